Background: an optimization exercise with open tools, aiming at small area. Do not read the settings as production practice. In this exercise RTL edits were held to simulation tests only and were not proved equivalent to the original. The runs stand in the order in which they began. Some may have run side by side, so a run need not build on the results above it, and the first need not be the original design. The series may have gaps, and a smaller design here may also do less where the tests do not look. In runs 17 to 36 the design's own scripts or RTL, not TritonCTS, make the clock network. The flow treats the clock pin as an ideal source. Dropping or thinning the clock tree relies on that and would not hold on a real chip. No activity file was given, so power comes from the tool's default toggle rates.

==> flow/design.v <==
module DebouncePulse (
    input  clk,
    input  in,
    output out
);
    reg [3:0] cnt;
    always @(posedge clk) begin
        if (!in)
            cnt <= 4'd0;
        else if (!(cnt[3] & cnt[1] & cnt[0]))
            cnt <= cnt + 4'd1;
    end
    assign out = (cnt == 4'd10);
endmodule
module UART (
    input        rst,
    input        clk,
    input        pop,       
    input  [2:0] code,      
    output       ready,
    output       tx
);
    reg [13:0] v;
    wire baud = v[13] & v[11] & v[7] & v[5] & v[4];
    always @(posedge clk) begin
        if (rst)       v <= 14'd0;
        else if (baud) v <= 14'd1;
        else           v <= v + 14'd1;
    end
    reg [3:0] u;
    reg [2:0] cd;
    always @(posedge clk) begin
        if (rst) u <= 4'd0;
        else case (u)
            4'd0:  if (pop) u <= 4'd1;
            4'd1:  u <= 4'd2;
            4'd12: u <= 4'd0;
            default: if (baud) u <= u + 4'd1;
        endcase
        if (u == 4'd0 && pop) cd <= code;
    end
    assign ready = (u == 4'd0) | (u == 4'd1);
    wire [3:0] d = (cd == 3'd5) ? 4'd8 : {1'b0, cd};
    assign tx = (u <= 4'd2) | (u == 4'd12) | (u[3:2] == 2'b01 & d[u[1:0]]);
endmodule
module PmodGYRO (
	input rst,
	input clk,
	output reg cs,
	output     sclk,
	output reg mosi,
	input      miso,
	output [15:0] data_x,
	output [15:0] data_y,
	output [15:0] data_z,
	output        valid,
	output        update
);
	reg [19:0] c;
	reg  [2:0] b;
	reg  [1:0] ph;
	reg [47:0] sr;
	reg [47:0] xyz;
	reg        vld;
	wire run = &ph;
	wire fin = run ? (&b) : b[1];
	wire e   = c[3] & c[0] & (fin ? c[19] : c[7]);
	always @(posedge clk) begin
		if (rst) begin
			c  <= 20'h80009;
			b  <= 3'd7;
			ph <= 2'd0;
		end else if (e) begin
			c <= 20'd9;
			if (fin) begin
				b <= 3'd0;
				if (!run && !b[2]) ph <= ph + 2'd1;
			end else
				b <= b + 3'd1;
		end else
			c <= c + 20'd1;
	end
	always @(posedge clk)
		cs <= rst | (fin & (cs | ~c[0]));
	wire load = run & fin & ~cs & c[0];
	assign update = run & fin & ~cs & ~c[0];
	reg [7:0] cmd;
	always @* begin
		if (run)
			cmd = (b == 3'd0) ? 8'hE8 : 8'h00;
		else case (ph + b[1:0])
			2'd0: cmd = 8'h20;
			2'd1: cmd = 8'h0F;
			2'd2: cmd = 8'h24;
			default: cmd = 8'h10;
		endcase
	end
	always @(posedge clk) begin
		if (rst)
			mosi <= 1'b0;
		else if (!fin && c[3:0] == 4'd15)
			mosi <= cmd[~c[6:4]];
	end
	assign sclk = fin | c[3];
	always @(posedge clk)
		if (c[3:0] == 4'd7)
			sr <= {sr[46:0], miso};
	always @(posedge clk) begin
		if (load)
			xyz <= {sr[7:0], sr[15:8], sr[23:16], sr[31:24], sr[39:32], sr[47:40]};
		if (rst)
			vld <= 1'b0;
		else if (load)
			vld <= 1'b1;
	end
	assign data_z = xyz[47:32];
	assign data_y = xyz[31:16];
	assign data_x = xyz[15:0];
	assign valid  = vld;
endmodule
module TopGlove (
    input clk,
    input rst,
    input [1:0] sw,
    input btn_up,
    input btn_down,
    input btn_left,
    input btn_center,
    output gyro_cs,
    output gyro_sclk,
    output gyro_mosi,
    input  gyro_miso,
    output reg [15:0] LED,
    input       master_rts,
    output      master_rx,
    input       master_tx,
    output      master_cts
);
    wire up_p, down_p, left_p, center_p;
    DebouncePulse db_up(.clk(clk), .in(btn_up), .out(up_p));
    DebouncePulse db_down(.clk(clk), .in(btn_down), .out(down_p));
    DebouncePulse db_left(.clk(clk), .in(btn_left), .out(left_p));
    DebouncePulse db_center(.clk(clk), .in(btn_center), .out(center_p));
    assign master_cts = 0;
    wire [15:0] data_x, data_y, data_z;
    wire valid, update;
    PmodGYRO pgyro0 (
        .rst   (rst),
        .clk   (clk),
        .cs    (gyro_cs),
        .sclk  (gyro_sclk),
        .mosi  (gyro_mosi),
        .miso  (gyro_miso),
        .data_x(data_x),
        .data_y(data_y),
        .data_z(data_z),
        .valid (valid),
        .update(update)
    );
    reg [2:0] buffer [0:3];
    reg [1:0] head, tail;
    reg       tb;       
    wire ready;
    wire pop = ready && !master_rts && head != tail;
    UART master (
        .rst  (rst),
        .clk  (clk),
        .pop  (pop),
        .code (buffer[head]),
        .ready(ready),
        .tx   (master_rx)
    );
    wire notfull = (tail == 2'd3) || (tail + 2'd1 != head);
    wire [4:0] g = tb ? data_z[15:11] : data_y[15:11];
    wire g_neg = g[4] & ~&g[3:0];    
    wire g_pos = ~g[4] & |g[3:1];    
    reg       push;
    reg [2:0] wcode;
    always @* begin
        push = 1'b1;
        if (left_p)        wcode = 3'd4;
        else if (center_p) wcode = 3'd5;
        else if (up_p)     wcode = 3'd6;
        else if (down_p)   wcode = 3'd7;
        else begin
            wcode = {1'b0, ~tb, g_pos};
            push  = update & (g_neg | g_pos);
        end
    end
    always @(posedge clk) begin
        if (notfull && push)
            buffer[tail] <= wcode;
        if (rst) begin
            head <= 0;
            tail <= 0;
            tb   <= 0;
        end else begin
            if (pop)
                head <= head + 1;
            if (notfull && push)
                tail <= tail + 1;
            if (!notfull)
                tb <= 0;
            else if (!(left_p | center_p | up_p | down_p) && update)
                tb <= ~tb;
        end
    end
    always @* begin
        if (!valid)        LED = 16'd0;
        else case (sw)
            2'b00:   LED = data_x;
            2'b01:   LED = data_y;
            default: LED = data_z;
        endcase
    end
endmodule
==> flow/run.sh <==
#!/bin/bash
# synth_recipe.tcl (not shown) runs the flow's synth.tcl, then flattens the netlist and writes it again
# the make line also repeats each setting of config.mk as NAME=value (left out here)
make -C /OpenROAD-flow-scripts/flow DESIGN_CONFIG=/design/flow/config.mk WORK_HOME=/design/flow/orfs CLKGATE_MAP_FILE= SYNTH_SCRIPT=/design/flow/synth_recipe.tcl finish
==> flow/config.mk <==
export PLATFORM = sky130hd
export DESIGN_NAME = TopGlove
export DESIGN_NICKNAME = TopGlove
export VERILOG_FILES = /design/flow/design.v
export SDC_FILE = /design/flow/constraint.sdc
export NUM_CORES = 4
export LEC_CHECK = 0
export CAP_MARGIN = 20
export CORE_MARGIN = 2
export CORE_UTILIZATION = 40
export SLEW_MARGIN = 20
==> flow/constraint.sdc <==
create_clock -name core_clock -period 10.0 [get_ports {clk}]
set_input_delay 2.0000 -clock core_clock [delete_from_list [all_inputs] [get_ports {clk}]]
set_output_delay 2.0000 -clock core_clock [all_outputs]
set_load 0.01 [all_outputs]
==> results.yml, run 1 <==
floorplanning:
  fp-row-count: 49
  coreArea_sq_um: 18000
  die-area_sq_um: 19500
  start_util: 0.409
  fp.dieW_um: 140
  die_h_um: 140
  io-pin-count: 32
yosys:
  synth_edf_count: 111
  avgSynthCellArea_sq_um: 12.6
  yosysWarnings: 4
  ys_types: 58
  netlist_area_sq_um: 7370
  syn_inst: 587
  synth_top_family_by_area: "simple AND/OR/NAND/NOR gates"
  ys_seq_area_frac: 0.635
  synthSimpleGateAreaFrac: 0.140
  syn_nets: 623
  synth-async-reset-ratio: 0
  synthMuxAreaShare: 0.0428
  ys_ff_latch: 178
  synth_ff_type: "edfxtp_1"
  synth_compound_area_frac: 0.0659
  yosys.area_share.xor_xnor: 0.0487
  synthAdderAreaFrac: 0.0425
power_and_ir_drop:
  seq_power_share: 0.520
  ir_drop_mv: 0.125
  leakage_nw: 2.93
  p_sw_mw: 0.381
  power.internal_mw: 1.17
  combPwrFrac: 0.063
  switching_share: 0.246
  clkPwrFrac: 0.417
  power_density_nw_per_um2: 183
global_route:
  grt_max_degree: 50
  grt_pass1_wl_um: 21100
  grt_pass1_vias: 4344
  grt_usage: 0.136
  antenna_found_initial: 0
  grt-ovfl-total: 0
placed_design:
  hpwlAfterDp_um: 8310
  placed_area_sq_um: 7870
  place.gp.congestion: 0.782
  io_buffer_count: 29
timing:
  slew_headroom: 0.332
  grt_setup_unrepaired: "false"
  tns_ns: 0
  slew_violations: 0
  fin_crit_sh: 0.613
  clock-skew-final_ns: 0.0130
  fin_hold_ws_ns: 0.429
  max_freq_mhz: 163
  min_period_ns: 6.13
  worst_pin_slew_ns: 1.00
  hold_violations: 0
  setup_violations: 0
clock_network:
  cts_inserted_buffers: 17
  ctsResizeCount: 0
  clkSlewWorstSetupHoldPaths_ns: 0.07
  cts_buffer_depth: 2
  cts_hold_buffers: 0
  root_buffer: "clkbuf_16"
  cts_setup_buffers: 0
  clkLatencyLatePin_ns: 0.43
  cts_sinks: 178
  cts_tree: "built"
  htree_levels: 4
finish:
  diodes: 0
  drive_gt1_frac: 0.0808
  syn_to_final_growth_pct: 14.7
  multi_input_area_sq_um: 2520
  fin_util: 0.469
  final_area_sq_um: 8450
  nets: 654
  seqCellArea_sq_um: 4670
  fill_cells: 1622
critical_path:
  required_ns: 8.00
  cp-startpoint: "sw[1]"
  reg2reg_from: "pgyro0.b[1]$_SDFFE_PP1P_"
  crit_path_max_fanout: 32
  arrival_ns: 4.13
  rrSetupSlack_ns: 7.61
  endpoint_kind: "output port"
  rr_endpoint: "buffer[2][2]$_DFFE_PP_"
  critPathKind: "input port to output port"
  endpoint: "LED[11]"
  r2r_cells: 7
  start_kind: "input port"
job:
  maxCapViolations: 0
detailed_routing:
  drt_iter0_markers: 253
  wire_per_inst_um: 14.7
  drc: 0
  wl_um: 12700
  ant_nets: 0
  vias: 4323
  vias_per_cell: 5.03
  first_pass_iters: 4
worst_hold_path:
  hp-class: "flip-flop to flip-flop"
status:
  outcome: "no timing/DRC/antenna violations"
cells in the mapped netlist (10+ instances only):
cell type / count / area [sq um]
xnor2_1: 31 / 272
nand2_1: 47 / 176
nand3_1: 12 / 60.1
inv_1: 21 / 78.8
nor2_1: 57 / 214
nor3_1: 13 / 65.1
and2_1: 23 / 144
ha_1: 25 / 313
o21ai_0: 24 / 120
edfxtp_1: 111 / 3330
mux2i_1: 21 / 210
dfxtp_1: 67 / 1340
xor2_1: 10 / 87.6
nand2b_1: 10 / 62.6
layer usage:
layer / up-vias / track usage / wire [um]
met2: 52 / 0.221 / 6080
li1: 2148 / - / -
met1: 2108 / 0.171 / 5990
met5: - / 0 / 0
met4: 0 / 0.0526 / 183
met3: 15 / 0.0385 / 416
sequential cells by signal, indices dropped and copies added (netlist names), 2 cells and up:
signal,count
pgyro0.sr,48
pgyro0.xyz,48
pgyro0.c,20
master.v,14
buffer,12
db_center.cnt,4
db_down.cnt,4
db_left.cnt,4
db_up.cnt,4
master.u,4
master.cd,3
pgyro0.b,3
head,2
pgyro0.ph,2
tail,2
cell families (layout without fill, tap and decap cells):
kind of cell	Yosys count	count (layout)
AND/OR/NAND/NOR	204	204
flip-flops	178	178
AO/OA/AOI/OAI	72	72
XOR/XNOR	41	41
buffers and inverters	40	84
multiplexers	26	26
adder cells (fa/ha/maj)	25	25
other	1	1
cells in the final DEF (no fill, tap or decap), drive strengths merged, types with 13 or more instances in the layout:
cell / Yosys / final
nor3: 13 / 13
inv: 21 / 29
edfxtp: 111 / 111
nand2: 48 / 48
clkdlybuf4s50: 0 / 28
and2: 26 / 26
ha: 25 / 25
xnor2: 31 / 31
mux2i: 22 / 22
o21ai: 24 / 24
clkbuf: 9 / 18
dfxtp: 67 / 67
nor2: 58 / 58
worst min path at each step:
stage	from	end	slack (ns)	depth (start not counted)
2_1_floorplan	pgyro0.sr[47]$_DFFE_PN_	pgyro0.xyz[7]$_DFFE_PP_	0.40	0
3_3_place_gp	pgyro0.sr[47]$_DFFE_PN_	pgyro0.xyz[7]$_DFFE_PP_	0.41	0
3_5_place_dp	pgyro0.sr[47]$_DFFE_PN_	pgyro0.xyz[7]$_DFFE_PP_	0.41	0
4_1_cts	pgyro0.sr[47]$_DFFE_PN_	pgyro0.xyz[7]$_DFFE_PP_	0.44	0
5_1_grt	pgyro0.sr[39]$_DFFE_PN_	pgyro0.sr[40]$_DFFE_PN_	0.45	0
6_report	pgyro0.sr[47]$_DFFE_PN_	pgyro0.xyz[7]$_DFFE_PP_	0.43	0
per-stage QoR:
stage | setup slack [ns] | std cells | power [mW]
after global placement | 3.66 | 828 | 0.914
after detailed placement | 3.64 | 828 | 0.920
final | 3.87 | 860 | 1.55
after global routing | 3.66 | 860 | 1.61
after floorplan | 5.10 | 587 | 0.897
after CTS | 3.63 | 860 | 1.57
power groups by stage:
stage               Sequential (mW)  Combinational (mW)  Clock, mW
CTS                           0.805               0.100      0.665
detailed placement            0.821              0.0990          0
floorplan                     0.817              0.0803          0
finish                        0.805              0.0980      0.645
global placement              0.819              0.0946          0
global route                  0.808               0.111      0.694
cell type report:
type | instances | share of cell area
clock inverters | 14 | 0.0184
clock buffers | 18 | 0.0508
repair buffers | 31 | 0.0355
flip-flops and latches | 178 | 0.553
multi-input cells | 369 | 0.299
well taps | 229 | 0.0339
inverters | 21 | 0.00933
worst max-delay path, cell delays in order:
cell and delay, ns:
clkdlybuf4s50_1 1.13, o21ai_0 0.28, and2_1 0.23, clkdlybuf4s50_1 0.47
==> run 2, diff against run 1 <==
--- a/flow/config.mk
+++ b/flow/config.mk
@@ -9,3 +9,4 @@
 export CORE_MARGIN = 2
 export CORE_UTILIZATION = 40
 export SLEW_MARGIN = 20
+export SYNTH_HIERARCHICAL = 1
==> run 2 against run 1 <==
Compared with the run above: global-route usage barely moved; synthesized cell count grew 2.9%; clock power is 2% higher; critical path depth grew 1; register-to-register slack got worse by 0.37 ns; sequential share of layout area fell by 0.75 points; combinational power grew 62%; clock-buffer cell count fell by 1; die area increased by 2.1%; power is 6.6% higher; core utilization shrank 0.38 points; cell count increased by 3.0%.
==> results.yml, run 2 <==
detailed_routing:
  dr_wl_met3_um: 306
  vias_per_cell: 5.08
  first_pass_iters: 5
  top_layer: "met4"
  wl_um: 12900
  drt_iter0_markers: 305
  ant_nets: 0
  vias: 4504
  wire_per_inst_um: 14.5
  drc: 0
  met2_length_um: 6350
  wl_met1_um: 6000
placed_design:
  hpwlAfterDp_um: 8440
  dp_cells: 854
  detailedPlace.worstSlack_ns: 3.65
  place.gp.congestion: 0.784
  io_buffer_count: 29
critical_path:
  rr_endpoint: "buffer[0][0]$_DFFE_PP_"
  start_kind: "input port"
  critPathKind: "input port to output port"
  reg2reg_from: "pgyro0.b[1]$_SDFFE_PP1P_"
  r2r_cells: 8
  crit_path_max_fanout: 16
  rrSetupSlack_ns: 7.24
  required_ns: 8.00
  endpoint_kind: "output port"
  arrival_ns: 4.26
clock_network:
  cts_buffer_depth: 2
  root_buffer: "clkbuf_16"
  cts_hold_buffers: 0
  clkLatencyLatePin_ns: 0.43
  clkSlewWorstSetupHoldPaths_ns: 0.07
  ctsResizeCount: 0
  cts_tree: "built"
  cts_setup_buffers: 0
  htree_levels: 4
  cts_sinks: 180
  cts_inserted_buffers: 17
timing:
  worst_pin_slew_ns: 1.04
  clock-skew-final_ns: 0.00845
  setup_violations: 0
  fin_crit_sh: 0.626
  hold_violations: 0
  tns_ns: 0
  slew_headroom: 0.302
  grt_setup_unrepaired: "false"
  worst_slack_ns: 3.74
  slew_violations: 0
  min_period_ns: 6.26
  max_freq_mhz: 160
  fin_hold_ws_ns: 0.436
finish:
  nets: 675
  layout_commonest_cell: "edfxtp_1"
  largestRegisters: "pgyro0.sr x48, pgyro0.xyz x48, pgyro0.c x20"
  syn_to_final_growth_pct: 14.8
  drive_gt1_frac: 0.0859
  layout.cells.non_filler: 886
  layout_common_cells: "edfxtp_1, dfxtp_1, nor2_1, nand2_1, clkdlybuf4s50_1"
  diodes: 0
floorplanning:
  fp.dieW_um: 141
  fp-row-count: 50
  io-pin-count: 32
  start_util: 0.405
  die-area_sq_um: 19900
  coreArea_sq_um: 18600
  die_h_um: 141
yosys:
  synth_ff_type: "edfxtp_1"
  synthTopCellsByArea: "edfxtp_1, dfxtp_1, ha_1"
  synth_edf_count: 111
  avgSynthCellArea_sq_um: 12.5
  yosysTopAreaCell: "edfxtp_1"
  yosysWarnings: 10
  syn_inst: 604
  synth_top_area_share: 0.443
  synth-async-reset-ratio: 0
  netlist_area_sq_um: 7530
  syn_nets: 640
  ys_seq_area_frac: 0.626
  ys_top_cells_by_count: "edfxtp_1, dfxtp_1, nand2_1, nor2_1"
  synth.most_common_cell: "edfxtp_1"
  ys_types: 65
  ys_ff_latch: 180
global_route:
  grt_pass1_wl_um: 21300
  grt_max_degree: 50
  grt_pass1_vias: 4473
  grt_usage: 0.136
  grt-ovfl-total: 0
  antenna_found_initial: 0
worst_hold_path:
  holdPathStages: 0
  hp-class: "flip-flop to flip-flop"
  hold_end: "pgyro0.xyz[7]$_DFFE_PP_"
  hp-start: "pgyro0.sr[47]$_DFFE_PN_"
power_and_ir_drop:
  p_total_mw: 1.65
  leakage_nw: 2.95
  ir_drop_mv: 0.120
  power_density_nw_per_um2: 191
job:
  maxCapViolations: 0
status:
  outcome: "no timing/DRC/antenna violations"
==> run 2: logic make-up after synthesis <==
family / after synthesis / share of synthesized area
multiplexers: 28 / 0.0422
flip-flops: 180 / 0.626
AO/OA/AOI/OAI: 86 / 0.0791
buffers and inverters: 42 / 0.0241
XOR/XNOR: 31 / 0.0361
adder cells (fa/ha/maj): 25 / 0.0416
other: 1 / 0.000498
AND/OR/NAND/NOR: 211 / 0.150
==> run 2: stage by stage <==
step                 util  cell area [sq um]
CTS                 0.465               8640
detailed placement  0.433               8050
floorplan               -               7530
global route        0.465               8640
finish              0.465               8640
global placement    0.433               8050
==> run 2: per-module statistics from Yosys (local to each module, per instance) <==
module,copies in the design,flops+latches,area (sq um)
PmodGYRO,1,124,4320
TopGlove,1,19,1440
UART,1,21,1030
DebouncePulse,4,4,184
==> run 2: final cells by class <==
| class | count | area [sq um] |
|---|---|---|
| clock buffer | 17 | 425 |
| clock inverter | 15 | 160 |
| fill | 1608 | 9940 |
| inverter | 27 | 101 |
| multi-input combinational | 382 | 2640 |
| sequential | 180 | 4710 |
| tap | 234 | 293 |
| timing repair buffer | 31 | 305 |
==> run 2: worst max path at each step <==
stage                     start      end  slack [ns]
after floorplan           sw[0]  LED[10]        5.10
after detailed placement  sw[0]  LED[15]        3.65
after global placement    sw[0]  LED[14]        3.67
after CTS                 sw[0]  LED[15]        3.64
after global routing      sw[0]  LED[13]        3.53
final                     sw[0]  LED[15]        3.74
==> run 2: layer usage <==
metal  vias up  track usage
li1       2271            -
met1      2158        0.167
met2        61        0.227
met3        14       0.0329
met4         0       0.0605
met5         -            0
==> run 2: power by group <==
part / internal [mW] / switching, mW
Clock: 0.354 / 0.301
Sequential: 0.803 / 0.0317
Combinational: 0.0685 / 0.0905
Total: 1.23 / 0.423
==> run 2: worst max-delay path, cell delays in order <==
cell	delay [ns]
clkdlybuf4s50_1	1.16
mux2i_1	0.16
o21ai_0	0.19
and2_1	0.20
clkdlybuf4s50_1	0.55
==> run 3, diff against run 2 <==
--- a/flow/config.mk
+++ b/flow/config.mk
@@ -8,5 +8,7 @@
 export CAP_MARGIN = 20
 export CORE_MARGIN = 2
 export CORE_UTILIZATION = 40
+export CTS_BUF_LIST = sky130_fd_sc_hd__clkbuf_8
+export CTS_CLUSTER_DIAMETER = 200
+export CTS_CLUSTER_SIZE = 60
 export SLEW_MARGIN = 20
-export SYNTH_HIERARCHICAL = 1
==> run 3 against run 2 <==
Compared with the run above: setup slack better by 0.15 ns; synthesized cell count is 2.8% lower; routed wire length is 2.8% lower; first-iteration DRC count is 21% lower; sequential power fell by 3.7%; cell count is 2.9% lower; highest routed layer unchanged.
==> results.yml, run 3 <==
clock_network:
  ctsResizeCount: 0
  cts_setup_buffers: 0
  root_buffer: "clkbuf_8"
  cts_buffer_depth: 2
  htree_levels: 4
  cts_inserted_buffers: 17
  clkLatencyLatePin_ns: 0.46
  clkSlewWorstSetupHoldPaths_ns: 0.11
  cts_hold_buffers: 0
  cts_sinks: 178
  cts_tree: "built"
critical_path:
  reg2reg_from: "pgyro0.b[1]$_SDFFE_PP1P_"
  required_ns: 8.00
  endpoint_kind: "output port"
  crit_path_max_fanout: 32
  start_kind: "input port"
  endpoint: "LED[11]"
  r2r_cells: 7
  rr_endpoint: "buffer[2][2]$_DFFE_PP_"
  critPathKind: "input port to output port"
  rrSetupSlack_ns: 7.62
  arrival_ns: 4.12
  cp-startpoint: "sw[1]"
power_and_ir_drop:
  ir_drop_mv: 0.0921
  switching_share: 0.259
  power.internal_mw: 1.02
  power_density_nw_per_um2: 167
  clkPwrFrac: 0.344
  combPwrFrac: 0.071
  seq_power_share: 0.585
  p_sw_mw: 0.357
  leakage_nw: 2.85
finish:
  layout_common_cells: "edfxtp_1, dfxtp_1, nor2_1, nand2_1, xnor2_1"
  largestRegisters: "pgyro0.sr x48, pgyro0.xyz x48, pgyro0.c x20"
  diodes: 0
  layout_commonest_cell: "edfxtp_1"
  syn_to_final_growth_pct: 12.1
  fin_util: 0.458
  nets: 654
  layout.cells.non_filler: 860
  drive_gt1_frac: 0.0808
  fill_cells: 1647
timing:
  fin_crit_sh: 0.612
  grt_setup_unrepaired: "false"
  hold_violations: 0
  setup_violations: 0
  slew_violations: 0
  slew_headroom: 0.339
  max_freq_mhz: 163
  worst_slack_ns: 3.88
  tns_ns: 0
  worst_pin_slew_ns: 0.989
  fin_hold_ws_ns: 0.441
  min_period_ns: 6.12
  clock-skew-final_ns: 0.0188
detailed_routing:
  first_pass_iters: 4
  ant_nets: 0
  drt_iter0_markers: 240
  vias_per_cell: 5.02
  drc: 0
  wire_per_inst_um: 14.5
  wl_um: 12500
  vias: 4318
placed_design:
  place.gp.congestion: 0.782
  hpwlAfterDp_um: 8310
  dp_cells: 828
  detailedPlace.worstSlack_ns: 3.64
  io_buffer_count: 29
yosys:
  synth_compound_area_frac: 0.0659
  ys_types: 58
  ys_top_cells_by_count: "edfxtp_1, dfxtp_1, nor2_1"
  synth.most_common_cell: "edfxtp_1"
  synth_top_area_share: 0.452
  yosysWarnings: 4
  yosysTopAreaCell: "edfxtp_1"
  synthSimpleGateAreaFrac: 0.140
  ys_seq_area_frac: 0.635
  syn_nets: 623
  netlist_area_sq_um: 7370
  synthAdderAreaFrac: 0.0425
  avgSynthCellArea_sq_um: 12.6
  syn_inst: 587
  synth_ff_type: "edfxtp_1"
  synth-async-reset-ratio: 0
  synthMuxAreaShare: 0.0428
  synth_top_family_by_area: "simple AND/OR/NAND/NOR gates"
  yosys.area_share.xor_xnor: 0.0487
  synth_edf_count: 111
  ys_ff_latch: 178
  synthTopCellsByArea: "edfxtp_1, dfxtp_1, ha_1"
global_route:
  grt_max_degree: 50
  grt-ovfl-total: 0
  grt_usage: 0.134
  antenna_found_initial: 0
  grt_pass1_wl_um: 20900
  grt_pass1_vias: 4324
worst_hold_path:
  hp-class: "flip-flop to flip-flop"
floorplanning:
  io-pin-count: 32
  start_util: 0.409
  die_h_um: 140
  fp-row-count: 49
  fp.dieW_um: 140
  die-area_sq_um: 19500
  coreArea_sq_um: 18000
status:
  outcome: "no timing/DRC/antenna violations"
job:
  maxCapViolations: 0
-- run 3: cell types whose count changed after synthesis, sizes merged, moves of 5 or more --
cell    before  now
inv         26   21
nand2       53   48
nand4       12    6
nor2        49   58
o211ai       5    0
or4          7    0
xnor2       25   31
-- run 3: through the flow --
stage / total power, mW / area [sq um]
6_report: 1.38 / 8260
5_1_grt: 1.44 / 8260
4_1_cts: 1.40 / 8260
3_5_place_dp: 0.920 / 7870
3_3_place_gp: 0.914 / 7870
2_1_floorplan: 0.897 / 7370
-- run 3: cell type report --
cell class              instances  area (sq um)  area share
flip-flops and latches        178          4670       0.566
multi-input cells             369          2520       0.306
repair buffers                 31           300      0.0364
well taps                     229           287      0.0347
clock buffers                  17           234      0.0283
clock inverters                15           159      0.0192
inverters                      21          78.8     0.00955
-- run 3: worst min-delay path by stage --
stage / start / to / slack (ns) / cells after the start
detailed placement: pgyro0.sr[47]$_DFFE_PN_ / pgyro0.xyz[7]$_DFFE_PP_ / 0.41 / 0
CTS: pgyro0.sr[47]$_DFFE_PN_ / pgyro0.xyz[7]$_DFFE_PP_ / 0.45 / 0
floorplan: pgyro0.sr[47]$_DFFE_PN_ / pgyro0.xyz[7]$_DFFE_PP_ / 0.40 / 0
global route: pgyro0.sr[39]$_DFFE_PN_ / pgyro0.sr[40]$_DFFE_PN_ / 0.46 / 0
global placement: pgyro0.sr[47]$_DFFE_PN_ / pgyro0.xyz[7]$_DFFE_PP_ / 0.41 / 0
finish: pgyro0.sr[47]$_DFFE_PN_ / pgyro0.xyz[7]$_DFFE_PP_ / 0.44 / 0
-- run 3: logic make-up (layout without fill, tap and decap cells) --
family / Yosys count / count (layout)
AO/OA/AOI/OAI: 72 / 72
other: 1 / 1
XOR/XNOR: 41 / 41
AND/OR/NAND/NOR: 204 / 204
adder cells (fa/ha/maj): 25 / 25
flip-flops: 178 / 178
buffers and inverters: 40 / 84
multiplexers: 26 / 26
-- run 3: layer usage --
layer / track usage / share of wire
met2: 0.219 / 0.48
met3: 0.0354 / 0.028
met1: 0.170 / 0.48
met5: 0 / 0
met4: 0.0516 / 0.015
-- run 3: critical path: stages --
cell	delay [ns]
clkdlybuf4s50_1	1.12
o21ai_0	0.28
and2_1	0.23
clkdlybuf4s50_1	0.47
-- run 3: power groups by stage --
stage                     registers [mW]  logic (mW)  clock network [mW]
after detailed placement           0.821      0.0990                   0
final                              0.804      0.0979               0.474
after global placement             0.819      0.0946                   0
after global routing               0.808       0.111               0.522
after floorplan                    0.817      0.0803                   0
after CTS                          0.804      0.0999               0.493
==> run 4, diff against run 3 <==
--- a/flow/design.v
+++ b/flow/design.v
@@ -3,14 +3,14 @@
     input  in,
     output out
 );
-    reg [3:0] cnt;
-    always @(posedge clk) begin
-        if (!in)
-            cnt <= 4'd0;
-        else if (!(cnt[3] & cnt[1] & cnt[0]))
-            cnt <= cnt + 4'd1;
-    end
-    assign out = (cnt == 4'd10);
+    reg [3:0] s;
+    always @(posedge clk) begin
+        s[0] <= in & (~s[1] | s[2]);
+        s[1] <= in & ~s[2];
+        s[2] <= in & (s[2] ^ s[3]);
+        s[3] <= in & ~s[0];
+    end
+    assign out = s[0] & s[1] & s[2];
 endmodule
 module UART (
     input        rst,
@@ -21,11 +21,11 @@
     output       tx
 );
     reg [13:0] v;
-    wire baud = v[13] & v[11] & v[7] & v[5] & v[4];
+    wire baud = (v == 14'h0E53);
     always @(posedge clk) begin
         if (rst)       v <= 14'd0;
         else if (baud) v <= 14'd1;
-        else           v <= v + 14'd1;
+        else           v <= {v[12:0], ~(v[13] ^ v[12])};
     end
     reg [3:0] u;
     reg [2:0] cd;
@@ -205,12 +205,9 @@
                 tb <= ~tb;
         end
     end
-    always @* begin
-        if (!valid)        LED = 16'd0;
-        else case (sw)
-            2'b00:   LED = data_x;
-            2'b01:   LED = data_y;
-            default: LED = data_z;
-        endcase
-    end
-endmodule
+    wire sel_x = valid & ~sw[1] & ~sw[0];
+    wire sel_y = valid & ~sw[1] & sw[0];
+    wire sel_z = valid & sw[1];
+    always @*
+        LED = ({16{sel_x}} & data_x) | ({16{sel_y}} & data_y) | ({16{sel_z}} & data_z);
+endmodule
--- a/flow/config.mk
+++ b/flow/config.mk
@@ -9,6 +9,4 @@
 export CORE_MARGIN = 2
 export CORE_UTILIZATION = 40
 export CTS_BUF_LIST = sky130_fd_sc_hd__clkbuf_8
-export CTS_CLUSTER_DIAMETER = 200
-export CTS_CLUSTER_SIZE = 60
 export SLEW_MARGIN = 20
==> run 4 against run 3 <==
Compared with the run above: clock-buffer cell count stayed put; sequential share of layout area is 3.3 points higher; die area is 6.2% lower; global-route usage is 0.15 points lower; via count is 11% lower; critical path depth is 1 higher; area after synthesis is 6.4% lower.
==> results.yml, run 4 <==
critical_path:
  start_kind: "input port"
  critPathKind: "input port to output port"
  reg2reg_from: "pgyro0.b[1]$_SDFFE_PP1P_"
  crit_path_frequent_cell: "clkdlybuf4s50_1"
  crit_path_max_fanout: 16
  required_ns: 8.00
  cp_slowest_cell: "clkdlybuf4s50_1"
  endpoint_kind: "output port"
  slowest_delay_ns: 1.20
  rr_endpoint: "pgyro0.c[3]$_SDFF_PP1_"
  crit_path_cell_trace: "clkdlybuf4s50_1, mux2i_1, o21ai_0, and2_1, clkdlybuf4s50_1"
  arrival_ns: 4.35
  r2r_cells: 7
  rrSetupSlack_ns: 7.47
power_and_ir_drop:
  p_total_mw: 1.43
  power_density_nw_per_um2: 183
  ir_drop_mv: 0.0912
  leakage_nw: 2.73
yosys:
  yosysTopAreaCell: "edfxtp_1"
  synth_ff_type: "edfxtp_1"
  avgSynthCellArea_sq_um: 13.3
  synth-async-reset-ratio: 0
  netlist_area_sq_um: 6900
  synth.most_common_cell: "edfxtp_1"
  yosysWarnings: 4
  ys_ff_latch: 178
  synth_top_area_share: 0.483
  ys_top_cells_by_count: "edfxtp_1, dfxtp_1, nor2_1"
  synth_edf_count: 111
  syn_nets: 547
  ys_types: 53
  ys_seq_area_frac: 0.678
  syn_inst: 519
  synthTopCellsByArea: "edfxtp_1, dfxtp_1, ha_1"
clock_network:
  htree_levels: 4
  cts_hold_buffers: 0
  cts_buffer_depth: 2
  cts_setup_buffers: 0
  root_buffer: "clkbuf_8"
  ctsResizeCount: 0
  cts_inserted_buffers: 17
  cts_sinks: 178
  clkSlewWorstSetupHoldPaths_ns: 0.09
  cts_tree: "built"
  clkLatencyLatePin_ns: 0.46
placed_design:
  place.gp.congestion: 0.798
  placed_area_sq_um: 7430
  detailedPlace.worstSlack_ns: 3.61
  hpwlAfterDp_um: 7400
  io_buffer_count: 29
global_route:
  grt_max_degree: 50
  grt_pass1_vias: 3835
  grt-ovfl-total: 0
  grt_usage: 0.132
  antenna_found_initial: 0
  grt_pass1_wl_um: 18500
timing:
  worst_slack_ns: 3.65
  clock-skew-final_ns: 0.0173
  setup_violations: 0
  grt_setup_unrepaired: "false"
  hold_violations: 0
  slew_violations: 0
  fin_crit_sh: 0.635
  max_freq_mhz: 157
  min_period_ns: 6.35
  tns_ns: 0
  slew_headroom: 0.264
  worst_pin_slew_ns: 1.10
detailed_routing:
  wire_per_inst_um: 14.5
  drt_iter0_markers: 227
  wl_um: 11500
  drc: 0
  vias: 3852
  first_pass_iters: 6
  vias_per_cell: 4.87
  ant_nets: 0
worst_hold_path:
  holdPathStages: 1
  hp-start: "db_center.s[0]$_DFF_P_"
  hold_end: "db_center.s[3]$_DFF_P_"
  hp-class: "flip-flop to flip-flop"
floorplanning:
  die_h_um: 135
  fp-row-count: 48
  fp.dieW_um: 135
  start_util: 0.404
  die-area_sq_um: 18300
  coreArea_sq_um: 17100
  io-pin-count: 32
finish:
  nets: 581
  drive_gt1_frac: 0.0813
  layout_common_cells: "edfxtp_1, dfxtp_1, nor2_1, nand2_1, and2_1"
  diodes: 0
  final_area_sq_um: 7810
  layout_commonest_cell: "edfxtp_1"
  largestRegisters: "pgyro0.sr x48, pgyro0.xyz x48, pgyro0.c x20"
  syn_to_final_growth_pct: 13.2
  fill_cells: 1562
job:
  maxCapViolations: 0
status:
  outcome: "no timing/DRC/antenna violations"
run 4: cells by family (layout without fill, tap and decap cells):
group	after synthesis	count (layout)	synth area share
other cells	1	1	0.000544
mux	25	25	0.0421
compound gates	56	56	0.0531
flops	178	178	0.678
fa+ha+maj	17	17	0.0308
simple gates	177	177	0.137
xor+xnor	30	30	0.0381
buf+inv	35	82	0.0203
run 4: per-layer routing:
layer,track usage,vias to the layer above,part of all wire
li1,-,1919,-
met1,0.169,1860,0.47
met2,0.213,59,0.48
met3,0.0367,14,0.033
met4,0.0556,0,0.014
met5,0,-,0
run 4: cell type report:
class                   count  area (sq um)  area share
clock buffers              17           234      0.0300
clock inverters            15           144      0.0184
inverters                  18          67.6     0.00865
multi-input cells         306          2100       0.269
flip-flops and latches    178          4670       0.599
well taps                 225           282      0.0361
repair buffers             32           308      0.0394
run 4: how the worst max path moves through the flow:
stage / startpoint / to / cells past startpoint
after global placement: sw[0] / LED[15] / 5
final: sw[0] / LED[15] / 5
after detailed placement: sw[0] / LED[15] / 5
after floorplan: sw[0] / LED[10] / 5
after global routing: sw[0] / LED[14] / 5
after CTS: sw[0] / LED[15] / 5
run 4: stage by stage:
step                      utilization  hold WS, ns  cells
after floorplan                     -        0.393    519
final                           0.458        0.429    791
after detailed placement        0.436        0.412    759
after global routing            0.458        0.440    791
after global placement          0.436        0.403    759
after CTS                       0.458        0.425    791
run 4: power by group:
part           switching, mW  internal [mW]  total, mW
sequential            0.0287          0.798      0.826
clock                  0.278          0.184      0.462
combinational         0.0777         0.0656      0.143
run 4: worst max-delay path, delay by kind of cell:
kind,cells,cell delay (ns)
AO/OA/AOI/OAI,1,0.28
AND/OR/NAND/NOR,1,0.17
buffers and inverters,2,1.73
multiplexers,1,0.17
==> run 5, diff against run 4 <==
--- a/flow/design.v
+++ b/flow/design.v
@@ -3,14 +3,14 @@
     input  in,
     output out
 );
-    reg [3:0] s;
-    always @(posedge clk) begin
-        s[0] <= in & (~s[1] | s[2]);
-        s[1] <= in & ~s[2];
-        s[2] <= in & (s[2] ^ s[3]);
-        s[3] <= in & ~s[0];
-    end
-    assign out = s[0] & s[1] & s[2];
+    reg [3:0] cnt;
+    always @(posedge clk) begin
+        if (!in)
+            cnt <= 4'd0;
+        else if (!(cnt[3] & cnt[1] & cnt[0]))
+            cnt <= cnt + 4'd1;
+    end
+    assign out = (cnt == 4'd10);
 endmodule
 module UART (
     input        rst,
@@ -21,11 +21,11 @@
     output       tx
 );
     reg [13:0] v;
-    wire baud = (v == 14'h0E53);
+    wire baud = v[13] & v[11] & v[7] & v[5] & v[4];
     always @(posedge clk) begin
         if (rst)       v <= 14'd0;
         else if (baud) v <= 14'd1;
-        else           v <= {v[12:0], ~(v[13] ^ v[12])};
+        else           v <= v + 14'd1;
     end
     reg [3:0] u;
     reg [2:0] cd;
@@ -205,9 +205,12 @@
                 tb <= ~tb;
         end
     end
-    wire sel_x = valid & ~sw[1] & ~sw[0];
-    wire sel_y = valid & ~sw[1] & sw[0];
-    wire sel_z = valid & sw[1];
-    always @*
-        LED = ({16{sel_x}} & data_x) | ({16{sel_y}} & data_y) | ({16{sel_z}} & data_z);
-endmodule
+    always @* begin
+        if (!valid)        LED = 16'd0;
+        else case (sw)
+            2'b00:   LED = data_x;
+            2'b01:   LED = data_y;
+            default: LED = data_z;
+        endcase
+    end
+endmodule
--- a/flow/config.mk
+++ b/flow/config.mk
@@ -8,5 +8,5 @@
 export CAP_MARGIN = 20
 export CORE_MARGIN = 2
 export CORE_UTILIZATION = 40
-export CTS_BUF_LIST = sky130_fd_sc_hd__clkbuf_8
+export CTS_BUF_LIST = sky130_fd_sc_hd__clkbuf_4 sky130_fd_sc_hd__clkbuf_8
 export SLEW_MARGIN = 20
==> run 5 against run 4 <==
Compared with the run above: sequential power decreased by 2.7%; synthesized cell count increased by 13%; global-route usage increased by 0.15 points; cell count increased by 8.7%; area after synthesis increased by 6.8%; hold slack improved by 0.013 ns; first-iteration DRC count increased by 10%; sequential share of layout area decreased by 3.3 points; design area increased by 5.8%; core utilization increased by 0.061 points; clock skew increased by 0.0018 ns; largest power group unchanged; highest routed layer unchanged.
==> results.yml, run 5 <==
critical_path:
  critPathKind: "input port to output port"
  crit_path_frequent_cell: "clkdlybuf4s50_1"
  required_ns: 8.00
  arrival_ns: 4.12
  crit_path_cell_trace: "clkdlybuf4s50_1, o21ai_0, and2_1, clkdlybuf4s50_1"
  slowest_delay_ns: 1.13
  start_kind: "input port"
  cp-startpoint: "sw[1]"
  reg2reg_from: "pgyro0.b[1]$_SDFFE_PP1P_"
  cp_slowest_cell: "clkdlybuf4s50_1"
  crit_path_max_fanout: 32
  endpoint_kind: "output port"
clock_network:
  cts_setup_buffers: 0
  htree_levels: 4
  cts_hold_buffers: 0
  cts_inserted_buffers: 17
  clkSlewWorstSetupHoldPaths_ns: 0.11
  ctsResizeCount: 0
  clkLatencyLatePin_ns: 0.46
  cts_sinks: 178
  root_buffer: "clkbuf_8"
  cts_tree: "built"
  cts_buffer_depth: 2
finish:
  syn_to_final_growth_pct: 12.1
  layout_common_cells: "edfxtp_1, dfxtp_1, nor2_1, nand2_1, xnor2_1"
  nets: 654
  diodes: 0
  layout_commonest_cell: "edfxtp_1"
  drive_gt1_frac: 0.0824
  fin_util: 0.458
  largestRegisters: "pgyro0.sr x48, pgyro0.xyz x48, pgyro0.c x20"
timing:
  slew_headroom: 0.334
  grt_setup_unrepaired: "false"
  worst_pin_slew_ns: 0.996
  min_period_ns: 6.12
  setup_violations: 0
  tns_ns: 0
  clock-skew-final_ns: 0.0191
  max_freq_mhz: 163
  slew_violations: 0
  fin_crit_sh: 0.612
  fin_hold_ws_ns: 0.442
  hold_violations: 0
detailed_routing:
  dr_wl_met3_um: 331
  wl_met1_um: 5990
  met2_length_um: 6030
  wire_per_inst_um: 14.6
  drc: 0
  drt_iter0_markers: 250
  vias: 4319
  first_pass_iters: 4
  ant_nets: 0
  wl_um: 12500
  vias_per_cell: 5.02
  top_layer: "met4"
global_route:
  grt-ovfl-total: 0
  antenna_found_initial: 0
  grt_usage: 0.134
  grt_pass1_vias: 4324
  grt_max_degree: 50
  grt_pass1_wl_um: 20900
power_and_ir_drop:
  leakage_nw: 2.85
  switching_share: 0.259
  p_sw_mw: 0.357
  seq_power_share: 0.583
  ir_drop_mv: 0.0922
  clkPwrFrac: 0.346
  power.internal_mw: 1.02
  combPwrFrac: 0.071
  p_total_mw: 1.38
  power_density_nw_per_um2: 167
floorplanning:
  fp-row-count: 49
  io-pin-count: 32
  start_util: 0.409
  die_h_um: 140
  coreArea_sq_um: 18000
  die-area_sq_um: 19500
  fp.dieW_um: 140
yosys:
  synthTopCellsByArea: "edfxtp_1, dfxtp_1, ha_1"
  syn_nets: 623
  synth_ff_type: "edfxtp_1"
  ys_top_cells_by_count: "edfxtp_1, dfxtp_1, nor2_1"
  netlist_area_sq_um: 7370
  synth.most_common_cell: "edfxtp_1"
  avgSynthCellArea_sq_um: 12.6
  ys_seq_area_frac: 0.635
  yosysWarnings: 4
  synth-async-reset-ratio: 0
  synth_edf_count: 111
  yosysTopAreaCell: "edfxtp_1"
  ys_types: 58
  ys_ff_latch: 178
  synth_top_area_share: 0.452
  syn_inst: 587
job:
  maxCapViolations: 0
status:
  outcome: "no timing/DRC/antenna violations"
worst_hold_path:
  hp-start: "pgyro0.sr[47]$_DFFE_PN_"
  hp-class: "flip-flop to flip-flop"
placed_design:
  hpwlAfterDp_um: 8310
  place.gp.congestion: 0.782
  io_buffer_count: 29
run 5: cell count changes after synthesis, moves of 5 or more:
cell	change
nor2b_1	-7
and2_1	-8
ha_1	+8
nor2_1	+18
nand2_1	+11
a21oi_1	+5
xnor2_1	+19
xor2_1	-8
nor3_1	+5
run 5: logic make-up (layout without fill, tap and decap cells):
logic type	after synthesis	after routing	synth area share
buf+inv	40	84	0.0248
other cells	1	1	0.000509
simple gates	204	204	0.140
fa+ha+maj	25	25	0.0425
xor+xnor	41	41	0.0487
flops	178	178	0.635
compound gates	72	72	0.0659
mux	26	26	0.0428
run 5: path summary, 6_finish.rpt:
kind                                   to  slack, ns  cells after the start
setup / recovery                  LED[11]       3.88                      4
hold / removal    pgyro0.xyz[7]$_DFFE_PP_       0.44                      0
setup reg to reg   buffer[2][2]$_DFFE_PP_       7.62                      7
hold reg to reg   pgyro0.xyz[7]$_DFFE_PP_       0.44                      0
run 5: through the flow:
step | instances | cell area, sq um | setup slack [ns]
6_report | 860 | 8260 | 3.88
5_1_grt | 860 | 8260 | 3.65
4_1_cts | 860 | 8270 | 3.63
3_5_place_dp | 828 | 7870 | 3.64
3_3_place_gp | 828 | 7870 | 3.66
2_1_floorplan | 587 | 7370 | 5.10
run 5: critical path: cells and delay by family:
| kind | cells | cell delay [ns] |
|---|---|---|
| buf+inv | 2 | 1.60 |
| compound gates | 1 | 0.28 |
| simple gates | 1 | 0.23 |
run 5: power groups by stage:
stage,combinational [mW],clock (mW),sequential (mW)
detailed placement,0.0990,0,0.821
global placement,0.0946,0,0.819
finish,0.0979,0.477,0.804
global route,0.111,0.526,0.808
floorplan,0.0803,0,0.817
CTS,0.0999,0.497,0.804
run 5: final cells by class:
cell class	count	area, sq um
tap	229	287
sequential	178	4670
clock buffer	18	241
clock inverter	14	155
multi-input combinational	369	2520
inverter	21	78.8
fill	1647	9760
timing repair buffer	31	300
run 5: routing by layer:
layer,global-route usage,vias up
met3,0.0354,14
met5,0,-
met1,0.170,2109
met2,0.219,44
met4,0.0516,0
li1,-,2152
==> run 6, diff against run 5 <==
--- a/flow/design.v
+++ b/flow/design.v
@@ -3,14 +3,14 @@
     input  in,
     output out
 );
-    reg [3:0] cnt;
-    always @(posedge clk) begin
-        if (!in)
-            cnt <= 4'd0;
-        else if (!(cnt[3] & cnt[1] & cnt[0]))
-            cnt <= cnt + 4'd1;
-    end
-    assign out = (cnt == 4'd10);
+    reg [3:0] s;
+    always @(posedge clk) begin
+        s[0] <= in & (~s[1] | s[2]);
+        s[1] <= in & ~s[2];
+        s[2] <= in & (s[2] ^ s[3]);
+        s[3] <= in & ~s[0];
+    end
+    assign out = s[0] & s[1] & s[2];
 endmodule
 module UART (
     input        rst,
@@ -21,11 +21,11 @@
     output       tx
 );
     reg [13:0] v;
-    wire baud = v[13] & v[11] & v[7] & v[5] & v[4];
+    wire baud = (v == 14'h0E53);
     always @(posedge clk) begin
         if (rst)       v <= 14'd0;
         else if (baud) v <= 14'd1;
-        else           v <= v + 14'd1;
+        else           v <= {v[12:0], ~(v[13] ^ v[12])};
     end
     reg [3:0] u;
     reg [2:0] cd;
@@ -205,12 +205,9 @@
                 tb <= ~tb;
         end
     end
-    always @* begin
-        if (!valid)        LED = 16'd0;
-        else case (sw)
-            2'b00:   LED = data_x;
-            2'b01:   LED = data_y;
-            default: LED = data_z;
-        endcase
-    end
-endmodule
+    wire sel_x = valid & ~sw[1] & ~sw[0];
+    wire sel_y = valid & ~sw[1] & sw[0];
+    wire sel_z = valid & sw[1];
+    always @*
+        LED = ({16{sel_x}} & data_x) | ({16{sel_y}} & data_y) | ({16{sel_z}} & data_z);
+endmodule
--- a/flow/config.mk
+++ b/flow/config.mk
@@ -8,5 +8,6 @@
 export CAP_MARGIN = 20
 export CORE_MARGIN = 2
 export CORE_UTILIZATION = 40
-export CTS_BUF_LIST = sky130_fd_sc_hd__clkbuf_4 sky130_fd_sc_hd__clkbuf_8
+export CTS_BUF_LIST = sky130_fd_sc_hd__clkbuf_8
 export SLEW_MARGIN = 20
+export SYNTH_HIERARCHICAL = 1
==> run 6 against run 5 <==
Compared with the run above: critical endpoint is now LED[0]; register-to-register slack got worse by 0.46 ns; via count down 3.1%; flip-flop and latch count up 2; fmax is 4.2% lower; clock-buffer cell count decreased by 1; setup slack worse by 0.27 ns; core utilization decreased by 0.28 points.
==> results.yml, run 6 <==
status:
  outcome: "no timing/DRC/antenna violations"
critical_path:
  cp_top_family: "buffers and inverters"
  reg2reg_from: "pgyro0.b[1]$_SDFFE_PP1P_"
  arrival_ns: 4.39
  rr_endpoint: "buffer[1][2]$_DFFE_PP_"
  crit_path_cell_trace: "clkdlybuf4s50_1, mux2i_1, o21ai_0, and2_1, clkdlybuf4s50_1"
  r2r_cells: 8
  slowest_delay_ns: 1.20
  crit_path_frequent_cell: "clkdlybuf4s50_1"
  endpoint_kind: "output port"
  cp_num_buf_inv: 2
  cp_slowest_cell: "clkdlybuf4s50_1"
  critPathKind: "input port to output port"
  start_kind: "input port"
  required_ns: 8.00
  crit_path_max_fanout: 16
  rrSetupSlack_ns: 7.16
timing:
  max_freq_mhz: 156
  grt_setup_unrepaired: "false"
  clock-skew-final_ns: 0.0135
  min_period_ns: 6.39
  slew_headroom: 0.256
  slew_violations: 0
  worst_pin_slew_ns: 1.11
  hold_violations: 0
  setup_violations: 0
  fin_crit_sh: 0.639
  tns_ns: 0
power_and_ir_drop:
  seq_power_share: 0.555
  leakage_nw: 2.75
  clkPwrFrac: 0.286
  combPwrFrac: 0.159
  power_density_nw_per_um2: 192
  power.internal_mw: 1.11
  ir_drop_mv: 0.0987
  switching_share: 0.286
  p_sw_mw: 0.444
placed_design:
  place.gp.congestion: 0.741
  placed_area_sq_um: 7740
  hpwlAfterDp_um: 7900
  io_buffer_count: 29
floorplanning:
  start_util: 0.405
  fp.dieW_um: 138
  die-area_sq_um: 19100
  io-pin-count: 32
  coreArea_sq_um: 17800
  die_h_um: 138
  fp-row-count: 49
clock_network:
  cts_buffer_depth: 2
  htree_levels: 4
  cts_hold_buffers: 0
  clkSlewWorstSetupHoldPaths_ns: 0.09
  root_buffer: "clkbuf_8"
  ctsResizeCount: 0
  cts_setup_buffers: 0
  clkLatencyLatePin_ns: 0.45
  cts_tree: "built"
  cts_inserted_buffers: 17
  cts_sinks: 180
finish:
  largestRegisters: "pgyro0.sr x48, pgyro0.xyz x48, pgyro0.c x20"
  diodes: 0
  drive_gt1_frac: 0.102
  multi_input_area_sq_um: 2330
  final_area_sq_um: 8100
  nets: 615
  syn_to_final_growth_pct: 12.6
  layout_commonest_cell: "edfxtp_1"
  fill_cells: 1582
  seqCellArea_sq_um: 4710
  layout_common_cells: "edfxtp_1, dfxtp_1, nor2_1, nand2_1, and2_1"
worst_hold_path:
  hp-start: "db_left.s[0]$_DFF_P_"
  hold_end: "db_left.s[3]$_DFF_P_"
  holdPathStages: 1
  hp-class: "flip-flop to flip-flop"
yosys:
  synthTopCellsByArea: "edfxtp_1, dfxtp_1, ha_1"
  synth-async-reset-ratio: 0
  synth_top_area_share: 0.463
  ys_top_cells_by_count: "edfxtp_1, dfxtp_1, nor2_1"
  synth_ff_type: "edfxtp_1"
  syn_nets: 580
  ys_ff_latch: 180
  synth_edf_count: 111
  syn_inst: 552
  ys_types: 65
  synth.most_common_cell: "edfxtp_1"
  yosysWarnings: 10
  ys_seq_area_frac: 0.655
  avgSynthCellArea_sq_um: 13.0
  yosysTopAreaCell: "edfxtp_1"
  netlist_area_sq_um: 7200
detailed_routing:
  wl_um: 12000
  first_pass_iters: 5
  wire_per_inst_um: 14.5
  ant_nets: 0
  vias_per_cell: 5.05
  drt_iter0_markers: 308
  vias: 4184
  drc: 0
global_route:
  grt_pass1_wl_um: 20300
  antenna_found_initial: 0
  grt_usage: 0.131
  grt_max_degree: 50
  grt-ovfl-total: 0
  grt_pass1_vias: 4208
job:
  maxCapViolations: 0
[run 6: layout make-up]
cell class                      instances  share of cell area
Clock buffer                           17              0.0289
Clock inverter                         15              0.0151
Inverter                               26              0.0120
Multi-Input combinational cell        330               0.288
Sequential cell                       180               0.582
Tap cell                              229              0.0354
Timing Repair Buffer                   32              0.0386
[run 6: worst max-delay path by stage]
stage | start | end | slack (ns) | cells after the start
final | sw[0] | LED[0] | 3.61 | 5
after global routing | sw[0] | LED[15] | 3.47 | 5
after CTS | sw[0] | LED[0] | 3.56 | 5
after detailed placement | sw[0] | LED[0] | 3.55 | 5
after global placement | sw[0] | LED[0] | 3.59 | 5
after floorplan | sw[0] | LED[0] | 5.10 | 5
[run 6: power by group through the flow]
| stage | combinational [mW] | clock [mW] | sequential, mW |
|---|---|---|---|
| floorplan | 0.194 | 0 | 0.868 |
| global placement | 0.235 | 0 | 0.877 |
| detailed placement | 0.245 | 0 | 0.880 |
| CTS | 0.247 | 0.461 | 0.863 |
| global route | 0.280 | 0.493 | 0.870 |
| finish | 0.247 | 0.445 | 0.863 |
[run 6: layer usage]
layer | global-route usage | vias up | wire length (um) | share of wire
met5 | 0 | - | 0 | 0
met4 | 0.0478 | 0 | 159 | 0.013
met3 | 0.0336 | 15 | 358 | 0.030
met2 | 0.221 | 74 | 6000 | 0.50
met1 | 0.163 | 2031 | 5520 | 0.46
li1 | - | 2064 | - | -
[run 6: modules after synthesis (local to each module, per instance)]
| module | cells | flops+latches |
|---|---|---|
| PmodGYRO | 262 | 124 |
| TopGlove | 153 | 19 |
| UART | 93 | 21 |
| DebouncePulse | 11 | 4 |
[run 6: kinds of logic (layout without fill, tap and decap cells)]
| logic type | Yosys count | count (layout) | synth area share |
|---|---|---|---|
| AOI/OAI and AO/OA | 64 | 64 | 0.0623 |
| xor gates and xnor gates | 27 | 27 | 0.0329 |
| adders and majority gates | 17 | 17 | 0.0296 |
| buffers and inverters | 42 | 90 | 0.0233 |
| DFF | 180 | 180 | 0.655 |
| muxes | 24 | 24 | 0.0391 |
| other | 1 | 1 | 0.000521 |
| and+or+nand+nor | 197 | 197 | 0.157 |
[run 6: through the flow]
stage	util	setup slack, ns	hold WS [ns]	power (mW)	instances
after floorplan	-	5.10	0.383	1.06	552
after global placement	0.435	3.59	0.391	1.11	797
after detailed placement	0.435	3.55	0.399	1.13	797
after CTS	0.455	3.56	0.414	1.57	829
after global routing	0.456	3.47	0.429	1.64	829
final	0.456	3.61	0.410	1.55	829
==> run 7, diff against run 6 <==
--- a/flow/config.mk
+++ b/flow/config.mk
@@ -5,9 +5,9 @@
 export SDC_FILE = /design/flow/constraint.sdc
 export NUM_CORES = 4
 export LEC_CHECK = 0
+export ABC_AREA = 1
 export CAP_MARGIN = 20
 export CORE_MARGIN = 2
 export CORE_UTILIZATION = 40
 export CTS_BUF_LIST = sky130_fd_sc_hd__clkbuf_8
 export SLEW_MARGIN = 20
-export SYNTH_HIERARCHICAL = 1
==> run 7 against run 6 <==
Compared with the run above: flip-flop and latch count shrank 2; global-route usage grew 1.0 points; hold slack gained 0.012 ns; first-iteration DRC count grew 9.4%; clock-buffer cell count is the same; register-to-register slack gained 0.73 ns; design area shrank 0.82%; synthesized cell count grew 20%; routed wire length is essentially flat; critical path depth is the same; setup slack gained 0.40 ns.
==> results.yml, run 7 <==
status:
  outcome: "no timing/DRC/antenna violations"
yosys:
  ys_top_cells_by_count: "nand2_1, edfxtp_1, inv_1"
  synth.most_common_cell: "nand2_1"
  avgSynthCellArea_sq_um: 10.6
  synth_ff_type: "edfxtp_1"
  ys_seq_area_frac: 0.663
  synth_top_area_share: 0.473
  netlist_area_sq_um: 7050
  synth_edf_count: 111
  synthTopCellsByArea: "edfxtp_1, dfxtp_1, nand2_1"
  syn_inst: 665
  ys_types: 39
  synth-async-reset-ratio: 0
  yosysWarnings: 4
  syn_nets: 693
  ys_ff_latch: 178
  yosysTopAreaCell: "edfxtp_1"
detailed_routing:
  vias_per_cell: 4.69
  wire_per_inst_um: 12.8
  first_pass_iters: 6
  drt_iter0_markers: 337
  wl_um: 12000
  drc: 0
  ant_nets: 0
  vias: 4428
global_route:
  grt_max_degree: 50
  grt_pass1_wl_um: 20300
  antenna_found_initial: 0
  grt_usage: 0.141
  grt-ovfl-total: 0
  grt_pass1_vias: 4328
critical_path:
  rrSetupSlack_ns: 7.89
  arrival_ns: 4.00
  required_ns: 8.00
  endpoint_kind: "output port"
  rr_endpoint: "buffer[3][2]$_DFFE_PP_"
  crit_path_cell_trace: "clkdlybuf4s50_1, nor3_4, nand2_1, o211ai_1, clkdlybuf4s50_1"
  slowest_delay_ns: 0.64
  reg2reg_from: "pgyro0.b[1]$_SDFFE_PP1P_"
  r2r_cells: 8
  crit_path_frequent_cell: "clkdlybuf4s50_1"
  critPathKind: "input port to output port"
  start_kind: "input port"
  cp_slowest_cell: "nor3_4"
  crit_path_max_fanout: 16
timing:
  hold_violations: 0
  worst_slack_ns: 4.00
  min_period_ns: 6.00
  clock-skew-final_ns: 0.0115
  tns_ns: 0
  setup_violations: 0
  slew_headroom: 0.532
  fin_crit_sh: 0.600
  grt_setup_unrepaired: "false"
  slew_violations: 0
  worst_pin_slew_ns: 0.699
  max_freq_mhz: 167
floorplanning:
  start_util: 0.409
  die_h_um: 137
  die-area_sq_um: 18700
  fp-row-count: 48
  coreArea_sq_um: 17200
  io-pin-count: 32
  fp.dieW_um: 137
clock_network:
  clkSlewWorstSetupHoldPaths_ns: 0.08
  cts_sinks: 178
  root_buffer: "clkbuf_8"
  cts_setup_buffers: 0
  clkLatencyLatePin_ns: 0.46
  cts_buffer_depth: 2
  ctsResizeCount: 0
  cts_hold_buffers: 0
  cts_tree: "built"
  cts_inserted_buffers: 17
  htree_levels: 4
finish:
  layout_common_cells: "nand2_1, edfxtp_1, inv_1, nor2_1, dfxtp_1"
  syn_to_final_growth_pct: 13.9
  nets: 734
  fill_cells: 1550
  drive_gt1_frac: 0.0793
  layout_commonest_cell: "nand2_1"
  diodes: 0
  largestRegisters: "pgyro0.sr x48, pgyro0.xyz x48, pgyro0.c x20"
worst_hold_path:
  hp-start: "db_center.s[0]$_DFF_P_"
  hp-class: "flip-flop to flip-flop"
  hold_end: "db_center.s[3]$_DFF_P_"
  holdPathStages: 1
power_and_ir_drop:
  leakage_nw: 2.97
  ir_drop_mv: 0.106
  power_density_nw_per_um2: 196
placed_design:
  place.gp.congestion: 0.806
  detailedPlace.worstSlack_ns: 3.69
  hpwlAfterDp_um: 8020
  io_buffer_count: 29
job:
  maxCapViolations: 0
## run 7: cell types whose count changed in the layout (fill, tap and decap cells not counted), moves of 10 or more
cell | before | now
nand2_1 | 33 | 140
nand3_1 | 11 | 39
and2_1 | 32 | 0
xnor2_1 | 20 | 7
a21oi_1 | 6 | 16
inv_1 | 28 | 88
nor2b_1 | 12 | 0
nor2_1 | 38 | 78
mux2i_1 | 20 | 0
## run 7: where the power goes
group / leakage (nW) / switching, mW / internal, mW
logic: 1.21 / 0.140 / 0.0835
clock network: 0.214 / 0.279 / 0.236
registers: 1.55 / 0.0344 / 0.806
## run 7: per-stage QoR
step | power, mW | util | std cells | area (sq um) | hold WS, ns
after floorplan | 1.03 | - | 665 | 7050 | 0.393
after global placement | 1.07 | 0.441 | 912 | 7600 | 0.402
after detailed placement | 1.08 | 0.441 | 912 | 7600 | 0.410
after CTS | 1.60 | 0.466 | 944 | 8030 | 0.426
after global routing | 1.67 | 0.466 | 944 | 8030 | 0.442
final | 1.58 | 0.466 | 944 | 8030 | 0.423
## run 7: critical path: cells and delay by family
family          cells  cell delay [ns]
compound gates      1             0.17
buf+inv             2             1.07
simple gates        2             0.75
## run 7: cells by family after synthesis
logic type / count (synthesis) / share of synthesized area
AO/OA/AOI/OAI: 63 / 0.0545
XOR/XNOR: 13 / 0.0161
adder cells (fa/ha/maj): 17 / 0.0302
buffers and inverters: 100 / 0.0559
flip-flops: 178 / 0.663
other: 1 / 0.000532
AND/OR/NAND/NOR: 293 / 0.180
## run 7: worst max path at each step
stage	end	slack [ns]	start	cells past startpoint
after floorplan	LED[10]	5.12	sw[1]	4
after global placement	LED[15]	3.73	sw[1]	5
after detailed placement	LED[15]	3.69	sw[1]	5
after CTS	LED[15]	3.67	sw[1]	5
after global routing	LED[0]	3.87	sw[1]	5
final	LED[15]	4.00	sw[1]	5
## run 7: metal layers
layer  GRT usage  share of wire  up-vias
met5           0              0        -
met4      0.0430         0.0085        0
met3      0.0456          0.037        9
met2       0.229           0.48       54
met1       0.179           0.48     2088
li1            -              -     2277
## run 7: layout make-up
cell class | instances | area [sq um] | area share
Sequential cell | 178 | 4670 | 0.582
Multi-Input combinational cell | 387 | 2010 | 0.250
Inverter | 91 | 342 | 0.0425
Timing Repair Buffer | 31 | 305 | 0.0380
Tap cell | 225 | 282 | 0.0350
Clock buffer | 17 | 234 | 0.0291
Clock inverter | 15 | 190 | 0.0237
==> run 8, diff against run 7 <==
==> flow/flow/run.sh (new file) <==
#!/bin/bash
# Standard layout, with small port buffers and a leaner clock tree.
bash standard.sh "BUFFER_PORTS_ARGS=-buffer_cell sky130_fd_sc_hd__buf_1" "CTS_ARGS=-sink_clustering_enable -repair_clock_nets -dont_use_dummy_load -buf_list {sky130_fd_sc_hd__clkbuf_2 sky130_fd_sc_hd__clkbuf_4 sky130_fd_sc_hd__clkbuf_8}" finish > standard.log 2>&1
==> flow/standard.sh (new file) <==
#!/bin/bash
# synth_recipe.tcl (not shown) runs the flow's synth.tcl, then flattens the netlist and writes it again
# the make line also repeats each setting of config.mk as NAME=value (left out here)
make -C /OpenROAD-flow-scripts/flow DESIGN_CONFIG=/design/flow/config.mk WORK_HOME=/design/flow/orfs CLKGATE_MAP_FILE= SYNTH_SCRIPT=/design/flow/synth_recipe.tcl "${@:-finish}"
--- a/flow/config.mk
+++ b/flow/config.mk
@@ -5,7 +5,6 @@
 export SDC_FILE = /design/flow/constraint.sdc
 export NUM_CORES = 4
 export LEC_CHECK = 0
-export ABC_AREA = 1
 export CAP_MARGIN = 20
 export CORE_MARGIN = 2
 export CORE_UTILIZATION = 40
removed: flow/run.sh
==> run 8 against run 7 <==
Compared with the run above: design area fell by 6.6%; non-clock buffer count rose by 3; die area fell by 2.1%; flip-flop and latch count did not move; global-route usage fell by 1.0 points; critical path depth rose by 1; sequential power fell by 2%; largest cell class unchanged.
==> results.yml, run 8 <==
critical_path:
  endpoint_kind: "output port"
  cp-startpoint: "sw[0]"
  start_kind: "input port"
  required_ns: 8.00
  critPathKind: "input port to output port"
  rrSetupSlack_ns: 7.51
  crit_path_max_fanout: 16
  reg2reg_from: "pgyro0.b[1]$_SDFFE_PP1P_"
  arrival_ns: 3.03
clock_network:
  cts_inserted_buffers: 17
  cts_setup_buffers: 0
  clkSlewWorstSetupHoldPaths_ns: 0.06
  cts_sinks: 178
  cts_tree: "built"
  root_buffer: "clkbuf_8"
  cts_buffer_depth: 2
  cts_hold_buffers: 0
  ctsResizeCount: 0
  htree_levels: 4
  clkLatencyLatePin_ns: 0.45
global_route:
  antenna_found_initial: 1
  grt_max_degree: 50
  grt_pass1_wl_um: 18400
  grt_pass1_vias: 3835
  grt-ovfl-total: 0
  grt_usage: 0.130
floorplanning:
  die_h_um: 135
  fp-row-count: 48
  coreArea_sq_um: 17100
  die-area_sq_um: 18300
  io-pin-count: 32
  fp.dieW_um: 135
  start_util: 0.404
yosys:
  syn_nets: 547
  avgSynthCellArea_sq_um: 13.3
  ys_top_cells_by_count: "edfxtp_1, dfxtp_1, nor2_1"
  synth_top_area_share: 0.483
  ys_types: 53
  yosysWarnings: 4
  synth-async-reset-ratio: 0
  yosysTopAreaCell: "edfxtp_1"
  syn_inst: 519
  synthTopCellsByArea: "edfxtp_1, dfxtp_1, ha_1"
  synth.most_common_cell: "edfxtp_1"
  netlist_area_sq_um: 6900
  synth_ff_type: "edfxtp_1"
  ys_ff_latch: 178
  ys_seq_area_frac: 0.678
  synth_edf_count: 111
detailed_routing:
  dr_wl_met3_um: 359
  wl_met1_um: 5320
  vias: 3809
  wl_um: 11200
  met2_length_um: 5340
  drc: 0
  ant_nets: 0
  drt_iter0_markers: 209
  top_layer: "met5"
  first_pass_iters: 5
  vias_per_cell: 4.90
  wire_per_inst_um: 14.4
timing:
  clock-skew-final_ns: 0.0327
  max_freq_mhz: 199
  tns_ns: 0
  hold_violations: 0
  slew_headroom: 0.495
  setup_violations: 0
  grt_setup_unrepaired: "false"
  fin_crit_sh: 0.503
  min_period_ns: 5.03
  worst_pin_slew_ns: 0.747
  slew_violations: 0
finish:
  largestRegisters: "pgyro0.sr x48, pgyro0.xyz x48, pgyro0.c x20"
  syn_to_final_growth_pct: 8.76
  drive_gt1_frac: 0.0597
  diodes: 0
  layout_common_cells: "edfxtp_1, dfxtp_1, nor2_1, nand2_1, and2_1"
  layout_commonest_cell: "edfxtp_1"
  nets: 583
  fill_cells: 1596
  final_area_sq_um: 7500
  layout.cells.non_filler: 778
placed_design:
  dp_cells: 761
  hpwlAfterDp_um: 7440
  place.gp.congestion: 0.783
  placed_area_sq_um: 7270
  io_buffer_count: 29
worst_hold_path:
  hp-class: "flip-flop to flip-flop"
  hp-start: "db_up.s[0]$_DFF_P_"
status:
  outcome: "no timing/DRC/antenna violations"
power_and_ir_drop:
  leakage_nw: 2.60
  p_total_mw: 1.32
  ir_drop_mv: 0.106
  power_density_nw_per_um2: 176
job:
  maxCapViolations: 0
==> run 8: cell types whose count changed after synthesis, sizes merged, moves of 20 or more <==
cell	previous run	this run
and2	0	32
inv	91	18
mux2i	0	20
nand2	143	36
nand3	39	13
nor2	82	39
==> run 8: logic make-up after synthesis <==
family / share of synthesized area
adders and majority gates: 0.0308
muxes: 0.0421
DFF: 0.678
other: 0.000544
and+or+nand+nor: 0.137
xor gates and xnor gates: 0.0381
buffers and inverters: 0.0203
AOI/OAI and AO/OA: 0.0531
==> run 8: worst max-delay path, stage by stage <==
cell,delay (ns)
buf_1,0.07
buf_4,0.29
mux2i_1,0.27
o21ai_0,0.09
and2_1,0.17
buf_1,0.12
==> run 8: through the flow <==
step,hold WS [ns],utilization,setup WS (ns)
finish,0.423,0.440,4.97
global route,0.446,0.440,4.88
CTS,0.425,0.440,4.96
detailed placement,0.407,0.426,4.96
global placement,0.403,0.426,4.94
floorplan,0.393,-,4.74
==> run 8: area by class of cell <==
class | instances | area [sq um] | share of cell area
flip-flops and latches | 178 | 4670 | 0.623
multi-input cells | 306 | 2100 | 0.280
well taps | 225 | 282 | 0.0375
clock buffers | 17 | 234 | 0.0312
repair buffers | 34 | 146 | 0.0195
inverters | 18 | 67.6 | 0.00901
==> run 8: power by group <==
group          internal (mW)  switching (mW)
clock                  0.150           0.203
sequential             0.798          0.0292
combinational         0.0620          0.0795
total                   1.01           0.312
==> run 8: worst paths after layout <==
check,to,cells after the start
worst max-delay path,LED[7],6
worst min register to register,db_up.s[3]$_DFF_P_,1
worst max register to register,pgyro0.c[3]$_SDFF_PP1_,7
worst min-delay path,db_up.s[3]$_DFF_P_,1
==> run 8: metal layers <==
metal / global-route usage / vias to the layer above
met3: 0.0363 / 14
met5: 0 / -
met2: 0.211 / 56
met4: 0.0527 / 2
li1: - / 1899
met1: 0.166 / 1838
==> run 9, diff against run 8 <==
==> flow/flow/run.sh (replaced) <==
#!/bin/bash
# Standard layout, with small port buffers and a leaner clock tree.
bash standard.sh "BUFFER_PORTS_ARGS=-buffer_cell sky130_fd_sc_hd__buf_1" "CTS_ARGS=-sink_clustering_enable -repair_clock_nets -dont_use_dummy_load -buf_list sky130_fd_sc_hd__clkbuf_8" finish > standard.log 2>&1
==> run 9 against run 8 <==
Compared with the run above: area after synthesis unchanged; critical path type unchanged; power is the same; design area unchanged; still clean; clock power about the same; first-iteration DRC count is the same.
==> results.yml, run 9 <==
finish:
  largestRegisters: "pgyro0.sr x48, pgyro0.xyz x48, pgyro0.c x20"
  drive_gt1_frac: 0.0597
  syn_to_final_growth_pct: 8.76
  fill_cells: 1596
  multi_input_area_sq_um: 2100
  layout.cells.non_filler: 778
  diodes: 0
  seqCellArea_sq_um: 4670
  nets: 583
  layout_commonest_cell: "edfxtp_1"
  layout_common_cells: "edfxtp_1, dfxtp_1, nor2_1, nand2_1, and2_1"
critical_path:
  path_depth: 6
  arrival_ns: 3.03
  cp_top_family: "buffers and inverters"
  crit_path_max_fanout: 16
  crit_path_frequent_cell: "buf_1"
  crit_path_cell_trace: "buf_1, buf_4, mux2i_1, o21ai_0, and2_1, buf_1"
  cp_slowest_cell: "buf_4"
  critPathKind: "input port to output port"
  r2r_cells: 7
  endpoint_kind: "output port"
  rr_endpoint: "pgyro0.c[3]$_SDFF_PP1_"
  cp_num_buf_inv: 3
  reg2reg_from: "pgyro0.b[1]$_SDFFE_PP1P_"
  rrSetupSlack_ns: 7.51
  start_kind: "input port"
  required_ns: 8.00
  slowest_delay_ns: 0.29
yosys:
  netlist_area_sq_um: 6900
  synth-async-reset-ratio: 0
  synth.most_common_cell: "edfxtp_1"
  synth_ff_type: "edfxtp_1"
  syn_inst: 519
  ys_ff_latch: 178
  syn_nets: 547
  avgSynthCellArea_sq_um: 13.3
  yosysTopAreaCell: "edfxtp_1"
  ys_types: 53
  synth_top_area_share: 0.483
  ys_top_cells_by_count: "edfxtp_1, dfxtp_1, nor2_1"
  yosysWarnings: 4
  synthTopCellsByArea: "edfxtp_1, dfxtp_1, ha_1"
  ys_seq_area_frac: 0.678
  synth_edf_count: 111
clock_network:
  htree_levels: 4
  cts_buffer_depth: 2
  cts_setup_buffers: 0
  root_buffer: "clkbuf_8"
  cts_tree: "built"
  cts_sinks: 178
  clkSlewWorstSetupHoldPaths_ns: 0.06
  ctsResizeCount: 0
  cts_inserted_buffers: 17
  cts_hold_buffers: 0
  clkLatencyLatePin_ns: 0.45
detailed_routing:
  vias: 3809
  drc: 0
  first_pass_iters: 5
  wire_per_inst_um: 14.4
  wl_um: 11200
  drt_iter0_markers: 209
  vias_per_cell: 4.90
  ant_nets: 0
floorplanning:
  io-pin-count: 32
  fp.dieW_um: 135
  die_h_um: 135
  coreArea_sq_um: 17100
  start_util: 0.404
  fp-row-count: 48
  die-area_sq_um: 18300
timing:
  setup_violations: 0
  hold_violations: 0
  slew_headroom: 0.495
  max_freq_mhz: 199
  grt_setup_unrepaired: "false"
  min_period_ns: 5.03
  worst_pin_slew_ns: 0.747
  fin_crit_sh: 0.503
  tns_ns: 0
  slew_violations: 0
  clock-skew-final_ns: 0.0327
power_and_ir_drop:
  leakage_nw: 2.60
  power_density_nw_per_um2: 176
  ir_drop_mv: 0.106
  p_total_mw: 1.32
placed_design:
  hpwlAfterDp_um: 7440
  place.gp.congestion: 0.783
  io_buffer_count: 29
  dp_cells: 761
worst_hold_path:
  holdPathStages: 1
  hp-start: "db_up.s[0]$_DFF_P_"
  hp-class: "flip-flop to flip-flop"
  hold_end: "db_up.s[3]$_DFF_P_"
global_route:
  antenna_found_initial: 1
  grt_pass1_wl_um: 18400
  grt_max_degree: 50
  grt_usage: 0.130
  grt-ovfl-total: 0
  grt_pass1_vias: 3835
job:
  maxCapViolations: 0
status:
  outcome: "no timing/DRC/antenna violations"
[run 9: worst register-to-register path, delay by kind of cell (launching register included)]
kind / cells / cell delay [ns]
AO/OA/AOI/OAI: 1 / 0.29
AND/OR/NAND/NOR: 2 / 0.66
flip-flops: 1 / 0.37
adder cells (fa/ha/maj): 2 / 0.40
multiplexers: 2 / 0.66
[run 9: how the worst max path moves through the flow]
stage | startpoint | to | slack [ns]
CTS | sw[0] | LED[15] | 4.96
floorplan | sw[0] | LED[10] | 4.74
global placement | sw[0] | LED[15] | 4.94
finish | sw[0] | LED[7] | 4.97
global route | sw[0] | LED[7] | 4.88
detailed placement | sw[0] | LED[15] | 4.96
[run 9: where the power goes]
group | total, mW | internal [mW] | switching (mW)
registers | 0.827 | 0.798 | 0.0292
clock network | 0.354 | 0.150 | 0.203
logic | 0.142 | 0.0620 | 0.0795
[run 9: layout make-up]
type / count / share of cell area
multi-input combinational: 306 / 0.280
sequential: 178 / 0.623
clock buffer: 17 / 0.0312
tap: 225 / 0.0375
timing repair buffer: 34 / 0.0195
inverter: 18 / 0.00901
[run 9: kinds of logic after synthesis]
family	count (synthesis)	share of synthesized area
muxes	25	0.0421
adders and majority gates	17	0.0308
AOI/OAI and AO/OA	56	0.0531
xor gates and xnor gates	30	0.0381
DFF	178	0.678
and+or+nand+nor	177	0.137
buffers and inverters	35	0.0203
other	1	0.000544
[run 9: through the flow]
step	setup slack [ns]	hold slack (ns)	instance area [sq um]	util
floorplan	4.74	0.393	6900	-
global placement	4.94	0.403	7270	0.426
detailed placement	4.96	0.407	7270	0.426
CTS	4.96	0.425	7500	0.440
global route	4.88	0.446	7500	0.440
finish	4.97	0.423	7500	0.440
[run 9: layer usage]
layer,GRT usage,wire length (um)
met2,0.211,5340
met4,0.0527,152
met5,0,10
met1,0.166,5320
met3,0.0363,359
==> run 10, diff against run 9 <==
--- a/flow/design.v
+++ b/flow/design.v
@@ -65,20 +65,27 @@
 	wire run = &ph;
 	wire fin = run ? (&b) : b[1];
 	wire e   = c[3] & c[0] & (fin ? c[19] : c[7]);
+	wire carry = &c[7:0];
 	always @(posedge clk) begin
 		if (rst) begin
 			c  <= 20'h80009;
 			b  <= 3'd7;
 			ph <= 2'd0;
-		end else if (e) begin
-			c <= 20'd9;
-			if (fin) begin
-				b <= 3'd0;
-				if (!run && !b[2]) ph <= ph + 2'd1;
-			end else
-				b <= b + 3'd1;
-		end else
-			c <= c + 20'd1;
+		end else begin
+			c[18:8] <= c[18:8] + {10'd0, carry};
+			if (e) begin
+				c[7:0] <= 8'd9;
+				c[19]  <= 1'b0;
+				if (fin) begin
+					b <= 3'd0;
+					if (!run && !b[2]) ph <= ph + 2'd1;
+				end else
+					b <= b + 3'd1;
+			end else begin
+				c[7:0] <= c[7:0] + 8'd1;
+				c[19]  <= c[19] | (carry & (&c[18:8]));
+			end
+		end
 	end
 	always @(posedge clk)
 		cs <= rst | (fin & (cs | ~c[0]));
==> flow/flow/run.sh (replaced) <==
#!/bin/bash
# The standard layout, with three changes:
#  - synthesis maps logic with an area-oriented ABC script (flow/area.abc)
#    in place of ORFS's speed script; everything else in synthesis is as
#    standard.sh runs it;
#  - port buffers are sky130_fd_sc_hd__buf_1;
#  - the clock tree uses clkbuf_8 and no dummy loads.
set -euo pipefail
W=$(pwd)
sed "s#^  log_cmd abc {\*}\$abc_args#  set abc_args [lreplace \$abc_args 1 1 $W/flow/area.abc]\n  log_cmd abc {*}\$abc_args#" \
  "$FLOW_HOME/scripts/synth.tcl" > "$W/synth_area.tcl"
sed "s#source \$::env(SCRIPTS_DIR)/synth.tcl#source $W/synth_area.tcl#" synth_recipe.tcl > "$W/synth_recipe_area.tcl"
bash standard.sh "SYNTH_SCRIPT=$W/synth_recipe_area.tcl" \
  "BUFFER_PORTS_ARGS=-buffer_cell sky130_fd_sc_hd__buf_1" \
  "CTS_ARGS=-sink_clustering_enable -repair_clock_nets -dont_use_dummy_load -buf_list sky130_fd_sc_hd__clkbuf_8" \
  finish > standard.log 2>&1
==> flow/flow/area.abc (new file) <==
strash
dc2
dch -f
amap
topo
==> run 10 against run 9 <==
Compared with the run above: still clean on timing, DRC and antenna; sequential power rose by 1%; core utilization grew 1.2 points; clock skew decreased by 0.0041 ns; clock power grew 1%; die area is 5.3% lower; hold slack lost 0.0030 ns; first-iteration DRC count is 78% higher; sequential share of layout area grew 2.8 points; critical endpoint is now LED[0].
==> results.yml, run 10 <==
status:
  outcome: "no timing/DRC/antenna violations"
global_route:
  grt_pass1_vias: 3900
  grt_pass1_wl_um: 18500
  grt_max_degree: 50
  grt-ovfl-total: 0
  grt_usage: 0.134
  antenna_found_initial: 0
critical_path:
  required_ns: 8.00
  start_kind: "input port"
  r2r_cells: 10
  arrival_ns: 3.42
  rrSetupSlack_ns: 7.49
  rr_endpoint: "pgyro0.c[4]$_SDFF_PP0_"
  critPathKind: "input port to output port"
  reg2reg_from: "pgyro0.b[0]$_SDFFE_PP1P_"
  endpoint_kind: "output port"
  crit_path_max_fanout: 16
clock_network:
  clkLatencyLatePin_ns: 0.45
  cts_setup_buffers: 0
  ctsResizeCount: 0
  root_buffer: "clkbuf_8"
  cts_buffer_depth: 2
  cts_sinks: 178
  cts_inserted_buffers: 17
  htree_levels: 4
  cts_tree: "built"
  cts_hold_buffers: 0
  clkSlewWorstSetupHoldPaths_ns: 0.06
yosys:
  ys_seq_area_frac: 0.717
  syn_inst: 503
  ys_ff_latch: 178
  synth-async-reset-ratio: 0
  syn_nets: 533
  ys_top_cells_by_count: "edfxtp_1, clkinv_1, dfxtp_1"
  synth_ff_type: "edfxtp_1"
  synth.most_common_cell: "edfxtp_1"
  netlist_area_sq_um: 6520
  synth_edf_count: 111
  ys_types: 40
  yosysWarnings: 4
  synthTopCellsByArea: "edfxtp_1, dfxtp_1, clkinv_1"
  yosysTopAreaCell: "edfxtp_1"
  synth_top_area_share: 0.511
  avgSynthCellArea_sq_um: 13.0
timing:
  setup_violations: 0
  slew_violations: 0
  slew_headroom: 0.463
  hold_violations: 0
  max_freq_mhz: 185
  fin_hold_ws_ns: 0.420
  worst_slack_ns: 4.58
  grt_setup_unrepaired: "false"
  fin_crit_sh: 0.542
  tns_ns: 0
  worst_pin_slew_ns: 0.797
  min_period_ns: 5.42
  clock-skew-final_ns: 0.0286
finish:
  syn_to_final_growth_pct: 10.1
  drive_gt1_frac: 0.0452
  layout_commonest_cell: "edfxtp_1"
  layout.cells.non_filler: 769
  diodes: 0
  nets: 585
  largestRegisters: "pgyro0.sr x48, pgyro0.xyz x48, pgyro0.c x20"
  layout_common_cells: "edfxtp_1, clkinv_1, dfxtp_1, nor2_1, buf_1"
  fill_cells: 1490
power_and_ir_drop:
  leakage_nw: 2.34
  ir_drop_mv: 0.103
  power_density_nw_per_um2: 190
  p_total_mw: 1.37
worst_hold_path:
  hp-class: "flip-flop to flip-flop"
  hold_end: "master.v[4]$_SDFF_PP0_"
  hp-start: "master.v[3]$_SDFF_PP0_"
  holdPathStages: 2
detailed_routing:
  drt_iter0_markers: 372
  drc: 0
  wire_per_inst_um: 14.3
  vias: 3891
  wl_um: 11000
  ant_nets: 0
  first_pass_iters: 4
  vias_per_cell: 5.06
  met2_length_um: 5370
  dr_wl_met3_um: 497
  wl_met1_um: 5010
  top_layer: "met4"
floorplanning:
  fp-row-count: 46
  io-pin-count: 32
  fp.dieW_um: 132
  start_util: 0.411
  die-area_sq_um: 17300
  die_h_um: 132
  coreArea_sq_um: 15900
job:
  maxCapViolations: 0
placed_design:
  detailedPlace.worstSlack_ns: 4.55
  dp_cells: 752
  place.gp.congestion: 0.797
  io_buffer_count: 29
  hpwlAfterDp_um: 7200
## run 10: layout make-up
cell class | instances | area (sq um) | share of cell area
clock buffers | 17 | 234 | 0.0326
inverters | 67 | 251 | 0.0350
multi-input cells | 257 | 1610 | 0.224
flip-flops and latches | 178 | 4670 | 0.651
well taps | 216 | 270 | 0.0376
repair buffers | 34 | 146 | 0.0204
## run 10: cells by family after synthesis
kind of cell,synth area share
DFF,0.717
and+or+nand+nor,0.0930
AOI/OAI and AO/OA,0.112
buffers and inverters,0.0397
adders and majority gates,0.0364
xor gates and xnor gates,0.00134
other,0.000575
## run 10: metrics by stage
step           utilization  cell area, sq um
2_1_floorplan            -              6520
3_3_place_gp         0.437              6950
3_5_place_dp         0.437              6950
4_1_cts              0.452              7180
5_1_grt              0.452              7180
6_report             0.452              7180
## run 10: worst max path at each step
stage	cells past startpoint	slack (ns)	startpoint	endpoint
4_1_cts	6	4.54	sw[1]	LED[0]
6_report	6	4.58	sw[1]	LED[0]
3_3_place_gp	6	4.52	sw[1]	LED[0]
2_1_floorplan	3	4.75	sw[1]	LED[13]
3_5_place_dp	6	4.55	sw[1]	LED[0]
5_1_grt	6	4.48	sw[1]	LED[0]
## run 10: metal layers
| metal | GRT usage | vias to the layer above |
|---|---|---|
| met4 | 0.0447 | 0 |
| met1 | 0.167 | 1881 |
| met2 | 0.221 | 63 |
| met5 | 0 | - |
| met3 | 0.0444 | 6 |
| li1 | - | 1941 |
## run 10: critical path, stage by stage
cell and delay (ns):
buf_1 0.12, clkinv_1 0.09, and3_1 0.40, a222oi_1 0.54
clkinv_1 0.13, buf_1 0.14
## run 10: report_power, final
part / internal (mW) / switching, mW
clock: 0.150 / 0.209
combinational: 0.0638 / 0.107
sequential: 0.805 / 0.0308
==> run 11, diff against run 10 <==
--- a/flow/flow/run.sh
+++ b/flow/flow/run.sh
@@ -12,5 +12,5 @@
 sed "s#source \$::env(SCRIPTS_DIR)/synth.tcl#source $W/synth_area.tcl#" synth_recipe.tcl > "$W/synth_recipe_area.tcl"
 bash standard.sh "SYNTH_SCRIPT=$W/synth_recipe_area.tcl" \
   "BUFFER_PORTS_ARGS=-buffer_cell sky130_fd_sc_hd__buf_1" \
-  "CTS_ARGS=-sink_clustering_enable -repair_clock_nets -dont_use_dummy_load -buf_list sky130_fd_sc_hd__clkbuf_8" \
+  "CTS_ARGS=-sink_clustering_enable -sink_clustering_size 40 -sink_clustering_max_diameter 150 -sink_clustering_levels 1 -repair_clock_nets -dont_use_dummy_load -buf_list sky130_fd_sc_hd__clkbuf_8" \
   finish > standard.log 2>&1
==> run 11 against run 10 <==
Compared with the run above: flip-flop and latch count unchanged; sequential power about the same; clock skew stayed put; setup slack is the same; core utilization is the same; global-route usage stayed put; via count stayed put; critical endpoint unchanged.
==> results.yml, run 11 <==
detailed_routing:
  vias_per_cell: 5.06
  drc: 0
  ant_nets: 0
  wire_per_inst_um: 14.3
  vias: 3891
  drt_iter0_markers: 372
  wl_um: 11000
  first_pass_iters: 4
finish:
  layout_common_cells: "edfxtp_1, clkinv_1, dfxtp_1, nor2_1, buf_1"
  drive_gt1_frac: 0.0452
  layout_commonest_cell: "edfxtp_1"
  diodes: 0
  syn_to_final_growth_pct: 10.1
  nets: 585
  largestRegisters: "pgyro0.sr x48, pgyro0.xyz x48, pgyro0.c x20"
clock_network:
  cts_buffer_depth: 2
  htree_levels: 4
  clkSlewWorstSetupHoldPaths_ns: 0.06
  ctsResizeCount: 0
  cts_sinks: 178
  cts_inserted_buffers: 17
  cts_setup_buffers: 0
  clkLatencyLatePin_ns: 0.45
  cts_hold_buffers: 0
  root_buffer: "clkbuf_8"
  cts_tree: "built"
critical_path:
  endpoint_kind: "output port"
  arrival_ns: 3.42
  cp_num_buf_inv: 4
  cp_top_family: "compound AO/OA/AOI/OAI gates"
  cp_slowest_cell: "a222oi_1"
  required_ns: 8.00
  slowest_delay_ns: 0.54
  critPathKind: "input port to output port"
  start_kind: "input port"
  crit_path_max_fanout: 16
  crit_path_cell_trace: "buf_1, clkinv_1, and3_1, a222oi_1, clkinv_1, buf_1"
floorplanning:
  io-pin-count: 32
  start_util: 0.411
  fp-row-count: 46
  die-area_sq_um: 17300
  fp.dieW_um: 132
  die_h_um: 132
  coreArea_sq_um: 15900
yosys:
  ys_types: 40
  synth_edf_count: 111
  netlist_area_sq_um: 6520
  avgSynthCellArea_sq_um: 13.0
  yosysWarnings: 4
  ys_ff_latch: 178
  syn_inst: 503
  synth_ff_type: "edfxtp_1"
  syn_nets: 533
  synthTopCellsByArea: "edfxtp_1, dfxtp_1, clkinv_1"
  synth-async-reset-ratio: 0
  synth_top_area_share: 0.511
  ys_top_cells_by_count: "edfxtp_1, clkinv_1, dfxtp_1"
  yosysTopAreaCell: "edfxtp_1"
  ys_seq_area_frac: 0.717
  synth.most_common_cell: "edfxtp_1"
global_route:
  grt_usage: 0.134
  antenna_found_initial: 0
  grt_max_degree: 50
  grt_pass1_wl_um: 18500
  grt_pass1_vias: 3900
  grt-ovfl-total: 0
power_and_ir_drop:
  ir_drop_mv: 0.103
  leakage_nw: 2.34
  p_total_mw: 1.37
  power_density_nw_per_um2: 190
timing:
  slew_headroom: 0.463
  max_freq_mhz: 185
  tns_ns: 0
  grt_setup_unrepaired: "false"
  fin_hold_ws_ns: 0.420
  fin_crit_sh: 0.542
  setup_violations: 0
  min_period_ns: 5.42
  clock-skew-final_ns: 0.0286
  slew_violations: 0
  worst_pin_slew_ns: 0.797
  hold_violations: 0
status:
  outcome: "no timing/DRC/antenna violations"
job:
  maxCapViolations: 0
worst_hold_path:
  hp-class: "flip-flop to flip-flop"
placed_design:
  place.gp.congestion: 0.797
  io_buffer_count: 29
  hpwlAfterDp_um: 7200
-- run 11: cell counts after synthesis --
No cell type changed its count.
-- run 11: layout make-up --
class / count / area, sq um
sequential: 178 / 4670
timing repair buffer: 34 / 146
fill: 1490 / 8700
multi-input combinational: 257 / 1610
clock buffer: 17 / 234
tap: 216 / 270
inverter: 67 / 251
-- run 11: final timing paths --
| check | from | end | slack (ns) | depth (start not counted) |
|---|---|---|---|---|
| setup / recovery | sw[1] | LED[0] | 4.58 | 6 |
| hold / removal | master.v[3]$_SDFF_PP0_ | master.v[4]$_SDFF_PP0_ | 0.42 | 2 |
| setup reg to reg | pgyro0.b[0]$_SDFFE_PP1P_ | pgyro0.c[4]$_SDFF_PP0_ | 7.49 | 10 |
| hold reg to reg | master.v[3]$_SDFF_PP0_ | master.v[4]$_SDFF_PP0_ | 0.42 | 2 |
-- run 11: cells by family (layout without fill, tap and decap cells) --
kind of cell,after synthesis,count (layout),synth area share
flip-flops,178,178,0.717
AND/OR/NAND/NOR,132,132,0.0930
AO/OA/AOI/OAI,104,104,0.112
buffers and inverters,68,118,0.0397
adder cells (fa/ha/maj),19,19,0.0364
other,1,1,0.000575
XOR/XNOR,1,1,0.00134
-- run 11: routing by layer --
layer,up-vias,share of wire,global-route usage
li1,1941,-,-
met1,1881,0.46,0.167
met2,63,0.49,0.221
met3,6,0.045,0.0444
met4,0,0.011,0.0447
met5,-,0,0
-- run 11: worst min-delay path, delay by kind of cell (launching register included) --
kind	cells	cell delay, ns
buffers and inverters	1	0.04
DFF	1	0.30
and+or+nand+nor	1	0.04
-- run 11: stage by stage --
| step | util | cells | setup WS [ns] | instance area (sq um) |
|---|---|---|---|---|
| 6_report | 0.452 | 769 | 4.58 | 7180 |
| 5_1_grt | 0.452 | 769 | 4.48 | 7180 |
| 4_1_cts | 0.452 | 769 | 4.54 | 7180 |
| 3_5_place_dp | 0.437 | 752 | 4.55 | 6950 |
| 3_3_place_gp | 0.437 | 752 | 4.52 | 6950 |
| 2_1_floorplan | - | 503 | 4.75 | 6520 |
-- run 11: where the power goes --
group          internal (mW)  switching (mW)  total (mW)  leakage, nW
Sequential             0.805          0.0308       0.836         1.55
Combinational         0.0638           0.107       0.171        0.667
Clock                  0.150           0.209       0.359        0.122
Total                   1.02           0.347        1.37         2.34
==> run 12, diff against run 11 <==
--- a/flow/flow/run.sh
+++ b/flow/flow/run.sh
@@ -12,5 +12,5 @@
 sed "s#source \$::env(SCRIPTS_DIR)/synth.tcl#source $W/synth_area.tcl#" synth_recipe.tcl > "$W/synth_recipe_area.tcl"
 bash standard.sh "SYNTH_SCRIPT=$W/synth_recipe_area.tcl" \
   "BUFFER_PORTS_ARGS=-buffer_cell sky130_fd_sc_hd__buf_1" \
-  "CTS_ARGS=-sink_clustering_enable -sink_clustering_size 40 -sink_clustering_max_diameter 150 -sink_clustering_levels 1 -repair_clock_nets -dont_use_dummy_load -buf_list sky130_fd_sc_hd__clkbuf_8" \
+  "CTS_ARGS=-sink_clustering_enable -sink_buffer_max_cap_derate 1.0 -repair_clock_nets -dont_use_dummy_load -buf_list sky130_fd_sc_hd__clkbuf_8" \
   finish > standard.log 2>&1
==> run 12 against run 11 <==
Compared with the run above: via count is the same; sequential share of layout area is the same; register-to-register slack about the same; cell count unchanged; design area unchanged; critical path type unchanged; critical endpoint unchanged; largest cell class unchanged.
==> results.yml, run 12 <==
status:
  outcome: "no timing/DRC/antenna violations"
finish:
  layout_common_cells: "edfxtp_1, clkinv_1, dfxtp_1, nor2_1, buf_1"
  syn_to_final_growth_pct: 10.1
  drive_gt1_frac: 0.0452
  multi_input_area_sq_um: 1610
  diodes: 0
  nets: 585
  fill_cells: 1490
  seqCellArea_sq_um: 4670
  largestRegisters: "pgyro0.sr x48, pgyro0.xyz x48, pgyro0.c x20"
  layout_commonest_cell: "edfxtp_1"
  final_area_sq_um: 7180
timing:
  max_freq_mhz: 185
  clock-skew-final_ns: 0.0286
  min_period_ns: 5.42
  worst_pin_slew_ns: 0.797
  setup_violations: 0
  slew_violations: 0
  fin_crit_sh: 0.542
  tns_ns: 0
  slew_headroom: 0.463
  hold_violations: 0
  grt_setup_unrepaired: "false"
  fin_hold_ws_ns: 0.420
power_and_ir_drop:
  p_sw_mw: 0.347
  power.internal_mw: 1.02
  switching_share: 0.254
  seq_power_share: 0.612
  clkPwrFrac: 0.263
  ir_drop_mv: 0.103
  power_density_nw_per_um2: 190
  leakage_nw: 2.34
  combPwrFrac: 0.125
detailed_routing:
  wire_per_inst_um: 14.3
  vias: 3891
  drc: 0
  wl_um: 11000
  vias_per_cell: 5.06
  ant_nets: 0
  first_pass_iters: 4
  drt_iter0_markers: 372
floorplanning:
  coreArea_sq_um: 15900
  fp-row-count: 46
  fp.dieW_um: 132
  die-area_sq_um: 17300
  die_h_um: 132
  start_util: 0.411
  io-pin-count: 32
yosys:
  yosysTopAreaCell: "edfxtp_1"
  synthTopCellsByArea: "edfxtp_1, dfxtp_1, clkinv_1"
  synth_ff_type: "edfxtp_1"
  avgSynthCellArea_sq_um: 13.0
  ys_ff_latch: 178
  syn_nets: 533
  synth.most_common_cell: "edfxtp_1"
  ys_seq_area_frac: 0.717
  ys_top_cells_by_count: "edfxtp_1, clkinv_1, dfxtp_1"
  synth-async-reset-ratio: 0
  synth_edf_count: 111
  syn_inst: 503
  yosysWarnings: 4
  synth_top_area_share: 0.511
  netlist_area_sq_um: 6520
  ys_types: 40
clock_network:
  cts_tree: "built"
  cts_buffer_depth: 2
  cts_sinks: 178
  clkSlewWorstSetupHoldPaths_ns: 0.06
  cts_hold_buffers: 0
  clkLatencyLatePin_ns: 0.45
  root_buffer: "clkbuf_8"
  cts_setup_buffers: 0
  cts_inserted_buffers: 17
  ctsResizeCount: 0
  htree_levels: 4
placed_design:
  io_buffer_count: 29
  hpwlAfterDp_um: 7200
  place.gp.congestion: 0.797
  placed_area_sq_um: 6950
critical_path:
  crit_path_max_fanout: 16
  critPathKind: "input port to output port"
  endpoint_kind: "output port"
  required_ns: 8.00
  arrival_ns: 3.42
  start_kind: "input port"
global_route:
  antenna_found_initial: 0
  grt-ovfl-total: 0
  grt_pass1_wl_um: 18500
  grt_max_degree: 50
  grt_usage: 0.134
  grt_pass1_vias: 3900
job:
  maxCapViolations: 0
worst_hold_path:
  hp-class: "flip-flop to flip-flop"
[run 12: power groups by stage]
stage          registers [mW]  logic (mW)  clock network (mW)
6_report                0.836       0.171               0.359
5_1_grt                 0.842       0.201               0.403
4_1_cts                 0.836       0.172               0.373
3_5_place_dp            0.853       0.171                   0
3_3_place_gp            0.851       0.162                   0
2_1_floorplan           0.845       0.132                   0
[run 12: critical path, cell delays in order]
cell and delay, ns:
buf_1 0.12, clkinv_1 0.09, and3_1 0.40, a222oi_1 0.54, clkinv_1 0.13, buf_1 0.14
[run 12: kinds of logic (layout without fill, tap and decap cells)]
logic type / Yosys count / after routing / share of synthesized area
buf+inv: 68 / 118 / 0.0397
other cells: 1 / 1 / 0.000575
simple gates: 132 / 132 / 0.0930
compound gates: 104 / 104 / 0.112
xor+xnor: 1 / 1 / 0.00134
fa+ha+maj: 19 / 19 / 0.0364
flops: 178 / 178 / 0.717
[run 12: final cells by class]
type                            count  area share
Clock buffer                       17      0.0326
Inverter                           67      0.0350
Multi-Input combinational cell    257       0.224
Sequential cell                   178       0.651
Tap cell                          216      0.0376
Timing Repair Buffer               34      0.0204
[run 12: final timing paths]
kind                            startpoint                     end  slack (ns)  cells past startpoint
setup / recovery                     sw[1]                  LED[0]        4.58                      6
hold / removal      master.v[3]$_SDFF_PP0_  master.v[4]$_SDFF_PP0_        0.42                      2
setup reg to reg  pgyro0.b[0]$_SDFFE_PP1P_  pgyro0.c[4]$_SDFF_PP0_        7.49                     10
hold reg to reg     master.v[3]$_SDFF_PP0_  master.v[4]$_SDFF_PP0_        0.42                      2
[run 12: per-stage QoR]
step	instances	setup WS, ns	util	power (mW)
5_1_grt	769	4.48	0.452	1.45
2_1_floorplan	503	4.75	-	0.977
4_1_cts	769	4.54	0.452	1.38
3_5_place_dp	752	4.55	0.437	1.02
6_report	769	4.58	0.452	1.37
3_3_place_gp	752	4.52	0.437	1.01
[run 12: metal layers]
| metal | global-route usage | routed length, um |
|---|---|---|
| met2 | 0.221 | 5370 |
| met5 | 0 | 0 |
| met4 | 0.0447 | 125 |
| met1 | 0.167 | 5010 |
| met3 | 0.0444 | 497 |
==> run 13, diff against run 12 <==
--- a/flow/flow/run.sh
+++ b/flow/flow/run.sh
@@ -12,5 +12,5 @@
 sed "s#source \$::env(SCRIPTS_DIR)/synth.tcl#source $W/synth_area.tcl#" synth_recipe.tcl > "$W/synth_recipe_area.tcl"
 bash standard.sh "SYNTH_SCRIPT=$W/synth_recipe_area.tcl" \
   "BUFFER_PORTS_ARGS=-buffer_cell sky130_fd_sc_hd__buf_1" \
-  "CTS_ARGS=-sink_clustering_enable -sink_buffer_max_cap_derate 1.0 -repair_clock_nets -dont_use_dummy_load -buf_list sky130_fd_sc_hd__clkbuf_8" \
+  "CTS_ARGS=-repair_clock_nets -dont_use_dummy_load -buf_list sky130_fd_sc_hd__clkbuf_8" \
   finish > standard.log 2>&1
==> run 13 against run 12 <==
Compared with the run above: largest power group unchanged; still clean; global-route usage is the same; hold slack is the same; via count unchanged; fmax stayed put; setup slack unchanged; first-iteration DRC count is the same; clock power is essentially flat.
==> results.yml, run 13 <==
status:
  outcome: "no timing/DRC/antenna violations"
placed_design:
  io_buffer_count: 29
  hpwlAfterDp_um: 7200
  dp_cells: 752
  place.gp.congestion: 0.797
timing:
  slew_violations: 0
  slew_headroom: 0.463
  fin_crit_sh: 0.542
  grt_setup_unrepaired: "false"
  setup_violations: 0
  max_freq_mhz: 185
  min_period_ns: 5.42
  worst_pin_slew_ns: 0.797
  hold_violations: 0
  tns_ns: 0
  clock-skew-final_ns: 0.0286
clock_network:
  clkLatencyLatePin_ns: 0.45
  cts_setup_buffers: 0
  htree_levels: 4
  ctsResizeCount: 0
  cts_buffer_depth: 2
  cts_inserted_buffers: 17
  cts_sinks: 178
  cts_hold_buffers: 0
  root_buffer: "clkbuf_8"
  clkSlewWorstSetupHoldPaths_ns: 0.06
  cts_tree: "built"
yosys:
  synth-async-reset-ratio: 0
  synth_top_area_share: 0.511
  synth.most_common_cell: "edfxtp_1"
  ys_seq_area_frac: 0.717
  ys_ff_latch: 178
  yosysTopAreaCell: "edfxtp_1"
  synthTopCellsByArea: "edfxtp_1, dfxtp_1, clkinv_1"
  yosysWarnings: 4
  avgSynthCellArea_sq_um: 13.0
  synth_edf_count: 111
  ys_types: 40
  netlist_area_sq_um: 6520
  syn_inst: 503
  synth_ff_type: "edfxtp_1"
  syn_nets: 533
  ys_top_cells_by_count: "edfxtp_1, clkinv_1, dfxtp_1"
critical_path:
  cp_num_buf_inv: 4
  cp_slowest_cell: "a222oi_1"
  required_ns: 8.00
  r2r_cells: 10
  critPathKind: "input port to output port"
  start_kind: "input port"
  slowest_delay_ns: 0.54
  path_depth: 6
  crit_path_cell_trace: "buf_1, clkinv_1, and3_1, a222oi_1, clkinv_1, buf_1"
  cp_top_family: "compound AO/OA/AOI/OAI gates"
  endpoint_kind: "output port"
  arrival_ns: 3.42
  crit_path_max_fanout: 16
power_and_ir_drop:
  power_density_nw_per_um2: 190
  ir_drop_mv: 0.103
  leakage_nw: 2.34
global_route:
  grtUsageMet3: 0.0444
  grt_usage: 0.134
  grt_pass1_vias: 3900
  grt-ovfl-total: 0
  grt_pass1_wl_um: 18500
  gr-usage-met2: 0.221
  antenna_found_initial: 0
  top_usage_layer: "met2"
  grtUsageMet1: 0.167
  grt_max_degree: 50
floorplanning:
  io-pin-count: 32
  die-area_sq_um: 17300
  fp-row-count: 46
  start_util: 0.411
  coreArea_sq_um: 15900
  die_h_um: 132
  fp.dieW_um: 132
finish:
  drive_gt1_frac: 0.0452
  layout_common_cells: "edfxtp_1, clkinv_1, dfxtp_1, nor2_1, buf_1"
  syn_to_final_growth_pct: 10.1
  layout_commonest_cell: "edfxtp_1"
  layout.cells.non_filler: 769
  multi_input_area_sq_um: 1610
  diodes: 0
  seqCellArea_sq_um: 4670
  fill_cells: 1490
  largestRegisters: "pgyro0.sr x48, pgyro0.xyz x48, pgyro0.c x20"
  nets: 585
worst_hold_path:
  hp-class: "flip-flop to flip-flop"
  holdPathStages: 2
detailed_routing:
  vias: 3891
  drc: 0
  wire_per_inst_um: 14.3
  first_pass_iters: 4
  wl_um: 11000
  drt_iter0_markers: 372
  vias_per_cell: 5.06
  ant_nets: 0
job:
  maxCapViolations: 0
==> run 13: cell counts in the layout (fill, tap and decap cells not counted) <==
No cell type changed its count.
==> run 13: report_power, final <==
group          leakage [nW]  total (mW)  switching (mW)  internal, mW
Sequential             1.55       0.836          0.0308         0.805
Clock                 0.122       0.359           0.209         0.150
Combinational         0.667       0.171           0.107        0.0638
Total                  2.34        1.37           0.347          1.02
==> run 13: worst min-delay path, cell delays in order, from the launching register on <==
cell      delay (ns)
dfxtp_1         0.30
clkinv_1        0.04
nor2_1          0.04
==> run 13: final timing paths <==
path                                 start                      to  slack, ns
setup / recovery                     sw[1]                  LED[0]       4.58
hold / removal      master.v[3]$_SDFF_PP0_  master.v[4]$_SDFF_PP0_       0.42
setup reg to reg  pgyro0.b[0]$_SDFFE_PP1P_  pgyro0.c[4]$_SDFF_PP0_       7.49
hold reg to reg     master.v[3]$_SDFF_PP0_  master.v[4]$_SDFF_PP0_       0.42
==> run 13: kinds of logic (layout without fill, tap and decap cells) <==
kind of cell,count (synthesis),count (layout),share of synthesized area
AOI/OAI and AO/OA,104,104,0.112
adders and majority gates,19,19,0.0364
and+or+nand+nor,132,132,0.0930
xor gates and xnor gates,1,1,0.00134
buffers and inverters,68,118,0.0397
other,1,1,0.000575
DFF,178,178,0.717
==> run 13: final cells by class <==
cell class,instances,share of cell area
timing repair buffer,34,0.0204
inverter,67,0.0350
multi-input combinational,257,0.224
sequential,178,0.651
tap,216,0.0376
clock buffer,17,0.0326
==> run 13: layer usage <==
layer	vias up	wire, um
met5	-	0
met4	0	125
met3	6	497
met2	63	5370
met1	1881	5010
li1	1941	-
==> run 13: stage by stage <==
stage / setup slack, ns / power (mW) / utilization / instance area [sq um] / hold slack, ns
CTS: 4.54 / 1.38 / 0.452 / 7180 / 0.422
floorplan: 4.75 / 0.977 / - / 6520 / 0.385
finish: 4.58 / 1.37 / 0.452 / 7180 / 0.420
global placement: 4.52 / 1.01 / 0.437 / 6950 / 0.394
detailed placement: 4.55 / 1.02 / 0.437 / 6950 / 0.405
global route: 4.48 / 1.45 / 0.452 / 7180 / 0.432
==> run 14, diff against run 13 <==
--- a/flow/flow/run.sh
+++ b/flow/flow/run.sh
@@ -12,5 +12,5 @@
 sed "s#source \$::env(SCRIPTS_DIR)/synth.tcl#source $W/synth_area.tcl#" synth_recipe.tcl > "$W/synth_recipe_area.tcl"
 bash standard.sh "SYNTH_SCRIPT=$W/synth_recipe_area.tcl" \
   "BUFFER_PORTS_ARGS=-buffer_cell sky130_fd_sc_hd__buf_1" \
-  "CTS_ARGS=-repair_clock_nets -dont_use_dummy_load -buf_list sky130_fd_sc_hd__clkbuf_8" \
+  "CTS_ARGS=-sink_clustering_enable -sink_clustering_size 40 -sink_clustering_max_diameter 300 -repair_clock_nets -dont_use_dummy_load -buf_list sky130_fd_sc_hd__clkbuf_16" \
   finish > standard.log 2>&1
==> run 14 against run 13 <==
Compared with the run above: still clean on timing, DRC and antenna; non-clock buffer count stayed put; largest power group unchanged; hold slack worse by 0.0031 ns; die area stayed put.
==> results.yml, run 14 <==
status:
  outcome: "no timing/DRC/antenna violations"
floorplanning:
  start_util: 0.411
  coreArea_sq_um: 15900
  io-pin-count: 32
  die-area_sq_um: 17300
  fp-row-count: 46
  fp.dieW_um: 132
  die_h_um: 132
yosys:
  yosysTopAreaCell: "edfxtp_1"
  synth_edf_count: 111
  ys_top_cells_by_count: "edfxtp_1, clkinv_1, dfxtp_1"
  syn_nets: 533
  netlist_area_sq_um: 6520
  synth.most_common_cell: "edfxtp_1"
  synth-async-reset-ratio: 0
  synth_ff_type: "edfxtp_1"
  ys_seq_area_frac: 0.717
  ys_ff_latch: 178
  yosysWarnings: 4
  synthTopCellsByArea: "edfxtp_1, dfxtp_1, clkinv_1"
  avgSynthCellArea_sq_um: 13.0
  synth_top_area_share: 0.511
  ys_types: 40
  syn_inst: 503
power_and_ir_drop:
  leakage_nw: 2.42
  p_total_mw: 1.53
  power_density_nw_per_um2: 208
  ir_drop_mv: 0.140
detailed_routing:
  drc: 0
  drt_iter0_markers: 385
  first_pass_iters: 4
  wl_um: 11100
  vias: 3884
  vias_per_cell: 5.05
  ant_nets: 0
  wire_per_inst_um: 14.4
critical_path:
  critPathKind: "input port to output port"
  crit_path_max_fanout: 16
  endpoint_kind: "output port"
  start_kind: "input port"
  arrival_ns: 3.43
  required_ns: 8.00
clock_network:
  cts_buffer_depth: 2
  ctsResizeCount: 0
  cts_hold_buffers: 0
  cts_setup_buffers: 0
  clkSlewWorstSetupHoldPaths_ns: 0.06
  htree_levels: 4
  cts_inserted_buffers: 17
  cts_sinks: 178
  clkLatencyLatePin_ns: 0.42
  root_buffer: "clkbuf_16"
  cts_tree: "built"
timing:
  setup_violations: 0
  clock-skew-final_ns: 0.0245
  hold_violations: 0
  slew_headroom: 0.475
  slew_violations: 0
  max_freq_mhz: 184
  min_period_ns: 5.43
  tns_ns: 0
  worst_pin_slew_ns: 0.779
  fin_crit_sh: 0.543
  grt_setup_unrepaired: "false"
global_route:
  grt_max_degree: 50
  grt-ovfl-total: 0
  grt_pass1_vias: 3905
  antenna_found_initial: 0
  grt_usage: 0.135
  grt_pass1_wl_um: 18700
finish:
  diodes: 0
  nets: 585
  syn_to_final_growth_pct: 13.1
  fill_cells: 1475
  layout_commonest_cell: "edfxtp_1"
  seqCellArea_sq_um: 4670
  layout_common_cells: "edfxtp_1, clkinv_1, dfxtp_1, nor2_1, buf_1"
  drive_gt1_frac: 0.0452
  layout.cells.non_filler: 769
  largestRegisters: "pgyro0.sr x48, pgyro0.xyz x48, pgyro0.c x20"
  multi_input_area_sq_um: 1610
placed_design:
  hpwlAfterDp_um: 7200
  place.gp.congestion: 0.797
  dp_cells: 752
  io_buffer_count: 29
worst_hold_path:
  hp-class: "flip-flop to flip-flop"
job:
  maxCapViolations: 0
run 14: cell counts after synthesis:
Identical to the previous run, type by type.
run 14: final timing paths:
check / startpoint / end / slack [ns] / cells past startpoint
max: sw[1] / LED[0] / 4.57 / 6
min: db_center.s[0]$_DFF_P_ / db_center.s[3]$_DFF_P_ / 0.42 / 1
max reg2reg: pgyro0.b[0]$_SDFFE_PP1P_ / pgyro0.c[4]$_SDFF_PP0_ / 7.50 / 10
min reg2reg: db_center.s[0]$_DFF_P_ / db_center.s[3]$_DFF_P_ / 0.42 / 1
run 14: per-stage QoR:
step | utilization | instance area (sq um) | hold slack (ns) | setup slack [ns]
floorplan | - | 6520 | 0.385 | 4.75
global placement | 0.437 | 6950 | 0.394 | 4.52
detailed placement | 0.437 | 6950 | 0.405 | 4.55
CTS | 0.464 | 7370 | 0.418 | 4.54
global route | 0.464 | 7370 | 0.431 | 4.48
finish | 0.464 | 7370 | 0.416 | 4.57
run 14: where the power goes:
part           switching, mW  total, mW  internal (mW)
clock                  0.227      0.522          0.295
sequential            0.0308      0.837          0.806
combinational          0.108      0.171         0.0638
total                  0.365       1.53           1.17
run 14: critical path, cell delays in order:
cell      delay [ns]
buf_1           0.12
clkinv_1        0.09
and3_1          0.41
a222oi_1        0.55
clkinv_1        0.13
buf_1           0.14
run 14: cell families after synthesis:
kind of cell | count (synthesis) | synth area share
xor gates and xnor gates | 1 | 0.00134
adders and majority gates | 19 | 0.0364
AOI/OAI and AO/OA | 104 | 0.112
other | 1 | 0.000575
buffers and inverters | 68 | 0.0397
and+or+nand+nor | 132 | 0.0930
DFF | 178 | 0.717
run 14: layer usage:
layer,track usage,vias up,share of wire
li1,-,1945,-
met1,0.166,1880,0.47
met2,0.225,52,0.49
met3,0.0455,7,0.028
met4,0.0465,0,0.011
met5,0,-,0
run 14: final cells by class:
cell class,instances,area share
clock buffer,17,0.0577
inverter,67,0.0341
multi-input combinational,257,0.218
sequential,178,0.634
tap,216,0.0366
timing repair buffer,34,0.0199
==> run 15, diff against run 14 <==
--- a/flow/design.v
+++ b/flow/design.v
@@ -34,14 +34,33 @@
         else case (u)
             4'd0:  if (pop) u <= 4'd1;
             4'd1:  u <= 4'd2;
-            4'd12: u <= 4'd0;
-            default: if (baud) u <= u + 4'd1;
+            4'd2:  if (baud) u <= 4'd3;
+            4'd3:  if (baud) u <= 4'd4;
+            4'd4:  if (baud) u <= 4'd5;
+            4'd5:  if (baud) u <= 4'd6;
+            4'd6:  if (baud) u <= 4'd7;
+            4'd7:  if (baud) u <= 4'd8;
+            4'd8:  if (baud) u <= 4'd9;
+            4'd9:  if (baud) u <= 4'd10;
+            4'd10: if (baud) u <= 4'd11;
+            4'd11: if (baud) u <= 4'd12;
+            default: u <= 4'd0;
         endcase
         if (u == 4'd0 && pop) cd <= code;
     end
     assign ready = (u == 4'd0) | (u == 4'd1);
     wire [3:0] d = (cd == 3'd5) ? 4'd8 : {1'b0, cd};
-    assign tx = (u <= 4'd2) | (u == 4'd12) | (u[3:2] == 2'b01 & d[u[1:0]]);
+    reg txr;
+    always @* case (u)
+        4'd3:  txr = 1'b0;           
+        4'd4:  txr = d[0];
+        4'd5:  txr = d[1];
+        4'd6:  txr = d[2];
+        4'd7:  txr = d[3];
+        4'd8, 4'd9, 4'd10, 4'd11: txr = 1'b0;
+        default: txr = 1'b1;         
+    endcase
+    assign tx = txr;
 endmodule
 module PmodGYRO (
 	input rst,
@@ -91,22 +110,28 @@
 		cs <= rst | (fin & (cs | ~c[0]));
 	wire load = run & fin & ~cs & c[0];
 	assign update = run & fin & ~cs & ~c[0];
-	reg [7:0] cmd;
-	always @* begin
-		if (run)
-			cmd = (b == 3'd0) ? 8'hE8 : 8'h00;
-		else case (ph + b[1:0])
-			2'd0: cmd = 8'h20;
-			2'd1: cmd = 8'h0F;
-			2'd2: cmd = 8'h24;
-			default: cmd = 8'h10;
-		endcase
-	end
+	reg nb;
+	wire [2:0] bi = run ? ((b == 3'd0) ? 3'd4 : 3'd5) : {1'b0, ph + b[1:0]};
+	always @* case ({bi, c[6:4]})
+		6'd2: nb = 1'b1;
+		6'd12: nb = 1'b1;
+		6'd13: nb = 1'b1;
+		6'd14: nb = 1'b1;
+		6'd15: nb = 1'b1;
+		6'd18: nb = 1'b1;
+		6'd21: nb = 1'b1;
+		6'd27: nb = 1'b1;
+		6'd32: nb = 1'b1;
+		6'd33: nb = 1'b1;
+		6'd34: nb = 1'b1;
+		6'd36: nb = 1'b1;
+		default: nb = 1'b0;
+	endcase
 	always @(posedge clk) begin
 		if (rst)
 			mosi <= 1'b0;
 		else if (!fin && c[3:0] == 4'd15)
-			mosi <= cmd[~c[6:4]];
+			mosi <= nb;
 	end
 	assign sclk = fin | c[3];
 	always @(posedge clk)
--- a/flow/flow/run.sh
+++ b/flow/flow/run.sh
@@ -12,5 +12,5 @@
 sed "s#source \$::env(SCRIPTS_DIR)/synth.tcl#source $W/synth_area.tcl#" synth_recipe.tcl > "$W/synth_recipe_area.tcl"
 bash standard.sh "SYNTH_SCRIPT=$W/synth_recipe_area.tcl" \
   "BUFFER_PORTS_ARGS=-buffer_cell sky130_fd_sc_hd__buf_1" \
-  "CTS_ARGS=-sink_clustering_enable -sink_clustering_size 40 -sink_clustering_max_diameter 300 -repair_clock_nets -dont_use_dummy_load -buf_list sky130_fd_sc_hd__clkbuf_16" \
+  "CTS_ARGS=-sink_clustering_enable -repair_clock_nets -dont_use_dummy_load -buf_list sky130_fd_sc_hd__clkbuf_8" \
   finish > standard.log 2>&1
==> flow/flow/area.abc (replaced) <==
strash
dc2
dch -f
amap -m
topo
mfs3 -aez
topo
--- a/flow/config.mk
+++ b/flow/config.mk
@@ -5,8 +5,8 @@
 export SDC_FILE = /design/flow/constraint.sdc
 export NUM_CORES = 4
 export LEC_CHECK = 0
-export CAP_MARGIN = 20
+export CAP_MARGIN = 0
 export CORE_MARGIN = 2
 export CORE_UTILIZATION = 40
 export CTS_BUF_LIST = sky130_fd_sc_hd__clkbuf_8
-export SLEW_MARGIN = 20
+export SLEW_MARGIN = 0
==> run 15 against run 14 <==
Compared with the run above: still clean on timing, DRC and antenna; routed wire length shrank 2.8%; design area shrank 3.5%; non-clock buffer count shrank 1.
==> results.yml, run 15 <==
status:
  outcome: "no timing/DRC/antenna violations"
yosys:
  synth.most_common_cell: "edfxtp_1"
  synthMuxAreaShare: 0
  yosysTopAreaCell: "edfxtp_1"
  ys_ff_latch: 178
  synth_edf_count: 111
  netlist_area_sq_um: 6460
  synth_compound_area_frac: 0.112
  ys_types: 39
  yosys.area_share.xor_xnor: 0.00407
  synthSimpleGateAreaFrac: 0.0965
  synthAdderAreaFrac: 0.0271
  yosysWarnings: 4
  syn_inst: 497
  synth_ff_type: "edfxtp_1"
  synth-async-reset-ratio: 0
  synth_top_area_share: 0.516
  syn_nets: 522
  synth_top_family_by_area: "compound AO/OA/AOI/OAI gates"
  ys_seq_area_frac: 0.724
  ys_top_cells_by_count: "edfxtp_1, dfxtp_1, nor2_1"
  avgSynthCellArea_sq_um: 13.0
  synthTopCellsByArea: "edfxtp_1, dfxtp_1, nor2_1"
finish:
  largestRegisters: "pgyro0.sr x48, pgyro0.xyz x48, pgyro0.c x20"
  nets: 573
  multi_input_area_sq_um: 1570
  layout_common_cells: "edfxtp_1, dfxtp_1, clkinv_1, nor2_1, buf_1"
  final_area_sq_um: 7120
  seqCellArea_sq_um: 4670
  layout_commonest_cell: "edfxtp_1"
  syn_to_final_growth_pct: 10.1
  drive_gt1_frac: 0.0440
  fill_cells: 1456
  diodes: 0
detailed_routing:
  drc: 0
  wl_um: 10700
  first_pass_iters: 7
  ant_nets: 0
  drt_iter0_markers: 332
  vias: 3870
  wire_per_inst_um: 14.1
  vias_per_cell: 5.08
clock_network:
  clkSlewWorstSetupHoldPaths_ns: 0.06
  clkLatencyLatePin_ns: 0.45
  cts_hold_buffers: 0
  cts_sinks: 178
  root_buffer: "clkbuf_8"
  cts_setup_buffers: 0
  ctsResizeCount: 0
  cts_tree: "built"
  cts_buffer_depth: 2
  htree_levels: 4
  cts_inserted_buffers: 17
timing:
  slew_headroom: 0.175
  hold_violations: 0
  max_freq_mhz: 177
  slew_violations: 0
  fin_crit_sh: 0.566
  worst_pin_slew_ns: 1.23
  grt_setup_unrepaired: "false"
  clock-skew-final_ns: 0.0241
  min_period_ns: 5.66
  tns_ns: 0
  setup_violations: 0
floorplanning:
  fp.dieW_um: 131
  coreArea_sq_um: 15800
  fp-row-count: 46
  start_util: 0.408
  io-pin-count: 32
  die_h_um: 131
  die-area_sq_um: 17200
critical_path:
  crit_path_max_fanout: 16
  endpoint_kind: "output port"
  required_ns: 8.00
  arrival_ns: 3.66
  r2r_cells: 15
  critPathKind: "input port to output port"
  start_kind: "input port"
worst_hold_path:
  hp-class: "flip-flop to flip-flop"
  holdPathStages: 1
power_and_ir_drop:
  p_sw_mw: 0.325
  combPwrFrac: 0.107
  switching_share: 0.244
  clkPwrFrac: 0.268
  power_density_nw_per_um2: 187
  seq_power_share: 0.625
  leakage_nw: 2.31
  power.internal_mw: 1.01
  ir_drop_mv: 0.0980
placed_design:
  hpwlAfterDp_um: 6970
  place.gp.congestion: 0.804
  placed_area_sq_um: 6880
  io_buffer_count: 29
global_route:
  grt-ovfl-total: 0
  antenna_found_initial: 0
  grt_pass1_wl_um: 17700
  grt_usage: 0.135
  grt_pass1_vias: 3729
  grt_max_degree: 50
job:
  maxCapViolations: 0
run 15: changes by cell type in the layout (fill, tap and decap cells not counted), sizes merged, moves of 2 or more:
cell / delta
xnor2: +2
and2: +7
a31oi: -2
nand2: -2
o21a: -2
nor2: +4
clkinv: -6
a21oi: +3
nand4: -2
nor3: -5
a311oi: -3
nor2b: +2
or3: -2
ha: -5
run 15: cell families after synthesis:
logic type,Yosys count
compound gates,104
fa+ha+maj,14
buf+inv,62
other cells,1
xor+xnor,3
flops,178
simple gates,135
run 15: layer usage:
| metal | wire length [um] | global-route usage | vias to the layer above |
|---|---|---|---|
| li1 | - | - | 1902 |
| met1 | 4950 | 0.171 | 1863 |
| met2 | 5130 | 0.215 | 81 |
| met3 | 417 | 0.0386 | 24 |
| met4 | 257 | 0.0663 | 0 |
| met5 | 0 | 0 | - |
run 15: per-stage QoR:
| stage | hold slack, ns | setup slack, ns | power (mW) | instances | utilization |
|---|---|---|---|---|---|
| floorplan | 0.385 | 4.66 | 0.948 | 497 | - |
| CTS | 0.419 | 4.37 | 1.35 | 762 | 0.450 |
| global placement | 0.393 | 4.37 | 0.979 | 745 | 0.435 |
| finish | 0.416 | 4.34 | 1.33 | 762 | 0.450 |
| global route | 0.428 | 4.14 | 1.40 | 762 | 0.450 |
| detailed placement | 0.411 | 4.37 | 0.990 | 745 | 0.435 |
run 15: area by class of cell:
| class | instances | area share |
|---|---|---|
| sequential | 178 | 0.657 |
| multi-input combinational | 257 | 0.221 |
| tap | 216 | 0.0380 |
| clock buffer | 17 | 0.0329 |
| inverter | 61 | 0.0322 |
| timing repair buffer | 33 | 0.0195 |
run 15: worst paths after layout:
kind,startpoint,endpoint,slack (ns)
worst min-delay path,db_center.s[0]$_DFF_P_,db_center.s[3]$_DFF_P_,0.42
worst max register to register,pgyro0.c[0]$_SDFF_PP1_,pgyro0.c[18]$_SDFF_PP0_,7.38
worst min register to register,db_center.s[0]$_DFF_P_,db_center.s[3]$_DFF_P_,0.42
worst max-delay path,sw[1],LED[0],4.34
run 15: worst max-delay path, stage by stage:
cell and delay (ns):
buf_1 0.11, nor3b_2 1.00, a222oi_1 0.30, clkinv_1 0.09, buf_1 0.16
run 15: power by group through the flow:
stage	sequential, mW	clock [mW]	combinational, mW
2_1_floorplan	0.842	0	0.106
3_3_place_gp	0.847	0	0.132
3_5_place_dp	0.849	0	0.141
4_1_cts	0.832	0.373	0.142
5_1_grt	0.837	0.400	0.167
6_report	0.833	0.356	0.143
==> run 16, diff against run 15 <==
--- a/flow/config.mk
+++ b/flow/config.mk
@@ -5,8 +5,8 @@
 export SDC_FILE = /design/flow/constraint.sdc
 export NUM_CORES = 4
 export LEC_CHECK = 0
-export CAP_MARGIN = 0
+export CAP_MARGIN = 20
 export CORE_MARGIN = 2
 export CORE_UTILIZATION = 40
 export CTS_BUF_LIST = sky130_fd_sc_hd__clkbuf_8
-export SLEW_MARGIN = 0
+export SLEW_MARGIN = 20
==> run 16 against run 15 <==
Compared with the run above: cell count stayed put; area after synthesis stayed put; first-iteration DRC count increased by 2.4%; critical path type unchanged; clock-buffer cell count unchanged; clock power barely moved; register-to-register slack improved by 0.04 ns; global-route usage about the same; combinational power is essentially flat.
==> results.yml, run 16 <==
finish:
  layout_commonest_cell: "edfxtp_1"
  drive_gt1_frac: 0.0440
  fill_cells: 1467
  nets: 573
  fin_util: 0.450
  syn_to_final_growth_pct: 10.2
  largestRegisters: "pgyro0.sr x48, pgyro0.xyz x48, pgyro0.c x20"
  layout_common_cells: "edfxtp_1, dfxtp_1, clkinv_1, nor2_1, buf_1"
  final_area_sq_um: 7120
  diodes: 0
  layout.cells.non_filler: 762
floorplanning:
  io-pin-count: 32
  die-area_sq_um: 17200
  fp-row-count: 46
  start_util: 0.408
  die_h_um: 131
  fp.dieW_um: 131
  coreArea_sq_um: 15800
timing:
  min_period_ns: 5.57
  worst_pin_slew_ns: 1.13
  slew_violations: 0
  clock-skew-final_ns: 0.0267
  max_freq_mhz: 180
  setup_violations: 0
  fin_crit_sh: 0.557
  tns_ns: 0
  worst_slack_ns: 4.43
  slew_headroom: 0.248
  hold_violations: 0
  fin_hold_ws_ns: 0.412
  grt_setup_unrepaired: "false"
detailed_routing:
  drt_iter0_markers: 340
  ant_nets: 0
  vias: 3856
  wire_per_inst_um: 14.2
  wl_um: 10800
  drc: 0
  first_pass_iters: 5
  vias_per_cell: 5.06
clock_network:
  root_buffer: "clkbuf_8"
  cts_inserted_buffers: 17
  cts_tree: "built"
  clkLatencyLatePin_ns: 0.45
  cts_hold_buffers: 0
  cts_buffer_depth: 2
  clkSlewWorstSetupHoldPaths_ns: 0.08
  ctsResizeCount: 0
  htree_levels: 4
  cts_setup_buffers: 0
  cts_sinks: 178
critical_path:
  required_ns: 8.00
  critPathKind: "input port to output port"
  start_kind: "input port"
  endpoint_kind: "output port"
  crit_path_max_fanout: 16
  arrival_ns: 3.57
placed_design:
  place.gp.congestion: 0.804
  dp_cells: 745
  io_buffer_count: 29
  placed_area_sq_um: 6890
  hpwlAfterDp_um: 6960
  detailedPlace.worstSlack_ns: 4.48
global_route:
  antenna_found_initial: 0
  grt_pass1_wl_um: 17600
  grt_max_degree: 50
  grt_pass1_vias: 3734
  grt_usage: 0.135
  grt-ovfl-total: 0
yosys:
  syn_nets: 522
  ys_seq_area_frac: 0.724
  synthTopCellsByArea: "edfxtp_1, dfxtp_1, nor2_1"
  avgSynthCellArea_sq_um: 13.0
  ys_types: 39
  netlist_area_sq_um: 6460
  yosysWarnings: 4
  ys_ff_latch: 178
  synth_ff_type: "edfxtp_1"
  synth_edf_count: 111
  synth-async-reset-ratio: 0
  syn_inst: 497
  synth.most_common_cell: "edfxtp_1"
  ys_top_cells_by_count: "edfxtp_1, dfxtp_1, nor2_1"
  yosysTopAreaCell: "edfxtp_1"
  synth_top_area_share: 0.516
power_and_ir_drop:
  ir_drop_mv: 0.0867
  power_density_nw_per_um2: 187
  p_total_mw: 1.33
  leakage_nw: 2.31
status:
  outcome: "no timing/DRC/antenna violations"
worst_hold_path:
  hp-class: "flip-flop to flip-flop"
job:
  maxCapViolations: 0
==> run 16: changes by cell type in the layout (fill, tap and decap cells not counted) <==
cell	change
nor3b_2	-1
nor3b_4	+1
==> run 16: cell families after synthesis <==
family,share of synthesized area
buffers and inverters,0.0366
flip-flops,0.724
adder cells (fa/ha/maj),0.0271
other,0.000581
AO/OA/AOI/OAI,0.112
AND/OR/NAND/NOR,0.0965
XOR/XNOR,0.00407
==> run 16: worst paths after layout <==
kind / from / to / slack (ns) / cells past startpoint
setup reg to reg: pgyro0.c[0]$_SDFF_PP1_ / pgyro0.c[18]$_SDFF_PP0_ / 7.42 / 15
hold reg to reg: pgyro0.sr[47]$_DFFE_PN_ / pgyro0.xyz[7]$_DFFE_PP_ / 0.41 / 0
setup / recovery: sw[1] / LED[0] / 4.43 / 5
hold / removal: pgyro0.sr[47]$_DFFE_PN_ / pgyro0.xyz[7]$_DFFE_PP_ / 0.41 / 0
==> run 16: layout make-up <==
type	count	area [sq um]	area share
timing repair buffer	33	139	0.0195
clock buffer	17	234	0.0329
inverter	61	229	0.0322
tap	216	270	0.0379
multi-input combinational	257	1580	0.221
sequential	178	4670	0.656
==> run 16: where the power goes <==
group | internal (mW) | switching (mW)
Combinational | 0.0528 | 0.0900
Sequential | 0.805 | 0.0281
Clock | 0.150 | 0.207
==> run 16: per-layer routing <==
layer / global-route usage / wire, um / part of all wire / up-vias
met5: 0 / 0 / 0 / -
met3: 0.0479 / 460 / 0.043 / 10
met1: 0.171 / 5050 / 0.47 / 1846
met2: 0.215 / 5170 / 0.48 / 91
met4: 0.0501 / 123 / 0.011 / 0
li1: - / - / - / 1909
==> run 16: critical path: stages <==
cell and delay (ns):
buf_1 0.18, and2_0 0.91, a222oi_1 0.23, clkinv_1 0.09, buf_1 0.15
==> run 17, diff against run 16 <==
--- a/flow/flow/run.sh
+++ b/flow/flow/run.sh
@@ -6,11 +6,13 @@
 #  - port buffers are sky130_fd_sc_hd__buf_1;
 #  - the clock tree uses clkbuf_8 and no dummy loads.
 set -euo pipefail
+export CTS_TREE_NET=clk CTS_TREE_MAX_SINKS=16 CTS_TREE_LEAF=sky130_fd_sc_hd__clkbuf_8 CTS_TREE_ROOT=sky130_fd_sc_hd__clkbuf_8
 W=$(pwd)
 sed "s#^  log_cmd abc {\*}\$abc_args#  set abc_args [lreplace \$abc_args 1 1 $W/flow/area.abc]\n  log_cmd abc {*}\$abc_args#" \
   "$FLOW_HOME/scripts/synth.tcl" > "$W/synth_area.tcl"
 sed "s#source \$::env(SCRIPTS_DIR)/synth.tcl#source $W/synth_area.tcl#" synth_recipe.tcl > "$W/synth_recipe_area.tcl"
 bash standard.sh "SYNTH_SCRIPT=$W/synth_recipe_area.tcl" \
   "BUFFER_PORTS_ARGS=-buffer_cell sky130_fd_sc_hd__buf_1" \
+  "PRE_CTS_TCL=$W/flow/cts_tree.tcl" \
   "CTS_ARGS=-sink_clustering_enable -repair_clock_nets -dont_use_dummy_load -buf_list sky130_fd_sc_hd__clkbuf_8" \
   finish > standard.log 2>&1
==> flow/flow/cts_tree.tcl (new file) <==
# Sourced before CTS (PRE_CTS_TCL). Replaces TritonCTS with a two-level
# clock tree: the flip-flops are split by recursive median bisection into
# groups of at most CTS_TREE_MAX_SINKS, each group is driven by a leaf
# buffer at its centre, and one root buffer, driven by the clock port,
# drives the leaf buffers. All flip-flops are two buffers from the port.
rename clock_tree_synthesis __triton_clock_tree_synthesis

proc cts_tree_bisect {pts maxn} {
  set n [llength $pts]
  if {$n <= $maxn} { return [list $pts] }
  set xs {}; set ys {}
  foreach p $pts { lappend xs [lindex $p 0]; lappend ys [lindex $p 1] }
  set dx [expr {[tcl::mathfunc::max {*}$xs] - [tcl::mathfunc::min {*}$xs]}]
  set dy [expr {[tcl::mathfunc::max {*}$ys] - [tcl::mathfunc::min {*}$ys]}]
  set k [expr {$dx >= $dy ? 0 : 1}]
  set s [lsort -integer -index $k $pts]
  set g [expr {($n + $maxn - 1) / $maxn}]
  set g1 [expr {$g / 2}]
  set cut [expr {int(round(double($n) * $g1 / $g))}]
  return [concat [cts_tree_bisect [lrange $s 0 [expr {$cut - 1}]] $maxn] \
                 [cts_tree_bisect [lrange $s $cut end] $maxn]]
}

proc cts_tree_place {inst x y} {
  set m [$inst getMaster]
  $inst setLocation [expr {int($x - [$m getWidth] / 2)}] [expr {int($y - [$m getHeight] / 2)}]
  $inst setPlacementStatus PLACED
}

proc clock_tree_synthesis {args} {
  set db [ord::get_db]
  set block [ord::get_db_block]
  set clk [$block findNet $::env(CTS_TREE_NET)]
  set pts {}
  foreach it [$clk getITerms] {
    set bb [[$it getInst] getBBox]
    lappend pts [list [expr {([$bb xMin] + [$bb xMax]) / 2}] \
                      [expr {([$bb yMin] + [$bb yMax]) / 2}] $it]
  }
  set groups [cts_tree_bisect $pts $::env(CTS_TREE_MAX_SINKS)]
  set leafm [$db findMaster $::env(CTS_TREE_LEAF)]
  set rootm [$db findMaster $::env(CTS_TREE_ROOT)]
  set rootnet [odb::dbNet_create $block clknet_root]
  $rootnet setSigType CLOCK
  set i 0; set sx 0.0; set sy 0.0
  foreach grp $groups {
    set cx 0.0; set cy 0.0
    foreach p $grp { set cx [expr {$cx + [lindex $p 0]}]; set cy [expr {$cy + [lindex $p 1]}] }
    set cx [expr {$cx / [llength $grp]}]; set cy [expr {$cy / [llength $grp]}]
    set net [odb::dbNet_create $block clknet_leaf_$i]
    $net setSigType CLOCK
    foreach p $grp {
      set it [lindex $p 2]
      $it disconnect
      $it connect $net
    }
    set buf [odb::dbInst_create $block $leafm clkbuf_leaf_$i]
    [$buf findITerm A] connect $rootnet
    [$buf findITerm X] connect $net
    cts_tree_place $buf $cx $cy
    puts "cts_tree: leaf $i drives [llength $grp] sinks at ([expr {int($cx)}], [expr {int($cy)}])"
    set sx [expr {$sx + $cx}]; set sy [expr {$sy + $cy}]
    incr i
  }
  set root [odb::dbInst_create $block $rootm clkbuf_root]
  [$root findITerm A] connect $clk
  [$root findITerm X] connect $rootnet
  cts_tree_place $root [expr {$sx / $i}] [expr {$sy / $i}]
  puts "cts_tree: root drives $i leaf buffers"
  global_connect
  set_propagated_clock [all_clocks]
}
==> run 17 against run 16 <==
Compared with the run above: largest cell class unchanged; still clean on timing, DRC and antenna; first-iteration DRC count down 17%; clock skew down 0.016 ns; critical path type unchanged; combinational power about the same.
==> results.yml, run 17 <==
yosys:
  ys_seq_area_frac: 0.724
  yosysWarnings: 4
  netlist_area_sq_um: 6460
  synth-async-reset-ratio: 0
  synth_ff_type: "edfxtp_1"
  synth_top_area_share: 0.516
  avgSynthCellArea_sq_um: 13.0
  synth.most_common_cell: "edfxtp_1"
  ys_types: 39
  syn_nets: 522
  syn_inst: 497
  synthTopCellsByArea: "edfxtp_1, dfxtp_1, nor2_1"
  synth_edf_count: 111
  ys_ff_latch: 178
  yosysTopAreaCell: "edfxtp_1"
  ys_top_cells_by_count: "edfxtp_1, dfxtp_1, nor2_1"
timing:
  min_period_ns: 5.53
  fin_hold_ws_ns: 0.419
  worst_pin_slew_ns: 1.08
  slew_violations: 0
  worst_slack_ns: 4.47
  setup_violations: 0
  grt_setup_unrepaired: "false"
  hold_violations: 0
  tns_ns: 0
  slew_headroom: 0.282
  clock-skew-final_ns: 0.0111
  max_freq_mhz: 181
  fin_crit_sh: 0.553
finish:
  syn_to_final_growth_pct: 9.39
  seqCellArea_sq_um: 4670
  largestRegisters: "pgyro0.sr x48, pgyro0.xyz x48, pgyro0.c x20"
  fill_cells: 1471
  nets: 569
  layout_commonest_cell: "edfxtp_1"
  multi_input_area_sq_um: 1580
  drive_gt1_frac: 0.0369
  fin_util: 0.446
  layout_common_cells: "edfxtp_1, dfxtp_1, clkinv_1, nor2_1, buf_1"
  final_area_sq_um: 7070
  layout.cells.non_filler: 758
  diodes: 0
critical_path:
  arrival_ns: 3.53
  start_kind: "input port"
  required_ns: 8.00
  crit_path_frequent_cell: "buf_1"
  crit_path_max_fanout: 16
  endpoint_kind: "output port"
  cp_slowest_cell: "and2_0"
  slowest_delay_ns: 0.87
  r2r_cells: 15
  crit_path_cell_trace: "buf_1, and2_0, a222oi_1, clkinv_1, buf_1"
  critPathKind: "input port to output port"
power_and_ir_drop:
  ir_drop_mv: 0.119
  power.internal_mw: 0.973
  p_total_mw: 1.29
  power_density_nw_per_um2: 183
  leakage_nw: 2.28
  combPwrFrac: 0.110
  clkPwrFrac: 0.247
  p_sw_mw: 0.321
  seq_power_share: 0.643
  switching_share: 0.248
floorplanning:
  fp.dieW_um: 131
  die_h_um: 131
  fp-row-count: 46
  start_util: 0.408
  io-pin-count: 32
  die-area_sq_um: 17200
  coreArea_sq_um: 15800
global_route:
  antenna_found_initial: 0
  grt_pass1_vias: 3727
  grt_pass1_wl_um: 17600
  grt_usage: 0.125
  grt_max_degree: 50
  grt-ovfl-total: 0
job:
  maxCapViolations: 0
detailed_routing:
  drc: 0
  wire_per_inst_um: 14.2
  wl_um: 10800
  first_pass_iters: 5
  ant_nets: 0
  vias: 3838
  vias_per_cell: 5.06
  drt_iter0_markers: 281
clock_network:
  cts_hold_buffers: 0
  clkSlewWorstSetupHoldPaths_ns: 0.08
  clkLatencyLatePin_ns: 0.44
  ctsResizeCount: 0
  cts_setup_buffers: 0
placed_design:
  placed_area_sq_um: 6890
  io_buffer_count: 29
  hpwlAfterDp_um: 6960
  dp_cells: 745
  place.gp.congestion: 0.804
  detailedPlace.worstSlack_ns: 4.48
worst_hold_path:
  hp-class: "flip-flop to flip-flop"
  holdPathStages: 1
status:
  outcome: "no timing/DRC/antenna violations"
[run 17: worst max-delay path, delay by kind of cell]
kind	cells	cell delay [ns]
buffers and inverters	3	0.42
AO/OA/AOI/OAI	1	0.22
AND/OR/NAND/NOR	1	0.87
[run 17: area by class of cell]
type | instances | area share
Sequential cell | 178 | 0.661
Multi-Input combinational cell | 257 | 0.223
Tap cell | 216 | 0.0382
Inverter | 61 | 0.0324
Buffer | 13 | 0.0253
Timing Repair Buffer | 33 | 0.0197
[run 17: final timing paths]
kind,endpoint,slack [ns],startpoint
min reg2reg,db_center.s[3]$_DFF_P_,0.42,db_center.s[0]$_DFF_P_
max,LED[10],4.47,sw[1]
max reg2reg,pgyro0.c[18]$_SDFF_PP0_,7.41,pgyro0.c[0]$_SDFF_PP1_
min,db_center.s[3]$_DFF_P_,0.42,db_center.s[0]$_DFF_P_
[run 17: logic make-up after synthesis]
family	count (synthesis)	share of synthesized area
compound gates	104	0.112
xor+xnor	3	0.00407
fa+ha+maj	14	0.0271
buf+inv	62	0.0366
flops	178	0.724
other cells	1	0.000581
simple gates	135	0.0965
[run 17: power groups by stage]
stage	combinational [mW]	clock (mW)	sequential, mW
after global routing	0.166	0.363	0.837
after detailed placement	0.141	0	0.849
after CTS	0.142	0.338	0.832
after global placement	0.132	0	0.847
after floorplan	0.106	0	0.842
final	0.142	0.320	0.832
[run 17: metal layers]
| metal | vias to the layer above | wire length [um] | global-route usage |
|---|---|---|---|
| met4 | 0 | 197 | 0.0238 |
| met5 | - | 0 | 0 |
| met3 | 21 | 456 | 0.0158 |
| met1 | 1849 | 4940 | 0.170 |
| li1 | 1896 | - | - |
| met2 | 72 | 5190 | 0.217 |
==> run 18, diff against run 17 <==
--- a/flow/flow/run.sh
+++ b/flow/flow/run.sh
@@ -6,7 +6,7 @@
 #  - port buffers are sky130_fd_sc_hd__buf_1;
 #  - the clock tree uses clkbuf_8 and no dummy loads.
 set -euo pipefail
-export CTS_TREE_NET=clk CTS_TREE_MAX_SINKS=16 CTS_TREE_LEAF=sky130_fd_sc_hd__clkbuf_8 CTS_TREE_ROOT=sky130_fd_sc_hd__clkbuf_8
+export CTS_TREE_NET=clk CTS_TREE_MAX_SINKS=20 CTS_TREE_LEAF=sky130_fd_sc_hd__clkbuf_8 CTS_TREE_ROOT=sky130_fd_sc_hd__clkbuf_4
 W=$(pwd)
 sed "s#^  log_cmd abc {\*}\$abc_args#  set abc_args [lreplace \$abc_args 1 1 $W/flow/area.abc]\n  log_cmd abc {*}\$abc_args#" \
   "$FLOW_HOME/scripts/synth.tcl" > "$W/synth_area.tcl"
==> run 18 against run 17 <==
Compared with the run above: still clean on timing, DRC and antenna; global-route usage down 0.18 points; power shrank 3.1%; routed wire length shrank 1.3%; design area down 0.67%; hold slack better by 0.0037 ns; sequential share of layout area up 0.45 points; combinational power about the same; clock skew is 0.0049 ns higher; largest cell class unchanged; largest power group unchanged; highest routed layer is now met5.
==> results.yml, run 18 <==
placed_design:
  dp_cells: 745
  place.gp.congestion: 0.804
  hpwlAfterDp_um: 6960
  io_buffer_count: 29
clock_network:
  cts_setup_buffers: 0
  clkSlewWorstSetupHoldPaths_ns: 0.11
  clkLatencyLatePin_ns: 0.52
  cts_hold_buffers: 0
  ctsResizeCount: 0
detailed_routing:
  wl_met1_um: 5010
  drt_iter0_markers: 309
  met2_length_um: 5060
  wire_per_inst_um: 14.1
  drc: 0
  ant_nets: 0
  wl_um: 10600
  dr_wl_met3_um: 363
  first_pass_iters: 5
  vias_per_cell: 5.05
  vias: 3809
  top_layer: "met5"
global_route:
  grt_pass1_vias: 3697
  grt_max_degree: 50
  antenna_found_initial: 1
  grt-ovfl-total: 0
  grt_usage: 0.123
  grt_pass1_wl_um: 17400
floorplanning:
  fp-row-count: 46
  coreArea_sq_um: 15800
  die-area_sq_um: 17200
  fp.dieW_um: 131
  io-pin-count: 32
  start_util: 0.408
  die_h_um: 131
critical_path:
  rrSetupSlack_ns: 7.40
  arrival_ns: 3.51
  endpoint_kind: "output port"
  r2r_cells: 15
  reg2reg_from: "pgyro0.c[0]$_SDFF_PP1_"
  start_kind: "input port"
  crit_path_max_fanout: 16
  cp-startpoint: "sw[1]"
  critPathKind: "input port to output port"
  rr_endpoint: "pgyro0.c[18]$_SDFF_PP0_"
  required_ns: 8.00
timing:
  worst_pin_slew_ns: 1.04
  tns_ns: 0
  slew_headroom: 0.309
  fin_crit_sh: 0.551
  clock-skew-final_ns: 0.0160
  setup_violations: 0
  grt_setup_unrepaired: "false"
  hold_violations: 0
  slew_violations: 0
  min_period_ns: 5.51
  max_freq_mhz: 181
status:
  outcome: "no timing/DRC/antenna violations"
power_and_ir_drop:
  leakage_nw: 2.26
  power_density_nw_per_um2: 179
  ir_drop_mv: 0.0961
yosys:
  synth_top_area_share: 0.516
  synth.most_common_cell: "edfxtp_1"
  synthTopCellsByArea: "edfxtp_1, dfxtp_1, nor2_1"
  ys_ff_latch: 178
  netlist_area_sq_um: 6460
  ys_seq_area_frac: 0.724
  synth_edf_count: 111
  synth-async-reset-ratio: 0
  yosysWarnings: 4
  syn_inst: 497
  syn_nets: 522
  ys_types: 39
  synth_ff_type: "edfxtp_1"
  yosysTopAreaCell: "edfxtp_1"
  avgSynthCellArea_sq_um: 13.0
  ys_top_cells_by_count: "edfxtp_1, dfxtp_1, nor2_1"
finish:
  drive_gt1_frac: 0.0315
  layout_common_cells: "edfxtp_1, dfxtp_1, clkinv_1, nor2_1, buf_1"
  diodes: 0
  nets: 566
  syn_to_final_growth_pct: 8.66
  fill_cells: 1465
  layout.cells.non_filler: 755
  largestRegisters: "pgyro0.sr x48, pgyro0.xyz x48, pgyro0.c x20"
  layout_commonest_cell: "edfxtp_1"
job:
  maxCapViolations: 0
worst_hold_path:
  holdPathStages: 1
  hold_end: "db_up.s[3]$_DFF_P_"
  hp-start: "db_up.s[0]$_DFF_P_"
  hp-class: "flip-flop to flip-flop"
-- run 18: cell types whose count changed in the layout (fill, tap and decap cells not counted), sizes merged --
cell,delta
clkbuf,-3
-- run 18: cell type report --
class | instances | area [sq um] | share of cell area
Inverter | 61 | 229 | 0.0326
Sequential cell | 178 | 4670 | 0.666
Timing Repair Buffer | 33 | 139 | 0.0198
Tap cell | 216 | 270 | 0.0385
Buffer | 10 | 131 | 0.0187
Multi-Input combinational cell | 257 | 1580 | 0.224
-- run 18: critical path, stage by stage --
cell	delay (ns)
buf_1	0.17
and2_0	0.84
a222oi_1	0.25
clkinv_1	0.09
buf_1	0.15
-- run 18: worst max path at each step --
| stage | cells past startpoint | to |
|---|---|---|
| 5_1_grt | 5 | LED[0] |
| 2_1_floorplan | 3 | LED[3] |
| 6_report | 5 | LED[0] |
| 4_1_cts | 5 | LED[0] |
| 3_5_place_dp | 5 | LED[0] |
| 3_3_place_gp | 5 | LED[3] |
-- run 18: cells by family after synthesis --
group,synth area share
flops,0.724
simple gates,0.0965
compound gates,0.112
buf+inv,0.0366
fa+ha+maj,0.0271
xor+xnor,0.00407
other cells,0.000581
-- run 18: per-layer routing --
| layer | vias up | track usage |
|---|---|---|
| met2 | 59 | 0.214 |
| li1 | 1889 | - |
| met1 | 1837 | 0.167 |
| met5 | - | 0 |
| met4 | 2 | 0.0263 |
| met3 | 22 | 0.0142 |
-- run 18: stage by stage --
stage	util	setup WS [ns]	hold slack, ns	power (mW)	instance area (sq um)
3_3_place_gp	0.435	4.37	0.393	0.979	6880
3_5_place_dp	0.435	4.48	0.411	0.989	6890
5_1_grt	0.443	4.32	0.445	1.32	7020
2_1_floorplan	-	4.66	0.385	0.948	6460
6_report	0.443	4.49	0.423	1.25	7020
4_1_cts	0.443	4.47	0.429	1.27	7020
-- run 18: report_power, final --
part	switching, mW	internal (mW)	total [mW]
logic	0.0899	0.0528	0.143
registers	0.0279	0.804	0.832
clock network	0.194	0.0853	0.279
==> run 19, diff against run 18 <==
--- a/flow/flow/run.sh
+++ b/flow/flow/run.sh
@@ -6,7 +6,7 @@
 #  - port buffers are sky130_fd_sc_hd__buf_1;
 #  - the clock tree uses clkbuf_8 and no dummy loads.
 set -euo pipefail
-export CTS_TREE_NET=clk CTS_TREE_MAX_SINKS=20 CTS_TREE_LEAF=sky130_fd_sc_hd__clkbuf_8 CTS_TREE_ROOT=sky130_fd_sc_hd__clkbuf_4
+export CTS_TREE_NET=clk CTS_TREE_MAX_SINKS=30 CTS_TREE_LEAF=sky130_fd_sc_hd__clkbuf_16 CTS_TREE_ROOT=sky130_fd_sc_hd__clkbuf_4
 W=$(pwd)
 sed "s#^  log_cmd abc {\*}\$abc_args#  set abc_args [lreplace \$abc_args 1 1 $W/flow/area.abc]\n  log_cmd abc {*}\$abc_args#" \
   "$FLOW_HOME/scripts/synth.tcl" > "$W/synth_area.tcl"
==> run 19 against run 18 <==
Compared with the run above: still clean; power increased by 2.2%; cell count decreased by 0.40%; setup slack got worse by 0.013 ns; area after synthesis unchanged; first-iteration DRC count unchanged; via count decreased by 0.63%; clock skew decreased by 0.0073 ns; sequential power about the same; sequential share of layout area decreased by 0.25 points; core utilization increased by 0.17 points; design area increased by 0.37%; critical path type unchanged; critical endpoint is now LED[10]; largest power group unchanged; highest routed layer unchanged.
==> results.yml, run 19 <==
status:
  outcome: "no timing/DRC/antenna violations"
floorplanning:
  fp.dieW_um: 131
  fp-row-count: 46
  die_h_um: 131
  start_util: 0.408
  coreArea_sq_um: 15800
  io-pin-count: 32
  die-area_sq_um: 17200
timing:
  max_freq_mhz: 181
  worst_pin_slew_ns: 1.09
  hold_violations: 0
  grt_setup_unrepaired: "false"
  fin_crit_sh: 0.552
  setup_violations: 0
  slew_headroom: 0.274
  fin_hold_ws_ns: 0.422
  min_period_ns: 5.52
  tns_ns: 0
  clock-skew-final_ns: 0.00874
  slew_violations: 0
global_route:
  grt_max_degree: 50
  grt_pass1_wl_um: 17300
  grt_pass1_vias: 3649
  grt_usage: 0.122
  grt-ovfl-total: 0
  antenna_found_initial: 1
finish:
  seqCellArea_sq_um: 4670
  nets: 563
  largestRegisters: "pgyro0.sr x48, pgyro0.xyz x48, pgyro0.c x20"
  layout_commonest_cell: "edfxtp_1"
  layout_common_cells: "edfxtp_1, dfxtp_1, clkinv_1, nor2_1, buf_1"
  fill_cells: 1463
  diodes: 0
  fin_util: 0.445
  drive_gt1_frac: 0.0261
  final_area_sq_um: 7050
  multi_input_area_sq_um: 1580
  syn_to_final_growth_pct: 9.06
yosys:
  ys_types: 39
  synthTopCellsByArea: "edfxtp_1, dfxtp_1, nor2_1"
  synth_edf_count: 111
  ys_ff_latch: 178
  netlist_area_sq_um: 6460
  syn_nets: 522
  syn_inst: 497
  synth_top_area_share: 0.516
  ys_seq_area_frac: 0.724
  avgSynthCellArea_sq_um: 13.0
  yosysWarnings: 4
  synth-async-reset-ratio: 0
  synth_ff_type: "edfxtp_1"
  ys_top_cells_by_count: "edfxtp_1, dfxtp_1, nor2_1"
  synth.most_common_cell: "edfxtp_1"
  yosysTopAreaCell: "edfxtp_1"
placed_design:
  hpwlAfterDp_um: 6960
  placed_area_sq_um: 6890
  io_buffer_count: 29
  place.gp.congestion: 0.804
detailed_routing:
  drt_iter0_markers: 309
  vias_per_cell: 5.03
  vias: 3785
  ant_nets: 0
  drc: 0
  first_pass_iters: 5
  wl_um: 10600
  wire_per_inst_um: 14.1
critical_path:
  start_kind: "input port"
  arrival_ns: 3.52
  endpoint_kind: "output port"
  critPathKind: "input port to output port"
  crit_path_max_fanout: 16
  required_ns: 8.00
power_and_ir_drop:
  p_total_mw: 1.28
  leakage_nw: 2.27
  ir_drop_mv: 0.148
  power_density_nw_per_um2: 182
clock_network:
  ctsResizeCount: 0
  cts_setup_buffers: 0
  cts_hold_buffers: 0
  clkSlewWorstSetupHoldPaths_ns: 0.11
  clkLatencyLatePin_ns: 0.52
worst_hold_path:
  hp-class: "flip-flop to flip-flop"
job:
  maxCapViolations: 0
## run 19: cell types whose count changed in the layout (fill, tap and decap cells not counted), sizes merged
cell / delta
clkbuf: -3
## run 19: cells by family after synthesis
| group | count (synthesis) | synth area share |
|---|---|---|
| AOI/OAI and AO/OA | 104 | 0.112 |
| xor gates and xnor gates | 3 | 0.00407 |
| adders and majority gates | 14 | 0.0271 |
| buffers and inverters | 62 | 0.0366 |
| DFF | 178 | 0.724 |
| other | 1 | 0.000581 |
| and+or+nand+nor | 135 | 0.0965 |
## run 19: final timing paths
check                                          endpoint                   start  depth (start not counted)  slack, ns
worst max-delay path                            LED[10]                   sw[1]                          5       4.48
worst min-delay path                 db_up.s[3]$_DFF_P_      db_up.s[0]$_DFF_P_                          1       0.42
worst max register to register  pgyro0.c[18]$_SDFF_PP0_  pgyro0.c[0]$_SDFF_PP1_                         15       7.41
worst min register to register       db_up.s[3]$_DFF_P_      db_up.s[0]$_DFF_P_                          1       0.42
## run 19: worst max-delay path, stage by stage
cell and delay [ns]:
buf_1 0.18, and2_0 0.88, a222oi_1 0.22, clkinv_1 0.09
buf_1 0.15
## run 19: layer usage
| metal | vias to the layer above | share of wire | GRT usage |
|---|---|---|---|
| met1 | 1827 | 0.47 | 0.170 |
| li1 | 1883 | - | - |
| met2 | 56 | 0.48 | 0.213 |
| met5 | - | 0.0011 | 0 |
| met3 | 17 | 0.032 | 0.0114 |
| met4 | 2 | 0.017 | 0.0225 |
## run 19: layout make-up
class | instances | share of cell area
multi-input cells | 257 | 0.224
flip-flops and latches | 178 | 0.663
well taps | 216 | 0.0384
repair buffers | 33 | 0.0197
inverters | 61 | 0.0325
plain buffers | 7 | 0.0224
## run 19: stage by stage
stage / std cells / setup WS (ns)
2_1_floorplan: 497 / 4.66
3_3_place_gp: 745 / 4.37
3_5_place_dp: 745 / 4.48
4_1_cts: 752 / 4.47
5_1_grt: 752 / 4.33
6_report: 752 / 4.48
## run 19: report_power, final
part | leakage (nW) | internal [mW] | total [mW] | switching (mW)
Clock | 0.0785 | 0.112 | 0.307 | 0.195
Sequential | 1.55 | 0.804 | 0.832 | 0.0280
Combinational | 0.645 | 0.0527 | 0.142 | 0.0895
==> run 20, diff against run 19 <==
--- a/flow/flow/run.sh
+++ b/flow/flow/run.sh
@@ -6,7 +6,7 @@
 #  - port buffers are sky130_fd_sc_hd__buf_1;
 #  - the clock tree uses clkbuf_8 and no dummy loads.
 set -euo pipefail
-export CTS_TREE_NET=clk CTS_TREE_MAX_SINKS=30 CTS_TREE_LEAF=sky130_fd_sc_hd__clkbuf_16 CTS_TREE_ROOT=sky130_fd_sc_hd__clkbuf_4
+export CTS_TREE_NET=clk CTS_TREE_MAX_SINKS=18 CTS_TREE_LEAF=sky130_fd_sc_hd__clkbuf_8 CTS_TREE_ROOT=sky130_fd_sc_hd__clkbuf_4
 W=$(pwd)
 sed "s#^  log_cmd abc {\*}\$abc_args#  set abc_args [lreplace \$abc_args 1 1 $W/flow/area.abc]\n  log_cmd abc {*}\$abc_args#" \
   "$FLOW_HOME/scripts/synth.tcl" > "$W/synth_area.tcl"
==> run 20 against run 19 <==
Compared with the run above: flip-flop and latch count stayed put; power is 1.1% lower; via count is 0.53% higher; register-to-register slack hardly changed; critical path depth stayed put; hold slack worse by 0.0012 ns; sequential power hardly changed; core utilization is 0.063 points lower; design area is 0.14% lower; combinational power hardly changed; global-route usage is 0.096 points higher; critical endpoint is now LED[0]; largest cell class unchanged; largest power group unchanged.
==> results.yml, run 20 <==
clock_network:
  clkSlewWorstSetupHoldPaths_ns: 0.10
  cts_hold_buffers: 0
  clkLatencyLatePin_ns: 0.54
  ctsResizeCount: 0
  cts_setup_buffers: 0
placed_design:
  placed_area_sq_um: 6890
  detailedPlace.worstSlack_ns: 4.48
  place.gp.congestion: 0.804
  hpwlAfterDp_um: 6960
  io_buffer_count: 29
timing:
  slew_headroom: 0.289
  worst_slack_ns: 4.46
  max_freq_mhz: 180
  worst_pin_slew_ns: 1.07
  tns_ns: 0
  min_period_ns: 5.54
  fin_crit_sh: 0.554
  hold_violations: 0
  slew_violations: 0
  grt_setup_unrepaired: "false"
  setup_violations: 0
  clock-skew-final_ns: 0.0131
critical_path:
  cp_slowest_cell: "and2_0"
  critPathKind: "input port to output port"
  crit_path_cell_trace: "buf_1, and2_0, a222oi_1, clkinv_1, buf_1"
  endpoint: "LED[0]"
  r2r_cells: 15
  cp-startpoint: "sw[1]"
  required_ns: 8.00
  crit_path_max_fanout: 16
  rr_endpoint: "pgyro0.c[18]$_SDFF_PP0_"
  reg2reg_from: "pgyro0.c[0]$_SDFF_PP1_"
  rrSetupSlack_ns: 7.41
  path_depth: 5
  crit_path_frequent_cell: "buf_1"
  start_kind: "input port"
  cp_top_family: "simple AND/OR/NAND/NOR gates"
  cp_num_buf_inv: 3
  slowest_delay_ns: 0.87
  endpoint_kind: "output port"
  arrival_ns: 3.54
yosys:
  synth_edf_count: 111
  yosysWarnings: 4
  synth.most_common_cell: "edfxtp_1"
  syn_inst: 497
  netlist_area_sq_um: 6460
  syn_nets: 522
  avgSynthCellArea_sq_um: 13.0
  synth_top_area_share: 0.516
  ys_top_cells_by_count: "edfxtp_1, dfxtp_1, nor2_1"
  ys_seq_area_frac: 0.724
  yosysTopAreaCell: "edfxtp_1"
  synth_ff_type: "edfxtp_1"
  synth-async-reset-ratio: 0
  ys_types: 39
  ys_ff_latch: 178
  synthTopCellsByArea: "edfxtp_1, dfxtp_1, nor2_1"
detailed_routing:
  drt_iter0_markers: 331
  vias: 3805
  ant_nets: 0
  vias_per_cell: 5.03
  wire_per_inst_um: 14.1
  wl_um: 10700
  first_pass_iters: 6
  drc: 0
floorplanning:
  die-area_sq_um: 17200
  io-pin-count: 32
  coreArea_sq_um: 15800
  start_util: 0.408
  die_h_um: 131
  fp-row-count: 46
  fp.dieW_um: 131
finish:
  syn_to_final_growth_pct: 8.91
  fill_cells: 1471
  final_area_sq_um: 7040
  layout_common_cells: "edfxtp_1, dfxtp_1, clkinv_1, nor2_1, buf_1"
  layout_commonest_cell: "edfxtp_1"
  nets: 567
  largestRegisters: "pgyro0.sr x48, pgyro0.xyz x48, pgyro0.c x20"
  drive_gt1_frac: 0.0333
global_route:
  grt_pass1_vias: 3705
  grt_usage: 0.123
  grt_pass1_wl_um: 17400
  antenna_found_initial: 1
  grt-ovfl-total: 0
  grt_max_degree: 50
power_and_ir_drop:
  leakage_nw: 2.27
  ir_drop_mv: 0.0936
  power_density_nw_per_um2: 180
job:
  maxCapViolations: 0
worst_hold_path:
  hp-class: "flip-flop to flip-flop"
status:
  outcome: "no timing/DRC/antenna violations"
==> run 20: per-layer routing <==
layer / routed length, um / share of wire / vias up / track usage
li1: - / - / 1895 / -
met1: 5060 / 0.47 / 1826 / 0.168
met2: 5020 / 0.47 / 63 / 0.212
met3: 384 / 0.036 / 21 / 0.0138
met4: 242 / 0.023 / 0 / 0.0307
met5: 0 / 0 / - / 0
==> run 20: power by group <==
part / leakage (nW) / total [mW] / internal [mW] / switching, mW
clock network: 0.0765 / 0.293 / 0.0935 / 0.199
registers: 1.55 / 0.832 / 0.804 / 0.0278
logic: 0.645 / 0.142 / 0.0526 / 0.0895
==> run 20: how the worst min path moves through the flow <==
stage	start	endpoint	slack (ns)	cells after the start
floorplan	db_center.s[0]$_DFF_P_	db_center.s[3]$_DFF_P_	0.38	1
global placement	db_center.s[0]$_DFF_P_	db_center.s[3]$_DFF_P_	0.39	1
detailed placement	db_center.s[0]$_DFF_P_	db_center.s[3]$_DFF_P_	0.41	1
CTS	db_center.s[0]$_DFF_P_	db_center.s[3]$_DFF_P_	0.43	1
global route	db_center.s[0]$_DFF_P_	db_center.s[3]$_DFF_P_	0.44	1
finish	db_up.s[0]$_DFF_P_	db_up.s[3]$_DFF_P_	0.42	1
==> run 20: cell type report <==
class,instances,area (sq um),area share
sequential,178,4670,0.664
inverter,61,229,0.0325
multi-input combinational,257,1580,0.224
buffer,11,145,0.0206
antenna,1,2.50,0.000356
timing repair buffer,33,139,0.0197
tap,216,270,0.0384
==> run 20: through the flow <==
| step | total power, mW | utilization | hold slack, ns | cells |
|---|---|---|---|---|
| after floorplan | 0.948 | - | 0.385 | 497 |
| after global placement | 0.979 | 0.435 | 0.393 | 745 |
| after detailed placement | 0.989 | 0.435 | 0.411 | 745 |
| after CTS | 1.28 | 0.444 | 0.427 | 756 |
| after global routing | 1.33 | 0.444 | 0.436 | 756 |
| final | 1.27 | 0.445 | 0.421 | 757 |
==> run 20: cell families after synthesis <==
family,count (synthesis),share of synthesized area
xor+xnor,3,0.00407
fa+ha+maj,14,0.0271
simple gates,135,0.0965
buf+inv,62,0.0366
flops,178,0.724
compound gates,104,0.112
other cells,1,0.000581
==> run 21, diff against run 20 <==
--- a/flow/flow/run.sh
+++ b/flow/flow/run.sh
@@ -6,7 +6,7 @@
 #  - port buffers are sky130_fd_sc_hd__buf_1;
 #  - the clock tree uses clkbuf_8 and no dummy loads.
 set -euo pipefail
-export CTS_TREE_NET=clk CTS_TREE_MAX_SINKS=18 CTS_TREE_LEAF=sky130_fd_sc_hd__clkbuf_8 CTS_TREE_ROOT=sky130_fd_sc_hd__clkbuf_4
+export CTS_TREE_NET=clk CTS_TREE_MAX_SINKS=36 CTS_TREE_LEAF=sky130_fd_sc_hd__clkbuf_16 CTS_TREE_ROOT=sky130_fd_sc_hd__clkbuf_4
 W=$(pwd)
 sed "s#^  log_cmd abc {\*}\$abc_args#  set abc_args [lreplace \$abc_args 1 1 $W/flow/area.abc]\n  log_cmd abc {*}\$abc_args#" \
   "$FLOW_HOME/scripts/synth.tcl" > "$W/synth_area.tcl"
==> run 21 against run 20 <==
Compared with the run above: still clean; global-route usage fell by 0.12 points; die area is the same; flip-flop and latch count stayed put; core utilization shrank 0.095 points; routed wire length shrank 1.4%; cell count fell by 0.79%; sequential share of layout area is 0.14 points higher; sequential power hardly changed; combinational power about the same; critical path type unchanged; largest cell class unchanged; largest power group unchanged.
==> results.yml, run 21 <==
status:
  outcome: "no timing/DRC/antenna violations"
critical_path:
  arrival_ns: 3.49
  crit_path_max_fanout: 16
  rrSetupSlack_ns: 7.41
  required_ns: 8.00
  endpoint_kind: "output port"
  critPathKind: "input port to output port"
  start_kind: "input port"
yosys:
  syn_inst: 497
  ys_types: 39
  yosysTopAreaCell: "edfxtp_1"
  synth_ff_type: "edfxtp_1"
  ys_top_cells_by_count: "edfxtp_1, dfxtp_1, nor2_1"
  synth_edf_count: 111
  yosysWarnings: 4
  synth_top_area_share: 0.516
  ys_seq_area_frac: 0.724
  ys_ff_latch: 178
  syn_nets: 522
  synth-async-reset-ratio: 0
  avgSynthCellArea_sq_um: 13.0
  synth.most_common_cell: "edfxtp_1"
  netlist_area_sq_um: 6460
  synthTopCellsByArea: "edfxtp_1, dfxtp_1, nor2_1"
timing:
  setup_violations: 0
  hold_violations: 0
  fin_crit_sh: 0.549
  fin_hold_ws_ns: 0.424
  tns_ns: 0
  min_period_ns: 5.49
  worst_pin_slew_ns: 1.06
  clock-skew-final_ns: 0.0113
  slew_violations: 0
  worst_slack_ns: 4.51
  slew_headroom: 0.294
  max_freq_mhz: 182
  grt_setup_unrepaired: "false"
finish:
  layout_commonest_cell: "edfxtp_1"
  nets: 562
  final_area_sq_um: 7020
  syn_to_final_growth_pct: 8.68
  layout_common_cells: "edfxtp_1, dfxtp_1, clkinv_1, nor2_1, buf_1"
  fin_util: 0.444
  largestRegisters: "pgyro0.sr x48, pgyro0.xyz x48, pgyro0.c x20"
  drive_gt1_frac: 0.0243
  diodes: 0
clock_network:
  cts_setup_buffers: 0
  ctsResizeCount: 0
  clkSlewWorstSetupHoldPaths_ns: 0.12
  clkLatencyLatePin_ns: 0.49
  cts_hold_buffers: 0
floorplanning:
  die_h_um: 131
  coreArea_sq_um: 15800
  fp.dieW_um: 131
  die-area_sq_um: 17200
  start_util: 0.408
  fp-row-count: 46
  io-pin-count: 32
detailed_routing:
  wl_um: 10600
  drt_iter0_markers: 360
  drc: 0
  ant_nets: 0
  wire_per_inst_um: 14.0
  vias_per_cell: 5.02
  first_pass_iters: 5
  vias: 3773
global_route:
  antenna_found_initial: 1
  grt_max_degree: 50
  grt_pass1_wl_um: 17300
  grt-ovfl-total: 0
  grt_usage: 0.122
  grt_pass1_vias: 3619
placed_design:
  io_buffer_count: 29
  place.gp.congestion: 0.804
  placed_area_sq_um: 6890
  hpwlAfterDp_um: 6960
  detailedPlace.worstSlack_ns: 4.48
power_and_ir_drop:
  leakage_nw: 2.26
  power_density_nw_per_um2: 180
  ir_drop_mv: 0.151
job:
  maxCapViolations: 0
worst_hold_path:
  hp-class: "flip-flop to flip-flop"
-- run 21: stage by stage --
step / std cells / power [mW]
floorplan: 497 / 0.948
global placement: 745 / 0.979
detailed placement: 745 / 0.989
CTS: 751 / 1.27
global route: 751 / 1.33
finish: 751 / 1.26
-- run 21: worst paths after layout --
check	from	to	cells past startpoint
worst max-delay path	sw[1]	LED[14]	5
worst min-delay path	db_up.s[0]$_DFF_P_	db_up.s[3]$_DFF_P_	1
worst max register to register	pgyro0.c[0]$_SDFF_PP1_	pgyro0.c[18]$_SDFF_PP0_	15
worst min register to register	db_up.s[0]$_DFF_P_	db_up.s[3]$_DFF_P_	1
-- run 21: per-layer routing --
metal  routed length (um)  up-vias  GRT usage
li1                     -     1889          -
met1                 4980     1816      0.172
met2                 5070       53      0.212
met3                  360       13     0.0122
met4                  126        2     0.0169
met5                   12        -          0
-- run 21: kinds of logic after synthesis --
group | Yosys count | synth area share
DFF | 178 | 0.724
and+or+nand+nor | 135 | 0.0965
AOI/OAI and AO/OA | 104 | 0.112
buffers and inverters | 62 | 0.0366
adders and majority gates | 14 | 0.0271
xor gates and xnor gates | 3 | 0.00407
other | 1 | 0.000581
-- run 21: final cells by class --
type / count / area, sq um
sequential: 178 / 4670
fill: 1466 / 8810
inverter: 61 / 229
tap: 216 / 270
timing repair buffer: 33 / 139
multi-input combinational: 257 / 1580
buffer: 6 / 133
-- run 21: power breakdown --
group	leakage [nW]	internal, mW	total (mW)	switching (mW)
registers	1.55	0.804	0.832	0.0280
logic	0.645	0.0527	0.142	0.0892
clock network	0.0662	0.0956	0.286	0.191
total	2.26	0.953	1.26	0.308
-- run 21: worst max-delay path: stages --
cell and delay [ns]:
buf_1 0.17, and2_0 0.86, a222oi_1 0.17, clkinv_1 0.12, buf_1 0.16
==> run 22, diff against run 21 <==
--- a/flow/flow/run.sh
+++ b/flow/flow/run.sh
@@ -1,12 +1,15 @@
 #!/bin/bash
-# The standard layout, with three changes:
+# The standard layout, with these changes:
 #  - synthesis maps logic with an area-oriented ABC script (flow/area.abc)
 #    in place of ORFS's speed script; everything else in synthesis is as
 #    standard.sh runs it;
 #  - port buffers are sky130_fd_sc_hd__buf_1;
-#  - the clock tree uses clkbuf_8 and no dummy loads.
+#  - the clock tree is built by flow/cts_tree.tcl (a root buffer driving
+#    leaf buffers of at most CTS_TREE_MAX_SINKS flip-flops each) in place
+#    of TritonCTS.
+# Each tool's output goes to the ORFS logs under orfs/logs and to standard.log.
 set -euo pipefail
-export CTS_TREE_NET=clk CTS_TREE_MAX_SINKS=36 CTS_TREE_LEAF=sky130_fd_sc_hd__clkbuf_16 CTS_TREE_ROOT=sky130_fd_sc_hd__clkbuf_4
+export CTS_TREE_NET=clk CTS_TREE_MAX_SINKS=18 CTS_TREE_LEAF=sky130_fd_sc_hd__clkbuf_8 CTS_TREE_ROOT=sky130_fd_sc_hd__clkbuf_4
 W=$(pwd)
 sed "s#^  log_cmd abc {\*}\$abc_args#  set abc_args [lreplace \$abc_args 1 1 $W/flow/area.abc]\n  log_cmd abc {*}\$abc_args#" \
   "$FLOW_HOME/scripts/synth.tcl" > "$W/synth_area.tcl"
==> run 22 against run 21 <==
Compared with the run above: core utilization is 0.095 points higher; design area is 0.21% higher; cell count is 0.80% higher; routed wire length is 1.5% higher; sequential share of layout area is 0.14 points lower; clock skew is 0.0018 ns higher; area after synthesis stayed put; critical path depth stayed put; register-to-register slack hardly changed; clock power is 2% higher; synthesized cell count stayed put; critical path type unchanged.
==> results.yml, run 22 <==
status:
  outcome: "no timing/DRC/antenna violations"
power_and_ir_drop:
  power_density_nw_per_um2: 180
  ir_drop_mv: 0.0936
  leakage_nw: 2.27
yosys:
  synth_ff_type: "edfxtp_1"
  ys_types: 39
  synth_edf_count: 111
  syn_inst: 497
  synth.most_common_cell: "edfxtp_1"
  ys_seq_area_frac: 0.724
  synthTopCellsByArea: "edfxtp_1, dfxtp_1, nor2_1"
  synth-async-reset-ratio: 0
  synth_top_area_share: 0.516
  ys_ff_latch: 178
  yosysWarnings: 4
  netlist_area_sq_um: 6460
  syn_nets: 522
  avgSynthCellArea_sq_um: 13.0
  ys_top_cells_by_count: "edfxtp_1, dfxtp_1, nor2_1"
  yosysTopAreaCell: "edfxtp_1"
detailed_routing:
  wl_um: 10700
  wire_per_inst_um: 14.1
  ant_nets: 0
  vias_per_cell: 5.03
  vias: 3805
  drt_iter0_markers: 331
  drc: 0
  first_pass_iters: 6
timing:
  hold_violations: 0
  grt_setup_unrepaired: "false"
  max_freq_mhz: 180
  setup_violations: 0
  slew_violations: 0
  fin_crit_sh: 0.554
  worst_pin_slew_ns: 1.07
  min_period_ns: 5.54
  clock-skew-final_ns: 0.0131
  worst_slack_ns: 4.46
  fin_hold_ws_ns: 0.421
  slew_headroom: 0.289
  tns_ns: 0
clock_network:
  cts_hold_buffers: 0
  clkLatencyLatePin_ns: 0.54
  ctsResizeCount: 0
  cts_setup_buffers: 0
  clkSlewWorstSetupHoldPaths_ns: 0.10
critical_path:
  arrival_ns: 3.54
  critPathKind: "input port to output port"
  rrSetupSlack_ns: 7.41
  start_kind: "input port"
  r2r_cells: 15
  endpoint: "LED[0]"
  endpoint_kind: "output port"
  required_ns: 8.00
  crit_path_max_fanout: 16
  cp-startpoint: "sw[1]"
  reg2reg_from: "pgyro0.c[0]$_SDFF_PP1_"
  rr_endpoint: "pgyro0.c[18]$_SDFF_PP0_"
global_route:
  grt_pass1_wl_um: 17400
  grt_usage: 0.123
  grt_pass1_vias: 3705
  grt-ovfl-total: 0
  antenna_found_initial: 1
  grt_max_degree: 50
finish:
  syn_to_final_growth_pct: 8.91
  nets: 567
  fill_cells: 1471
  layout.cells.non_filler: 757
  layout_commonest_cell: "edfxtp_1"
  fin_util: 0.445
  drive_gt1_frac: 0.0333
  largestRegisters: "pgyro0.sr x48, pgyro0.xyz x48, pgyro0.c x20"
  layout_common_cells: "edfxtp_1, dfxtp_1, clkinv_1, nor2_1, buf_1"
placed_design:
  io_buffer_count: 29
  dp_cells: 745
  place.gp.congestion: 0.804
  hpwlAfterDp_um: 6960
  detailedPlace.worstSlack_ns: 4.48
floorplanning:
  coreArea_sq_um: 15800
  fp-row-count: 46
  die_h_um: 131
  die-area_sq_um: 17200
  start_util: 0.408
  fp.dieW_um: 131
  io-pin-count: 32
worst_hold_path:
  hp-class: "flip-flop to flip-flop"
job:
  maxCapViolations: 0
[run 22: cell counts after synthesis]
No cell type changed its count.
[run 22: power breakdown]
group	total [mW]	internal, mW	switching [mW]
combinational	0.142	0.0526	0.0895
clock	0.293	0.0935	0.199
sequential	0.832	0.804	0.0278
total	1.27	0.950	0.316
[run 22: logic make-up (layout without fill, tap and decap cells)]
kind of cell | Yosys count | in the layout | synth area share
buffers and inverters | 62 | 105 | 0.0366
DFF | 178 | 178 | 0.724
other | 1 | 2 | 0.000581
adders and majority gates | 14 | 14 | 0.0271
and+or+nand+nor | 135 | 135 | 0.0965
AOI/OAI and AO/OA | 104 | 104 | 0.112
xor gates and xnor gates | 3 | 3 | 0.00407
[run 22: cell type report]
cell class | instances | area, sq um | area share
inverter | 61 | 229 | 0.0325
timing repair buffer | 33 | 139 | 0.0197
buffer | 11 | 145 | 0.0206
sequential | 178 | 4670 | 0.664
tap | 216 | 270 | 0.0384
multi-input combinational | 257 | 1580 | 0.224
antenna | 1 | 2.50 | 0.000356
[run 22: how the worst min path moves through the flow]
stage	start	end	slack, ns	cells after the start
after floorplan	db_center.s[0]$_DFF_P_	db_center.s[3]$_DFF_P_	0.38	1
after global placement	db_center.s[0]$_DFF_P_	db_center.s[3]$_DFF_P_	0.39	1
after detailed placement	db_center.s[0]$_DFF_P_	db_center.s[3]$_DFF_P_	0.41	1
after CTS	db_center.s[0]$_DFF_P_	db_center.s[3]$_DFF_P_	0.43	1
after global routing	db_center.s[0]$_DFF_P_	db_center.s[3]$_DFF_P_	0.44	1
final	db_up.s[0]$_DFF_P_	db_up.s[3]$_DFF_P_	0.42	1
[run 22: metal layers]
layer | GRT usage | routed length, um | vias to the layer above
li1 | - | - | 1895
met1 | 0.168 | 5060 | 1826
met2 | 0.212 | 5020 | 63
met3 | 0.0138 | 384 | 21
met4 | 0.0307 | 242 | 0
met5 | 0 | 0 | -
[run 22: critical path, stage by stage]
cell and delay [ns]:
buf_1 0.18, and2_0 0.87, a222oi_1 0.25, clkinv_1 0.09
buf_1 0.15
[run 22: metrics by stage]
stage                     total power, mW  cell area (sq um)
after global routing                 1.33               7030
after floorplan                     0.948               6460
final                                1.27               7040
after detailed placement            0.989               6890
after CTS                            1.28               7030
after global placement              0.979               6880
==> run 23, diff against run 22 <==
--- a/flow/design.v
+++ b/flow/design.v
@@ -3,12 +3,13 @@
     input  in,
     output out
 );
-    reg [3:0] s;
-    always @(posedge clk) begin
-        s[0] <= in & (~s[1] | s[2]);
-        s[1] <= in & ~s[2];
-        s[2] <= in & (s[2] ^ s[3]);
-        s[3] <= in & ~s[0];
+    reg  [3:0] t;
+    wire [3:0] s = t ^ 4'b1011;
+    always @(posedge clk) begin
+        t[0] <= ~(in & (~s[1] | s[2]));
+        t[1] <= ~(in & ~s[2]);
+        t[2] <=   in & (s[2] ^ s[3]);
+        t[3] <= ~(in & ~s[0]);
     end
     assign out = s[0] & s[1] & s[2];
 endmodule
@@ -20,32 +21,40 @@
     output       ready,
     output       tx
 );
-    reg [13:0] v;
+    localparam [13:0] PV = 14'h0008;    
+    reg  [13:0] vt;
+    wire [13:0] v = vt ^ PV;
     wire baud = (v == 14'h0E53);
     always @(posedge clk) begin
-        if (rst)       v <= 14'd0;
-        else if (baud) v <= 14'd1;
-        else           v <= {v[12:0], ~(v[13] ^ v[12])};
-    end
-    reg [3:0] u;
-    reg [2:0] cd;
-    always @(posedge clk) begin
-        if (rst) u <= 4'd0;
+        if (rst)       vt <= 14'd0 ^ PV;
+        else if (baud) vt <= 14'd1 ^ PV;
+        else           vt <= {v[12:0], ~(v[13] ^ v[12])} ^ PV;
+    end
+    localparam [3:0] PU = 4'h1;          
+    reg  [3:0] ut;
+    wire [3:0] u = ut ^ PU;
+    reg  [3:0] u_n;
+    reg  [2:0] cd;
+    always @* begin
+        if (rst) u_n = 4'd0;
         else case (u)
-            4'd0:  if (pop) u <= 4'd1;
-            4'd1:  u <= 4'd2;
-            4'd2:  if (baud) u <= 4'd3;
-            4'd3:  if (baud) u <= 4'd4;
-            4'd4:  if (baud) u <= 4'd5;
-            4'd5:  if (baud) u <= 4'd6;
-            4'd6:  if (baud) u <= 4'd7;
-            4'd7:  if (baud) u <= 4'd8;
-            4'd8:  if (baud) u <= 4'd9;
-            4'd9:  if (baud) u <= 4'd10;
-            4'd10: if (baud) u <= 4'd11;
-            4'd11: if (baud) u <= 4'd12;
-            default: u <= 4'd0;
+            4'd0:  u_n = pop ? 4'd1 : 4'd0;
+            4'd1:  u_n = 4'd2;
+            4'd2:  u_n = baud ? 4'd3 : 4'd2;
+            4'd3:  u_n = baud ? 4'd4 : 4'd3;
+            4'd4:  u_n = baud ? 4'd5 : 4'd4;
+            4'd5:  u_n = baud ? 4'd6 : 4'd5;
+            4'd6:  u_n = baud ? 4'd7 : 4'd6;
+            4'd7:  u_n = baud ? 4'd8 : 4'd7;
+            4'd8:  u_n = baud ? 4'd9 : 4'd8;
+            4'd9:  u_n = baud ? 4'd10 : 4'd9;
+            4'd10: u_n = baud ? 4'd11 : 4'd10;
+            4'd11: u_n = baud ? 4'd12 : 4'd11;
+            default: u_n = 4'd0;
         endcase
+    end
+    always @(posedge clk) begin
+        ut <= u_n ^ PU;
         if (u == 4'd0 && pop) cd <= code;
     end
     assign ready = (u == 4'd0) | (u == 4'd1);
@@ -75,9 +84,15 @@
 	output        valid,
 	output        update
 );
-	reg [19:0] c;
-	reg  [2:0] b;
-	reg  [1:0] ph;
+	localparam [19:0] PC = 20'h00810;
+	localparam [2:0]  PB = 3'h0;
+	localparam [1:0]  PP = 2'h0;
+	reg [19:0] ct;
+	reg  [2:0] bt;
+	reg  [1:0] pt;
+	wire [19:0] c  = ct ^ PC;
+	wire  [2:0] b  = bt ^ PB;
+	wire  [1:0] ph = pt ^ PP;
 	reg [47:0] sr;
 	reg [47:0] xyz;
 	reg        vld;
@@ -85,26 +100,37 @@
 	wire fin = run ? (&b) : b[1];
 	wire e   = c[3] & c[0] & (fin ? c[19] : c[7]);
 	wire carry = &c[7:0];
-	always @(posedge clk) begin
+	reg [19:0] c_n;
+	reg  [2:0] b_n;
+	reg  [1:0] ph_n;
+	always @* begin
+		c_n  = c;
+		b_n  = b;
+		ph_n = ph;
 		if (rst) begin
-			c  <= 20'h80009;
-			b  <= 3'd7;
-			ph <= 2'd0;
+			c_n  = 20'h80009;
+			b_n  = 3'd7;
+			ph_n = 2'd0;
 		end else begin
-			c[18:8] <= c[18:8] + {10'd0, carry};
+			c_n[18:8] = c[18:8] + {10'd0, carry};
 			if (e) begin
-				c[7:0] <= 8'd9;
-				c[19]  <= 1'b0;
+				c_n[7:0] = 8'd9;
+				c_n[19]  = 1'b0;
 				if (fin) begin
-					b <= 3'd0;
-					if (!run && !b[2]) ph <= ph + 2'd1;
+					b_n = 3'd0;
+					if (!run && !b[2]) ph_n = ph + 2'd1;
 				end else
-					b <= b + 3'd1;
+					b_n = b + 3'd1;
 			end else begin
-				c[7:0] <= c[7:0] + 8'd1;
-				c[19]  <= c[19] | (carry & (&c[18:8]));
+				c_n[7:0] = c[7:0] + 8'd1;
+				c_n[19]  = c[19] | (carry & (&c[18:8]));
 			end
 		end
+	end
+	always @(posedge clk) begin
+		ct <= c_n ^ PC;
+		bt <= b_n ^ PB;
+		pt <= ph_n ^ PP;
 	end
 	always @(posedge clk)
 		cs <= rst | (fin & (cs | ~c[0]));
==> run 23 against run 22 <==
Compared with the run above: fmax grew 0.88%; power shrank 3.4%; cell count fell by 3.0%; core utilization decreased by 0.28 points; clock power is 2% lower.
==> results.yml, run 23 <==
detailed_routing:
  ant_nets: 0
  wl_um: 10600
  vias: 3668
  drc: 0
  wire_per_inst_um: 14.4
  vias_per_cell: 5.00
  first_pass_iters: 5
  drt_iter0_markers: 280
global_route:
  grt_max_degree: 50
  grt-ovfl-total: 0
  antenna_found_initial: 1
  grt_pass1_wl_um: 17200
  grt_usage: 0.123
  grt_pass1_vias: 3731
yosys:
  synth_top_area_share: 0.524
  synthTopCellsByArea: "edfxtp_1, dfxtp_1, clkinv_1"
  ys_ff_latch: 178
  syn_nets: 498
  synth_ff_type: "edfxtp_1"
  ys_seq_area_frac: 0.735
  synth_edf_count: 111
  ys_types: 37
  netlist_area_sq_um: 6360
  yosysWarnings: 4
  avgSynthCellArea_sq_um: 13.5
  ys_top_cells_by_count: "edfxtp_1, dfxtp_1, clkinv_1"
  syn_inst: 473
  synth.most_common_cell: "edfxtp_1"
  yosysTopAreaCell: "edfxtp_1"
  synth-async-reset-ratio: 0
clock_network:
  clkLatencyLatePin_ns: 0.51
  cts_hold_buffers: 0
  clkSlewWorstSetupHoldPaths_ns: 0.10
  ctsResizeCount: 0
  cts_setup_buffers: 0
finish:
  drive_gt1_frac: 0.0368
  syn_to_final_growth_pct: 9.06
  multi_input_area_sq_um: 1520
  largestRegisters: "pgyro0.sr x48, pgyro0.xyz x48, pgyro0.ct x20"
  layout_commonest_cell: "edfxtp_1"
  layout.cells.non_filler: 734
  seqCellArea_sq_um: 4670
  nets: 544
  layout_common_cells: "edfxtp_1, dfxtp_1, clkinv_1, nor2_1, buf_1"
  fill_cells: 1435
  fin_util: 0.442
placed_design:
  io_buffer_count: 29
  place.gp.congestion: 0.766
  dp_cells: 722
  hpwlAfterDp_um: 6940
timing:
  slew_violations: 0
  min_period_ns: 5.49
  slew_headroom: 0.316
  fin_hold_ws_ns: 0.395
  max_freq_mhz: 182
  clock-skew-final_ns: 0.0101
  hold_violations: 0
  fin_crit_sh: 0.549
  setup_violations: 0
  tns_ns: 0
  grt_setup_unrepaired: "false"
  worst_pin_slew_ns: 1.03
floorplanning:
  die_h_um: 130
  die-area_sq_um: 16900
  fp.dieW_um: 130
  io-pin-count: 32
  fp-row-count: 46
  start_util: 0.405
  coreArea_sq_um: 15700
critical_path:
  start_kind: "input port"
  reg2reg_from: "pgyro0.pt[0]$_SDFFE_PP0P_"
  arrival_ns: 3.49
  rrSetupSlack_ns: 7.38
  critPathKind: "input port to output port"
  endpoint: "LED[14]"
  r2r_cells: 9
  required_ns: 8.00
  endpoint_kind: "output port"
  rr_endpoint: "pgyro0.pt[1]$_SDFFE_PP0P_"
  crit_path_max_fanout: 16
  cp-startpoint: "sw[1]"
power_and_ir_drop:
  power_density_nw_per_um2: 176
  ir_drop_mv: 0.0969
  p_total_mw: 1.22
  leakage_nw: 2.26
job:
  maxCapViolations: 0
worst_hold_path:
  hp-class: "flip-flop to flip-flop"
status:
  outcome: "no timing/DRC/antenna violations"
[run 23: cell count changes in the layout (fill, tap and decap cells not counted), moves of 3 or more]
cell | previous run | this run
and3_1 | 5 | 9
a211oi_1 | 14 | 4
nor2b_1 | 14 | 9
nor3_1 | 7 | 17
o221ai_1 | 1 | 6
o21ai_0 | 19 | 23
nor2_1 | 60 | 44
clkinv_1 | 61 | 48
nor3b_1 | 0 | 3
and2_0 | 8 | 4
[run 23: report_power, final]
group / total [mW] / internal, mW / switching, mW
registers: 0.824 / 0.801 / 0.0230
logic: 0.112 / 0.0416 / 0.0701
clock network: 0.288 / 0.0937 / 0.194
[run 23: worst min-delay path by stage]
stage | slack (ns) | end | cells after the start | start
after floorplan | 0.36 | db_center.t[3]$_DFF_P_ | 1 | db_center.t[0]$_DFF_P_
after CTS | 0.39 | db_up.t[3]$_DFF_P_ | 1 | db_up.t[0]$_DFF_P_
after global placement | 0.36 | db_left.t[3]$_DFF_P_ | 1 | db_left.t[0]$_DFF_P_
final | 0.39 | db_left.t[3]$_DFF_P_ | 1 | db_left.t[0]$_DFF_P_
after global routing | 0.42 | db_center.t[3]$_DFF_P_ | 1 | db_center.t[0]$_DFF_P_
after detailed placement | 0.37 | db_up.t[3]$_DFF_P_ | 1 | db_up.t[0]$_DFF_P_
[run 23: layout make-up]
cell class                 instances  share of cell area
inverter                          48              0.0260
timing repair buffer              34              0.0211
buffer                            11              0.0209
antenna                            1            0.000361
multi-input combinational        246               0.219
tap                              216              0.0389
sequential                       178               0.674
[run 23: cells by family after synthesis]
family,Yosys count,synth area share
flops,178,0.735
simple gates,130,0.0979
compound gates,98,0.106
buf+inv,49,0.0295
fa+ha+maj,14,0.0275
xor+xnor,2,0.00275
other cells,1,0.000589
mux,1,0.00157
[run 23: critical path, stage by stage]
cell      delay (ns)
buf_1           0.18
and2_0          0.84
a222oi_1        0.24
clkinv_1        0.09
buf_1           0.15
[run 23: per-stage QoR]
stage               setup WS (ns)  instance area [sq um]
floorplan                    4.67                   6360
global placement             4.46                   6790
detailed placement           4.47                   6790
CTS                          4.47                   6940
global route                 4.36                   6940
finish                       4.51                   6940
[run 23: per-layer routing]
metal  share of wire  vias to the layer above  global-route usage
met5               0                        -                   0
met4           0.020                        0              0.0247
met3           0.034                       17              0.0176
met2            0.48                       55               0.224
met1            0.47                     1743               0.157
li1                -                     1853                   -
==> run 24, diff against run 23 <==
--- a/flow/config.mk
+++ b/flow/config.mk
@@ -5,8 +5,8 @@
 export SDC_FILE = /design/flow/constraint.sdc
 export NUM_CORES = 4
 export LEC_CHECK = 0
-export CAP_MARGIN = 20
+export CAP_MARGIN = 0
 export CORE_MARGIN = 2
 export CORE_UTILIZATION = 40
 export CTS_BUF_LIST = sky130_fd_sc_hd__clkbuf_8
-export SLEW_MARGIN = 20
+export SLEW_MARGIN = 0
==> run 24 against run 23 <==
Compared with the run above: still clean; critical path depth stayed put; clock skew stayed put; clock power hardly changed; cell count stayed put; critical path type unchanged; critical endpoint unchanged; largest power group unchanged.
==> results.yml, run 24 <==
timing:
  grt_setup_unrepaired: "false"
  worst_slack_ns: 4.51
  clock-skew-final_ns: 0.0101
  hold_violations: 0
  slew_headroom: 0.316
  slew_violations: 0
  setup_violations: 0
  fin_hold_ws_ns: 0.395
  max_freq_mhz: 182
  worst_pin_slew_ns: 1.03
  tns_ns: 0
  min_period_ns: 5.49
  fin_crit_sh: 0.549
critical_path:
  r2r_cells: 9
  arrival_ns: 3.49
  cp_slowest_cell: "and2_0"
  crit_path_frequent_cell: "buf_1"
  endpoint_kind: "output port"
  slowest_delay_ns: 0.84
  cp_num_buf_inv: 3
  rrSetupSlack_ns: 7.38
  critPathKind: "input port to output port"
  start_kind: "input port"
  crit_path_max_fanout: 16
  crit_path_cell_trace: "buf_1, and2_0, a222oi_1, clkinv_1, buf_1"
  rr_endpoint: "pgyro0.pt[1]$_SDFFE_PP0P_"
  required_ns: 8.00
  reg2reg_from: "pgyro0.pt[0]$_SDFFE_PP0P_"
  cp_top_family: "simple AND/OR/NAND/NOR gates"
power_and_ir_drop:
  p_sw_mw: 0.287
  leakage_nw: 2.26
  switching_share: 0.235
  power_density_nw_per_um2: 176
  combPwrFrac: 0.091
  power.internal_mw: 0.936
  ir_drop_mv: 0.0969
  seq_power_share: 0.674
  p_total_mw: 1.22
  clkPwrFrac: 0.235
worst_hold_path:
  hp-class: "flip-flop to flip-flop"
  hold_end: "db_left.t[3]$_DFF_P_"
  holdPathStages: 1
  hp-start: "db_left.t[0]$_DFF_P_"
floorplanning:
  die_h_um: 130
  io-pin-count: 32
  coreArea_sq_um: 15700
  fp.dieW_um: 130
  start_util: 0.405
  die-area_sq_um: 16900
  fp-row-count: 46
job:
  maxCapViolations: 0
global_route:
  grt_pass1_vias: 3731
  grt_pass1_wl_um: 17200
  grt_usage: 0.123
  antenna_found_initial: 1
  grt_max_degree: 50
  grt-ovfl-total: 0
finish:
  layout_commonest_cell: "edfxtp_1"
  drive_gt1_frac: 0.0368
  layout_common_cells: "edfxtp_1, dfxtp_1, clkinv_1, nor2_1, buf_1"
  largestRegisters: "pgyro0.sr x48, pgyro0.xyz x48, pgyro0.ct x20"
  syn_to_final_growth_pct: 9.06
  fin_util: 0.442
  nets: 544
  fill_cells: 1435
  layout.cells.non_filler: 734
  final_area_sq_um: 6940
yosys:
  syn_nets: 498
  synth_top_area_share: 0.524
  netlist_area_sq_um: 6360
  ys_ff_latch: 178
  yosysTopAreaCell: "edfxtp_1"
  ys_types: 37
  synth.most_common_cell: "edfxtp_1"
  avgSynthCellArea_sq_um: 13.5
  syn_inst: 473
  synthTopCellsByArea: "edfxtp_1, dfxtp_1, clkinv_1"
  synth_ff_type: "edfxtp_1"
  yosysWarnings: 4
  synth_edf_count: 111
  ys_top_cells_by_count: "edfxtp_1, dfxtp_1, clkinv_1"
  ys_seq_area_frac: 0.735
  synth-async-reset-ratio: 0
clock_network:
  ctsResizeCount: 0
  cts_setup_buffers: 0
  cts_hold_buffers: 0
  clkLatencyLatePin_ns: 0.51
  clkSlewWorstSetupHoldPaths_ns: 0.10
detailed_routing:
  vias: 3668
  drt_iter0_markers: 280
  wire_per_inst_um: 14.4
  first_pass_iters: 5
  wl_um: 10600
  ant_nets: 0
  vias_per_cell: 5.00
  drc: 0
placed_design:
  place.gp.congestion: 0.766
  io_buffer_count: 29
  placed_area_sq_um: 6790
  dp_cells: 722
  hpwlAfterDp_um: 6940
  detailedPlace.worstSlack_ns: 4.47
status:
  outcome: "no timing/DRC/antenna violations"
## run 24: cell counts in the layout (fill, tap and decap cells not counted)
No cell type changed its count.
## run 24: routing by layer
| layer | track usage | up-vias | wire length (um) |
|---|---|---|---|
| met3 | 0.0176 | 17 | 364 |
| met4 | 0.0247 | 0 | 214 |
| li1 | - | 1853 | - |
| met1 | 0.157 | 1743 | 4930 |
| met5 | 0 | - | 0 |
| met2 | 0.224 | 55 | 5090 |
## run 24: cell type report
class | count | area [sq um] | area share
plain buffers | 11 | 145 | 0.0209
well taps | 216 | 270 | 0.0389
flip-flops and latches | 178 | 4670 | 0.674
repair buffers | 34 | 146 | 0.0211
inverters | 48 | 180 | 0.0260
multi-input cells | 246 | 1520 | 0.219
diodes | 1 | 2.50 | 0.000361
## run 24: worst register-to-register path, delay by kind of cell (launching register included)
kind / cells / cell delay (ns)
and+or+nand+nor: 5 / 1.43
DFF: 1 / 0.42
adders and majority gates: 1 / 0.26
muxes: 1 / 0.25
buffers and inverters: 1 / 0.09
AOI/OAI and AO/OA: 1 / 0.08
## run 24: how the worst max path moves through the flow
| stage | startpoint | end | slack, ns | depth (start not counted) |
|---|---|---|---|---|
| CTS | sw[1] | LED[14] | 4.47 | 5 |
| floorplan | sw[1] | LED[13] | 4.67 | 3 |
| detailed placement | sw[1] | LED[14] | 4.47 | 5 |
| global placement | sw[1] | LED[14] | 4.46 | 5 |
| finish | sw[1] | LED[14] | 4.51 | 5 |
| global route | sw[1] | LED[15] | 4.36 | 5 |
## run 24: power by group through the flow
stage,clock (mW),sequential [mW],combinational (mW)
floorplan,0,0.836,0.0840
global placement,0,0.839,0.106
detailed placement,0,0.841,0.111
CTS,0.304,0.824,0.113
global route,0.328,0.829,0.130
finish,0.288,0.824,0.112
## run 24: kinds of logic (layout without fill, tap and decap cells)
group	Yosys count	after routing	synth area share
and+or+nand+nor	130	130	0.0979
adders and majority gates	14	14	0.0275
muxes	1	1	0.00157
DFF	178	178	0.735
other	1	2	0.000589
buffers and inverters	49	93	0.0295
xor gates and xnor gates	2	2	0.00275
AOI/OAI and AO/OA	98	98	0.106
==> run 25, diff against run 24 <==
--- a/flow/design.v
+++ b/flow/design.v
@@ -217,6 +217,8 @@
     );
     reg [2:0] buffer [0:3];
     reg [1:0] head, tail;
+    wire [1:0] head_inc = {head[0], ~head[1]};
+    wire [1:0] tail_inc = {tail[0], ~tail[1]};
     reg       tb;       
     wire ready;
     wire pop = ready && !master_rts && head != tail;
@@ -228,7 +230,7 @@
         .ready(ready),
         .tx   (master_rx)
     );
-    wire notfull = (tail == 2'd3) || (tail + 2'd1 != head);
+    wire notfull = (tail == 2'b10) || (tail_inc != head);
     wire [4:0] g = tb ? data_z[15:11] : data_y[15:11];
     wire g_neg = g[4] & ~&g[3:0];    
     wire g_pos = ~g[4] & |g[3:1];    
@@ -254,9 +256,9 @@
             tb   <= 0;
         end else begin
             if (pop)
-                head <= head + 1;
+                head <= head_inc;
             if (notfull && push)
-                tail <= tail + 1;
+                tail <= tail_inc;
             if (!notfull)
                 tb <= 0;
             else if (!(left_p | center_p | up_p | down_p) && update)
--- a/flow/config.mk
+++ b/flow/config.mk
@@ -5,8 +5,8 @@
 export SDC_FILE = /design/flow/constraint.sdc
 export NUM_CORES = 4
 export LEC_CHECK = 0
-export CAP_MARGIN = 0
+export CAP_MARGIN = 20
 export CORE_MARGIN = 2
 export CORE_UTILIZATION = 40
 export CTS_BUF_LIST = sky130_fd_sc_hd__clkbuf_8
-export SLEW_MARGIN = 0
+export SLEW_MARGIN = 20
==> run 25 against run 24 <==
Compared with the run above: routed wire length up 2.4%; first-iteration DRC count down 2.9%; hold slack worse by 0.0010 ns; register-to-register slack worse by 0.09 ns.
==> results.yml, run 25 <==
job:
  maxCapViolations: 0
critical_path:
  reg2reg_from: "tb$_SDFFE_PP0P_"
  required_ns: 8.00
  crit_path_max_fanout: 16
  r2r_cells: 10
  start_kind: "input port"
  critPathKind: "input port to output port"
  rr_endpoint: "buffer[2][2]$_DFFE_PP_"
  endpoint_kind: "output port"
  rrSetupSlack_ns: 7.29
  arrival_ns: 3.48
floorplanning:
  die-area_sq_um: 16900
  io-pin-count: 32
  coreArea_sq_um: 15700
  fp.dieW_um: 130
  start_util: 0.404
  fp-row-count: 46
  die_h_um: 130
timing:
  worst_slack_ns: 4.52
  slew_violations: 0
  min_period_ns: 5.48
  tns_ns: 0
  slew_headroom: 0.318
  worst_pin_slew_ns: 1.02
  hold_violations: 0
  clock-skew-final_ns: 0.0122
  max_freq_mhz: 182
  setup_violations: 0
  grt_setup_unrepaired: "false"
  fin_crit_sh: 0.548
finish:
  drive_gt1_frac: 0.0345
  layout_common_cells: "edfxtp_1, dfxtp_1, clkinv_1, nor2_1, buf_1"
  diodes: 0
  nets: 545
  syn_to_final_growth_pct: 9.02
  fill_cells: 1434
  fin_util: 0.441
  largestRegisters: "pgyro0.sr x48, pgyro0.xyz x48, pgyro0.ct x20"
  layout.cells.non_filler: 738
  layout_commonest_cell: "edfxtp_1"
yosys:
  synth_top_area_share: 0.525
  ys_types: 40
  yosysWarnings: 4
  synth-async-reset-ratio: 0
  synth_edf_count: 111
  synth_ff_type: "edfxtp_1"
  synthTopCellsByArea: "edfxtp_1, dfxtp_1, nor2_1"
  synth.most_common_cell: "edfxtp_1"
  ys_top_cells_by_count: "edfxtp_1, dfxtp_1, nor2_1"
  netlist_area_sq_um: 6350
  avgSynthCellArea_sq_um: 13.3
  yosysTopAreaCell: "edfxtp_1"
  ys_ff_latch: 178
  syn_inst: 479
  syn_nets: 500
  ys_seq_area_frac: 0.736
placed_design:
  hpwlAfterDp_um: 7030
  detailedPlace.worstSlack_ns: 4.29
  place.gp.congestion: 0.789
  io_buffer_count: 29
  dp_cells: 727
global_route:
  grt_usage: 0.129
  antenna_found_initial: 1
  grt-ovfl-total: 0
  grt_pass1_vias: 3670
  grt_max_degree: 50
  grt_pass1_wl_um: 17900
detailed_routing:
  wire_per_inst_um: 14.7
  vias: 3753
  wl_um: 10800
  drt_iter0_markers: 272
  first_pass_iters: 5
  vias_per_cell: 5.09
  drc: 0
  ant_nets: 0
clock_network:
  cts_setup_buffers: 0
  clkLatencyLatePin_ns: 0.55
  ctsResizeCount: 0
  cts_hold_buffers: 0
  clkSlewWorstSetupHoldPaths_ns: 0.09
power_and_ir_drop:
  power_density_nw_per_um2: 178
  ir_drop_mv: 0.0957
  leakage_nw: 2.25
worst_hold_path:
  hp-class: "flip-flop to flip-flop"
  hold_end: "db_center.t[3]$_DFF_P_"
  hp-start: "db_center.t[0]$_DFF_P_"
  holdPathStages: 1
status:
  outcome: "no timing/DRC/antenna violations"
-- run 25: through the flow --
stage / cell area (sq um) / total power, mW / hold WS (ns)
6_report: 6920 / 1.23 / 0.394
5_1_grt: 6920 / 1.30 / 0.415
4_1_cts: 6920 / 1.25 / 0.400
3_5_place_dp: 6770 / 0.959 / 0.367
3_3_place_gp: 6770 / 0.952 / 0.365
2_1_floorplan: 6350 / 0.925 / 0.358
-- run 25: kinds of logic after synthesis --
family,count (synthesis),share of synthesized area
AO/OA/AOI/OAI,93,0.103
XOR/XNOR,2,0.00276
adder cells (fa/ha/maj),10,0.0197
buffers and inverters,52,0.0313
flip-flops,178,0.736
multiplexers,1,0.00158
other,1,0.000590
AND/OR/NAND/NOR,142,0.105
-- run 25: area by class of cell --
type | count | area [sq um] | area share
Sequential cell | 178 | 4670 | 0.675
Multi-Input combinational cell | 249 | 1500 | 0.217
Tap cell | 216 | 270 | 0.0390
Inverter | 51 | 191 | 0.0276
Buffer | 11 | 145 | 0.0210
Timing Repair Buffer | 33 | 139 | 0.0201
-- run 25: report_power, final --
group	total (mW)	internal [mW]	switching, mW
clock network	0.290	0.0933	0.197
logic	0.116	0.0437	0.0724
registers	0.828	0.802	0.0254
-- run 25: per-layer routing --
layer | up-vias | routed length, um | track usage
met3 | 18 | 306 | 0.0103
met2 | 58 | 5320 | 0.232
met4 | 2 | 260 | 0.0240
met1 | 1813 | 4950 | 0.173
li1 | 1862 | - | -
met5 | - | 13 | 0
-- run 25: how the worst max path moves through the flow --
| stage | startpoint | endpoint | slack (ns) |
|---|---|---|---|
| floorplan | sw[1] | LED[13] | 4.66 |
| global placement | sw[0] | LED[13] | 4.32 |
| detailed placement | sw[1] | LED[13] | 4.29 |
| CTS | sw[1] | LED[13] | 4.29 |
| global route | sw[1] | LED[14] | 4.34 |
| finish | sw[1] | LED[13] | 4.52 |
-- run 25: critical path: stages --
cell and delay, ns:
buf_1 0.17, and2_0 0.83, a222oi_1 0.25, clkinv_1 0.09
buf_1 0.15
==> run 26, diff against run 25 <==
==> flow/flow/area.abc (replaced) <==
strash
dc2
dch -f
amap -m
topo
mfs3 -aez
topo
strash
dch -f
amap -m
topo
mfs3 -aez
topo
strash
dch -f
amap -m
topo
mfs3 -aez
topo
strash
dch -f
amap -m
topo
mfs3 -aez
topo
strash
dch -f
amap -m
topo
mfs3 -aez
topo
==> run 26 against run 25 <==
Compared with the run above: hold slack worse by 0.0021 ns; via count down 1.4%; clock power is essentially flat; design area fell by 0.47%; flip-flop and latch count is the same; global-route usage down 0.46 points; setup slack improved by 0.030 ns; core utilization is 0.93 points higher; power rose by 0.22%; critical endpoint is now LED[14]; largest cell class unchanged.
==> results.yml, run 26 <==
finish:
  layout_common_cells: "edfxtp_1, dfxtp_1, nor2_1, clkinv_1, buf_1"
  drive_gt1_frac: 0.0366
  layout_commonest_cell: "edfxtp_1"
  nets: 542
  fin_util: 0.450
  syn_to_final_growth_pct: 9.03
  largestRegisters: "pgyro0.sr x48, pgyro0.xyz x48, pgyro0.ct x20"
job:
  maxCapViolations: 0
critical_path:
  rr_endpoint: "buffer[2][1]$_DFFE_PP_"
  required_ns: 8.00
  cp_slowest_cell: "and2_0"
  start_kind: "input port"
  endpoint_kind: "output port"
  r2r_cells: 10
  slowest_delay_ns: 0.52
  reg2reg_from: "pgyro0.bt[0]$_SDFFE_PP1P_"
  crit_path_max_fanout: 16
  critPathKind: "input port to output port"
  arrival_ns: 3.45
  crit_path_frequent_cell: "buf_1"
  crit_path_cell_trace: "buf_1, and2_0, a222oi_1, clkinv_1, buf_1"
  rrSetupSlack_ns: 7.20
  cp_top_family: "simple AND/OR/NAND/NOR gates"
  cp_num_buf_inv: 3
placed_design:
  place.gp.congestion: 0.802
  io_buffer_count: 29
  hpwlAfterDp_um: 6750
power_and_ir_drop:
  power_density_nw_per_um2: 179
  leakage_nw: 2.21
  ir_drop_mv: 0.0967
  p_total_mw: 1.24
timing:
  fin_hold_ws_ns: 0.392
  clock-skew-final_ns: 0.0153
  fin_crit_sh: 0.545
  min_period_ns: 5.45
  grt_setup_unrepaired: "false"
  worst_pin_slew_ns: 1.01
  max_freq_mhz: 183
  slew_violations: 0
  setup_violations: 0
  slew_headroom: 0.328
  tns_ns: 0
  hold_violations: 0
detailed_routing:
  ant_nets: 0
  vias_per_cell: 5.06
  drt_iter0_markers: 268
  wl_um: 10600
  vias: 3700
  wire_per_inst_um: 14.5
  drc: 0
  first_pass_iters: 5
global_route:
  grt_pass1_vias: 3593
  grt_pass1_wl_um: 17200
  grtUsageMet1: 0.171
  grt_max_degree: 50
  antenna_found_initial: 0
  gr-usage-met2: 0.217
  grt-ovfl-total: 0
  grtUsageMet3: 0.0103
  grt_usage: 0.124
  top_usage_layer: "met2"
yosys:
  synth_top_area_share: 0.527
  ys_ff_latch: 178
  yosysTopAreaCell: "edfxtp_1"
  ys_types: 39
  syn_nets: 496
  synth.most_common_cell: "edfxtp_1"
  netlist_area_sq_um: 6320
  synth_edf_count: 111
  synth_ff_type: "edfxtp_1"
  synth-async-reset-ratio: 0
  yosysWarnings: 4
  ys_seq_area_frac: 0.740
  syn_inst: 475
  synthTopCellsByArea: "edfxtp_1, dfxtp_1, nor2_1"
  ys_top_cells_by_count: "edfxtp_1, dfxtp_1, nor2_1"
  avgSynthCellArea_sq_um: 13.3
worst_hold_path:
  hold_end: "db_down.t[3]$_DFF_P_"
  holdPathStages: 1
  hp-start: "db_down.t[0]$_DFF_P_"
  hp-class: "flip-flop to flip-flop"
clock_network:
  clkLatencyLatePin_ns: 0.54
  cts_hold_buffers: 0
  ctsResizeCount: 0
  cts_setup_buffers: 0
  clkSlewWorstSetupHoldPaths_ns: 0.10
status:
  outcome: "no timing/DRC/antenna violations"
floorplanning:
  coreArea_sq_um: 15300
  die-area_sq_um: 16800
  fp.dieW_um: 130
  fp-row-count: 45
  start_util: 0.413
  die_h_um: 130
  io-pin-count: 32
## run 26: cell types whose count changed in the layout (fill, tap and decap cells not counted), sizes merged, moves of 3 or more
| cell | before | now |
|---|---|---|
| nor2b | 9 | 6 |
| o21ai | 20 | 17 |
| o22ai | 5 | 11 |
| a211oi | 4 | 7 |
| a221oi | 7 | 4 |
| nand3 | 7 | 4 |
| and3 | 9 | 6 |
## run 26: layout make-up
| type | instances | area, sq um |
|---|---|---|
| antenna | 1 | 2.50 |
| buffer | 11 | 145 |
| fill | 1407 | 8420 |
| inverter | 50 | 188 |
| multi-input combinational | 246 | 1470 |
| sequential | 178 | 4670 |
| tap | 211 | 264 |
| timing repair buffer | 34 | 146 |
## run 26: worst max path at each step
stage          start  endpoint  slack, ns  depth (start not counted)
6_report       sw[1]   LED[14]       4.55                          5
5_1_grt        sw[1]   LED[14]       4.38                          5
4_1_cts        sw[1]   LED[13]       4.50                          5
3_5_place_dp   sw[1]   LED[13]       4.50                          5
3_3_place_gp   sw[1]   LED[14]       4.51                          5
2_1_floorplan  sw[1]   LED[13]       4.66                          3
## run 26: kinds of logic (layout without fill, tap and decap cells)
logic type | count (synthesis) | count (layout) | synth area share
other cells | 1 | 2 | 0.000593
fa+ha+maj | 10 | 10 | 0.0198
compound gates | 98 | 98 | 0.108
mux | 1 | 1 | 0.00158
simple gates | 136 | 136 | 0.0996
buf+inv | 51 | 95 | 0.0309
flops | 178 | 178 | 0.740
## run 26: where the power goes
| part | switching [mW] | internal, mW |
|---|---|---|
| Clock | 0.198 | 0.0935 |
| Combinational | 0.0740 | 0.0434 |
| Sequential | 0.0254 | 0.802 |
## run 26: worst register-to-register path, stage by stage, from the launching register on
cell,delay (ns)
dfxtp_1,0.41
ha_1,0.18
ha_1,0.15
nand2_1,0.08
or2_0,0.27
or2_0,0.29
nor2_1,0.13
nor2_1,0.04
nor2_1,0.23
clkinv_1,0.19
nor3_1,0.48
## run 26: through the flow
stage	area, sq um	std cells	worst slack (ns)
after floorplan	6320	475	4.66
after global placement	6740	719	4.51
after detailed placement	6740	719	4.50
after CTS	6890	730	4.50
after global routing	6890	730	4.38
final	6890	731	4.55
## run 26: layer usage
layer  up-vias  wire length, um
met4         0              247
met1      1768             4990
met5         -                0
met2        64             5030
met3        17              362
li1       1851                -
==> run 27, diff against run 26 <==
--- a/flow/design.v
+++ b/flow/design.v
@@ -21,7 +21,7 @@
     output       ready,
     output       tx
 );
-    localparam [13:0] PV = 14'h0008;    
+    localparam [13:0] PV = 14'h000a;    
     reg  [13:0] vt;
     wire [13:0] v = vt ^ PV;
     wire baud = (v == 14'h0E53);
@@ -84,53 +84,57 @@
 	output        valid,
 	output        update
 );
-	localparam [19:0] PC = 20'h00810;
+	localparam [16:0] PC = 17'h00000;
 	localparam [2:0]  PB = 3'h0;
 	localparam [1:0]  PP = 2'h0;
-	reg [19:0] ct;
+	reg [16:0] ct;
 	reg  [2:0] bt;
 	reg  [1:0] pt;
-	wire [19:0] c  = ct ^ PC;
+	reg        fin;
+	wire [16:0] c  = ct ^ PC;
 	wire  [2:0] b  = bt ^ PB;
 	wire  [1:0] ph = pt ^ PP;
 	reg [47:0] sr;
 	reg [47:0] xyz;
 	reg        vld;
-	wire run = &ph;
-	wire fin = run ? (&b) : b[1];
-	wire e   = c[3] & c[0] & (fin ? c[19] : c[7]);
-	wire carry = &c[7:0];
-	reg [19:0] c_n;
+	wire run  = &ph;
+	wire last = run ? (b == 3'd6) : (b == 3'd1);    
+	wire e    = c[3] & c[0] & (fin ? b[2] : c[7]);
+	reg [16:0] c_n;
 	reg  [2:0] b_n;
 	reg  [1:0] ph_n;
+	reg        fin_n;
 	always @* begin
-		c_n  = c;
-		b_n  = b;
-		ph_n = ph;
+		c_n   = c;
+		b_n   = b;
+		ph_n  = ph;
+		fin_n = fin;
 		if (rst) begin
-			c_n  = 20'h80009;
-			b_n  = 3'd7;
-			ph_n = 2'd0;
+			c_n   = 17'd11;
+			b_n   = 3'd4;
+			ph_n  = 2'd0;
+			fin_n = 1'b1;
+		end else if (e) begin
+			c_n = 17'd9;
+			if (fin) begin
+				b_n   = 3'd0;
+				fin_n = 1'b0;
+				if (!run && !c[1]) ph_n = ph + 2'd1;
+			end else if (last) begin
+				b_n   = 3'd0;
+				fin_n = 1'b1;
+			end else
+				b_n = b + 3'd1;
 		end else begin
-			c_n[18:8] = c[18:8] + {10'd0, carry};
-			if (e) begin
-				c_n[7:0] = 8'd9;
-				c_n[19]  = 1'b0;
-				if (fin) begin
-					b_n = 3'd0;
-					if (!run && !b[2]) ph_n = ph + 2'd1;
-				end else
-					b_n = b + 3'd1;
-			end else begin
-				c_n[7:0] = c[7:0] + 8'd1;
-				c_n[19]  = c[19] | (carry & (&c[18:8]));
-			end
+			c_n = c + 17'd1;
+			if (fin && (&c)) b_n = b + 3'd1;
 		end
 	end
 	always @(posedge clk) begin
-		ct <= c_n ^ PC;
-		bt <= b_n ^ PB;
-		pt <= ph_n ^ PP;
+		ct  <= c_n ^ PC;
+		bt  <= b_n ^ PB;
+		pt  <= ph_n ^ PP;
+		fin <= fin_n;
 	end
 	always @(posedge clk)
 		cs <= rst | (fin & (cs | ~c[0]));
==> run 27 against run 26 <==
Compared with the run above: die area fell by 1.2%; clock power barely moved; largest power group unchanged; synthesized cell count fell by 0.63%; area after synthesis fell by 1.3%; design area fell by 1.6%; still clean; flip-flop and latch count fell by 2; register-to-register slack got worse by 0.32 ns; fmax fell by 0.46%; sequential power rose by 0.6%; via count rose by 0.30%.
==> results.yml, run 27 <==
yosys:
  ys_ff_latch: 176
  yosysWarnings: 4
  netlist_area_sq_um: 6240
  synth_ff_type: "edfxtp_1"
  synthTopCellsByArea: "edfxtp_1, dfxtp_1, nor2_1"
  ys_top_cells_by_count: "edfxtp_1, dfxtp_1, nor2_1"
  yosysTopAreaCell: "edfxtp_1"
  syn_inst: 472
  synthSimpleGateAreaFrac: 0.102
  ys_types: 36
  synth_top_area_share: 0.534
  synth-async-reset-ratio: 0
  syn_nets: 490
  synth_top_family_by_area: "compound AO/OA/AOI/OAI gates"
  synth_compound_area_frac: 0.108
  synth.most_common_cell: "edfxtp_1"
  synth_edf_count: 111
  synthAdderAreaFrac: 0.0140
  avgSynthCellArea_sq_um: 13.2
  synthMuxAreaShare: 0.00160
  yosys.area_share.xor_xnor: 0
  ys_seq_area_frac: 0.743
placed_design:
  place.gp.congestion: 0.804
  dp_cells: 693
  io_buffer_count: 29
  hpwlAfterDp_um: 6820
critical_path:
  crit_path_frequent_cell: "buf_1"
  arrival_ns: 3.48
  rr_endpoint: "pgyro0.bt[2]$_SDFFE_PP1P_"
  cp_top_family: "simple AND/OR/NAND/NOR gates"
  required_ns: 8.00
  reg2reg_from: "pgyro0.ct[0]$_SDFF_PP1_"
  endpoint: "LED[14]"
  r2r_cells: 18
  start_kind: "input port"
  cp-startpoint: "sw[1]"
  crit_path_max_fanout: 16
  endpoint_kind: "output port"
  critPathKind: "input port to output port"
  cp_slowest_cell: "and2_0"
  crit_path_cell_trace: "buf_1, and2_0, a222oi_1, clkinv_1, buf_1"
  path_depth: 5
  rrSetupSlack_ns: 6.88
  cp_num_buf_inv: 3
  slowest_delay_ns: 0.88
power_and_ir_drop:
  seq_power_share: 0.659
  power.internal_mw: 0.944
  p_sw_mw: 0.320
  combPwrFrac: 0.110
  ir_drop_mv: 0.0733
  power_density_nw_per_um2: 186
  clkPwrFrac: 0.231
  leakage_nw: 2.19
  switching_share: 0.253
finish:
  seqCellArea_sq_um: 4630
  layout_commonest_cell: "edfxtp_1"
  multi_input_area_sq_um: 1440
  nets: 536
  diodes: 0
  layout.cells.non_filler: 704
  layout_common_cells: "edfxtp_1, dfxtp_1, nor2_1, clkinv_1"
  fin_util: 0.446
  syn_to_final_growth_pct: 8.64
  largestRegisters: "pgyro0.sr x48, pgyro0.xyz x48, pgyro0.ct x17"
  fill_cells: 1391
  drive_gt1_frac: 0.0368
detailed_routing:
  ant_nets: 0
  vias: 3711
  drt_iter0_markers: 292
  wl_um: 10600
  first_pass_iters: 5
  wire_per_inst_um: 15.1
  vias_per_cell: 5.27
  drc: 0
timing:
  slew_violations: 0
  hold_violations: 0
  clock-skew-final_ns: 0.0123
  fin_crit_sh: 0.548
  grt_setup_unrepaired: "false"
  fin_hold_ws_ns: 0.391
  worst_pin_slew_ns: 1.10
  max_freq_mhz: 183
  tns_ns: 0
  setup_violations: 0
  min_period_ns: 5.48
  slew_headroom: 0.264
floorplanning:
  fp.dieW_um: 129
  fp-row-count: 45
  die-area_sq_um: 16600
  coreArea_sq_um: 15200
  start_util: 0.411
  io-pin-count: 32
  die_h_um: 129
global_route:
  antenna_found_initial: 1
  top_usage_layer: "met2"
  grt_max_degree: 50
  grtUsageMet3: 0.0137
  grt_usage: 0.126
  gr-usage-met2: 0.213
  grt-ovfl-total: 0
  grt_pass1_wl_um: 17300
  grt_pass1_vias: 3575
  grtUsageMet1: 0.179
clock_network:
  cts_hold_buffers: 0
  cts_setup_buffers: 0
  clkLatencyLatePin_ns: 0.54
  ctsResizeCount: 0
  clkSlewWorstSetupHoldPaths_ns: 0.11
job:
  maxCapViolations: 0
worst_hold_path:
  hp-class: "flip-flop to flip-flop"
status:
  outcome: "no timing/DRC/antenna violations"
-- run 27: area by class of cell --
| cell class | instances | share of cell area |
|---|---|---|
| sequential | 176 | 0.684 |
| buffer | 11 | 0.0214 |
| tap | 188 | 0.0347 |
| timing repair buffer | 34 | 0.0216 |
| multi-input combinational | 246 | 0.212 |
| inverter | 49 | 0.0271 |
-- run 27: cells by family after synthesis --
group           count (synthesis)
mux                             1
fa+ha+maj                       7
flops                         176
buf+inv                        50
other cells                     1
compound gates                 98
simple gates                  139
-- run 27: worst min-delay path by stage --
stage	slack, ns	depth (start not counted)	to	from
2_1_floorplan	0.36	1	db_center.t[3]$_DFF_P_	db_center.t[0]$_DFF_P_
3_3_place_gp	0.37	1	db_down.t[3]$_DFF_P_	db_down.t[0]$_DFF_P_
3_5_place_dp	0.37	1	master.vt[3]$_SDFF_PP1_	master.vt[2]$_SDFF_PP0_
4_1_cts	0.40	1	master.vt[3]$_SDFF_PP1_	master.vt[2]$_SDFF_PP0_
5_1_grt	0.41	1	master.vt[3]$_SDFF_PP1_	master.vt[2]$_SDFF_PP0_
6_report	0.39	1	master.vt[3]$_SDFF_PP1_	master.vt[2]$_SDFF_PP0_
-- run 27: power by group through the flow --
stage / clock [mW] / combinational (mW) / sequential, mW
after floorplan: 0 / 0.103 / 0.841
after global placement: 0 / 0.132 / 0.848
after detailed placement: 0 / 0.136 / 0.849
after CTS: 0.304 / 0.138 / 0.833
final: 0.292 / 0.139 / 0.833
after global routing: 0.326 / 0.158 / 0.838
-- run 27: layer usage --
layer,up-vias,wire (um)
met5,-,13
met4,2,207
met3,17,556
met2,96,4930
met1,1753,4940
li1,1843,-
-- run 27: worst register-to-register path, stage by stage, from the launching register on --
cell and delay [ns]:
dfxtp_1 0.40, ha_1 0.19, nand2_1 0.12, nor2_1 0.24, clkinv_1 0.13, nor2_1 0.16
nand2_1 0.08, nor2_1 0.16, and3_1 0.19, and2_0 0.23, nand3_1 0.10, and4b_1 0.29
ha_1 0.15, a21boi_0 0.15, clkinv_1 0.13, nand2_1 0.07, nor2_1 0.09, a21oi_1 0.04
o21ai_0 0.13
-- run 27: stage by stage --
stage / cell area, sq um / power, mW / setup slack, ns
2_1_floorplan: 6240 / 0.944 / 4.66
3_3_place_gp: 6640 / 0.979 / 4.48
3_5_place_dp: 6640 / 0.985 / 4.48
4_1_cts: 6780 / 1.27 / 4.49
5_1_grt: 6780 / 1.32 / 4.33
6_report: 6780 / 1.26 / 4.52
==> run 28, diff against run 27 <==
==> flow/flow/run.sh (replaced) <==
#!/bin/bash
# The standard layout, with these changes:
#  - synthesis maps logic with an area-oriented ABC script (flow/area.abc)
#    in place of ORFS's speed script; everything else in synthesis is as
#    standard.sh runs it. Should ABC fail on it, synthesis is rerun with
#    flow/area_safe.abc, the same mapping without the don't-care passes;
#  - port buffers are sky130_fd_sc_hd__buf_1;
#  - the clock tree is built by flow/cts_tree.tcl (a root buffer driving
#    leaf buffers of at most CTS_TREE_MAX_SINKS flip-flops each) in place
#    of TritonCTS.
# Each step's full output is in the ORFS logs under orfs/logs; the make
# output of each call is in synth.log, synth_safe.log and standard.log.
set -uo pipefail
export CTS_TREE_NET=clk CTS_TREE_MAX_SINKS=18 CTS_TREE_LEAF=sky130_fd_sc_hd__clkbuf_8 CTS_TREE_ROOT=sky130_fd_sc_hd__clkbuf_4
W=$(pwd)
make_synth_script() {  # $1 = ABC script, $2 = output name
  sed "s#^  log_cmd abc {\*}\$abc_args#  set abc_args [lreplace \$abc_args 1 1 $1]\n  log_cmd abc {*}\$abc_args#" \
    "$FLOW_HOME/scripts/synth.tcl" > "$W/synth_$2.tcl"
  sed "s#source \$::env(SCRIPTS_DIR)/synth.tcl#source $W/synth_$2.tcl#" synth_recipe.tcl > "$W/synth_recipe_$2.tcl"
}
make_synth_script "$W/flow/area.abc" area
make_synth_script "$W/flow/area_safe.abc" safe
S="$W/synth_recipe_area.tcl"
if ! bash standard.sh "SYNTH_SCRIPT=$S" synth > synth.log 2>&1; then
  S="$W/synth_recipe_safe.tcl"
  bash standard.sh "SYNTH_SCRIPT=$S" synth > synth_safe.log 2>&1 || exit 1
fi
bash standard.sh "SYNTH_SCRIPT=$S" \
  "BUFFER_PORTS_ARGS=-buffer_cell sky130_fd_sc_hd__buf_1" \
  "PRE_CTS_TCL=$W/flow/cts_tree.tcl" \
  finish > standard.log 2>&1
==> flow/flow/area.abc (replaced) <==
strash
bogus_command_xyz
==> flow/flow/area_safe.abc (new file) <==
strash
dc2
dch -f
amap
topo
==> run 28 against run 27 <==
Compared with the run above: design area grew 2.2%; cell count is 6.4% higher; register-to-register slack improved by 0.13 ns; setup slack improved by 0.061 ns; critical path type unchanged; highest routed layer is now met4.
==> results.yml, run 28 <==
status:
  outcome: "no timing/DRC/antenna violations"
floorplanning:
  io-pin-count: 32
  die_h_um: 130
  fp-row-count: 46
  die-area_sq_um: 16900
  fp.dieW_um: 130
  coreArea_sq_um: 15700
  start_util: 0.404
yosys:
  netlist_area_sq_um: 6340
  synth-async-reset-ratio: 0
  synth_ff_type: "edfxtp_1"
  ys_ff_latch: 176
  synth_top_family_by_area: "compound AO/OA/AOI/OAI gates"
  syn_inst: 489
  synth.most_common_cell: "edfxtp_1"
  synthMuxAreaShare: 0
  synth_edf_count: 111
  yosysWarnings: 4
  synth_top_area_share: 0.525
  synth_compound_area_frac: 0.111
  ys_top_cells_by_count: "edfxtp_1, dfxtp_1, clkinv_1"
  syn_nets: 507
  avgSynthCellArea_sq_um: 13.0
  synthAdderAreaFrac: 0.0138
  ys_types: 42
  yosysTopAreaCell: "edfxtp_1"
  synthSimpleGateAreaFrac: 0.107
  synthTopCellsByArea: "edfxtp_1, dfxtp_1, clkinv_1"
  ys_seq_area_frac: 0.730
  yosys.area_share.xor_xnor: 0
critical_path:
  crit_path_max_fanout: 16
  crit_path_frequent_cell: "buf_1"
  reg2reg_from: "pgyro0.ct[0]$_SDFF_PP1_"
  slowest_delay_ns: 0.71
  critPathKind: "input port to output port"
  r2r_cells: 18
  required_ns: 8.00
  crit_path_cell_trace: "buf_1, nor3b_4, a222oi_1, clkinv_1, buf_1"
  start_kind: "input port"
  arrival_ns: 3.42
  cp_slowest_cell: "nor3b_4"
  endpoint_kind: "output port"
  cp-startpoint: "sw[0]"
worst_hold_path:
  hp-start: "db_center.t[0]$_DFF_P_"
  holdPathStages: 1
  hp-class: "flip-flop to flip-flop"
power_and_ir_drop:
  leakage_nw: 2.19
  ir_drop_mv: 0.118
  power_density_nw_per_um2: 184
timing:
  fin_crit_sh: 0.542
  hold_violations: 0
  setup_violations: 0
  worst_pin_slew_ns: 0.794
  max_freq_mhz: 185
  grt_setup_unrepaired: "false"
  slew_violations: 0
  min_period_ns: 5.42
  tns_ns: 0
  clock-skew-final_ns: 0.0196
  slew_headroom: 0.470
finish:
  drive_gt1_frac: 0.0357
  seqCellArea_sq_um: 4630
  layout_common_cells: "edfxtp_1, dfxtp_1, clkinv_1, nor2_1, nand2_1"
  layout_commonest_cell: "edfxtp_1"
  multi_input_area_sq_um: 1520
  syn_to_final_growth_pct: 9.25
  nets: 552
  final_area_sq_um: 6930
  fill_cells: 1444
  largestRegisters: "pgyro0.sr x48, pgyro0.xyz x48, pgyro0.ct x17"
global_route:
  grt_usage: 0.130
  grtUsageMet1: 0.187
  top_usage_layer: "met2"
  gr-usage-met2: 0.218
  grt_pass1_vias: 3715
  grt-ovfl-total: 0
  grt_pass1_wl_um: 18100
  grt_max_degree: 50
  grtUsageMet3: 0.0160
  antenna_found_initial: 1
placed_design:
  place.gp.congestion: 0.801
  io_buffer_count: 29
  hpwlAfterDp_um: 7240
  placed_area_sq_um: 6780
detailed_routing:
  ant_nets: 0
  wl_um: 11100
  first_pass_iters: 5
  wire_per_inst_um: 14.9
  drt_iter0_markers: 306
  vias_per_cell: 5.15
  drc: 0
  vias: 3857
clock_network:
  cts_setup_buffers: 0
  clkSlewWorstSetupHoldPaths_ns: 0.10
  ctsResizeCount: 0
  clkLatencyLatePin_ns: 0.53
  cts_hold_buffers: 0
job:
  maxCapViolations: 0
-- run 28: worst paths after layout --
path | end | slack [ns]
max | LED[13] | 4.58
min | db_center.t[3]$_DFF_P_ | 0.39
max reg2reg | pgyro0.bt[2]$_SDFFE_PP1P_ | 7.01
min reg2reg | db_center.t[3]$_DFF_P_ | 0.39
-- run 28: logic make-up after synthesis --
kind of cell | count (synthesis)
adders and majority gates | 7
and+or+nand+nor | 147
DFF | 176
other | 1
buffers and inverters | 61
AOI/OAI and AO/OA | 97
-- run 28: area by class of cell --
type / count / share of cell area
well taps: 216 / 0.0390
plain buffers: 11 / 0.0209
inverters: 60 / 0.0325
repair buffers: 33 / 0.0200
diodes: 1 / 0.000361
multi-input cells: 252 / 0.219
flip-flops and latches: 176 / 0.669
-- run 28: critical path: cells and delay by family --
| kind | cells | cell delay [ns] |
|---|---|---|
| AO/OA/AOI/OAI | 1 | 0.28 |
| buffers and inverters | 3 | 0.43 |
| AND/OR/NAND/NOR | 1 | 0.71 |
-- run 28: through the flow --
step           hold WS [ns]  setup WS [ns]  power (mW)   util  cells
5_1_grt               0.419           4.44        1.35  0.441    748
4_1_cts               0.396           4.56        1.29  0.441    748
3_5_place_dp          0.372           4.57        1.00  0.432    737
3_3_place_gp          0.365           4.26       0.995  0.431    737
6_report              0.393           4.58        1.28  0.441    749
2_1_floorplan         0.358           4.69       0.958      -    489
-- run 28: where the power goes --
| group | internal (mW) | leakage, nW | switching, mW |
|---|---|---|---|
| logic | 0.0523 | 0.573 | 0.101 |
| clock network | 0.0936 | 0.0765 | 0.197 |
| registers | 0.803 | 1.54 | 0.0317 |
-- run 28: per-layer routing --
layer | part of all wire | vias to the layer above
li1 | - | 1914
met1 | 0.47 | 1865
met2 | 0.47 | 67
met3 | 0.045 | 11
met4 | 0.012 | 0
met5 | 0 | -
==> run 29, diff against run 28 <==
==> flow/flow/area.abc (replaced) <==
strash
dc2
dch -f
amap -m
topo
mfs3 -aez
topo
strash
dch -f
amap -m
topo
mfs3 -aez
topo
strash
dch -f
amap -m
topo
mfs3 -aez
topo
strash
dch -f
amap -m
topo
mfs3 -aez
topo
strash
dch -f
amap -m
topo
mfs3 -aez
topo
==> run 29 against run 28 <==
Compared with the run above: still clean; global-route usage down 0.36 points; synthesized cell count fell by 3.5%; setup slack got worse by 0.061 ns; sequential share of layout area rose by 1.5 points; clock power hardly changed.
==> results.yml, run 29 <==
timing:
  hold_violations: 0
  tns_ns: 0
  min_period_ns: 5.48
  slew_headroom: 0.264
  clock-skew-final_ns: 0.0123
  grt_setup_unrepaired: "false"
  setup_violations: 0
  worst_slack_ns: 4.52
  slew_violations: 0
  fin_crit_sh: 0.548
  max_freq_mhz: 183
  worst_pin_slew_ns: 1.10
global_route:
  grt_pass1_wl_um: 17300
  grt_pass1_vias: 3575
  grt_max_degree: 50
  grt_usage: 0.126
  grt-ovfl-total: 0
  antenna_found_initial: 1
detailed_routing:
  wl_um: 10600
  vias: 3711
  ant_nets: 0
  drt_iter0_markers: 292
  drc: 0
  first_pass_iters: 5
  wire_per_inst_um: 15.1
  vias_per_cell: 5.27
finish:
  layout_common_cells: "edfxtp_1, dfxtp_1, nor2_1, clkinv_1"
  drive_gt1_frac: 0.0368
  syn_to_final_growth_pct: 8.64
  nets: 536
  largestRegisters: "pgyro0.sr x48, pgyro0.xyz x48, pgyro0.ct x17"
  diodes: 0
  layout_commonest_cell: "edfxtp_1"
  fin_util: 0.446
power_and_ir_drop:
  power_density_nw_per_um2: 186
  leakage_nw: 2.19
  p_total_mw: 1.26
  ir_drop_mv: 0.0733
worst_hold_path:
  hold_end: "master.vt[3]$_SDFF_PP1_"
  holdPathStages: 1
  hp-class: "flip-flop to flip-flop"
  hp-start: "master.vt[2]$_SDFF_PP0_"
critical_path:
  reg2reg_from: "pgyro0.ct[0]$_SDFF_PP1_"
  required_ns: 8.00
  arrival_ns: 3.48
  rr_endpoint: "pgyro0.bt[2]$_SDFFE_PP1P_"
  endpoint_kind: "output port"
  critPathKind: "input port to output port"
  crit_path_max_fanout: 16
  rrSetupSlack_ns: 6.88
  start_kind: "input port"
  r2r_cells: 18
clock_network:
  cts_setup_buffers: 0
  cts_hold_buffers: 0
  clkLatencyLatePin_ns: 0.54
  clkSlewWorstSetupHoldPaths_ns: 0.11
  ctsResizeCount: 0
floorplanning:
  coreArea_sq_um: 15200
  start_util: 0.411
  fp-row-count: 45
  io-pin-count: 32
  fp.dieW_um: 129
  die-area_sq_um: 16600
  die_h_um: 129
yosys:
  synthTopCellsByArea: "edfxtp_1, dfxtp_1, nor2_1"
  netlist_area_sq_um: 6240
  ys_seq_area_frac: 0.743
  synth.most_common_cell: "edfxtp_1"
  synth_ff_type: "edfxtp_1"
  syn_inst: 472
  yosysWarnings: 4
  syn_nets: 490
  avgSynthCellArea_sq_um: 13.2
  ys_top_cells_by_count: "edfxtp_1, dfxtp_1, nor2_1"
  ys_ff_latch: 176
  synth-async-reset-ratio: 0
  yosysTopAreaCell: "edfxtp_1"
  ys_types: 36
  synth_top_area_share: 0.534
  synth_edf_count: 111
placed_design:
  io_buffer_count: 29
  place.gp.congestion: 0.804
  hpwlAfterDp_um: 6820
  detailedPlace.worstSlack_ns: 4.48
status:
  outcome: "no timing/DRC/antenna violations"
job:
  maxCapViolations: 0
[run 29: changes by cell type after synthesis, sizes merged, moves of 3 or more]
| cell | change |
|---|---|
| clkinv | -11 |
| o22ai | +10 |
| nand2 | -7 |
| a31oi | -6 |
| o21ai | +6 |
| a211oi | -5 |
| nor3 | +5 |
| and3 | +4 |
| nand4 | -4 |
| a21oi | +3 |
[run 29: per-layer routing]
metal | vias to the layer above | wire length, um | track usage
li1 | 1843 | - | -
met1 | 1753 | 4940 | 0.179
met2 | 96 | 4930 | 0.213
met3 | 17 | 556 | 0.0137
met4 | 2 | 207 | 0.0230
met5 | - | 13 | 0
[run 29: how the worst max path moves through the flow]
stage,from,end,cells past startpoint,slack [ns]
2_1_floorplan,sw[1],LED[14],3,4.66
3_3_place_gp,sw[1],LED[12],5,4.48
3_5_place_dp,sw[1],LED[12],5,4.48
4_1_cts,sw[1],LED[12],5,4.49
5_1_grt,sw[1],LED[12],5,4.33
6_report,sw[1],LED[14],5,4.52
[run 29: stage by stage]
| stage | cells | instance area, sq um | hold slack (ns) |
|---|---|---|---|
| 2_1_floorplan | 472 | 6240 | 0.358 |
| 3_5_place_dp | 693 | 6640 | 0.371 |
| 4_1_cts | 704 | 6780 | 0.396 |
| 3_3_place_gp | 693 | 6640 | 0.365 |
| 5_1_grt | 704 | 6780 | 0.407 |
| 6_report | 704 | 6780 | 0.391 |
[run 29: cell type report]
class / count / area [sq um]
sequential: 176 / 4630
fill: 1391 / 8420
buffer: 11 / 145
inverter: 49 / 184
timing repair buffer: 34 / 146
tap: 188 / 235
multi-input combinational: 246 / 1440
[run 29: where the power goes]
group	leakage, nW	switching (mW)	internal, mW
registers	1.53	0.0328	0.800
logic	0.581	0.0889	0.0498
clock network	0.0765	0.198	0.0935
total	2.19	0.320	0.944
[run 29: worst max-delay path, cell delays in order]
cell and delay [ns]:
buf_1 0.13, and2_0 0.88, a222oi_1 0.22, clkinv_1 0.09, buf_1 0.15
[run 29: logic make-up after synthesis]
group / Yosys count / share of synthesized area
DFF: 176 / 0.743
other: 1 / 0.000601
adders and majority gates: 7 / 0.0140
AOI/OAI and AO/OA: 98 / 0.108
muxes: 1 / 0.00160
and+or+nand+nor: 139 / 0.102
buffers and inverters: 50 / 0.0307
==> run 30, diff against run 29 <==
--- a/flow/design.v
+++ b/flow/design.v
@@ -90,7 +90,6 @@
 	reg [16:0] ct;
 	reg  [2:0] bt;
 	reg  [1:0] pt;
-	reg        fin;
 	wire [16:0] c  = ct ^ PC;
 	wire  [2:0] b  = bt ^ PB;
 	wire  [1:0] ph = pt ^ PP;
@@ -98,31 +97,28 @@
 	reg [47:0] xyz;
 	reg        vld;
 	wire run  = &ph;
+	wire fin  = cs | c[8];
 	wire last = run ? (b == 3'd6) : (b == 3'd1);    
-	wire e    = c[3] & c[0] & (fin ? b[2] : c[7]);
+	wire e    = c[3] & c[1] & (fin ? (b[2] & c[8]) : c[7]);
 	reg [16:0] c_n;
 	reg  [2:0] b_n;
 	reg  [1:0] ph_n;
-	reg        fin_n;
 	always @* begin
-		c_n   = c;
-		b_n   = b;
-		ph_n  = ph;
-		fin_n = fin;
+		c_n  = c;
+		b_n  = b;
+		ph_n = ph;
 		if (rst) begin
-			c_n   = 17'd11;
-			b_n   = 3'd4;
-			ph_n  = 2'd0;
-			fin_n = 1'b1;
+			c_n  = 17'h10109;
+			b_n  = 3'd4;
+			ph_n = 2'd0;
 		end else if (e) begin
-			c_n = 17'd9;
+			c_n = 17'd10;
 			if (fin) begin
-				b_n   = 3'd0;
-				fin_n = 1'b0;
-				if (!run && !c[1]) ph_n = ph + 2'd1;
+				b_n = 3'd0;
+				if (!run && !c[16]) ph_n = ph + 2'd1;
 			end else if (last) begin
-				b_n   = 3'd0;
-				fin_n = 1'b1;
+				b_n = 3'd0;
+				c_n = 17'h10A;
 			end else
 				b_n = b + 3'd1;
 		end else begin
@@ -131,15 +127,13 @@
 		end
 	end
 	always @(posedge clk) begin
-		ct  <= c_n ^ PC;
-		bt  <= b_n ^ PB;
-		pt  <= ph_n ^ PP;
-		fin <= fin_n;
-	end
-	always @(posedge clk)
-		cs <= rst | (fin & (cs | ~c[0]));
-	wire load = run & fin & ~cs & c[0];
-	assign update = run & fin & ~cs & ~c[0];
+		ct <= c_n ^ PC;
+		bt <= b_n ^ PB;
+		pt <= ph_n ^ PP;
+		cs <= rst | (fin & ~e);
+	end
+	wire load = run & ~fin & e & last;
+	assign update = run & fin & ~cs;
 	reg nb;
 	wire [2:0] bi = run ? ((b == 3'd0) ? 3'd4 : 3'd5) : {1'b0, ph + b[1:0]};
 	always @* case ({bi, c[6:4]})
==> run 30 against run 29 <==
Compared with the run above: critical path type unchanged; sequential share of layout area down 0.094 points; largest power group unchanged; flip-flop and latch count down 1; clock skew grew 0.0012 ns; register-to-register slack lost 0.13 ns; power is 7.3% lower; critical path depth unchanged; design area shrank 0.30%; first-iteration DRC count shrank 13%.
==> results.yml, run 30 <==
power_and_ir_drop:
  power_density_nw_per_um2: 173
  leakage_nw: 2.17
  ir_drop_mv: 0.0872
floorplanning:
  coreArea_sq_um: 15200
  start_util: 0.410
  io-pin-count: 32
  die_h_um: 129
  fp-row-count: 45
  die-area_sq_um: 16600
  fp.dieW_um: 129
yosys:
  syn_nets: 500
  avgSynthCellArea_sq_um: 12.9
  syn_inst: 482
  netlist_area_sq_um: 6230
  ys_types: 34
  synth_ff_type: "edfxtp_1"
  ys_seq_area_frac: 0.741
  ys_top_cells_by_count: "edfxtp_1, nor2_1, dfxtp_1"
  yosysTopAreaCell: "edfxtp_1"
  synth_edf_count: 111
  ys_ff_latch: 175
  yosysWarnings: 4
  synthTopCellsByArea: "edfxtp_1, dfxtp_1, nor2_1"
  synth_top_area_share: 0.535
  synth-async-reset-ratio: 0
  synth.most_common_cell: "edfxtp_1"
status:
  outcome: "no timing/DRC/antenna violations"
timing:
  setup_violations: 0
  clock-skew-final_ns: 0.0135
  fin_crit_sh: 0.560
  hold_violations: 0
  tns_ns: 0
  worst_pin_slew_ns: 1.13
  grt_setup_unrepaired: "false"
  worst_slack_ns: 4.40
  max_freq_mhz: 179
  slew_violations: 0
  min_period_ns: 5.60
  slew_headroom: 0.248
finish:
  drive_gt1_frac: 0.0343
  layout.cells.non_filler: 713
  syn_to_final_growth_pct: 8.54
  layout_commonest_cell: "edfxtp_1"
  fin_util: 0.445
  layout_common_cells: "edfxtp_1, nor2_1, dfxtp_1, clkinv_1, nand2_1"
  nets: 545
  diodes: 0
  largestRegisters: "pgyro0.sr x48, pgyro0.xyz x48, pgyro0.ct x17"
placed_design:
  place.gp.congestion: 0.789
  dp_cells: 702
  hpwlAfterDp_um: 6760
  io_buffer_count: 29
  detailedPlace.worstSlack_ns: 4.43
critical_path:
  required_ns: 8.00
  endpoint_kind: "output port"
  critPathKind: "input port to output port"
  start_kind: "input port"
  arrival_ns: 3.60
  crit_path_max_fanout: 16
detailed_routing:
  wire_per_inst_um: 14.7
  wl_um: 10500
  ant_nets: 0
  vias: 3698
  vias_per_cell: 5.19
  drc: 0
  drt_iter0_markers: 254
  first_pass_iters: 5
global_route:
  grt-ovfl-total: 0
  grt_max_degree: 50
  antenna_found_initial: 1
  grt_pass1_wl_um: 17000
  grt_usage: 0.123
  grt_pass1_vias: 3513
clock_network:
  ctsResizeCount: 0
  clkLatencyLatePin_ns: 0.53
  cts_hold_buffers: 0
  cts_setup_buffers: 0
  clkSlewWorstSetupHoldPaths_ns: 0.10
worst_hold_path:
  hp-class: "flip-flop to flip-flop"
job:
  maxCapViolations: 0
## run 30: changes by cell type in the layout (fill, tap and decap cells not counted), sizes merged, moves of 2 or more
cell | previous run | this run
a22oi | 4 | 7
nor4 | 1 | 4
a311oi | 2 | 0
and3 | 10 | 6
a21oi | 19 | 15
clkinv | 49 | 52
o21ai | 21 | 23
nor2b | 6 | 8
a2111oi | 3 | 1
nor2 | 53 | 68
nand2 | 29 | 33
nor3 | 23 | 18
## run 30: critical path: stages
cell,delay [ns]
buf_1,0.19
and2_0,0.91
a222oi_1,0.25
clkinv_1,0.09
buf_1,0.15
## run 30: final timing paths
kind | startpoint | endpoint | slack, ns | cells past startpoint
setup reg to reg | pgyro0.ct[1]$_SDFF_PP0_ | pgyro0.bt[2]$_SDFFE_PP1P_ | 6.75 | 20
setup / recovery | sw[1] | LED[15] | 4.40 | 5
hold reg to reg | db_center.t[0]$_DFF_P_ | db_center.t[3]$_DFF_P_ | 0.39 | 1
hold / removal | db_center.t[0]$_DFF_P_ | db_center.t[3]$_DFF_P_ | 0.39 | 1
## run 30: stage by stage
stage	hold slack (ns)	instance area, sq um	total power [mW]
detailed placement	0.372	6620	0.902
finish	0.394	6760	1.17
CTS	0.396	6760	1.19
global placement	0.365	6610	0.897
global route	0.412	6760	1.23
floorplan	0.358	6230	0.877
## run 30: layer usage
metal,GRT usage,wire (um)
met2,0.205,4780
met5,0,13
met1,0.179,5000
met4,0.0153,149
met3,0.0170,547
## run 30: logic make-up (layout without fill, tap and decap cells)
kind of cell,Yosys count,count (layout),share of synthesized area
adder cells (fa/ha/maj),7,7,0.0141
AO/OA/AOI/OAI,94,94,0.103
other,1,1,0.000602
flip-flops,175,175,0.741
XOR/XNOR,1,1,0.00141
buffers and inverters,53,96,0.0325
AND/OR/NAND/NOR,150,150,0.106
multiplexers,1,1,0.00161
## run 30: area by class of cell
| type | count | area (sq um) |
|---|---|---|
| plain buffers | 11 | 145 |
| fillers | 1394 | 8440 |
| multi-input cells | 254 | 1430 |
| well taps | 188 | 235 |
| inverters | 52 | 195 |
| flip-flops and latches | 175 | 4610 |
| repair buffers | 33 | 139 |
## run 30: where the power goes
part | internal (mW) | switching [mW] | leakage (nW)
Combinational | 0.0301 | 0.0510 | 0.578
Sequential | 0.784 | 0.0204 | 1.52
Clock | 0.0935 | 0.192 | 0.0765
Total | 0.908 | 0.264 | 2.17
==> run 31, diff against run 30 <==
--- a/flow/config.mk
+++ b/flow/config.mk
@@ -9,4 +9,5 @@
 export CORE_MARGIN = 2
 export CORE_UTILIZATION = 40
 export CTS_BUF_LIST = sky130_fd_sc_hd__clkbuf_8
+export GPL_TIMING_DRIVEN = 0
 export SLEW_MARGIN = 20
==> run 31 against run 30 <==
Compared with the run above: critical path type unchanged; still clean on timing, DRC and antenna; highest routed layer is now met4; clock power about the same; clock skew shrank 0.0025 ns; via count down 0.32%.
==> results.yml, run 31 <==
clock_network:
  ctsResizeCount: 0
  cts_setup_buffers: 0
  clkSlewWorstSetupHoldPaths_ns: 0.10
  cts_hold_buffers: 0
  clkLatencyLatePin_ns: 0.52
yosys:
  ys_ff_latch: 175
  synth_compound_area_frac: 0.103
  synth_ff_type: "edfxtp_1"
  avgSynthCellArea_sq_um: 12.9
  netlist_area_sq_um: 6230
  synth_edf_count: 111
  syn_inst: 482
  synth-async-reset-ratio: 0
  synth_top_family_by_area: "simple AND/OR/NAND/NOR gates"
  ys_types: 34
  yosysWarnings: 4
  synthSimpleGateAreaFrac: 0.106
  yosysTopAreaCell: "edfxtp_1"
  syn_nets: 500
  synth.most_common_cell: "edfxtp_1"
  ys_seq_area_frac: 0.741
  synth_top_area_share: 0.535
  synthTopCellsByArea: "edfxtp_1, dfxtp_1, nor2_1"
  synthAdderAreaFrac: 0.0141
  yosys.area_share.xor_xnor: 0.00141
  ys_top_cells_by_count: "edfxtp_1, nor2_1, dfxtp_1"
  synthMuxAreaShare: 0.00161
detailed_routing:
  ant_nets: 0
  first_pass_iters: 6
  wire_per_inst_um: 14.7
  vias: 3686
  drc: 0
  vias_per_cell: 5.16
  wl_um: 10500
  drt_iter0_markers: 298
critical_path:
  endpoint: "LED[12]"
  reg2reg_from: "pgyro0.ct[1]$_SDFF_PP0_"
  crit_path_frequent_cell: "buf_1"
  cp_slowest_cell: "and2_0"
  required_ns: 8.00
  rrSetupSlack_ns: 6.80
  r2r_cells: 20
  start_kind: "input port"
  rr_endpoint: "pgyro0.bt[2]$_SDFFE_PP1P_"
  crit_path_cell_trace: "buf_1, and2_0, a222oi_1, clkinv_1, buf_1"
  endpoint_kind: "output port"
  cp-startpoint: "sw[1]"
  slowest_delay_ns: 0.87
  crit_path_max_fanout: 16
  arrival_ns: 3.50
  critPathKind: "input port to output port"
status:
  outcome: "no timing/DRC/antenna violations"
finish:
  syn_to_final_growth_pct: 9.28
  final_area_sq_um: 6810
  drive_gt1_frac: 0.0380
  layout_commonest_cell: "edfxtp_1"
  nets: 546
  largestRegisters: "pgyro0.sr x48, pgyro0.xyz x48, pgyro0.ct x17"
  layout_common_cells: "edfxtp_1, nor2_1, dfxtp_1, clkinv_1, nand2_1"
placed_design:
  io_buffer_count: 29
  hpwlAfterDp_um: 7000
  detailedPlace.worstSlack_ns: 4.46
  placed_area_sq_um: 6650
  place.gp.congestion: 0.775
timing:
  max_freq_mhz: 182
  slew_headroom: 0.280
  setup_violations: 0
  worst_pin_slew_ns: 1.08
  hold_violations: 0
  clock-skew-final_ns: 0.0110
  fin_crit_sh: 0.550
  min_period_ns: 5.50
  worst_slack_ns: 4.50
  grt_setup_unrepaired: "false"
  slew_violations: 0
  tns_ns: 0
floorplanning:
  start_util: 0.410
  die-area_sq_um: 16600
  io-pin-count: 32
  fp.dieW_um: 129
  fp-row-count: 45
  die_h_um: 129
  coreArea_sq_um: 15200
global_route:
  grt_usage: 0.124
  grt-ovfl-total: 0
  grt_pass1_vias: 3511
  grt_max_degree: 29
  antenna_found_initial: 1
  grt_pass1_wl_um: 17000
power_and_ir_drop:
  leakage_nw: 2.19
  power_density_nw_per_um2: 172
  ir_drop_mv: 0.125
  p_total_mw: 1.17
worst_hold_path:
  hp-class: "flip-flop to flip-flop"
  hp-start: "db_down.t[0]$_DFF_P_"
job:
  maxCapViolations: 0
-- run 31: cell counts after synthesis --
No cell type changed its count.
-- run 31: worst min path at each step --
| stage | endpoint | slack (ns) | cells after the start |
|---|---|---|---|
| global route | db_left.t[3]$_DFF_P_ | 0.41 | 1 |
| global placement | db_down.t[3]$_DFF_P_ | 0.37 | 1 |
| CTS | db_down.t[3]$_DFF_P_ | 0.40 | 1 |
| finish | db_down.t[3]$_DFF_P_ | 0.39 | 1 |
| floorplan | db_center.t[3]$_DFF_P_ | 0.36 | 1 |
| detailed placement | db_down.t[3]$_DFF_P_ | 0.37 | 1 |
-- run 31: worst max-delay path: cells and delay by family --
kind	cells	cell delay, ns
AND/OR/NAND/NOR	1	0.87
buffers and inverters	3	0.43
AO/OA/AOI/OAI	1	0.20
-- run 31: cell type report --
class / count / area, sq um
fillers: 1406 / 8400
flip-flops and latches: 175 / 4610
multi-input cells: 254 / 1430
well taps: 188 / 235
inverters: 52 / 195
repair buffers: 33 / 179
plain buffers: 12 / 153
diodes: 1 / 2.50
-- run 31: stage by stage --
stage,utilization,std cells,hold slack (ns)
after floorplan,-,482,0.358
final,0.448,715,0.393
after detailed placement,0.437,702,0.372
after CTS,0.447,713,0.396
after global routing,0.448,714,0.414
after global placement,0.432,699,0.365
-- run 31: where the power goes --
part,switching [mW],leakage [nW],internal [mW]
Combinational,0.0513,0.589,0.0303
Clock,0.192,0.0765,0.0935
Sequential,0.0207,1.52,0.784
Total,0.264,2.19,0.908
-- run 31: routing by layer --
layer | track usage | wire length [um] | vias to the layer above
li1 | - | - | 1850
met1 | 0.180 | 5040 | 1755
met2 | 0.205 | 4770 | 66
met3 | 0.0141 | 489 | 15
met4 | 0.0217 | 204 | 0
met5 | 0 | 0 | -
-- run 31: cells by family after synthesis --
family,after synthesis
other,1
XOR/XNOR,1
buffers and inverters,53
AO/OA/AOI/OAI,94
AND/OR/NAND/NOR,150
flip-flops,175
multiplexers,1
adder cells (fa/ha/maj),7
==> run 32, diff against run 31 <==
--- a/flow/design.v
+++ b/flow/design.v
@@ -84,23 +84,19 @@
 	output        valid,
 	output        update
 );
-	localparam [16:0] PC = 17'h00000;
-	localparam [2:0]  PB = 3'h0;
-	localparam [1:0]  PP = 2'h0;
-	reg [16:0] ct;
-	reg  [2:0] bt;
-	reg  [1:0] pt;
-	wire [16:0] c  = ct ^ PC;
-	wire  [2:0] b  = bt ^ PB;
-	wire  [1:0] ph = pt ^ PP;
-	reg [47:0] sr;
+	reg  [7:0] c;
+	reg  [8:0] h;
+	reg  [2:0] b;
+	reg  [1:0] ph;
+	reg [38:0] sr;
 	reg [47:0] xyz;
 	reg        vld;
-	wire run  = &ph;
-	wire fin  = cs | c[8];
-	wire last = run ? (b == 3'd6) : (b == 3'd1);    
-	wire e    = c[3] & c[1] & (fin ? (b[2] & c[8]) : c[7]);
-	reg [16:0] c_n;
+	wire run    = &ph;
+	wire fin    = cs | (c[7] & c[6]);
+	wire last   = run ? (b == 3'd6) : (b == 3'd1);    
+	wire sample = c[3:0] == 4'd7;                    
+	wire e      = c[7] & c[1] & (fin ? (b[2] & c[6]) : c[3]);
+	reg  [7:0] c_n;
 	reg  [2:0] b_n;
 	reg  [1:0] ph_n;
 	always @* begin
@@ -108,28 +104,32 @@
 		b_n  = b;
 		ph_n = ph;
 		if (rst) begin
-			c_n  = 17'h10109;
-			b_n  = 3'd4;
+			c_n  = 8'hC1;
+			b_n  = 3'd5;
 			ph_n = 2'd0;
 		end else if (e) begin
-			c_n = 17'd10;
+			c_n = 8'd10;
 			if (fin) begin
 				b_n = 3'd0;
-				if (!run && !c[16]) ph_n = ph + 2'd1;
+				if (!run && !b[0]) ph_n = ph + 2'd1;
 			end else if (last) begin
 				b_n = 3'd0;
-				c_n = 17'h10A;
+				c_n = 8'hC2;
 			end else
 				b_n = b + 3'd1;
 		end else begin
-			c_n = c + 17'd1;
-			if (fin && (&c)) b_n = b + 3'd1;
+			c_n = c + 8'd1;
+			if (fin && (&c) && (&h)) b_n = b + 3'd1;
 		end
 	end
+	wire       h_en = fin ? ~e : (sample | e & last);
+	wire [8:0] h_d  = fin ? h + {8'd0, &c} : (e ? 9'd0 : {h[7:0], miso});
 	always @(posedge clk) begin
-		ct <= c_n ^ PC;
-		bt <= b_n ^ PB;
-		pt <= ph_n ^ PP;
+		c  <= c_n;
+		b  <= b_n;
+		ph <= ph_n;
+		if (h_en)
+			h <= h_d;
 		cs <= rst | (fin & ~e);
 	end
 	wire load = run & ~fin & e & last;
@@ -159,11 +159,12 @@
 	end
 	assign sclk = fin | c[3];
 	always @(posedge clk)
-		if (c[3:0] == 4'd7)
-			sr <= {sr[46:0], miso};
+		if (sample)
+			sr <= {sr[37:0], h[8]};
+	wire [47:0] ch = {sr, h};
 	always @(posedge clk) begin
 		if (load)
-			xyz <= {sr[7:0], sr[15:8], sr[23:16], sr[31:24], sr[39:32], sr[47:40]};
+			xyz <= {ch[7:0], ch[15:8], ch[23:16], ch[31:24], ch[39:32], ch[47:40]};
 		if (rst)
 			vld <= 1'b0;
 		else if (load)
--- a/flow/config.mk
+++ b/flow/config.mk
@@ -9,5 +9,4 @@
 export CORE_MARGIN = 2
 export CORE_UTILIZATION = 40
 export CTS_BUF_LIST = sky130_fd_sc_hd__clkbuf_8
-export GPL_TIMING_DRIVEN = 0
 export SLEW_MARGIN = 20
==> run 32 against run 31 <==
Compared with the run above: largest power group unchanged; fmax is 0.15% higher; critical endpoint is now LED[15]; first-iteration DRC count rose by 28%; sequential power grew 9.4%; synthesized cell count is 0.21% higher; highest routed layer unchanged; routed wire length increased by 4.9%.
==> results.yml, run 32 <==
placed_design:
  placed_area_sq_um: 6550
  place.gp.congestion: 0.817
  hpwlAfterDp_um: 7330
  io_buffer_count: 29
  dp_cells: 703
clock_network:
  cts_hold_buffers: 0
  ctsResizeCount: 0
  clkSlewWorstSetupHoldPaths_ns: 0.10
  cts_setup_buffers: 0
  clkLatencyLatePin_ns: 0.53
yosys:
  synthMuxAreaShare: 0
  synth_edf_count: 111
  ys_seq_area_frac: 0.719
  synth_compound_area_frac: 0.120
  syn_nets: 504
  avgSynthCellArea_sq_um: 12.8
  yosysTopAreaCell: "edfxtp_1"
  synthTopCellsByArea: "edfxtp_1, dfxtp_1, clkinv_1"
  ys_ff_latch: 166
  synth.most_common_cell: "edfxtp_1"
  synth_ff_type: "edfxtp_1"
  ys_types: 39
  netlist_area_sq_um: 6170
  yosysWarnings: 4
  synth_top_area_share: 0.541
  synthSimpleGateAreaFrac: 0.101
  synth_top_family_by_area: "compound AO/OA/AOI/OAI gates"
  ys_top_cells_by_count: "edfxtp_1, clkinv_1, nor2_1"
  synthAdderAreaFrac: 0.0203
  yosys.area_share.xor_xnor: 0.00142
  syn_inst: 483
  synth-async-reset-ratio: 0
global_route:
  grt_pass1_wl_um: 18200
  grt-ovfl-total: 0
  grt_max_degree: 50
  grt_pass1_vias: 3785
  grt_usage: 0.133
  antenna_found_initial: 1
critical_path:
  arrival_ns: 3.50
  reg2reg_from: "pgyro0.c[6]$_SDFF_PP1_"
  r2r_cells: 7
  cp-startpoint: "sw[1]"
  required_ns: 8.00
  rrSetupSlack_ns: 6.71
  endpoint_kind: "output port"
  crit_path_max_fanout: 16
  critPathKind: "input port to output port"
  start_kind: "input port"
  slowest_delay_ns: 0.84
  crit_path_cell_trace: "buf_1, and2_0, a222oi_1, clkinv_1, buf_1"
  cp_slowest_cell: "and2_0"
  crit_path_frequent_cell: "buf_1"
finish:
  largestRegisters: "pgyro0.xyz x48, pgyro0.sr x39, master.vt x14"
  final_area_sq_um: 6730
  multi_input_area_sq_um: 1530
  seqCellArea_sq_um: 4430
  drive_gt1_frac: 0.0361
  layout.cells.non_filler: 716
  syn_to_final_growth_pct: 9.21
  fill_cells: 1376
  layout_commonest_cell: "edfxtp_1"
  layout_common_cells: "edfxtp_1, clkinv_1, nor2_1, dfxtp_1, nand2_1"
  nets: 550
  largest-register: "pgyro0.xyz"
  largest_reg_flops: 48
timing:
  hold_violations: 0
  worst_pin_slew_ns: 1.02
  fin_crit_sh: 0.550
  grt_setup_unrepaired: "false"
  slew_headroom: 0.317
  setup_violations: 0
  max_freq_mhz: 182
  clock-skew-final_ns: 0.0139
  tns_ns: 0
  min_period_ns: 5.50
  slew_violations: 0
floorplanning:
  die-area_sq_um: 16400
  start_util: 0.407
  coreArea_sq_um: 15100
  io-pin-count: 32
  fp.dieW_um: 128
  fp-row-count: 45
  die_h_um: 128
detailed_routing:
  vias_per_cell: 5.41
  drt_iter0_markers: 380
  first_pass_iters: 5
  vias: 3872
  drc: 0
  ant_nets: 0
  wl_um: 11000
  wire_per_inst_um: 15.4
job:
  maxCapViolations: 0
power_and_ir_drop:
  power_density_nw_per_um2: 205
  p_total_mw: 1.38
  leakage_nw: 2.16
  ir_drop_mv: 0.0786
worst_hold_path:
  hp-start: "db_up.t[0]$_DFF_P_"
  hp-class: "flip-flop to flip-flop"
  holdPathStages: 1
status:
  outcome: "no timing/DRC/antenna violations"
run 32: changes by cell type after synthesis, sizes merged, moves of 4 or more:
| cell | before | now |
|---|---|---|
| o32ai | 1 | 7 |
| clkinv | 52 | 59 |
| a211oi | 6 | 1 |
| o22ai | 14 | 9 |
| nor3 | 18 | 14 |
| nand2 | 33 | 38 |
| a22oi | 7 | 2 |
| dfxtp | 64 | 55 |
| nor2 | 68 | 58 |
run 32: critical path, delay by kind of cell:
| kind | cells | cell delay, ns |
|---|---|---|
| buffers and inverters | 3 | 0.42 |
| AO/OA/AOI/OAI | 1 | 0.23 |
| AND/OR/NAND/NOR | 1 | 0.84 |
run 32: cell type report:
class / instances / share of cell area
diodes: 1 / 0.000372
repair buffers: 34 / 0.0247
well taps: 188 / 0.0349
inverters: 59 / 0.0329
flip-flops and latches: 166 / 0.658
plain buffers: 11 / 0.0216
multi-input cells: 257 / 0.227
run 32: report_power, final:
part           total, mW  internal (mW)  switching [mW]
sequential         0.881          0.819          0.0624
combinational      0.217         0.0781           0.139
clock              0.282         0.0934           0.188
total               1.38          0.991           0.390
run 32: metal layers:
metal	share of wire	vias up	global-route usage	routed length, um
met1	0.48	1889	0.191	5300
met5	0	-	0	0
met3	0.035	18	0.00876	385
met2	0.46	73	0.223	5100
li1	-	1892	-	-
met4	0.021	0	0.0271	231
run 32: cells by family after synthesis:
group	after synthesis
adders and majority gates	10
other	1
and+or+nand+nor	142
DFF	166
buffers and inverters	60
xor gates and xnor gates	1
AOI/OAI and AO/OA	103
run 32: per-stage QoR:
step                 util  hold slack (ns)  setup slack, ns
floorplan               -            0.358             4.67
global placement    0.433            0.365             4.37
detailed placement  0.433            0.364             4.36
CTS                 0.442            0.390             4.36
global route        0.445            0.414             4.33
finish              0.445            0.388             4.50
run 32: worst paths after layout:
kind | end
max | LED[15]
min | db_up.t[3]$_DFF_P_
max reg2reg | pgyro0.h[4]$_DFFE_PP_
min reg2reg | db_up.t[3]$_DFF_P_
==> run 33, diff against run 32 <==
--- a/flow/design.v
+++ b/flow/design.v
@@ -21,7 +21,7 @@
     output       ready,
     output       tx
 );
-    localparam [13:0] PV = 14'h000a;    
+    localparam [13:0] PV = 14'h200a;    
     reg  [13:0] vt;
     wire [13:0] v = vt ^ PV;
     wire baud = (v == 14'h0E53);
@@ -84,10 +84,16 @@
 	output        valid,
 	output        update
 );
-	reg  [7:0] c;
+	localparam [7:0] PC = 8'h20;
+	localparam [2:0] PB = 3'h0;
+	localparam [1:0] PP = 2'h0;
+	reg  [7:0] ct;
+	wire [7:0] c = ct ^ PC;
 	reg  [8:0] h;
-	reg  [2:0] b;
-	reg  [1:0] ph;
+	reg  [2:0] bt;
+	reg  [1:0] pt;
+	wire [2:0] b = bt ^ PB;
+	wire [1:0] ph = pt ^ PP;
 	reg [38:0] sr;
 	reg [47:0] xyz;
 	reg        vld;
@@ -125,9 +131,9 @@
 	wire       h_en = fin ? ~e : (sample | e & last);
 	wire [8:0] h_d  = fin ? h + {8'd0, &c} : (e ? 9'd0 : {h[7:0], miso});
 	always @(posedge clk) begin
-		c  <= c_n;
-		b  <= b_n;
-		ph <= ph_n;
+		ct <= c_n ^ PC;
+		bt <= b_n ^ PB;
+		pt <= ph_n ^ PP;
 		if (h_en)
 			h <= h_d;
 		cs <= rst | (fin & ~e);
==> run 33 against run 32 <==
Compared with the run above: still clean; flip-flop and latch count unchanged; die area decreased by 0.39%; clock power about the same; synthesized cell count decreased by 2.3%; sequential power about the same; power decreased by 1.5%; first-iteration DRC count increased by 6.6%; routed wire length increased by 1.2%; cell count decreased by 1.4%; clock skew increased by 0.0020 ns; sequential share of layout area increased by 0.37 points; combinational power decreased by 9.2%; critical path type unchanged; critical endpoint is now LED[10]; largest cell class unchanged.
==> results.yml, run 33 <==
status:
  outcome: "no timing/DRC/antenna violations"
critical_path:
  arrival_ns: 3.50
  cp_slowest_cell: "and2_0"
  rrSetupSlack_ns: 6.84
  crit_path_max_fanout: 16
  rr_endpoint: "pgyro0.xyz[24]$_DFFE_PP_"
  path_depth: 5
  r2r_cells: 7
  reg2reg_from: "pgyro0.ct[6]$_SDFF_PP1_"
  crit_path_frequent_cell: "buf_1"
  critPathKind: "input port to output port"
  cp_num_buf_inv: 3
  required_ns: 8.00
  endpoint_kind: "output port"
  cp_top_family: "simple AND/OR/NAND/NOR gates"
  cp-startpoint: "sw[1]"
  slowest_delay_ns: 0.86
  endpoint: "LED[10]"
  crit_path_cell_trace: "buf_1, and2_0, a222oi_1, clkinv_1, buf_1"
  start_kind: "input port"
yosys:
  synth_top_area_share: 0.543
  ys_seq_area_frac: 0.722
  ys_top_cells_by_count: "edfxtp_1, clkinv_1, dfxtp_1"
  syn_nets: 493
  synthTopCellsByArea: "edfxtp_1, dfxtp_1, clkinv_1"
  ys_ff_latch: 166
  synth_edf_count: 111
  ys_types: 36
  synth_ff_type: "edfxtp_1"
  synth.most_common_cell: "edfxtp_1"
  netlist_area_sq_um: 6140
  avgSynthCellArea_sq_um: 13.0
  yosysTopAreaCell: "edfxtp_1"
  synth-async-reset-ratio: 0
  syn_inst: 472
  yosysWarnings: 4
placed_design:
  hpwlAfterDp_um: 7300
  placed_area_sq_um: 6540
  place.gp.congestion: 0.880
  io_buffer_count: 29
  detailedPlace.worstSlack_ns: 4.35
global_route:
  grt-ovfl-total: 0
  grt_usage: 0.132
  grt_max_degree: 50
  grt_pass1_vias: 3647
  grt_pass1_wl_um: 17900
  antenna_found_initial: 1
finish:
  largestRegisters: "pgyro0.xyz x48, pgyro0.sr x39, master.vt x14"
  seqCellArea_sq_um: 4430
  layout_commonest_cell: "edfxtp_1"
  fill_cells: 1352
  largest_reg_flops: 48
  final_area_sq_um: 6700
  multi_input_area_sq_um: 1520
  layout_common_cells: "edfxtp_1, clkinv_1, dfxtp_1, nor2_1, buf_1"
  drive_gt1_frac: 0.0387
  syn_to_final_growth_pct: 9.05
  nets: 540
  largest-register: "pgyro0.xyz"
clock_network:
  cts_hold_buffers: 0
  clkSlewWorstSetupHoldPaths_ns: 0.10
  ctsResizeCount: 0
  clkLatencyLatePin_ns: 0.53
  cts_setup_buffers: 0
floorplanning:
  io-pin-count: 32
  die-area_sq_um: 16400
  start_util: 0.407
  die_h_um: 128
  fp.dieW_um: 128
  fp-row-count: 45
  coreArea_sq_um: 15100
power_and_ir_drop:
  power_density_nw_per_um2: 203
  ir_drop_mv: 0.0755
  leakage_nw: 2.17
timing:
  hold_violations: 0
  grt_setup_unrepaired: "false"
  max_freq_mhz: 182
  worst_slack_ns: 4.50
  slew_violations: 0
  fin_crit_sh: 0.550
  slew_headroom: 0.292
  tns_ns: 0
  worst_pin_slew_ns: 1.06
  fin_hold_ws_ns: 0.395
  min_period_ns: 5.50
  setup_violations: 0
  clock-skew-final_ns: 0.0159
detailed_routing:
  first_pass_iters: 5
  drc: 0
  drt_iter0_markers: 405
  ant_nets: 0
  vias: 3846
  wl_um: 11100
  vias_per_cell: 5.45
  wire_per_inst_um: 15.8
job:
  maxCapViolations: 0
worst_hold_path:
  hp-class: "flip-flop to flip-flop"
## run 33: cell type report
| type | count | share of cell area |
|---|---|---|
| Buffer | 11 | 0.0217 |
| Multi-Input combinational cell | 250 | 0.227 |
| Antenna cell | 1 | 0.000374 |
| Inverter | 55 | 0.0308 |
| Timing Repair Buffer | 35 | 0.0230 |
| Sequential cell | 166 | 0.662 |
| Tap cell | 188 | 0.0351 |
## run 33: where the power goes
group	switching (mW)	internal [mW]	leakage (nW)	total, mW
registers	0.0644	0.817	1.46	0.881
logic	0.124	0.0729	0.630	0.197
clock network	0.188	0.0933	0.0765	0.282
total	0.377	0.983	2.17	1.36
## run 33: worst min path at each step
stage | startpoint | to | slack [ns] | cells past startpoint
2_1_floorplan | db_center.t[0]$_DFF_P_ | db_center.t[3]$_DFF_P_ | 0.36 | 1
3_3_place_gp | db_down.t[0]$_DFF_P_ | db_down.t[3]$_DFF_P_ | 0.36 | 1
3_5_place_dp | db_center.t[0]$_DFF_P_ | db_center.t[3]$_DFF_P_ | 0.37 | 1
4_1_cts | db_up.t[0]$_DFF_P_ | db_up.t[3]$_DFF_P_ | 0.40 | 1
5_1_grt | db_center.t[0]$_DFF_P_ | db_center.t[3]$_DFF_P_ | 0.41 | 1
6_report | db_center.t[0]$_DFF_P_ | db_center.t[3]$_DFF_P_ | 0.40 | 1
## run 33: metal layers
layer | wire length (um) | vias up | track usage
met5 | 0 | - | 0
met4 | 177 | 0 | 0.0187
met3 | 472 | 14 | 0.0154
met2 | 5200 | 86 | 0.223
met1 | 5300 | 1866 | 0.188
li1 | - | 1880 | -
## run 33: through the flow
| step | util | instances | power, mW |
|---|---|---|---|
| after floorplan | - | 472 | 1.02 |
| after global placement | 0.434 | 694 | 1.08 |
| after detailed placement | 0.434 | 694 | 1.09 |
| after CTS | 0.443 | 705 | 1.37 |
| after global routing | 0.444 | 705 | 1.43 |
| final | 0.444 | 706 | 1.36 |
## run 33: logic make-up after synthesis
kind of cell,after synthesis,share of synthesized area
other,1,0.000611
adder cells (fa/ha/maj),10,0.0204
buffers and inverters,56,0.0348
flip-flops,166,0.722
AND/OR/NAND/NOR,130,0.0970
AO/OA/AOI/OAI,109,0.125
==> run 34, diff against run 33 <==
--- a/flow/flow/run.sh
+++ b/flow/flow/run.sh
@@ -11,7 +11,7 @@
 # Each step's full output is in the ORFS logs under orfs/logs; the make
 # output of each call is in synth.log, synth_safe.log and standard.log.
 set -uo pipefail
-export CTS_TREE_NET=clk CTS_TREE_MAX_SINKS=18 CTS_TREE_LEAF=sky130_fd_sc_hd__clkbuf_8 CTS_TREE_ROOT=sky130_fd_sc_hd__clkbuf_4
+export CTS_TREE_NET=clk CTS_TREE_MAX_SINKS=19 CTS_TREE_LEAF=sky130_fd_sc_hd__clkbuf_8 CTS_TREE_ROOT=sky130_fd_sc_hd__clkbuf_4
 W=$(pwd)
 make_synth_script() {  # $1 = ABC script, $2 = output name
   sed "s#^  log_cmd abc {\*}\$abc_args#  set abc_args [lreplace \$abc_args 1 1 $1]\n  log_cmd abc {*}\$abc_args#" \
==> run 34 against run 33 <==
Compared with the run above: still clean; area after synthesis unchanged; flip-flop and latch count unchanged; synthesized cell count unchanged; hold slack better by 0.00072 ns; critical endpoint unchanged; largest power group unchanged.
==> results.yml, run 34 <==
clock_network:
  clkLatencyLatePin_ns: 0.51
  ctsResizeCount: 0
  clkSlewWorstSetupHoldPaths_ns: 0.11
  cts_setup_buffers: 0
  cts_hold_buffers: 0
yosys:
  synth_ff_type: "edfxtp_1"
  ys_seq_area_frac: 0.722
  netlist_area_sq_um: 6140
  syn_nets: 493
  yosysWarnings: 4
  ys_ff_latch: 166
  yosysTopAreaCell: "edfxtp_1"
  synth-async-reset-ratio: 0
  synth_edf_count: 111
  avgSynthCellArea_sq_um: 13.0
  synth_top_area_share: 0.543
  synthTopCellsByArea: "edfxtp_1, dfxtp_1, clkinv_1"
  syn_inst: 472
  synth.most_common_cell: "edfxtp_1"
  ys_top_cells_by_count: "edfxtp_1, clkinv_1, dfxtp_1"
  ys_types: 36
floorplanning:
  die-area_sq_um: 16400
  fp.dieW_um: 128
  io-pin-count: 32
  coreArea_sq_um: 15100
  die_h_um: 128
  start_util: 0.407
  fp-row-count: 45
detailed_routing:
  wl_met1_um: 5350
  vias: 3794
  top_layer: "met4"
  wire_per_inst_um: 15.8
  drt_iter0_markers: 385
  vias_per_cell: 5.38
  met2_length_um: 5150
  wl_um: 11100
  ant_nets: 0
  dr_wl_met3_um: 411
  drc: 0
  first_pass_iters: 5
timing:
  tns_ns: 0
  worst_slack_ns: 4.53
  slew_violations: 0
  clock-skew-final_ns: 0.0129
  fin_crit_sh: 0.547
  worst_pin_slew_ns: 1.03
  min_period_ns: 5.47
  fin_hold_ws_ns: 0.396
  hold_violations: 0
  setup_violations: 0
  grt_setup_unrepaired: "false"
  slew_headroom: 0.312
  max_freq_mhz: 183
power_and_ir_drop:
  leakage_nw: 2.16
  ir_drop_mv: 0.0745
  p_total_mw: 1.35
  power_density_nw_per_um2: 202
global_route:
  grt_max_degree: 50
  antenna_found_initial: 1
  grt_pass1_wl_um: 17900
  grt_usage: 0.131
  grt_pass1_vias: 3633
  grt-ovfl-total: 0
critical_path:
  crit_path_max_fanout: 16
  slowest_delay_ns: 0.84
  crit_path_cell_trace: "buf_1, and2_0, a222oi_1, clkinv_1, buf_1"
  r2r_cells: 7
  crit_path_frequent_cell: "buf_1"
  rrSetupSlack_ns: 6.85
  arrival_ns: 3.47
  required_ns: 8.00
  cp-startpoint: "sw[1]"
  critPathKind: "input port to output port"
  rr_endpoint: "pgyro0.xyz[9]$_DFFE_PP_"
  start_kind: "input port"
  reg2reg_from: "pgyro0.ct[6]$_SDFF_PP1_"
  endpoint_kind: "output port"
  endpoint: "LED[10]"
  cp_slowest_cell: "and2_0"
placed_design:
  detailedPlace.worstSlack_ns: 4.35
  dp_cells: 694
  io_buffer_count: 29
  placed_area_sq_um: 6540
  hpwlAfterDp_um: 7300
  place.gp.congestion: 0.880
worst_hold_path:
  hp-class: "flip-flop to flip-flop"
job:
  maxCapViolations: 0
status:
  outcome: "no timing/DRC/antenna violations"
finish:
  syn_to_final_growth_pct: 8.82
  largest_reg_flops: 48
  fin_util: 0.443
  layout_commonest_cell: "edfxtp_1"
  final_area_sq_um: 6680
  drive_gt1_frac: 0.0368
  layout.cells.non_filler: 705
  layout_common_cells: "edfxtp_1, clkinv_1, dfxtp_1, nor2_1, buf_1"
  largest-register: "pgyro0.xyz"
  largestRegisters: "pgyro0.xyz x48, pgyro0.sr x39, master.vt x14"
  nets: 539
run 34: cell types whose count changed in the layout (fill, tap and decap cells not counted):
cell / before / now
clkbuf_8: 10 / 9
run 34: worst min-delay path by stage:
stage | start | end | slack (ns) | cells past startpoint
global route | db_center.t[0]$_DFF_P_ | db_center.t[3]$_DFF_P_ | 0.41 | 1
CTS | db_up.t[0]$_DFF_P_ | db_up.t[3]$_DFF_P_ | 0.40 | 1
global placement | db_down.t[0]$_DFF_P_ | db_down.t[3]$_DFF_P_ | 0.36 | 1
floorplan | db_center.t[0]$_DFF_P_ | db_center.t[3]$_DFF_P_ | 0.36 | 1
finish | db_up.t[0]$_DFF_P_ | db_up.t[3]$_DFF_P_ | 0.40 | 1
detailed placement | db_center.t[0]$_DFF_P_ | db_center.t[3]$_DFF_P_ | 0.37 | 1
run 34: worst max-delay path, delay by kind of cell:
kind	cells	cell delay, ns
and+or+nand+nor	1	0.84
buffers and inverters	3	0.40
AOI/OAI and AO/OA	1	0.23
run 34: logic make-up (layout without fill, tap and decap cells):
logic type               count (synthesis)  in the layout  share of synthesized area
flip-flops                             166            166                      0.722
AND/OR/NAND/NOR                        130            130                     0.0970
buffers and inverters                   56            100                     0.0348
adder cells (fa/ha/maj)                 10             10                     0.0204
other                                    1              2                   0.000611
AO/OA/AOI/OAI                          109            109                      0.125
run 34: power breakdown:
group          total, mW  internal [mW]  switching, mW  leakage [nW]
registers          0.881          0.817         0.0649          1.46
logic              0.197         0.0729          0.124         0.630
clock network      0.269         0.0850          0.184        0.0693
run 34: layout make-up:
class,instances,area [sq um]
Multi-Input combinational cell,250,1520
Sequential cell,166,4430
Inverter,55,206
Timing Repair Buffer,35,154
Tap cell,188,235
Fill cell,1361,8410
Antenna cell,1,2.50
Buffer,10,131
run 34: layer usage:
layer	vias to the layer above	global-route usage
met5	-	0
met2	71	0.224
li1	1879	-
met3	14	0.0142
met4	0	0.0207
met1	1830	0.186
==> run 35, diff against run 34 <==
--- a/flow/design.v
+++ b/flow/design.v
@@ -220,7 +220,7 @@
         .valid (valid),
         .update(update)
     );
-    reg [2:0] buffer [0:3];
+    reg [2:0] q0, q1, q2;
     reg [1:0] head, tail;
     wire [1:0] head_inc = {head[0], ~head[1]};
     wire [1:0] tail_inc = {tail[0], ~tail[1]};
@@ -231,7 +231,7 @@
         .rst  (rst),
         .clk  (clk),
         .pop  (pop),
-        .code (buffer[head]),
+        .code (q0),
         .ready(ready),
         .tx   (master_rx)
     );
@@ -252,9 +252,21 @@
             push  = update & (g_neg | g_pos);
         end
     end
-    always @(posedge clk) begin
-        if (notfull && push)
-            buffer[tail] <= wcode;
+    wire [1:0] hb = {head[1], head[1] ^ head[0]};    
+    wire [1:0] tl = {tail[1], tail[1] ^ tail[0]};
+    wire [1:0] n  = tl - hb;
+    wire       we = notfull && push;
+    wire [1:0] wpos = pop ? n - 2'd1 : n;
+    always @(posedge clk) begin
+        if (pop) begin
+            q0 <= (we && wpos == 2'd0) ? wcode : q1;
+            q1 <= (we && wpos == 2'd1) ? wcode : q2;
+            if (we && wpos == 2'd2) q2 <= wcode;
+        end else begin
+            if (we && wpos == 2'd0) q0 <= wcode;
+            if (we && wpos == 2'd1) q1 <= wcode;
+            if (we && wpos == 2'd2) q2 <= wcode;
+        end
         if (rst) begin
             head <= 0;
             tail <= 0;
==> run 35 against run 34 <==
Compared with the run above: still clean on timing, DRC and antenna; global-route usage up 0.17 points; via count up 1.4%; die area down 0.20%; hold slack worse by 0.0049 ns; area after synthesis down 0.20%; first-iteration DRC count up 5.2%; sequential power about the same; setup slack worse by 0.034 ns; critical path depth unchanged; critical endpoint is now LED[13].
==> results.yml, run 35 <==
status:
  outcome: "no timing/DRC/antenna violations"
timing:
  hold_violations: 0
  worst_slack_ns: 4.50
  max_freq_mhz: 182
  min_period_ns: 5.50
  grt_setup_unrepaired: "false"
  setup_violations: 0
  slew_headroom: 0.289
  slew_violations: 0
  worst_pin_slew_ns: 1.06
  fin_crit_sh: 0.550
  tns_ns: 0
  clock-skew-final_ns: 0.0146
finish:
  fin_util: 0.442
  largest_reg_flops: 48
  nets: 557
  syn_to_final_growth_pct: 8.78
  largest-register: "pgyro0.xyz"
  layout.cells.non_filler: 721
  layout_common_cells: "edfxtp_1, clkinv_1, dfxtp_1, nor2_1, nand2_1"
  largestRegisters: "pgyro0.xyz x48, pgyro0.sr x39, master.vt x14"
  drive_gt1_frac: 0.0320
  layout_commonest_cell: "edfxtp_1"
detailed_routing:
  drt_iter0_markers: 405
  vias: 3849
  ant_nets: 0
  vias_per_cell: 5.34
  wl_um: 11200
  wire_per_inst_um: 15.6
  drc: 0
  first_pass_iters: 6
yosys:
  ys_top_cells_by_count: "edfxtp_1, clkinv_1, nor2_1"
  ys_seq_area_frac: 0.709
  syn_inst: 492
  yosysWarnings: 4
  ys_types: 38
  synth_ff_type: "edfxtp_1"
  yosysTopAreaCell: "edfxtp_1"
  avgSynthCellArea_sq_um: 12.5
  syn_nets: 515
  ys_ff_latch: 163
  synth_edf_count: 108
  synthTopCellsByArea: "edfxtp_1, dfxtp_1, clkinv_1"
  synth.most_common_cell: "edfxtp_1"
  netlist_area_sq_um: 6130
  synth_top_area_share: 0.529
  synth-async-reset-ratio: 0
critical_path:
  cp_slowest_cell: "and2_0"
  start_kind: "input port"
  required_ns: 8.00
  arrival_ns: 3.50
  crit_path_max_fanout: 16
  critPathKind: "input port to output port"
  crit_path_cell_trace: "buf_1, and2_0, a222oi_1, clkinv_1, buf_1"
  endpoint_kind: "output port"
  crit_path_frequent_cell: "buf_1"
  slowest_delay_ns: 0.83
placed_design:
  place.gp.congestion: 0.793
  dp_cells: 709
  hpwlAfterDp_um: 7440
  detailedPlace.worstSlack_ns: 4.33
  io_buffer_count: 29
global_route:
  grt_pass1_wl_um: 18000
  grt_max_degree: 50
  grt_usage: 0.133
  grt_pass1_vias: 3685
  grt-ovfl-total: 0
  antenna_found_initial: 1
floorplanning:
  start_util: 0.406
  coreArea_sq_um: 15100
  fp.dieW_um: 128
  io-pin-count: 32
  die_h_um: 128
  fp-row-count: 45
  die-area_sq_um: 16300
clock_network:
  cts_hold_buffers: 0
  cts_setup_buffers: 0
  ctsResizeCount: 0
  clkSlewWorstSetupHoldPaths_ns: 0.11
  clkLatencyLatePin_ns: 0.52
power_and_ir_drop:
  combPwrFrac: 0.172
  power.internal_mw: 0.984
  ir_drop_mv: 0.0714
  power_density_nw_per_um2: 209
  switching_share: 0.294
  clkPwrFrac: 0.195
  seq_power_share: 0.633
  leakage_nw: 2.16
  p_sw_mw: 0.409
job:
  maxCapViolations: 0
worst_hold_path:
  hp-class: "flip-flop to flip-flop"
-- run 35: cell families after synthesis --
kind of cell	share of synthesized area
flops	0.709
other cells	0.000612
xor+xnor	0.00143
compound gates	0.126
buf+inv	0.0398
simple gates	0.0984
fa+ha+maj	0.0245
-- run 35: path summary, 6_finish.rpt --
kind	startpoint	end	slack, ns	cells past startpoint
worst max-delay path	sw[1]	LED[13]	4.50	5
worst min-delay path	db_up.t[0]$_DFF_P_	db_up.t[3]$_DFF_P_	0.39	1
worst max register to register	tail[1]$_SDFFE_PP0P_	q0[1]$_DFFE_PP_	6.86	9
worst min register to register	db_up.t[0]$_DFF_P_	db_up.t[3]$_DFF_P_	0.39	1
-- run 35: stage by stage --
stage	instance area (sq um)	hold slack [ns]	power [mW]
finish	6670	0.391	1.39
global route	6670	0.408	1.47
CTS	6630	0.393	1.40
detailed placement	6490	0.367	1.13
global placement	6490	0.365	1.12
floorplan	6130	0.358	1.06
-- run 35: cell type report --
cell class / count / area [sq um]
antenna: 1 / 2.50
buffer: 10 / 131
fill: 1409 / 8420
inverter: 63 / 236
multi-input combinational: 265 / 1570
sequential: 163 / 4340
tap: 188 / 235
timing repair buffer: 31 / 144
-- run 35: power by group through the flow --
stage          logic, mW  clock network (mW)  registers [mW]
3_5_place_dp       0.235                   0           0.896
6_report           0.239               0.272           0.882
3_3_place_gp       0.226                   0           0.892
4_1_cts            0.236               0.279           0.881
5_1_grt            0.273               0.300           0.895
2_1_floorplan      0.184                   0           0.873
-- run 35: per-layer routing --
layer | up-vias | global-route usage | wire length (um)
li1 | 1903 | - | -
met1 | 1843 | 0.190 | 5260
met2 | 85 | 0.221 | 5210
met3 | 18 | 0.0125 | 461
met4 | 0 | 0.0323 | 289
met5 | - | 0 | 0
-- run 35: critical path: cells and delay by family --
family                 cells  cell delay (ns)
and+or+nand+nor            1             0.83
buffers and inverters      3             0.46
AOI/OAI and AO/OA          1             0.21
==> run 36, diff against run 35 <==
--- a/flow/design.v
+++ b/flow/design.v
@@ -21,7 +21,7 @@
     output       ready,
     output       tx
 );
-    localparam [13:0] PV = 14'h200a;    
+    localparam [13:0] PV = 14'h200e;    
     reg  [13:0] vt;
     wire [13:0] v = vt ^ PV;
     wire baud = (v == 14'h0E53);
==> run 36 against run 35 <==
Compared with the run above: register-to-register slack worse by 0.03 ns; global-route usage is 0.50 points lower; hold slack hardly changed; critical path type unchanged; highest routed layer unchanged.
==> results.yml, run 36 <==
yosys:
  synthTopCellsByArea: "edfxtp_1, dfxtp_1, clkinv_1"
  syn_inst: 488
  synth-async-reset-ratio: 0
  synth_edf_count: 108
  ys_types: 37
  yosysWarnings: 4
  syn_nets: 511
  ys_ff_latch: 163
  avgSynthCellArea_sq_um: 12.5
  synth_top_area_share: 0.530
  ys_top_cells_by_count: "edfxtp_1, clkinv_1, nor2_1"
  ys_seq_area_frac: 0.710
  yosysTopAreaCell: "edfxtp_1"
  synth.most_common_cell: "edfxtp_1"
  synth_ff_type: "edfxtp_1"
  netlist_area_sq_um: 6110
floorplanning:
  fp.dieW_um: 128
  start_util: 0.405
  io-pin-count: 32
  fp-row-count: 45
  die_h_um: 128
  die-area_sq_um: 16300
  coreArea_sq_um: 15100
critical_path:
  r2r_cells: 5
  required_ns: 8.00
  rrSetupSlack_ns: 6.83
  endpoint_kind: "output port"
  rr_endpoint: "pgyro0.h[2]$_DFFE_PP_"
  start_kind: "input port"
  critPathKind: "input port to output port"
  arrival_ns: 3.50
  crit_path_max_fanout: 16
  reg2reg_from: "pgyro0.ct[6]$_SDFF_PP1_"
timing:
  hold_violations: 0
  fin_hold_ws_ns: 0.391
  min_period_ns: 5.50
  max_freq_mhz: 182
  setup_violations: 0
  slew_headroom: 0.298
  worst_pin_slew_ns: 1.05
  fin_crit_sh: 0.550
  slew_violations: 0
  clock-skew-final_ns: 0.0148
  grt_setup_unrepaired: "false"
  tns_ns: 0
finish:
  syn_to_final_growth_pct: 8.88
  largest-register: "pgyro0.xyz"
  seqCellArea_sq_um: 4340
  drive_gt1_frac: 0.0340
  layout_common_cells: "edfxtp_1, clkinv_1, nor2_1, dfxtp_1, nand2_1"
  layout_commonest_cell: "edfxtp_1"
  nets: 555
  largest_reg_flops: 48
  fill_cells: 1384
  multi_input_area_sq_um: 1570
  final_area_sq_um: 6660
  largestRegisters: "pgyro0.xyz x48, pgyro0.sr x39, master.vt x14"
  fin_util: 0.441
detailed_routing:
  drc: 0
  wire_per_inst_um: 15.1
  ant_nets: 0
  vias_per_cell: 5.24
  drt_iter0_markers: 352
  vias: 3769
  first_pass_iters: 5
  wl_um: 10900
status:
  outcome: "no timing/DRC/antenna violations"
global_route:
  antenna_found_initial: 1
  grt_pass1_vias: 3600
  grt_usage: 0.128
  grt-ovfl-total: 0
  grt_max_degree: 50
  grt_pass1_wl_um: 17500
placed_design:
  hpwlAfterDp_um: 7220
  place.gp.congestion: 0.823
  io_buffer_count: 29
  placed_area_sq_um: 6490
job:
  maxCapViolations: 0
power_and_ir_drop:
  leakage_nw: 2.17
  ir_drop_mv: 0.0825
  power_density_nw_per_um2: 208
worst_hold_path:
  hp-start: "db_down.t[0]$_DFF_P_"
  hold_end: "db_down.t[3]$_DFF_P_"
  hp-class: "flip-flop to flip-flop"
  holdPathStages: 1
clock_network:
  ctsResizeCount: 0
  clkLatencyLatePin_ns: 0.51
  cts_hold_buffers: 0
  clkSlewWorstSetupHoldPaths_ns: 0.12
  cts_setup_buffers: 0
run 36: cell count changes after synthesis, moves of 2 or more:
cell and change:
and3_1 +4, nand2_1 -4, nor2b_1 -4, o21ai_0 -4, clkinv_1 -3, nand2b_1 +2
nor2_1 +2, o221ai_1 -2, or3_1 +2
run 36: final cells by class:
| type | instances | area share |
|---|---|---|
| antenna | 1 | 0.000376 |
| inverter | 60 | 0.0338 |
| buffer | 10 | 0.0197 |
| timing repair buffer | 33 | 0.0227 |
| tap | 188 | 0.0353 |
| multi-input combinational | 264 | 0.235 |
| sequential | 163 | 0.653 |
run 36: how the worst max path moves through the flow:
stage,startpoint,to,slack [ns],cells past startpoint
floorplan,sw[1],LED[13],4.67,3
global placement,sw[1],LED[13],4.40,5
detailed placement,sw[1],LED[13],4.35,5
CTS,sw[1],LED[13],4.35,5
global route,sw[1],LED[15],4.37,5
finish,sw[1],LED[11],4.50,5
run 36: logic make-up after synthesis:
kind of cell	Yosys count	share of synthesized area
compound gates	111	0.124
flops	163	0.710
other cells	1	0.000613
buf+inv	61	0.0381
xor+xnor	1	0.00143
fa+ha+maj	12	0.0246
simple gates	139	0.101
run 36: metal layers:
layer	GRT usage	up-vias	wire, um
met4	0.0149	0	125
met2	0.215	58	5090
met3	0.0109	7	383
li1	-	1898	-
met5	0	-	0
met1	0.188	1806	5290
run 36: through the flow:
step	cells	setup WS, ns	power [mW]
2_1_floorplan	488	4.67	1.06
3_3_place_gp	707	4.40	1.12
3_5_place_dp	707	4.35	1.13
4_1_cts	717	4.35	1.40
5_1_grt	719	4.37	1.47
6_report	719	4.50	1.39
run 36: worst max-delay path, cell delays in order:
cell      delay, ns
buf_1          0.17
and2_0         0.85
a222oi_1       0.24
clkinv_1       0.09
buf_1          0.15
run 36: where the power goes:
group | switching (mW) | internal [mW]
sequential | 0.0691 | 0.814
combinational | 0.151 | 0.0861
clock | 0.182 | 0.0851
total | 0.402 | 0.986

re-timing with driven ports:
In the flow no input, the clock included, has a driving cell. The finished layouts below were timed again as built, in two steps.
Step 1 assumes that a clkbuf_16 drives the clock port and a buf_2 every other input.
Step 2 times the ports against the registers' clock, not the clock port: input delays grow and output delays shrink by t, the midpoint of the rising clock arrivals with the driver on.
Three values: ideal ports, drivers, drivers and shift; two values: the first two.
run	t (ns)	slack for setup (ns)	worst hold slack (ns)	clock arrival spread, ns	pins driven straight from the clock port
run 1	0.467	3.874 / 3.851 / 3.851	0.429 / 0.429 / 0.429	0.018 / 0.018	1
run 2	0.467	3.736 / 3.670 / 3.670	0.436 / 0.436 / 0.436	0.008 / 0.009	1
run 3	0.483	3.882 / 3.859 / 3.859	0.441 / 0.441 / 0.441	0.020 / 0.021	1
run 4	0.486	3.647 / 3.618 / 3.618	0.429 / 0.429 / 0.429	0.019 / 0.020	1
run 5	0.484	3.877 / 3.854 / 3.854	0.442 / 0.442 / 0.442	0.021 / 0.021	1
run 6	0.481	3.607 / 3.579 / 3.579	0.410 / 0.410 / 0.410	0.016 / 0.016	1
run 7	0.489	4.002 / 3.946 / 3.946	0.423 / 0.423 / 0.423	0.019 / 0.018	1
run 8	0.460	4.974 / 4.944 / 4.944	0.423 / 0.423 / 0.423	0.046 / 0.046	1
run 9	0.460	4.974 / 4.944 / 4.944	0.423 / 0.423 / 0.423	0.046 / 0.046	1
run 10	0.469	4.580 / 4.551 / 4.551	0.420 / 0.420 / 0.420	0.034 / 0.033	1
run 11	0.469	4.580 / 4.551 / 4.551	0.420 / 0.420 / 0.420	0.034 / 0.033	1
run 12	0.469	4.580 / 4.551 / 4.551	0.420 / 0.420 / 0.420	0.034 / 0.033	1
run 13	0.469	4.580 / 4.551 / 4.551	0.420 / 0.420 / 0.420	0.034 / 0.033	1
run 14	0.453	4.568 / 4.540 / 4.540	0.416 / 0.416 / 0.416	0.025 / 0.024	1
run 15	0.474	4.338 / 4.313 / 4.313	0.416 / 0.416 / 0.416	0.024 / 0.024	1
run 16	0.474	4.433 / 4.404 / 4.404	0.412 / 0.412 / 0.412	0.029 / 0.029	1
run 17	0.465	4.474 / 4.446 / 4.446	0.419 / 0.419 / 0.419	0.012 / 0.013	1
run 18	0.541	4.488 / 4.458 / 4.458	0.423 / 0.423 / 0.423	0.016 / 0.016	1
run 19	0.542	4.475 / 4.447 / 4.447	0.422 / 0.422 / 0.422	0.009 / 0.009	1
run 20	0.563	4.457 / 4.427 / 4.427	0.421 / 0.421 / 0.421	0.013 / 0.014	1
run 21	0.513	4.510 / 4.481 / 4.481	0.424 / 0.424 / 0.424	0.012 / 0.012	1
run 22	0.563	4.457 / 4.427 / 4.427	0.421 / 0.421 / 0.421	0.013 / 0.014	1
run 23	0.544	4.505 / 4.477 / 4.477	0.395 / 0.395 / 0.395	0.011 / 0.011	1
run 24	0.544	4.505 / 4.477 / 4.477	0.395 / 0.395 / 0.395	0.011 / 0.011	1
run 25	0.571	4.516 / 4.461 / 4.461	0.394 / 0.394 / 0.394	0.014 / 0.014	1
run 26	0.560	4.547 / 4.524 / 4.524	0.392 / 0.392 / 0.392	0.016 / 0.016	1
run 27	0.561	4.522 / 4.487 / 4.487	0.391 / 0.391 / 0.391	0.013 / 0.012	1
run 28	0.556	4.583 / 4.526 / 4.526	0.393 / 0.393 / 0.393	0.020 / 0.020	1
run 29	0.561	4.522 / 4.487 / 4.487	0.391 / 0.391 / 0.391	0.013 / 0.012	1
run 30	0.554	4.399 / 4.346 / 4.346	0.394 / 0.394 / 0.394	0.014 / 0.014	1
run 31	0.554	4.497 / 4.441 / 4.441	0.393 / 0.393 / 0.393	0.012 / 0.012	1
run 32	0.553	4.505 / 4.476 / 4.476	0.388 / 0.388 / 0.388	0.013 / 0.014	1
run 33	0.559	4.505 / 4.474 / 4.474	0.395 / 0.395 / 0.395	0.016 / 0.016	1
run 34	0.544	4.529 / 4.498 / 4.498	0.396 / 0.396 / 0.396	0.013 / 0.013	1
run 35	0.546	4.495 / 4.470 / 4.470	0.391 / 0.391 / 0.391	0.014 / 0.015	1
run 36	0.532	4.498 / 4.470 / 4.470	0.391 / 0.391 / 0.391	0.015 / 0.015	1
After both steps every run listed still meets setup and hold. The setup slack of run 2, which loses most, moves by -0.066 ns with the drivers and by -0.066 ns with both steps.
